From an optimization exercise on the open Yosys and OpenROAD flow, aimed at small area; shortcuts taken in it are not production practice.
At most, simulation tests tie the RTL to the original design; equivalence was not proved.
Order is by start time. A run may have started before the one above it ended, and the first run may already hold edits.
Some runs may be left out. An edit can pass the tests and still lose a function that they never use.
No functional check of the RTL was part of runs 8 and 9.
No activity file was given, so power comes from the tool's default toggle rates.

--- flow/design.v ---
`timescale 1ns / 1ps
module sram_if(
		input clk,
		input reset_n,
		input [15:0] data_write,
		output [15:0] data_read,
		input [19:0] addr,
		input uds,  
		input lds,  
		input rw,
		output ack,
		output [17:0] ram_addr,
		input  [31:0] ram_data_read,
		output reg [31:0] ram_data_write,
		output reg ram_data_is_output,
		output reg [1:0] ram_ce_n,
		output reg [1:0] ram_ub_n,
		output reg [1:0] ram_lb_n,
		output reg [1:0] ram_we_n,
		output reg [1:0] ram_oe_n
    );
	reg [31:0] data_read_from_ram;  
	wire ram_index = addr[1];  
	wire ram0_ce = ~ram_index;
	wire ram1_ce = ram_index;
	wire read_ack;
	wire write_ack;
	assign ack = read_ack || write_ack;
	assign ram_addr[17:0] = addr[19:2];
	reg data_read_done;  
	wire read_access = ( rw && (uds || lds) );
	assign data_read[15:0] = read_access ? ( ram_index ? data_read_from_ram[31:16] : data_read_from_ram[15:0] ) : 16'h0;
	assign read_ack = data_read_done;
	reg data_write_done;
	wire write_access = (~rw && (uds || lds) );
	assign write_ack = data_write_done;
	wire [1:0] write_ce_n = { ~ram1_ce, ~ram0_ce };
	wire [1:0] write_ub_n;
	wire [1:0] write_lb_n;
	wire [1:0] write_we_n;
	assign write_ub_n[0] = ~(ram0_ce && uds);
	assign write_ub_n[1] = ~(ram1_ce && uds);
	assign write_lb_n[0] = ~(ram0_ce && lds);
	assign write_lb_n[1] = ~(ram1_ce && lds);
	assign write_we_n[0] = ~(ram0_ce && ~rw);
	assign write_we_n[1] = ~(ram1_ce && ~rw);
	reg [2:0] state;
	always @(posedge clk) begin
		ram_ce_n[1:0] <= 2'b11;
		ram_ub_n[1:0] <= 2'b11;
		ram_lb_n[1:0] <= 2'b11;
		ram_we_n[1:0] <= 2'b11;
		ram_oe_n[1:0] <= 2'b11;
		data_read_done <= 0;
		data_write_done <= 0;
		ram_data_write <= 32'd0;
		ram_data_is_output <= 1'b0;
		state <= 'd0;
		if( ~reset_n ) begin
		end else	if ( read_access ) begin  
			ram_ce_n[1:0] <= 2'b00;
			ram_ub_n[1:0] <= 2'b00;
			ram_lb_n[1:0] <= 2'b00;
			ram_oe_n[1:0] <= 2'b00;
			ram_we_n[1:0] <= 2'b11;
			case( state )
				'd0: begin
					state <= 'd1;
				end
				'd1: begin
					data_read_from_ram[31:0] <= ram_data_read[31:0];
					state <= 'd2;
				end
				'd2: begin
					ram_ce_n[1:0] <= 2'b11;
					ram_ub_n[1:0] <= 2'b11;
					ram_lb_n[1:0] <= 2'b11;
					ram_oe_n[1:0] <= 2'b11;
					data_read_done <= 1;
					state <= 'd2;
				end
				default:	begin
					state <= 'd2;
				end
			endcase
		end else if ( write_access ) begin  
			ram_ce_n[1:0] <= write_ce_n[1:0];
			ram_ub_n[1:0] <= write_ub_n[1:0];
			ram_lb_n[1:0] <= write_lb_n[1:0];
			ram_oe_n[1:0] <= 2'b11;
			ram_we_n[1:0] <= write_we_n[1:0];
			ram_data_write[31:24] <= ram1_ce && uds ? data_write[15:8] : 8'd0;  
			ram_data_write[23:16] <= ram1_ce && lds ? data_write[7:0]  : 8'd0;
			ram_data_write[15:8]  <= ram0_ce && uds ? data_write[15:8] : 8'd0;
			ram_data_write[7:0]   <= ram0_ce && lds ? data_write[7:0]  : 8'd0;  
			ram_data_is_output <= 1'b1;
			case( state )
				'd0: begin
					state <= 'd1;
					ram_data_is_output <= 1'b1;
				end
				'd1: begin
					ram_ce_n[1:0] <= 2'b11;
					ram_ub_n[1:0] <= 2'b11;
					ram_lb_n[1:0] <= 2'b11;
					ram_we_n[1:0] <= 2'b11;
					ram_data_is_output <= 1'b0;
					data_write_done <= 1;
					state <= 'd1;
				end
				default:	state <= 'd1;
			endcase
		end
	end
endmodule
`timescale 1ns / 1ps
module fifo(
    input clk,
	 input reset_n,
    input [7:0] data_in,
    output [7:0] data_out,
    input push,
    input pop,
	 output empty,
	 output full
);
	reg [7:0] buffer[3:0];
	reg [1:0] rd_idx;
	reg [1:0] wr_idx;
	reg empty_n;
	assign empty = ~empty_n;
	assign full = ( wr_idx == rd_idx ) && ~empty;
	assign data_out[7:0] = buffer[rd_idx][7:0];
	wire [1:0] rd_idx_next = rd_idx + 2'd1;
	wire [1:0] wr_idx_next = wr_idx + 2'd1;
	reg push_r, pop_r;
	always @(posedge clk) begin
		push_r <= push;
		pop_r <= pop;
	end
	wire push_pe = ~push_r && push;
	wire pop_pe = ~pop_r && pop;
	always @(posedge clk) begin
		if( ~reset_n ) begin
			rd_idx <= 2'd0;
			wr_idx <= 2'd0;
			empty_n <= 1'b0;
			buffer[0] <= 8'd0;
			buffer[1] <= 8'd0;
			buffer[2] <= 8'd0;
			buffer[3] <= 8'd0;
		end else if( push_pe && ~full ) begin
			wr_idx <= wr_idx_next;
			buffer[wr_idx] <= data_in[7:0];
			empty_n <= 1'b1;
		end else if( pop_pe && ~empty ) begin
			rd_idx <= rd_idx_next;
			empty_n <= (wr_idx != rd_idx_next);
		end
	end
endmodule
`timescale 1ns / 1ns
module uart(
		input clk,
		input reset_n,
		input rx,
		output reg tx,
		input [15:0] data_write,
		output reg [15:0] data_read,
		input [7:0] addr,
		input uds,
		input lds,
		input rw,
		output reg ack,
		output tx_active,
		input rx_avail_clear_i,
		output [1:0] interrupt
    );
parameter SYS_CLK = 'd25_000_000;
parameter BAUDRATE = 'd115200;
reg tx_start;
reg [8:0] baud;
wire tick = (baud[8:0] == (SYS_CLK/BAUDRATE));
always @(posedge clk) begin
	if(~reset_n || tx_start || tick) begin
		baud <= 0;
	end else begin
		baud <= baud + 'd1;
	end
end
reg [7:0] tx_reg;
reg rx_is_being_read;  
reg status_is_being_read;  
wire [7:0] fifo_out;
reg fifo_pop;
wire [7:0] status;
reg rx_avail_flag;
assign rx_avail = rx_avail_flag;
always @(posedge clk) begin
	data_read[15:0] <= 16'h0;
	ack <= 1'b0;
	tx_start <= 0;
	rx_is_being_read <= 1'b0;
	status_is_being_read <= 1'b0;
	fifo_pop <= 1'b0;
	if( ~reset_n ) begin
	end else
	if( rw ) begin  
		if( addr[7:1] == 7'd0 ) begin
			if( uds ) begin  
			end
			if( lds ) begin  
			end
			ack <= 1;
		end else
		if( addr[7:1] == 7'd1 ) begin
			ack <= 1'b1;
			if( uds ) begin  
			end
			if( lds ) begin  
				data_read[7:0] <= fifo_out[7:0];
				rx_is_being_read <= 1'b1;
				fifo_pop <= 1;
			end
		end else
		if( addr[7:1] == 7'd2 ) begin
			if( uds ) begin  
			end
			if( lds ) begin  
			end
			ack <= 1'b1;
		end else
		if( addr[7:1] == 7'd3 ) begin
			ack <= 1'b1;
			if( uds ) begin  
			end
			if( lds ) begin  
				data_read[7:0] <= status[7:0];
				status_is_being_read <= 1'b1;
			end
		end
	end else begin  
		if( addr[7:1] == 7'd0 ) begin
			if( uds ) begin  
			end
			if( lds ) begin  
			end
			ack <= 1'b1;
		end else
		if( addr[7:1] == 7'd1 ) begin
			if( uds ) begin  
				if( tx_active == 0 ) begin
					ack <= 1'b1;
				end
			end
			if( lds ) begin  
				if( tx_active == 0 ) begin
					tx_start <= 1;
					ack <= 1'b1;
				end
			end
		end else
		if( addr[7:1] == 7'd2 ) begin
			if( uds ) begin  
			end
			if( lds ) begin  
			end
			ack <= 1'b1;
		end else
		if( addr[7:1] == 7'd3 ) begin
			if( uds ) begin  
			end
			if( lds ) begin  
			end
			ack <= 1'b1;
		end
	end  
end
reg [3:0] state_tx;
reg tx_send_tick;
assign tx_active = (state_tx != 0) || tx_start;
always @(posedge clk) begin
	state_tx <= state_tx;
	tx <= tx;
	tx_send_tick <= 0;
	if( ~reset_n ) begin
		tx_reg <= 0;
		state_tx <= 0;
		tx <= 1;
	end else begin
		case (state_tx)
			0: begin
				tx <= 1;
				state_tx <= 0;
				if( tx_start ) begin  
					tx_reg[7:0] <= data_write[7:0];
					tx <= 0;
					state_tx <= 1;
				end
			end
			1: begin
					tx <= 0;
					if( tick ) begin
						tx <= tx_reg[0];
						state_tx <= 2;
					end
				end
			2: begin
					tx <= tx_reg[0];
					if( tick ) begin
						tx <= tx_reg[1];
						state_tx <= 3;
					end
				end
			3: begin
					tx <= tx_reg[1];
					if( tick ) begin
						tx <= tx_reg[2];
						state_tx <= 4;
					end
				end
			4: begin
					tx <= tx_reg[2];
					if( tick ) begin
						tx <= tx_reg[3];
						state_tx <= 5;
					end
				end
			5: begin
					tx <= tx_reg[3];
					if( tick ) begin
						tx <= tx_reg[4];
						state_tx <= 6;
					end
				end
			6: begin
					tx <= tx_reg[4];
					if( tick ) begin
						tx <= tx_reg[5];
						state_tx <= 7;
					end
				end
			7: begin
					tx <= tx_reg[5];
					if( tick ) begin
						tx <= tx_reg[6];
						state_tx <= 8;
					end
				end
			8: begin
					tx <= tx_reg[6];
					if( tick ) begin
						tx <= tx_reg[7];
						state_tx <= 9;
					end
				end
			9: begin
					tx <= tx_reg[7];
					if( tick ) begin
						tx <= 1;
						state_tx <= 10;
					end
				end
			10: begin
					tx <= 1;
					if( tick ) begin
						tx <= 1;
						state_tx <= 11;
					end
				end
			11: begin
				tx <= 1;
				if( tick ) begin
					state_tx <= 12;
				end
			end
			12: begin
				tx <= 1;
				tx_send_tick <= 1;
				state_tx <= 0;
			end
			default: begin
					state_tx <= 0;
					tx <= 1;
				end
		endcase
	end
end
reg [8:0] baud_rx;
reg baud_start;
reg rx_overflow_flag;
wire baud_reset = (baud_rx[8:0] == (SYS_CLK/BAUDRATE));
wire tick_rx = (baud_rx[8:0] == (SYS_CLK/BAUDRATE)/2);
always @(posedge clk) begin
	if(~reset_n || baud_start || baud_reset ) begin
		baud_rx <= 0;
	end else begin
		baud_rx <= baud_rx + 9'd1;
	end
end
reg [3:0] state_rx;
reg rx_avail_tick;
reg [7:0] rx_reg;
always @(posedge clk) begin
	state_rx <= state_rx;
	baud_start <= 0;
	rx_avail_tick <= 0;
	if( ~reset_n ) begin
		state_rx <= 0;
		rx_reg <= 0;
	end else begin
		case ( state_rx )
			0:  
			begin
				if( rx == 0 ) begin
					baud_start <= 1;  
					state_rx <= 1;
				end
			end
			1:  
			if( tick_rx ) begin
				state_rx <= 2;
				if(rx == 1) begin
					state_rx <= 0;  
				end
			end
			2:  
			if( tick_rx ) begin
				rx_reg[0] <= rx;
				state_rx <= 3;
			end
			3:  
			if( tick_rx ) begin
				rx_reg[1] <= rx;
				state_rx <= 4;
			end
			4:  
			if( tick_rx ) begin
				rx_reg[2] <= rx;
				state_rx <= 5;
			end
			5:  
			if( tick_rx ) begin
				rx_reg[3] <= rx;
				state_rx <= 6;
			end
			6:  
			if( tick_rx ) begin
				rx_reg[4] <= rx;
				state_rx <= 7;
			end
			7:  
			if( tick_rx ) begin
				rx_reg[5] <= rx;
				state_rx <= 8;
			end
			8:  
			if( tick_rx ) begin
				rx_reg[6] <= rx;
				state_rx <= 9;
			end
			9:  
			if( tick_rx ) begin
				rx_reg[7] <= rx;
				state_rx <= 10;
			end
			10:  
			if( tick_rx ) begin
				if( rx == 1) begin
					rx_avail_tick <= 1;  
				end
				state_rx <= 0;
			end
			default: state_rx <= 0;
		endcase
	end
end
wire fifo_empty;
wire fifo_full;
always @(posedge clk) begin
	if( ~reset_n || rx_is_being_read || rx_avail_clear_i ) begin
		rx_avail_flag <= 1'b0;
	end else
	if(rx_avail_tick==1'b1) begin
		rx_avail_flag <= 1'b1;
	end
end
always @(posedge clk) begin
	if( ~reset_n || status_is_being_read ) begin
		rx_overflow_flag <= 0;
	end else
	if( rx_avail_tick && fifo_full ) begin
		rx_overflow_flag <= 1;
	end
end
fifo fifo_rx (
    .clk(clk), 
    .reset_n(reset_n), 
    .data_in(rx_reg), 
    .data_out(fifo_out), 
    .push(rx_avail_tick), 
    .pop(fifo_pop), 
    .empty(fifo_empty), 
    .full(fifo_full)
);
assign status[7:0] = { 5'd0, rx_overflow_flag, tx_active, ~fifo_empty };
assign interrupt[1:0] = { tx_send_tick, rx_avail_tick };
endmodule
`timescale 1ns / 1ns
module leds_dev(
		input clk,
		input reset_n,
		input [15:0] data_write,
		output reg [15:0] data_read,
		input [7:0] addr,
		input uds,
		input lds,
		input rw,
		output reg ack,
		output reg [7:0] leds
    );
	always @(posedge clk) begin
		data_read[15:0] <= 16'h0;
		ack <= 1'b0;
		if( ~reset_n ) begin
			leds <= 8'd0;
		end else
		if( rw ) begin  
			if( addr[7:1] == 7'd0 ) begin
				if( uds ) begin  
					data_read[15:8] <= leds[7:0];
					ack <= 1'b1;
				end
				if( lds ) begin  
					data_read[7:0] <= 8'd0;
					ack <= 1'b1;
				end
			end
		end else begin  
			if( addr[7:1] == 7'd0 ) begin
				if( uds ) begin  
					leds[7:0] <= data_write[15:8];
					ack <= 1'b1;
				end
				if( lds ) begin  
					ack <= 1'b1;
				end
			end  
		end  
	end
endmodule
`timescale 1ns / 1ps
module spi(
	input clk,
	input reset_n,
	input [15:0] data_write,
	output reg [15:0] data_read,
	input [7:0] addr,
	input uds,
	input lds,
	input rw,
	output reg ack,
	output spi_mosi,
	output spi_clk,
	input spi_miso,
	output [2:0] spi_cs_n,
	output spi_active
);
reg [15:0] clk_counter;
reg [2:0] clk_div;
reg [2:0] spi_cs_reg;
reg [7:0] rx_reg;
reg [7:0] tx_reg;
wire active;
assign spi_active = active;
reg start;
reg tx_out;
assign spi_mosi = active ? tx_out : 1'b0;  
assign spi_clk = active ? clk_counter[ clk_div[2:0] ] : 1'b0;
assign spi_cs_n[2:0] =	spi_cs_reg==1 ? 3'b110 : 
								spi_cs_reg==2 ? 3'b101 : 
								spi_cs_reg==3 ? 3'b011 :  3'b111;
always @(posedge clk) begin
	ack <= 1'b0;
	start <= 0;
	data_read[15:0] <= 0;
	if( ~reset_n ) begin
		clk_div <= 0;
		spi_cs_reg <= 0;
	end else
	if( rw ) begin  
		if( addr[7:1] == 7'd0 ) begin
			ack <= 1'b1;
			if( uds ) begin  
			end
			if( lds ) begin  
			end
		end else
		if( addr[7:1] == 7'd1 ) begin
			if( uds ) begin  
				if( ~active ) begin
					ack <= 1'b1;
				end
			end
			if( lds ) begin  
				if( ~active ) begin
					data_read[7:0] <= rx_reg[7:0];
					ack <= 1'b1;
				end
			end
		end else
		if( addr[7:1] == 7'd2 ) begin
			ack <= 1'b1;
			if( uds ) begin  
			end
			if( lds ) begin  
			end
		end else
		if( addr[7:1] == 7'd3 ) begin
			ack <= 1'b1;
			if( uds ) begin  
			end
			if( lds ) begin  
				data_read[7:0] <= { spi_cs_reg[2:0], clk_div[2:0], active };
			end
		end
	end else begin  
		if( addr[7:1] == 7'd0 ) begin
			ack <= 1'b1;
			if( uds ) begin  
			end
			if( lds ) begin  
			end
		end else
		if( addr[7:1] == 7'd1 ) begin
			if( uds ) begin  
				if( ~active ) begin
					ack <= 1'b1;
				end
			end
			if( lds ) begin  
				if( ~active ) begin
					start <= 1;
					tx_reg <= data_write[7:0];
					ack <= 1'b1;
				end
			end
		end else
		if( addr[7:1] == 7'd2 ) begin
			ack <= 1;
			if( uds ) begin  
			end
			if( lds ) begin  
			end
		end else
		if( addr[7:1] == 7'd3 ) begin
			if( uds ) begin  
				if( ~active ) begin
					ack <= 1;
				end
			end
			if( lds ) begin  
				if( ~active ) begin
					clk_div[2:0] <= data_write[3:1];
					spi_cs_reg[2:0] <= data_write[6:4];
					ack <= 1'b1;
				end
			end
		end
	end
end
always @(posedge clk) begin
	if( ~reset_n ) begin
		clk_counter <= 0; 
	end else
	if( active ) begin
		clk_counter <= clk_counter + 1'b1;
	end
end
reg spi_clk_r;
always @(posedge clk) spi_clk_r <= spi_clk;
wire spi_clk_ne = { spi_clk_r, spi_clk } == 2'b10;
wire spi_clk_pe = { spi_clk_r, spi_clk } == 2'b01;
wire tx_clk_tick = spi_clk_ne;  
wire rx_clk_tick = spi_clk_pe;  
reg [3:0] state_tx;
assign active = (state_tx != 0);
always @(posedge clk) begin
	if( ~reset_n ) begin
		state_tx <= 0;
		tx_out <= 'b0;
	end else begin
		case ( state_tx )
			0: if( start ) begin
				state_tx <= 'd1;
				tx_out <= tx_reg[7];
			end
			1: begin
					tx_out <= tx_reg[7];  
					if( tx_clk_tick ) begin
						state_tx <= 'd2;
						tx_out <= tx_reg[6];
					end
			end
			2: if( tx_clk_tick ) begin
				state_tx <= 'd3;
				tx_out <= tx_reg[5];
			end
			3: if( tx_clk_tick ) begin
				state_tx <= 'd4;
				tx_out <= tx_reg[4];
			end
			4: if( tx_clk_tick ) begin
				state_tx <= 'd5;
				tx_out <= tx_reg[3];
			end
			5: if( tx_clk_tick ) begin
				state_tx <= 'd6;
				tx_out <= tx_reg[2];
			end
			6: if( tx_clk_tick ) begin
				state_tx <= 'd7;
				tx_out <= tx_reg[1];
			end
			7: if( tx_clk_tick ) begin
				state_tx <= 'd8;
				tx_out <= tx_reg[0];
			end
			8: if( tx_clk_tick ) begin
				state_tx <= 'd0;
				tx_out <= 'b0;
			end
			default: state_tx <= 0;
		endcase
	end
end
reg [3:0] state_rx;
always @(posedge clk) begin
	if( ~reset_n ) begin
		state_rx <= 0;
		rx_reg <= 0;
	end else begin
		case ( state_rx )
			0: if( start ) begin
				state_rx <= 'd1;
			end
			1: if( rx_clk_tick ) begin
				rx_reg[7] <= spi_miso;
				state_rx <= 'd2;
			end
			2: if( rx_clk_tick ) begin
				rx_reg[6] <= spi_miso;
				state_rx <= 'd3;
			end
			3: if( rx_clk_tick ) begin
				rx_reg[5] <= spi_miso;
				state_rx <= 'd4;
			end
			4: if( rx_clk_tick ) begin
				rx_reg[4] <= spi_miso;
				state_rx <= 'd5;
			end
			5: if( rx_clk_tick ) begin
				rx_reg[3] <= spi_miso;
				state_rx <= 'd6;
			end
			6: if( rx_clk_tick ) begin
				rx_reg[2] <= spi_miso;
				state_rx <= 'd7;
			end
			7: if( rx_clk_tick ) begin
				rx_reg[1] <= spi_miso;
				state_rx <= 'd8;
			end
			8: if( rx_clk_tick ) begin
				rx_reg[0] <= spi_miso;
				state_rx <= 'd0;
			end
			default: state_rx <= 0;
		endcase
	end
end
endmodule
`timescale 1ns / 1ps
module timer(
		input clk,
		input reset_n,
		input [15:0] data_write,
		output reg [15:0] data_read,
		input [7:0] addr,
		input uds,
		input lds,
		input rw,
		output reg ack,
		output interrupt
);
reg [15:0] cnt;
reg [4:0] clk_div;
wire timer_clk = cnt[clk_div[3:0]];
reg timer_clk_r;
always @(posedge clk) timer_clk_r <= timer_clk;
wire timer_tick = { timer_clk_r, timer_clk } == 2'b01;
reg [31:0] cmp;
reg [31:0] timer;
reg enable;
wire overflow = enable && ( timer == cmp );
reg overflow_r;
always @(posedge clk) overflow_r <= overflow;
assign interrupt = { overflow_r, overflow } == 2'b01;
wire [15:0] ctrl = { 8'd0, { 2'b00, clk_div[4:0], enable } };
wire [6:0] addr7 = addr[7:1];
always @(posedge clk) begin
	ack <= 1'b0;
	if( ~reset_n ) begin
		clk_div <= 0;
		cmp <= 0;
		enable <= 0;
		data_read <= 16'd0;
	end else
	if( rw ) begin  
		if( addr[7:1] == 7'd0 ) begin
			if( uds ) begin  
				data_read[15:8] <= timer[31:24];
			end
			if( lds ) begin  
				data_read[7:0] <= timer[23:16];
			end
		end else
		if( addr[7:1] == 7'd1 ) begin
			if( uds ) begin  
				data_read[15:8] <= timer[15:8];
			end
			if( lds ) begin  
				data_read[7:0] <= timer[7:0];
			end
		end else
		if( addr[7:1] == 7'd2 ) begin
			if( uds ) begin  
				data_read[15:8] <= cmp[31:24];
			end
			if( lds ) begin  
				data_read[7:0] <= cmp[23:16];
			end
		end else
		if( addr[7:1] == 7'd3 ) begin
			if( uds ) begin  
				data_read[15:8] <= cmp[15:8];
			end
			if( lds ) begin  
				data_read[7:0] <= cmp[7:0];
			end
		end else		
		if( addr[7:1] == 7'd4 ) begin
			if( uds ) begin  
				data_read[15:8] <= 8'd1;
			end
			if( lds ) begin  
				data_read[7:0] <= 8'd2;
			end
		end else
		if( addr[7:1] == 7'd5 ) begin
			if( uds ) begin  
				data_read[15:8] <= 8'd3; 
			end
			if( lds ) begin  
				data_read[7:0] <= 8'd4; 
			end
		end
		if( uds || lds ) ack <= 1'b1;
	end else begin  
		if( addr[7:1] == 7'd0 ) begin
		end else
		if( addr[7:1] == 7'd1 ) begin
		end else
		if( addr[7:1] == 7'd2 ) begin
			if( uds ) begin  
				cmp[31:24] <= data_write[15:8];
			end
			if( lds ) begin  
				cmp[23:16] <= data_write[7:0];
			end
		end else
		if( addr[7:1] == 7'd3 ) begin
			if( uds ) begin  
				cmp[15:8] <= data_write[15:8];
			end
			if( lds ) begin  
				cmp[7:0] <= data_write[7:0];
			end
		end else
		if( addr[7:1] == 7'd4 ) begin
			if( uds ) begin  
			end
			if( lds ) begin  
			end
		end else
		if( addr[7:1] == 7'd5 ) begin
			if( uds ) begin  
			end
			if( lds ) begin  
				{ clk_div[4:0], enable } <= data_write[5:0];
			end
		end
		if( uds || lds ) ack <= 1;
	end
end
always @(posedge clk) begin
	if( ~reset_n ) begin
		timer <= 0;
	end else begin
		if( ~rw ) begin
			if( addr[7:1] == 7'd0 ) begin
				if( uds ) timer[31:24] <= data_write[15:8];
				if( lds ) timer[23:16] <= data_write[7:0];
			end else
			if( addr[7:1] == 7'd1 ) begin
				if( uds ) timer[15:8] <= data_write[15:8];
				if( lds ) timer[7:0] <= data_write[7:0];
			end
		end
		if( overflow && timer_tick ) begin
			timer <= 'd0;
		end else
		if( enable && timer_tick ) begin
			timer <= timer + 1'b1;
		end
	end
end
always @(posedge clk) begin
	if( ~reset_n ) begin
		cnt <= 0;
	end else
	if(enable) begin
		cnt <= cnt + 'd1;
	end
end
endmodule
`timescale 1ns / 1ps
module intctrl(
		input clk,
		input reset_n,
		input [15:0] data_write,
		output reg [15:0] data_read,
		input [7:0] addr,
		input uds,
		input lds,
		input rw,
		output reg ack,
		input as,
		output [2:0] ipl_n,
		input [2:0] interrupts
);
wire signal_int;  
reg [7:0] int_en;  
reg global_int_enable;  
reg [7:0] int_status;
wire [7:0] int_masked = int_en & int_status;
wire int_active = (int_masked != 0);
always @(posedge clk) begin
	ack <= 1'b0;
	data_read[15:0] <= 0;
	if( ~reset_n ) begin
		int_en <= 0;
		global_int_enable <= 0;
	end else
	if( rw ) begin  
		if( addr[7:1] == 7'd0 ) begin
			ack <= 1'b1;
			if( uds ) begin  
			end
			if( lds ) begin  
			end
		end else
		if( addr[7:1] == 7'd1 ) begin
			ack <= 1'b1;
			if( uds ) begin  
			end
			if( lds ) begin  
				data_read[7:0] <= { 6'd0, global_int_enable };
			end
		end else
		if( addr[7:1] == 7'd2 ) begin
			ack <= 1'b1;
			if( uds ) begin  
			end
			if( lds ) begin  
			end
		end else
		if( addr[7:1] == 7'd3 ) begin
			ack <= 1'b1;
			if( uds ) begin  
			end
			if( lds ) begin  
				data_read[7:0] <= int_en[7:0];
			end
		end else
		if( addr[7:1] == 7'd4 ) begin
			ack <= 1'b1;
			if( uds ) begin  
			end
			if( lds ) begin  
			end
		end else
		if( addr[7:1] == 7'd5 ) begin
			ack <= 1'b1;
			if( uds ) begin  
			end
			if( lds ) begin  
				data_read[7:0] <= int_status[7:0];
			end
		end
	end else begin  
		if( addr[7:1] == 7'd0 ) begin
			ack <= 1'b1;
			if( uds ) begin  
			end
			if( lds ) begin  
			end
		end else
		if( addr[7:1] == 7'd1 ) begin
			ack <= 1'b1;
			if( uds ) begin  
			end
			if( lds ) begin  
				global_int_enable <= data_write[0];
			end
		end else
		if( addr[7:1] == 7'd2 ) begin
			ack <= 1;
			if( uds ) begin  
			end
			if( lds ) begin  
			end
		end else
		if( addr[7:1] == 7'd3 ) begin
			ack <= 1'b1;
			if( uds ) begin  
			end
			if( lds ) begin  
				int_en[7:0] <= data_write[7:0];
			end
		end else
		if( addr[7:1] == 7'd4 ) begin
			ack <= 1'b1;
		end else
		if( addr[7:1] == 7'd5 ) begin
			ack <= 1'b1;
		end
	end
end
always @(posedge clk) begin : int_status_handling
	if( ~reset_n ) begin
		int_status <= 0;
	end else  
	if( global_int_enable && (interrupts != 0) ) begin
		int_status[2:0] <= int_status[2:0] | (int_en[2:0] & interrupts[2:0]);
	end else  
	if( ~rw ) begin  
		if( addr[7:1] == 7'd4 ) begin
			if( uds ) begin  
			end
			if( lds ) begin  
			end
		end else
		if( addr[7:1] == 7'd5 ) begin
			if( uds ) begin  
			end
			if( lds ) begin  
				int_status[7:0] <= data_write[7:0];
			end
		end
	end
end
assign ipl_n[2:0] =	global_int_enable ?
								int_masked[0] ? 3'd6 :  
								int_masked[1] ? 3'd6 :  
								int_masked[2] ? 3'd5 :  
								3'b111
							: 3'b111;
endmodule
`timescale 1ns / 1ps
module device_mux(
		input clk,
		input reset_n,
		input as,
		input [15:0] master_write,
		output [15:0] master_read,
		input [31:0] master_addr,
		input master_uds,
		input master_lds,
		output master_ack,
		input [15:0] slave1_read,
		output [15:0] slave1_write,
		output [23:0] slave1_addr,
		output slave1_uds,
		output slave1_lds,
		input slave1_ack,
		input [15:0] slave2_read,
		output [15:0] slave2_write,
		output [7:0] slave2_addr,
		output slave2_uds,
		output slave2_lds,
		input slave2_ack,
		input [15:0] slave3_read,
		output [15:0] slave3_write,
		output [7:0] slave3_addr,
		output slave3_uds,
		output slave3_lds,
		input slave3_ack,
		input [15:0] slave4_read,
		output [15:0] slave4_write,
		output [7:0] slave4_addr,
		output slave4_uds,
		output slave4_lds,
		input slave4_ack,
		input  [15:0] slave5_read,
		output [15:0] slave5_write,
		output [7:0]  slave5_addr,
		output slave5_uds,
		output slave5_lds,
		input  slave5_ack,
		input  [15:0] slave6_read,
		output [15:0] slave6_write,
		output [7:0]  slave6_addr,
		output slave6_uds,
		output slave6_lds,
		input  slave6_ack
    );
reg [3:0] slave_index;
reg int_ack;
always @(*) begin
	int_ack = 1'b0;
	slave_index = 4'd0;
	if( master_uds || master_lds ) begin
		if( master_addr < 32'h100000 ) begin
			slave_index = 4'd1;
		end else
		if( master_addr < 32'h100100 ) begin
			slave_index = 4'd2;
		end else
		if( master_addr < 32'h100200 ) begin
			slave_index = 4'd3;
		end else
		if( master_addr < 32'h100300 ) begin
			slave_index = 4'd4;
		end else
		if( master_addr < 32'h100400 ) begin
			slave_index = 4'd5;
		end else
		if( master_addr < 32'h100500 ) begin
			slave_index = 4'd6;
		end else
		if( master_addr >= 32'hFFFF_FFF0 ) begin
			int_ack = 1'b1;
		end
	end
end
assign master_read[15:0] =
	(slave_index == 1 ) ? slave1_read[15:0] :
	(slave_index == 2 ) ? slave2_read[15:0] :
	(slave_index == 3 ) ? slave3_read[15:0] :
	(slave_index == 4 ) ? slave4_read[15:0] :
	(slave_index == 5 ) ? slave5_read[15:0] :
	(slave_index == 6 ) ? slave6_read[15:0] :
		16'd0;
assign master_ack =
	(slave_index == 1 ) ? slave1_ack :
	(slave_index == 2 ) ? slave2_ack :
	(slave_index == 3 ) ? slave3_ack :
	(slave_index == 4 ) ? slave4_ack :
	(slave_index == 5 ) ? slave5_ack :
	(slave_index == 6 ) ? slave6_ack :
	            int_ack ? 1'b1 :  
		1'd0;
assign slave1_write[15:0] = master_write[15:0];
assign slave2_write[15:0] = master_write[15:0];
assign slave3_write[15:0] = master_write[15:0];
assign slave4_write[15:0] = master_write[15:0];
assign slave5_write[15:0] = master_write[15:0];
assign slave6_write[15:0] = master_write[15:0];
assign slave1_addr[23:0] = master_addr[23:0];
assign slave2_addr[7:0]  = master_addr[7:0];
assign slave3_addr[7:0]  = master_addr[7:0];
assign slave4_addr[7:0]  = master_addr[7:0];
assign slave5_addr[7:0]  = master_addr[7:0];
assign slave6_addr[7:0]  = master_addr[7:0];
assign slave1_uds = (slave_index == 1 ) ? master_uds : 1'b0;
assign slave1_lds = (slave_index == 1 ) ? master_lds : 1'b0;
assign slave2_uds = (slave_index == 2 ) ? master_uds : 1'b0;
assign slave2_lds = (slave_index == 2 ) ? master_lds : 1'b0;
assign slave3_uds = (slave_index == 3 ) ? master_uds : 1'b0;
assign slave3_lds = (slave_index == 3 ) ? master_lds : 1'b0;
assign slave4_uds = (slave_index == 4 ) ? master_uds : 1'b0;
assign slave4_lds = (slave_index == 4 ) ? master_lds : 1'b0;
assign slave5_uds = (slave_index == 5 ) ? master_uds : 1'b0;
assign slave5_lds = (slave_index == 5 ) ? master_lds : 1'b0;
assign slave6_uds = (slave_index == 6 ) ? master_uds : 1'b0;
assign slave6_lds = (slave_index == 6 ) ? master_lds : 1'b0;
endmodule
`timescale 1ns / 1ps
module m68k_periph(
	input clk,
	input reset_n,
	input  [31:0] bus_addr,
	input  [15:0] bus_wdata,
	output [15:0] bus_rdata,
	input  bus_uds,
	input  bus_lds,
	input  bus_rw,
	output bus_ack,
	output [2:0] ipl_n,
	output tx,
	input rx,
	output [7:0] leds,
	output [17:0] ram_addr,
	input  [31:0] ram_data_read,
	output [31:0] ram_data_write,
	output ram_data_is_output,
	output [1:0] ram_ce_n,
	output [1:0] ram_ub_n,
	output [1:0] ram_lb_n,
	output [1:0] ram_we_n,
	output [1:0] ram_oe_n,
	input spi_miso,
	output spi_mosi,
	output spi_clk,
	output [2:0] spi_cs_n
);
	wire rw = bus_rw;
	wire [15:0] mem_write;
	wire [15:0] mem_read;
	wire [23:0] mem_addr;
	wire mem_uds, mem_lds, mem_ack;
	sram_if sram (
		.clk(clk),
		.reset_n(reset_n),
		.data_write(mem_write),
		.data_read(mem_read),
		.addr(mem_addr[19:0]),
		.uds(mem_uds),
		.lds(mem_lds),
		.rw(rw),
		.ack(mem_ack),
		.ram_addr(ram_addr),
		.ram_data_read(ram_data_read),
		.ram_data_write(ram_data_write),
		.ram_data_is_output(ram_data_is_output),
		.ram_ce_n(ram_ce_n),
		.ram_ub_n(ram_ub_n),
		.ram_lb_n(ram_lb_n),
		.ram_we_n(ram_we_n),
		.ram_oe_n(ram_oe_n)
	);
	wire [15:0] uart1_write;
	wire [15:0] uart1_read;
	wire [7:0] uart1_addr;
	wire uart1_uds, uart1_lds, uart1_ack, uart1_tx_active;
	wire [1:0] uart_interrupt;
	uart #(.SYS_CLK('d12_500_000), .BAUDRATE('d115200)) uart1 (
		.clk(clk),
		.reset_n(reset_n),
		.rx(rx),
		.tx(tx),
		.data_write(uart1_write),
		.data_read(uart1_read),
		.addr(uart1_addr),
		.uds(uart1_uds),
		.lds(uart1_lds),
		.rw(rw),
		.ack(uart1_ack),
		.tx_active(uart1_tx_active),
		.rx_avail_clear_i(1'b0),
		.interrupt(uart_interrupt)
	);
	wire [15:0] leds_write;
	wire [15:0] leds_read;
	wire [7:0] leds_addr;
	wire leds_uds, leds_lds, leds_ack;
	leds_dev leds1 (
		.clk(clk),
		.reset_n(reset_n),
		.data_write(leds_write),
		.data_read(leds_read),
		.addr(leds_addr),
		.uds(leds_uds),
		.lds(leds_lds),
		.rw(rw),
		.ack(leds_ack),
		.leds(leds)
	);
	wire [15:0] spi_write;
	wire [15:0] spi_read;
	wire [7:0] spi_addr;
	wire spi_uds, spi_lds, spi_ack, spi_active;
	spi spi1 (
		.clk(clk),
		.reset_n(reset_n),
		.data_write(spi_write),
		.data_read(spi_read),
		.addr(spi_addr),
		.uds(spi_uds),
		.lds(spi_lds),
		.rw(rw),
		.ack(spi_ack),
		.spi_mosi(spi_mosi),
		.spi_clk(spi_clk),
		.spi_miso(spi_miso),
		.spi_cs_n(spi_cs_n),
		.spi_active(spi_active)
	);
	wire [15:0] timer_write;
	wire [15:0] timer_read;
	wire [7:0] timer_addr;
	wire timer_uds, timer_lds, timer_ack;
	wire timer_interrupt;
	timer timer1 (
		.clk(clk),
		.reset_n(reset_n),
		.data_write(timer_write),
		.data_read(timer_read),
		.addr(timer_addr),
		.uds(timer_uds),
		.lds(timer_lds),
		.rw(rw),
		.ack(timer_ack),
		.interrupt(timer_interrupt)
	);
	wire [2:0] interrupts = { uart_interrupt[1:0], timer_interrupt };
	wire [15:0] intctrl_write;
	wire [15:0] intctrl_read;
	wire [7:0] intctrl_addr;
	wire intctrl_uds, intctrl_lds, intctrl_ack;
	intctrl intctrl1 (
		.clk(clk),
		.reset_n(reset_n),
		.data_write(intctrl_write),
		.data_read(intctrl_read),
		.addr(intctrl_addr),
		.uds(intctrl_uds),
		.lds(intctrl_lds),
		.rw(rw),
		.ack(intctrl_ack),
		.as(1'b0),
		.ipl_n(ipl_n),
		.interrupts(interrupts)
	);
	device_mux mux (
		.clk(clk),
		.reset_n(reset_n),
		.as(1'b0),
		.master_write(bus_wdata),
		.master_read(bus_rdata),
		.master_addr(bus_addr),
		.master_uds(bus_uds),
		.master_lds(bus_lds),
		.master_ack(bus_ack),
		.slave1_read(mem_read),
		.slave1_write(mem_write),
		.slave1_addr(mem_addr),
		.slave1_uds(mem_uds),
		.slave1_lds(mem_lds),
		.slave1_ack(mem_ack),
		.slave2_read(uart1_read),
		.slave2_write(uart1_write),
		.slave2_addr(uart1_addr),
		.slave2_uds(uart1_uds),
		.slave2_lds(uart1_lds),
		.slave2_ack(uart1_ack),
		.slave3_read(leds_read),
		.slave3_write(leds_write),
		.slave3_addr(leds_addr),
		.slave3_uds(leds_uds),
		.slave3_lds(leds_lds),
		.slave3_ack(leds_ack),
		.slave4_read(spi_read),
		.slave4_write(spi_write),
		.slave4_addr(spi_addr),
		.slave4_uds(spi_uds),
		.slave4_lds(spi_lds),
		.slave4_ack(spi_ack),
		.slave5_read(timer_read),
		.slave5_write(timer_write),
		.slave5_addr(timer_addr),
		.slave5_uds(timer_uds),
		.slave5_lds(timer_lds),
		.slave5_ack(timer_ack),
		.slave6_read(intctrl_read),
		.slave6_write(intctrl_write),
		.slave6_addr(intctrl_addr),
		.slave6_uds(intctrl_uds),
		.slave6_lds(intctrl_lds),
		.slave6_ack(intctrl_ack)
	);
endmodule
--- flow/run.sh ---
#!/bin/bash
# synth_recipe.tcl (not shown) runs the flow's synth.tcl, then flattens the netlist and writes it again
# the make line also repeats each setting of config.mk as NAME=value (left out here)
make -C /OpenROAD-flow-scripts/flow DESIGN_CONFIG=/design/flow/config.mk WORK_HOME=/design/flow/orfs CLKGATE_MAP_FILE= SYNTH_SCRIPT=/design/flow/synth_recipe.tcl finish
--- flow/config.mk ---
export PLATFORM = sky130hd
export DESIGN_NAME = m68k_periph
export DESIGN_NICKNAME = m68k_periph
export VERILOG_FILES = /design/flow/design.v
export SDC_FILE = /design/flow/constraint.sdc
export NUM_CORES = 4
export LEC_CHECK = 0
export CAP_MARGIN = 20
export CORE_MARGIN = 2
export CORE_UTILIZATION = 40
export SLEW_MARGIN = 20
--- flow/constraint.sdc ---
create_clock -name core_clock -period 10.0 [get_ports {clk}]
set_input_delay 2.0000 -clock core_clock [delete_from_list [all_inputs] [get_ports {clk}]]
set_output_delay 2.0000 -clock core_clock [all_outputs]
set_load 0.01 [all_outputs]
==> results of run 1 <==
-- cell type report --
| class | instances | area [um2] |
|---|---|---|
| Tap cell | 585 | 732 |
| Inverter | 31 | 116 |
| Timing Repair Buffer | 195 | 1900 |
| Clock inverter | 15 | 236 |
| Fill cell | 4031 | 22000 |
| Multi-Input combinational cell | 1238 | 8430 |
| Sequential cell | 375 | 8230 |
| Clock buffer | 65 | 1300 |
-- layer usage --
layer | GRT usage | wire length (um) | up-vias
met5 | 0 | 0 | -
met2 | 0.363 | 23100 | 380
met1 | 0.267 | 20900 | 6449
li1 | - | - | 6514
met3 | 0.0387 | 2770 | 78
met4 | 0.0702 | 1330 | 0
-- path summary, 6_finish.rpt --
| check | endpoint | slack, ns | cells after the start |
|---|---|---|---|
| max | bus_rdata[6] | 2.42 | 8 |
| min reg2reg | uart1.fifo_rx.pop_r$_DFF_P_ | 0.38 | 0 |
| max reg2reg | timer1.timer[30]$_SDFFE_PP0P_ | 6.60 | 6 |
| min | uart1.fifo_rx.pop_r$_DFF_P_ | 0.38 | 0 |
-- kinds of logic (layout without fill, tap and decap cells) --
logic type / Yosys count / count (layout) / share of synthesized area
xor gates and xnor gates: 79 / 79 / 0.0399
and+or+nand+nor: 756 / 756 / 0.241
other: 1 / 1 / 0.000216
buffers and inverters: 162 / 306 / 0.0419
DFF: 375 / 375 / 0.474
muxes: 141 / 141 / 0.0962
adders and majority gates: 8 / 8 / 0.00577
AOI/OAI and AO/OA: 253 / 253 / 0.101
-- power by group --
group / switching, uW / leakage, uW / internal (uW) / total [uW]
clock network: 647 / 0.000749 / 1040 / 1680
logic: 73.0 / 0.00357 / 59.3 / 132
registers: 5.13 / 0.00310 / 1550 / 1550
-- stage by stage --
stage               hold WS [ns]  instances
floorplan                  0.344       1775
CTS                        0.379       2504
finish                     0.379       2504
global placement           0.375       2424
global route               0.381       2504
detailed placement         0.375       2424
-- cells in the final DEF, fill, tap and decap left out, types with 11 or more instances in the layout --
master / netlist / routed
nor3_1: 35 / 34
clkdlybuf4s50_1: 0 / 177
and2_1: 91 / 91
nand3_1: 50 / 50
nor2_1: 125 / 124
and3_1: 38 / 38
clkbuf_16: 0 / 46
xnor2_1: 55 / 55
nand4_1: 42 / 42
nor2b_1: 114 / 113
nand2b_1: 28 / 28
buf_4: 21 / 17
o211ai_1: 19 / 19
a21boi_0: 24 / 24
mux2i_1: 106 / 106
mux2_2: 16 / 16
a21oi_1: 39 / 39
mux4_2: 19 / 19
edfxtp_1: 72 / 72
inv_1: 31 / 31
xor2_1: 24 / 24
nor4_1: 27 / 27
and4_1: 12 / 12
nand2_1: 138 / 137
a211oi_1: 17 / 17
a22oi_1: 34 / 34
o21ai_0: 54 / 52
dfxtp_1: 303 / 303
clkbuf_1: 82 / 11
-- worst register-to-register path, cell delays in order (launching register included) --
cell       delay (ns)
dfxtp_1          0.49
mux4_2           0.55
mux4_2           0.53
nand2_1          0.72
and4_1           0.51
a211oi_1         0.12
a2111oi_2        0.38
==> flow_summary.toml, run 1 <==
[setup_path]
crit_required_ns = 8.00
cp_slowest_stage_delay_ns = 0.60
crit_buf_inv = 2
crit_chain = "clkdlybuf4s50_1 > nor4_1 > nand4_1 > o32ai_2 > and2_1 > nand2_1 > o211ai_1 > clkdlybuf4s50_1"
rr_startpoint = "timer1.clk_div[1]$_SDFFE_PN0P_"
cp-startpoint = "bus_addr[28]"
path_common_cell = "clkdlybuf4s50_1"
crit_family = "simple AND/OR/NAND/NOR gates"
critPathMaxFanout = 17
crit_slowest_cell = "clkdlybuf4s50_1"
worstSetupPathType = "input port to output pin"
end_kind = "output pin"
cp-start-kind = "input port"
cp.arrival_ns = 5.58

[clock_network]
cts.repair.resized = 0
clock_latency_ns = 0.57
postCtsSetupRepairBufs = 0
clk_pin_slew_ns = 0.06
ctsHoldBuffers = 0
cts_tree = "yes"
ctsRootBufferMaster = "clkbuf_16"
cts_max_level = 2
clock_tree.buffer_depth = 3
numCtsBuffers = 43
clkSinkCount = 375

[detailed_routing]
via_per_inst = 5.36
vias = 13421
wirelength_mm = 48.1
drtIter0Drc = 1035
drt-pass1-iter-count = 5
ant_nets = 0
wl_per_cell_um = 19.2
route.detailed.drc = 0

[placed_design]
post-place-ws_ns = 2.44
gp_congestion = 0.925
port-buffer-count = 179
dp_hpwl_mm = 34.4
placed_area_um2 = 19400

[floorplan]
coreArea_um2 = 43000
ios = 182
fp.dieArea_um2 = 45100
dieHeight_um = 212
die_x_um = 212
initial_core_util = 0.404
num_rows = 76

[timing]
hold_viol = 0
drv_slew = 0
period_needed_ns = 7.58
relSlewSlack = 0.271
fmax_ghz = 0.132
fin_crit_sh = 0.758
setup_viol = 0
skew_ns = 0.0195
fin_setup_tns_ns = 0
tightest_slew_ns = 1.08
rsz0062_at_grt = "false"
worst_slack_ns = 2.42

[synth]
synth_cell_type_count = 84
synth-edff-count = 72
syn_area_um2 = 17400
syn_avg_cell_area_um2 = 9.78
yosysTopAreaCellShare = 0.350
seq_area_frac_synth = 0.474
ys_ff_latch = 375
synth-main-ff-cell = "dfxtp_1"
syn-num-nets = 1870
synth_cells = 1775
synth_common_cells = "303 x dfxtp_1, 138 x nand2_1, 125 x nor2_1"
yosysMostFrequentCell = "dfxtp_1"
synthArstFlopShare = 0
ys.warnings.count = 9
synth_area_leaders = "dfxtp_1 35%, edfxtp_1 12%, mux2i_1 6.1%, nor2b_1 4.1%, and2_1 3.3%"
synth_top_cell_by_area = "dfxtp_1"

[power]
vdd.ir_drop.worst_mv = 0.0989
p_per_area_nw_per_um2 = 161
total_power_uw = 3370
cellLeakagePower_uw = 0.00742

[cells_and_area]
nNetsFinal = 1979
design_area_um2 = 21000
layout-drive-gt1-share = 0.0792
syn2layout_area_growth_pct = 20.7
antenna_cells = 0
utilization = 0.487

[global_route]
grt_max_degree = 74
grt_pass1_vias = 12990
antenna_found_initial = 0
track_usage = 0.211
grt_first_pass_wirelength_mm = 74.1
gr-total-overflow = 0

[outcome]
status = "timing/DRC/antenna clean"

[min_path]
hp-class = "flop to flop"
min_from = "uart1.fifo_pop$_SDFF_PP0_"

[flow_run]
drv_cap = 0
==> run 2, diff against run 1 <==
==> flow/design.v (replaced) <==
`timescale 1ns / 1ps
module m68k_periph(
	input clk,
	input reset_n,
	input  [31:0] bus_addr,
	input  [15:0] bus_wdata,
	output [15:0] bus_rdata,
	input  bus_uds,
	input  bus_lds,
	input  bus_rw,
	output bus_ack,
	output [2:0] ipl_n,
	output tx,
	input rx,
	output [7:0] leds,
	output [17:0] ram_addr,
	input  [31:0] ram_data_read,
	output [31:0] ram_data_write,
	output ram_data_is_output,
	output [1:0] ram_ce_n,
	output [1:0] ram_ub_n,
	output [1:0] ram_lb_n,
	output [1:0] ram_we_n,
	output [1:0] ram_oe_n,
	input spi_miso,
	output spi_mosi,
	output spi_clk,
	output [2:0] spi_cs_n
);
	wire uds = bus_uds;
	wire lds = bus_lds;
	wire rw = bus_rw;
	wire [15:0] wd = bus_wdata;
	wire [6:0] a71 = bus_addr[7:1];
	wire strobe = uds | lds;
	wire io_page = (bus_addr[31:20] == 12'h001) && (bus_addr[19:11] == 9'd0);
	wire sel_ram  = strobe && (bus_addr[31:20] == 12'h000);
	wire sel_uart = strobe && io_page && (bus_addr[10:8] == 3'd0);
	wire sel_leds = strobe && io_page && (bus_addr[10:8] == 3'd1);
	wire sel_spi  = strobe && io_page && (bus_addr[10:8] == 3'd2);
	wire sel_tmr  = strobe && io_page && (bus_addr[10:8] == 3'd3);
	wire sel_int  = strobe && io_page && (bus_addr[10:8] == 3'd4);
	wire sel_iack = strobe && (&bus_addr[31:4]);
	reg [1:0] ph;
	always @(posedge clk) begin
		if (~reset_n || ~strobe)
			ph <= 2'd0;
		else if (ph != 2'd3)
			ph <= ph + 2'd1;
	end
	reg ram_rd;       
	reg ram_w0;       
	reg [3:0] ram_be;  
	always @(posedge clk) begin
		ram_rd <= reset_n & sel_ram & rw & ~ph[1];
		ram_w0 <= reset_n & sel_ram & ~rw & (ph == 2'd0);
		ram_be <= {4{reset_n & sel_ram & ~rw}} &
			{ bus_addr[1] & uds, bus_addr[1] & lds, ~bus_addr[1] & uds, ~bus_addr[1] & lds };
	end
	wire ram_w1 = ram_w0 & (ram_be[3] | ram_be[2]);
	wire ram_w0b = ram_w0 & (ram_be[1] | ram_be[0]);
	assign ram_addr = bus_addr[19:2];
	assign ram_oe_n = {2{~ram_rd}};
	assign ram_we_n = { ~ram_w1, ~ram_w0b };
	assign ram_ce_n = { ~(ram_rd | ram_w1), ~(ram_rd | ram_w0b) };
	assign ram_ub_n = { ~(ram_rd | (ram_w0 & ram_be[3])), ~(ram_rd | (ram_w0 & ram_be[1])) };
	assign ram_lb_n = { ~(ram_rd | (ram_w0 & ram_be[2])), ~(ram_rd | (ram_w0 & ram_be[0])) };
	assign ram_data_is_output = ram_w0;
	reg [15:0] rd;
	assign ram_data_write = {
		{8{ram_be[3]}} & rd[15:8], {8{ram_be[2]}} & rd[7:0],
		{8{ram_be[1]}} & rd[15:8], {8{ram_be[0]}} & rd[7:0] };
	wire [15:0] ram_half = bus_addr[1] ? ram_data_read[31:16] : ram_data_read[15:0];
	localparam TICK = 7'd108;  
	localparam TX_IDLE = 4'd0, TX_STOP1 = 4'd1, TX_STOP2 = 4'd2, TX_LAST = 4'd3,
		TX_DONE = 4'd4, TX_START = 4'd7;  
	reg [6:0] baud;
	reg [3:0] txs;
	reg [7:0] tx_reg;
	reg tx_start;
	wire tick = (baud == TICK);
	wire tx_idle = (txs == TX_IDLE) || (txs == TX_DONE);
	wire tx_active = ~tx_idle || tx_start;
	wire tx_send_tick = (txs == TX_DONE);
	always @(posedge clk) begin
		if (~reset_n || tx_start || tick)
			baud <= 7'd0;
		else
			baud <= baud + 7'd1;
	end
	always @(posedge clk) begin
		tx_start <= reset_n & sel_uart & ~rw & (a71 == 7'd1) & lds & ~tx_active;
	end
	always @(posedge clk) begin
		if (~reset_n) begin
			txs <= TX_IDLE;
		end else if (tx_idle) begin
			txs <= TX_IDLE;
			if (tx_start) begin
				tx_reg <= wd[7:0];
				txs <= TX_START;
			end
		end else if (txs == TX_LAST) begin
			txs <= TX_DONE;
		end else if (tick) begin
			txs <= (txs == 4'd15) ? TX_STOP1 : txs + 4'd1;
		end
	end
	assign tx = txs[3] ? tx_reg[txs[2:0]] : (txs != TX_START);
	localparam RX_IDLE = 4'd0, RX_AVAIL = 4'd1, RX_STOP = 4'd2, RX_START = 4'd7;
	reg [6:0] baud_rx;
	reg baud_start;
	reg [3:0] rxs;
	reg [7:0] rx_reg;
	wire tick_rx = (baud_rx == TICK / 2);
	wire rx_idle = (rxs == RX_IDLE) || (rxs == RX_AVAIL);
	wire rx_avail_tick = (rxs == RX_AVAIL);
	always @(posedge clk) begin
		if (~reset_n || baud_start || baud_rx == TICK)
			baud_rx <= 7'd0;
		else
			baud_rx <= baud_rx + 7'd1;
	end
	always @(posedge clk) begin
		baud_start <= reset_n & rx_idle & ~rx;
	end
	always @(posedge clk) begin
		if (~reset_n) begin
			rxs <= RX_IDLE;
			rx_reg <= 8'd0;
		end else if (rx_idle) begin
			rxs <= rx ? RX_IDLE : RX_START;
		end else if (tick_rx) begin
			if (rxs == RX_START)
				rxs <= rx ? RX_IDLE : 4'd8;
			else if (rxs == RX_STOP)
				rxs <= rx ? RX_AVAIL : RX_IDLE;
			else begin
				rx_reg <= { rx, rx_reg[7:1] };
				rxs <= (rxs == 4'd15) ? RX_STOP : rxs + 4'd1;
			end
		end
	end
	reg [7:0] fb0, fb1, fb2, fb3;
	reg [1:0] rd_idx, wr_idx;
	reg fifo_ne;
	reg pop_now;      
	reg stat_read;    
	reg rx_ovf;
	wire fifo_full = (wr_idx == rd_idx) && fifo_ne;
	wire fifo_push = rx_avail_tick && ~fifo_full;
	wire fifo_pop = pop_now && fifo_ne && ~fifo_push;
	wire [1:0] rd_idx_next = rd_idx + 2'd1;
	wire [7:0] fifo_out = rd_idx[1] ? (rd_idx[0] ? fb3 : fb2) : (rd_idx[0] ? fb1 : fb0);
	always @(posedge clk) begin
		if (~reset_n) begin
			rd_idx <= 2'd0;
			wr_idx <= 2'd0;
			fifo_ne <= 1'b0;
		end else if (fifo_push) begin
			wr_idx <= wr_idx + 2'd1;
			fifo_ne <= 1'b1;
		end else if (fifo_pop) begin
			rd_idx <= rd_idx_next;
			fifo_ne <= (wr_idx != rd_idx_next);
		end
	end
	wire [7:0] fifo_din = {8{reset_n}} & rx_reg;
	always @(posedge clk) begin
		if (~reset_n || (fifo_push && wr_idx == 2'd0)) fb0 <= fifo_din;
		if (~reset_n || (fifo_push && wr_idx == 2'd1)) fb1 <= fifo_din;
		if (~reset_n || (fifo_push && wr_idx == 2'd2)) fb2 <= fifo_din;
		if (~reset_n || (fifo_push && wr_idx == 2'd3)) fb3 <= fifo_din;
	end
	always @(posedge clk) begin
		pop_now <= reset_n & sel_uart & rw & (a71 == 7'd1) & lds & (ph == 2'd0);
		stat_read <= reset_n & sel_uart & rw & (a71 == 7'd3) & lds;
	end
	always @(posedge clk) begin
		if (~reset_n || stat_read)
			rx_ovf <= 1'b0;
		else if (rx_avail_tick && fifo_full)
			rx_ovf <= 1'b1;
	end
	wire [7:0] uart_status = { 5'd0, rx_ovf, tx_active, fifo_ne };
	reg ack_uart;
	always @(posedge clk) begin
		ack_uart <= reset_n & (rw ? (a71 < 7'd4) :
			((a71 == 7'd0) | (a71 == 7'd2) | (a71 == 7'd3) | ((a71 == 7'd1) & sel_uart & ~tx_active)));
	end
	reg [7:0] leds_r;
	assign leds = leds_r;
	always @(posedge clk) begin
		if (~reset_n)
			leds_r <= 8'd0;
		else if (sel_leds & ~rw & (a71 == 7'd0) & uds)
			leds_r <= wd[15:8];
	end
	reg [7:0] spi_cnt;
	reg [2:0] spi_div;
	reg [2:0] spi_cs;
	reg [8:0] spi_sr;   
	reg [3:0] spi_st;   
	reg spi_clk_r;
	reg spi_start;
	wire spi_active = (spi_st != 4'd0);
	wire sclk = spi_active & spi_cnt[spi_div];
	wire spi_pe = sclk & ~spi_clk_r;
	wire spi_ne = ~sclk & spi_clk_r;
	wire spi_wr_data = sel_spi & ~rw & (a71 == 7'd1) & lds & ~spi_active;
	wire spi_wr_ctl = sel_spi & ~rw & (a71 == 7'd3) & lds & ~spi_active;
	assign spi_clk = sclk;
	assign spi_mosi = spi_active & (spi_clk_r ? spi_sr[8] : spi_sr[7]);
	assign spi_cs_n = (spi_cs == 3'd1) ? 3'b110 :
	                  (spi_cs == 3'd2) ? 3'b101 :
	                  (spi_cs == 3'd3) ? 3'b011 : 3'b111;
	always @(posedge clk) begin
		spi_clk_r <= sclk;
		spi_start <= reset_n & spi_wr_data;
	end
	always @(posedge clk) begin
		if (~reset_n) begin
			spi_div <= 3'd0;
			spi_cs <= 3'd0;
		end else if (spi_wr_ctl) begin
			spi_div <= wd[3:1];
			spi_cs <= wd[6:4];
		end
	end
	always @(posedge clk) begin
		if (~reset_n)
			spi_cnt <= 8'd0;
		else if (spi_active)
			spi_cnt <= spi_cnt + 8'd1;
	end
	always @(posedge clk) begin
		if (~reset_n)
			spi_st <= 4'd0;
		else if (~spi_active) begin
			if (spi_start)
				spi_st <= 4'd1;
		end else if (spi_ne)
			spi_st <= (spi_st == 4'd8) ? 4'd0 : spi_st + 4'd1;
	end
	always @(posedge clk) begin
		if (~reset_n)
			spi_sr <= 9'd0;
		else if (spi_wr_data)
			spi_sr[7:0] <= wd[7:0];
		else if (spi_pe)
			spi_sr <= { spi_sr[7:0], spi_miso };
	end
	reg ack_spi;
	always @(posedge clk) begin
		ack_spi <= reset_n & ((a71 == 7'd0) | (a71 == 7'd2) |
			((a71 == 7'd3) & (rw | (sel_spi & ~spi_active))) |
			((a71 == 7'd1) & sel_spi & ~spi_active));
	end
	reg [15:0] tcnt;
	reg [3:0] tdiv;
	reg ten;
	reg tclk_r;
	reg [31:0] cmp;
	reg [31:0] timer;
	reg tovf_r;
	reg [15:0] td;    
	wire tclk = tcnt[tdiv];
	wire ttick = tclk & ~tclk_r;
	wire teq = (timer == cmp);
	wire tovf = ten & teq;
	wire tmr_int = tovf & ~tovf_r;
	wire tw = sel_tmr & ~rw;
	always @(posedge clk) begin
		tclk_r <= tclk;
		tovf_r <= tovf;
	end
	always @(posedge clk) begin
		if (~reset_n)
			{ tdiv, ten } <= 5'd0;
		else if (tw & (a71 == 7'd5) & lds)
			{ tdiv, ten } <= wd[4:0];
	end
	always @(posedge clk) begin
		if (~reset_n)
			tcnt <= 16'd0;
		else if (ten)
			tcnt <= tcnt + 16'd1;
	end
	always @(posedge clk) begin
		if (~reset_n) begin
			cmp <= 32'd0;
		end else begin
			if (tw & (a71 == 7'd2) & uds) cmp[31:24] <= wd[15:8];
			if (tw & (a71 == 7'd2) & lds) cmp[23:16] <= wd[7:0];
			if (tw & (a71 == 7'd3) & uds) cmp[15:8] <= wd[15:8];
			if (tw & (a71 == 7'd3) & lds) cmp[7:0] <= wd[7:0];
		end
	end
	always @(posedge clk) begin
		if (~reset_n) begin
			timer <= 32'd0;
		end else if (ten & ttick) begin
			timer <= teq ? 32'd0 : timer + 32'd1;
		end else begin
			if (tw & (a71 == 7'd0) & uds) timer[31:24] <= wd[15:8];
			if (tw & (a71 == 7'd0) & lds) timer[23:16] <= wd[7:0];
			if (tw & (a71 == 7'd1) & uds) timer[15:8] <= wd[15:8];
			if (tw & (a71 == 7'd1) & lds) timer[7:0] <= wd[7:0];
		end
	end
	always @(posedge clk) begin
		if (~reset_n) begin
			td <= 16'd0;
		end else if (sel_tmr & rw) begin
			if (uds) begin
				case (a71)
					7'd0: td[15:8] <= timer[31:24];
					7'd1: td[15:8] <= timer[15:8];
					7'd2: td[15:8] <= cmp[31:24];
					7'd3: td[15:8] <= cmp[15:8];
					7'd4: td[15:8] <= 8'd1;
					7'd5: td[15:8] <= 8'd3;
					default: ;
				endcase
			end
			if (lds) begin
				case (a71)
					7'd0: td[7:0] <= timer[23:16];
					7'd1: td[7:0] <= timer[7:0];
					7'd2: td[7:0] <= cmp[23:16];
					7'd3: td[7:0] <= cmp[7:0];
					7'd4: td[7:0] <= 8'd2;
					7'd5: td[7:0] <= 8'd4;
					default: ;
				endcase
			end
		end
	end
	reg gie;
	reg [7:0] int_en;
	reg [7:0] int_status;
	wire [2:0] interrupts = { tx_send_tick, rx_avail_tick, tmr_int };
	wire iw = sel_int & ~rw & lds;
	always @(posedge clk) begin
		if (~reset_n) begin
			gie <= 1'b0;
			int_en <= 8'd0;
		end else begin
			if (iw & (a71 == 7'd1)) gie <= wd[0];
			if (iw & (a71 == 7'd3)) int_en <= wd[7:0];
		end
	end
	always @(posedge clk) begin
		if (~reset_n)
			int_status <= 8'd0;
		else if (gie && (interrupts != 3'd0))
			int_status[2:0] <= int_status[2:0] | (int_en[2:0] & interrupts);
		else if (iw & (a71 == 7'd5))
			int_status <= wd[7:0];
	end
	wire [2:0] int_masked = int_en[2:0] & int_status[2:0];
	assign ipl_n = ~gie ? 3'b111 :
		(int_masked[0] | int_masked[1]) ? 3'd6 :
		int_masked[2] ? 3'd5 : 3'b111;
	reg ack_int;
	always @(posedge clk) begin
		ack_int <= reset_n & (a71 <= 7'd5);
	end
	always @(posedge clk) begin
		if (reset_n & sel_ram) begin
			if (~rw)
				rd <= wd;
			else if (~ph[1])
				rd <= ram_half;
		end else if (reset_n & sel_uart) begin
			rd <= { 8'd0, a71[1] ? (a71[0] ? uart_status : 8'd0) : (a71[0] ? fifo_out : 8'd0) };
		end else if (reset_n & sel_leds) begin
			rd <= { leds_r, 8'd0 };
		end else if (reset_n & sel_spi) begin
			rd <= { 8'd0, a71[1] ? (a71[0] ? { 1'b0, spi_cs, spi_div, spi_active } : 8'd0) :
			                       (a71[0] ? spi_sr[7:0] : 8'd0) };
		end else if (reset_n & sel_int) begin
			rd <= { 8'd0, ~a71[0] ? 8'd0 : a71[2] ? int_status : a71[1] ? int_en : { 7'd0, gie } };
		end else begin
			rd <= 16'd0;
		end
	end
	assign bus_rdata = sel_tmr ? td : rd;
	assign bus_ack =
		sel_ram  ? (rw ? (ph == 2'd3) : ph[1]) :
		sel_uart ? ack_uart :
		sel_leds ? ((ph != 2'd0) & (a71 == 7'd0)) :
		sel_spi  ? ack_spi :
		sel_tmr  ? (ph != 2'd0) :
		sel_int  ? ack_int :
		sel_iack;
endmodule
==> run 2 against run 1 <==
Highest routed layer unchanged. Global-route usage is 2.2 points higher. Count of clock-buffer cells in the layout shrank 19. Routed wire length shrank 9.6%. Largest cell class unchanged. Combinational power grew about 70%. Total power shrank 29%.
==> flow_summary.toml, run 2 <==
[outcome]
status = "timing/DRC/antenna clean"

[cells_and_area]
reg_top3 = "cmp: 32 flops, timer: 32 flops"
antenna_cells = 0
design_area_um2 = 16900
final_common_cell = "nand2_1"
syn2layout_area_growth_pct = 20.7
nNetsFinal = 1832
layout_common_cells = "240 x nand2_1, 208 x dfxtp_1, 185 x nor2_1"
layout-drive-gt1-share = 0.0693
final_cell_count_no_fill = 2201

[detailed_routing]
via_per_inst = 5.58
route.detailed.drc = 0
drt-pass1-iter-count = 5
ant_nets = 0
wirelength_mm = 43.5
vias = 12274
drtIter0Drc = 972
wl_per_cell_um = 19.8

[timing]
setup_viol = 0
period_needed_ns = 7.87
skew_ns = 0.00705
hold_viol = 0
drv_slew = 0
fin_setup_tns_ns = 0
fmax_ghz = 0.127
holdWs_ns = 0.460
rsz0062_at_grt = "false"
relSlewSlack = 0.308
tightest_slew_ns = 1.04
fin_crit_sh = 0.787

[synth]
syn_area_um2 = 14000
synth_cell_type_count = 84
synth_compound_area_frac = 0.136
synth_top_cell_by_area = "dfxtp_1"
synth_top_family_by_area = "simple AND/OR/NAND/NOR gates"
synth_cells = 1610
syn-num-nets = 1719
synth-main-ff-cell = "dfxtp_1"
yosysMostFrequentCell = "nand2_1"
synthSimpleGateAreaFrac = 0.228
synth_area_leaders = "dfxtp_1 30%, edfxtp_1 12%, mux2i_1 7.4%, nand2_1 6.4%, nor2_1 4.9%"
synth_common_cells = "240 x nand2_1, 208 x dfxtp_1, 185 x nor2_1"
ys.warnings.count = 1
yosysTopAreaCellShare = 0.297
synth.area.mux_share = 0.105
ys_ff_latch = 264
yosys.area_share.adder = 0.0196
synth_xor_area_frac = 0.0449
synth-edff-count = 56
synthArstFlopShare = 0
syn_avg_cell_area_um2 = 8.72
seq_area_frac_synth = 0.416

[floorplan]
coreArea_um2 = 34500
dieHeight_um = 191
initial_core_util = 0.406
die_x_um = 191
num_rows = 68
ios = 182
fp.dieArea_um2 = 36600

[setup_path]
path_common_cell = "clkdlybuf4s50_1"
cp-start-kind = "input port"
reg2reg_slack_ns = 6.50
end_kind = "output pin"
cp-startpoint = "bus_addr[4]"
cp.arrival_ns = 5.87
rr_startpoint = "tdiv[2]$_SDFFE_PN0P_"
cp_slowest_stage_delay_ns = 0.72
crit_required_ns = 8.00
critPathMaxFanout = 16
crit_slowest_cell = "nor3_1"
worstSetupPathType = "input port to output pin"
reg2reg_depth = 8
crit_chain = "clkdlybuf4s50_1 > nor4_2 > nand2b_1 > nor3_1 > o21bai_1 > a211oi_1 > a221oi_1 > o21ai_0 > clkdlybuf4s50_1"

[placed_design]
dpl.cell_count = 2147
port-buffer-count = 179
gp_congestion = 0.891
dp_hpwl_mm = 31.4
placed_area_um2 = 16000

[global_route]
grt_max_degree = 67
antenna_found_initial = 1
grt_first_pass_wirelength_mm = 66.9
gr-total-overflow = 0
grt_pass1_vias = 11818
track_usage = 0.233

[clock_network]
clock_latency_ns = 0.56
clock_tree.buffer_depth = 3
ctsHoldBuffers = 0
cts.repair.resized = 0
clkSinkCount = 264
clk_pin_slew_ns = 0.06
postCtsSetupRepairBufs = 0
numCtsBuffers = 29
cts_max_level = 1
cts_tree = "yes"
ctsRootBufferMaster = "clkbuf_16"

[power]
cellLeakagePower_uw = 0.00680
p_per_area_nw_per_um2 = 142
vdd.ir_drop.worst_mv = 0.130
total_power_uw = 2400

[min_path]
min_from = "td[6]$_SDFFE_PN0P_"
hold_path_depth = 2
hp-class = "flop to flop"

[flow_run]
drv_cap = 0
==> run 2: cell count changes in the layout (fill, tap and decap cells not counted), moves of 19 or more <==
cell      before  now
a21boi_0      24    3
a21oi_1       39  102
a22oi_1       34   14
and2_1        91   52
dfxtp_1      303  208
nand2_1      137  240
nor2_1       124  185
nor2b_1      113   11
nor3_1        34   15
xnor2_1       55   12
xor2_1        24   60
==> run 2: layout make-up <==
type	instances	area, um2
flip-flops and latches	264	5850
well taps	455	569
clock inverters	8	57.6
fillers	3361	17600
clock buffers	46	895
multi-input cells	1185	7480
inverters	46	175
repair buffers	197	1910
==> run 2: worst max-delay path: cells and delay by family <==
kind,cells,cell delay (ns)
AND/OR/NAND/NOR,3,1.94
buffers and inverters,2,1.14
AO/OA/AOI/OAI,4,0.77
==> run 2: metal layers <==
layer,track usage,vias to the layer above,part of all wire
met5,0,-,0
li1,-,5875,-
met1,0.312,5847,0.45
met2,0.388,470,0.46
met3,0.0358,82,0.069
met4,0.0666,0,0.026
==> run 2: power breakdown <==
part	switching, uW	internal, uW	leakage, uW	total, uW
clock	443	614	0.000473	1060
sequential	18.0	1100	0.00228	1120
combinational	129	96.1	0.00404	225
==> run 2: path summary, 6_finish.rpt <==
check	end
min	td[6]$_SDFFE_PN0P_
min reg2reg	td[6]$_SDFFE_PN0P_
max	bus_ack
max reg2reg	timer[29]$_SDFFE_PN0P_
==> run 2: cell families after synthesis <==
logic type / after synthesis
muxes: 125
xor gates and xnor gates: 72
DFF: 264
adders and majority gates: 22
buffers and inverters: 161
AOI/OAI and AO/OA: 303
other: 1
and+or+nand+nor: 662
==> run 2: stage by stage <==
stage	setup WS, ns	util
finish	2.13	0.490
global placement	2.25	0.463
global route	2.00	0.490
detailed placement	2.17	0.463
CTS	2.15	0.490
floorplan	4.12	-
==> run 3, diff against run 2 <==
--- a/flow/config.mk
+++ b/flow/config.mk
@@ -7,5 +7,7 @@
 export LEC_CHECK = 0
+export ABC_AREA = 1
 export CAP_MARGIN = 20
 export CORE_MARGIN = 2
-export CORE_UTILIZATION = 40
+export CORE_UTILIZATION = 60
+export CTS_BUF_LIST = sky130_fd_sc_hd__clkbuf_4 sky130_fd_sc_hd__clkbuf_8
 export SLEW_MARGIN = 20
==> run 3 against run 2 <==
Flip-flop and latch count is the same. Non-clock buffer count shrank 14. Routed wire length grew 10%. Global-route usage grew 13 points. Largest power group unchanged.
==> flow_summary.toml, run 3 <==
[setup_path]
crit_required_ns = 8.00
critPathMaxFanout = 18
cp.arrival_ns = 5.04
r2r-end = "timer[8]$_SDFFE_PN0P_"
reg2reg_depth = 15
reg2reg_slack_ns = 6.97
cp_slowest_stage_delay_ns = 0.64
worstSetupPathType = "input port to output pin"
crit_chain = "clkdlybuf4s50_1 > nor2_2 > nor3_4 > nand3_2 > nor2_4 > nand4_2 > inv_2 > nand2_1 > nand2_1 > clkdlybuf4s50_1"
crit_slowest_cell = "clkdlybuf4s50_1"
cp-start-kind = "input port"
rr_startpoint = "timer[10]$_SDFFE_PN0P_"
end_kind = "output pin"

[synth]
synthArstFlopShare = 0
syn_avg_cell_area_um2 = 6.88
yosysMostFrequentCell = "nand2_1"
synth-main-ff-cell = "dfxtp_1"
synth_top_cell_by_area = "dfxtp_1"
synth_area_leaders = "dfxtp_1 28%, nand2_1 13%, edfxtp_1 11%, nor2_1 7.3%, inv_1 7.0%"
synth_common_cells = "511 x nand2_1, 292 x nor2_1, 278 x inv_1"
synth_cell_type_count = 55
yosysTopAreaCellShare = 0.279
syn-num-nets = 2281
seq_area_frac_synth = 0.391
syn_area_um2 = 14900
ys_ff_latch = 264
synth-edff-count = 56
synth_cells = 2172
ys.warnings.count = 1

[floorplan]
die_x_um = 162
dieHeight_um = 162
num_rows = 57
ios = 182
coreArea_um2 = 24400
initial_core_util = 0.613
fp.dieArea_um2 = 26200

[cells_and_area]
layout-drive-gt1-share = 0.0636
reg_top3 = "cmp: 32 flops, timer: 32 flops"
syn2layout_area_growth_pct = 18.3
layout_common_cells = "511 x nand2_1, 291 x nor2_1, 277 x inv_1"
final_cell_count_no_fill = 2665
final_common_cell = "nand2_1"
num-fill-cells = 2101
antenna_cells = 0
design_area_um2 = 17700
nNetsFinal = 2414

[detailed_routing]
route.detailed.drc = 0
via_per_inst = 5.78
ant_nets = 0
wl_per_cell_um = 18.0
drt-pass1-iter-count = 6
drtIter0Drc = 1601
vias = 15391
wirelength_mm = 48.0

[global_route]
grt_busiest_layer = "met2"
track_usage = 0.360
grt_first_pass_wirelength_mm = 74.8
use_met2 = 0.591
gr-total-overflow = 0
grt_pass1_vias = 14014
use_met3 = 0.0679
antenna_found_initial = 0
grtUsageMet1 = 0.479
grt_max_degree = 82

[outcome]
status = "timing/DRC/antenna clean"

[clock_network]
ctsHoldBuffers = 0
clock_latency_ns = 0.59
cts_tree = "yes"
postCtsSetupRepairBufs = 0
clock_tree.buffer_depth = 3
cts_max_level = 2
clkSinkCount = 264
clk_pin_slew_ns = 0.07
ctsRootBufferMaster = "clkbuf_8"
cts.repair.resized = 0
numCtsBuffers = 45

[power]
p_sw_frac = 0.260
sequentialPowerShare = 0.469
p_clk_frac = 0.438
p_per_area_nw_per_um2 = 135
pwr-share-comb = 0.093
cellLeakagePower_uw = 0.00727
p_switching_uw = 621
p_int_uw = 1770
vdd.ir_drop.worst_mv = 0.146

[timing]
hold_viol = 0
skew_ns = 0.0460
rsz0062_at_grt = "false"
fin_crit_sh = 0.704
tightest_slew_ns = 0.959
period_needed_ns = 7.04
relSlewSlack = 0.359
drv_slew = 0
fin_setup_tns_ns = 0
setup_viol = 0
worst_slack_ns = 2.96
fmax_ghz = 0.142

[placed_design]
dp_hpwl_mm = 35.2
post-place-ws_ns = 2.99
placed_area_um2 = 16700
dpl.cell_count = 2582
port-buffer-count = 179
gp_congestion = 0.988

[flow_run]
drv_cap = 0

[min_path]
hold_path_depth = 1
hold_path_end = "rx_ovf$_SDFFE_PP0P_"
hp-class = "flop to flop"
min_from = "stat_read$_DFF_P_"
[run 3: changes by cell type in the layout (fill, tap and decap cells not counted), sizes merged, moves of 43 or more]
cell / before / now
and2: 52 / 0
mux2i: 104 / 1
nor3: 18 / 61
nand2: 241 / 516
nand3: 44 / 108
o21ai: 77 / 202
inv: 46 / 287
nor2: 186 / 304
[run 3: cell type report]
cell class | instances | area (um2) | area share
clock buffers | 72 | 916 | 0.0518
clock inverters | 11 | 82.6 | 0.00467
inverters | 291 | 1090 | 0.0618
multi-input cells | 1520 | 7520 | 0.425
flip-flops and latches | 264 | 5850 | 0.331
well taps | 324 | 405 | 0.0229
repair buffers | 183 | 1820 | 0.103
[run 3: worst max path at each step]
stage	from	end	slack, ns	cells after the start
floorplan	bus_addr[24]	bus_rdata[10]	4.70	10
global placement	bus_uds	bus_rdata[1]	3.02	10
detailed placement	bus_uds	bus_rdata[1]	2.99	10
CTS	bus_uds	bus_rdata[1]	2.98	10
global route	bus_uds	bus_rdata[1]	2.83	10
finish	bus_uds	bus_rdata[1]	2.96	10
[run 3: through the flow]
step           total power, uW  utilization  hold WS, ns
2_1_floorplan             1270            -        0.367
3_3_place_gp              1350        0.684        0.393
3_5_place_dp              1360        0.684        0.383
4_1_cts                   2390        0.725        0.363
5_1_grt                   2460        0.725        0.391
6_report                  2390        0.725        0.386
[run 3: critical path: cells and delay by family]
| kind | cells | cell delay (ns) |
|---|---|---|
| buffers and inverters | 3 | 1.67 |
| and+or+nand+nor | 7 | 1.36 |
[run 3: kinds of logic (layout without fill, tap and decap cells)]
group                      count (synthesis)  in the layout  share of synthesized area
and+or+nand+nor                         1059           1059                      0.308
AOI/OAI and AO/OA                        406            406                      0.157
buffers and inverters                    388            557                      0.107
DFF                                      264            264                      0.391
xor gates and xnor gates                  31             31                     0.0182
adders and majority gates                 22             22                     0.0184
other                                      1              1                   0.000251
muxes                                      1              1                   0.000670
[run 3: per-layer routing]
metal  vias to the layer above  routed length (um)
met5                         -                   0
met4                         0                1590
met3                       120                5180
met2                       903               21600
met1                      7000               19700
li1                       7368                   -
[run 3: power groups by stage]
stage          logic, uW  clock network [uW]  registers, uW
2_1_floorplan        126                   0           1140
3_3_place_gp         209                   0           1140
3_5_place_dp         216                   0           1140
4_1_cts              217                1050           1120
5_1_grt              242                1100           1120
6_report             223                1050           1120
==> run 4, diff against run 3 <==
==> flow/flow/run.sh (new file) <==
#!/bin/bash
# Standard ORFS layout with smaller port buffers and a clock tree without
# dummy loads. Synthesis, floorplan, power grid and tap cells are the standard flow's own.
set -euo pipefail
export BUFFER_PORTS_ARGS="-buffer_cell sky130_fd_sc_hd__buf_1"
export CTS_ARGS="-sink_clustering_enable -repair_clock_nets -dont_use_dummy_load -buf_list {sky130_fd_sc_hd__clkbuf_2 sky130_fd_sc_hd__clkbuf_4}"
bash standard.sh finish > orfs_make.log 2>&1
==> flow/standard.sh (new file) <==
#!/bin/bash
# synth_recipe.tcl (not shown) runs the flow's synth.tcl, then flattens the netlist and writes it again
# the make line also repeats each setting of config.mk as NAME=value (left out here)
make -C /OpenROAD-flow-scripts/flow DESIGN_CONFIG=/design/flow/config.mk WORK_HOME=/design/flow/orfs CLKGATE_MAP_FILE= SYNTH_SCRIPT=/design/flow/synth_recipe.tcl "${@:-finish}"
--- a/flow/config.mk
+++ b/flow/config.mk
@@ -7,7 +7,5 @@
 export LEC_CHECK = 0
-export ABC_AREA = 1
 export CAP_MARGIN = 20
 export CORE_MARGIN = 2
-export CORE_UTILIZATION = 60
-export CTS_BUF_LIST = sky130_fd_sc_hd__clkbuf_4 sky130_fd_sc_hd__clkbuf_8
+export CORE_UTILIZATION = 40
 export SLEW_MARGIN = 20
removed: flow/run.sh
==> run 4 against run 3 <==
First-iteration DRC count fell by 39%. Clock skew rose by 0.037 ns. Flip-flop and latch count did not move. Register-to-register slack got worse by 0.37 ns. Via count fell by 19%. Combinational power fell by 9%. Critical endpoint is now bus_ack. Clock power fell by about 30%. Largest cell class unchanged. Count of clock-buffer cells in the layout rose by 1. Non-clock buffer count rose by 17. Sequential share of layout area rose by 4.7 points. Routed wire length fell by 11%. Synthesized cell count fell by 26%.
==> flow_summary.toml, run 4 <==
[synth]
synth_top_cell_by_area = "dfxtp_1"
syn-num-nets = 1719
synth_common_cells = "240 x nand2_1, 208 x dfxtp_1, 185 x nor2_1"
synth_cell_type_count = 84
ys_ff_latch = 264
seq_area_frac_synth = 0.416
yosysTopAreaCellShare = 0.297
synth-edff-count = 56
ys.warnings.count = 1
synth_cells = 1610
syn_area_um2 = 14000
syn_avg_cell_area_um2 = 8.72
synth-main-ff-cell = "dfxtp_1"
synthArstFlopShare = 0
yosysMostFrequentCell = "nand2_1"
synth_area_leaders = "dfxtp_1 30%, edfxtp_1 12%, mux2i_1 7.4%, nand2_1 6.4%, nor2_1 4.9%"

[flow_run]
drv_cap = 0

[clock_network]
cts_max_level = 3
numCtsBuffers = 73
postCtsSetupRepairBufs = 0
clock_latency_ns = 0.74
clk_pin_slew_ns = 0.05
clock_tree.buffer_depth = 3
cts.repair.resized = 0
cts_tree = "yes"
clkSinkCount = 264
ctsHoldBuffers = 0
ctsRootBufferMaster = "clkbuf_4"

[global_route]
grt_pass1_vias = 11890
antenna_found_initial = 2
grt_max_degree = 74
gr-total-overflow = 0
grt_first_pass_wirelength_mm = 65.7
track_usage = 0.232

[floorplan]
initial_core_util = 0.406
fp.dieArea_um2 = 36600
num_rows = 68
die_x_um = 191
dieHeight_um = 191
coreArea_um2 = 34500
ios = 182

[cells_and_area]
num-fill-cells = 3460
nNetsFinal = 1879
layout-drive-gt1-share = 0.0860
syn2layout_area_growth_pct = 10.1
final_common_cell = "nand2_1"
reg_top3 = "cmp: 32 flops, timer: 32 flops"
layout_common_cells = "240 x nand2_1, 208 x dfxtp_1, 184 x nor2_1"

[outcome]
status = "timing/DRC/antenna clean"

[detailed_routing]
ant_nets = 0
vias = 12425
via_per_inst = 5.59
wl_per_cell_um = 19.2
wirelength_mm = 42.7
route.detailed.drc = 0
drtIter0Drc = 969
drt-pass1-iter-count = 5

[setup_path]
end_kind = "output pin"
worstSetupPathType = "input port to output pin"
crit_required_ns = 8.00
cp.arrival_ns = 4.89
critPathMaxFanout = 16
cp-start-kind = "input port"

[timing]
drv_slew = 0
fin_crit_sh = 0.689
fin_setup_tns_ns = 0
tightest_slew_ns = 1.00
hold_viol = 0
period_needed_ns = 6.89
skew_ns = 0.0826
setup_viol = 0
fmax_ghz = 0.145
rsz0062_at_grt = "false"
worst_slack_ns = 3.11
relSlewSlack = 0.329
holdWs_ns = 0.455

[power]
p_per_area_nw_per_um2 = 134
p_switching_uw = 559
pwr-share-comb = 0.099
vdd.ir_drop.worst_mv = 0.0895
p_clk_frac = 0.358
p_int_uw = 1510
p_sw_frac = 0.271
cellLeakagePower_uw = 0.00622
sequentialPowerShare = 0.543

[placed_design]
post-place-ws_ns = 3.09
dp_hpwl_mm = 30.5
gp_congestion = 0.924
port-buffer-count = 179

[min_path]
hp-class = "flop to flop"
run 4: changes by cell type after synthesis, moves of 40 or more:
cell,change
mux2i_1,+103
nand2_1,-271
and2_1,+52
inv_1,-235
xor2_1,+40
o21ai_0,-119
nor2_1,-107
nand3_1,-62
run 4: per-stage QoR:
step,cell area (um2),instances,power [uW],utilization
floorplan,14000,1610,1270,-
global placement,14900,2150,1340,0.432
detailed placement,14900,2150,1340,0.432
CTS,15500,2223,2090,0.447
global route,15500,2224,2160,0.448
finish,15500,2224,2060,0.448
run 4: path summary, 6_finish.rpt:
check / end / cells after the start / slack [ns] / startpoint
hold / removal: td[2]$_SDFFE_PN0P_ / 2 / 0.46 / td[2]$_SDFFE_PN0P_
setup / recovery: bus_ack / 9 / 3.11 / bus_addr[5]
setup reg to reg: timer[29]$_SDFFE_PN0P_ / 8 / 6.60 / tdiv[2]$_SDFFE_PN0P_
hold reg to reg: td[2]$_SDFFE_PN0P_ / 2 / 0.46 / td[2]$_SDFFE_PN0P_
run 4: power groups by stage:
stage               Combinational [uW]  Clock (uW)  Sequential [uW]
floorplan                          137           0             1140
detailed placement                 200           0             1140
finish                             204         740             1120
global placement                   197           0             1140
CTS                                203         769             1120
global route                       224         811             1120
run 4: routing by layer:
layer	vias to the layer above	wire, um	track usage
li1	5959	-	-
met1	5832	18800	0.305
met2	529	19100	0.370
met3	105	3160	0.0411
met4	0	1730	0.109
met5	-	0	0
run 4: cell type report:
type,instances,area [um2],area share
Antenna cell,1,2.50,0.000162
Tap cell,455,569,0.0368
Clock buffer,73,548,0.0354
Timing Repair Buffer,200,835,0.0540
Sequential cell,264,5850,0.378
Multi-Input combinational cell,1185,7480,0.484
Inverter,46,175,0.0113
run 4: cells by family after synthesis:
kind of cell / count (synthesis) / synth area share
multiplexers: 125 / 0.105
XOR/XNOR: 72 / 0.0449
buffers and inverters: 161 / 0.0505
adder cells (fa/ha/maj): 22 / 0.0196
AND/OR/NAND/NOR: 662 / 0.228
flip-flops: 264 / 0.416
other: 1 / 0.000267
AO/OA/AOI/OAI: 303 / 0.136
run 4: critical path, cell delays in order:
cell and delay (ns):
buf_1 0.16, nor4_2 0.53, nand2b_1 0.54, nor3_1 0.68
o21bai_1 0.12, a211oi_1 0.26, a221oi_1 0.07, o21ai_0 0.30
buf_1 0.22
==> run 5, diff against run 4 <==
==> flow/flow/run.sh (replaced) <==
#!/bin/bash
set -euo pipefail
export BUFFER_PORTS_ARGS="-buffer_cell sky130_fd_sc_hd__buf_1"
export CTS_ARGS="-sink_clustering_enable -repair_clock_nets -dont_use_dummy_load -sink_clustering_size 30 -sink_clustering_max_diameter 150 -buf_list {sky130_fd_sc_hd__clkbuf_8 sky130_fd_sc_hd__clkbuf_16}"
bash standard.sh finish > orfs_make.log 2>&1
==> run 5 against run 4 <==
Still clean on timing, DRC and antenna. Global-route usage decreased by 0.66 points. Count of clock-buffer cells in the layout decreased by 61. Maximum frequency increased by 0.15%. Flip-flop and latch count unchanged. Clock power decreased by 24%. Cell area decreased by 1.6%. Routed wire length decreased by 1.5%. Die area unchanged. Total power decreased by 8.8%. First-iteration DRC count increased by 9.9%. Cell count decreased by 2.8%. Non-clock buffer count unchanged. Critical endpoint unchanged. Largest power group unchanged.
==> flow_summary.toml, run 5 <==
[clock_network]
ctsRootBufferMaster = "clkbuf_16"
cts_max_level = 1
postCtsSetupRepairBufs = 0
ctsHoldBuffers = 0
cts_tree = "yes"
clock_tree.buffer_depth = 3
cts.repair.resized = 0
clock_latency_ns = 0.52
numCtsBuffers = 12
clkSinkCount = 264
clk_pin_slew_ns = 0.11

[setup_path]
end_kind = "output pin"
r2r-end = "timer[29]$_SDFFE_PN0P_"
path_common_cell = "buf_1"
crit_slowest_cell = "nor3_1"
worstSetupPathType = "input port to output pin"
reg2reg_depth = 8
cp.arrival_ns = 4.88
crit_chain = "buf_1 > nor4_2 > nand2b_1 > nor3_1 > o21bai_1 > a211oi_1 > a221oi_1 > o21ai_0 > buf_1"
critPathMaxFanout = 16
crit_buf_inv = 2
crit_required_ns = 8.00
crit_family = "simple AND/OR/NAND/NOR gates"
cp-start-kind = "input port"
reg2reg_slack_ns = 6.55
rr_startpoint = "tdiv[2]$_SDFFE_PN0P_"
cp_slowest_stage_delay_ns = 0.68

[floorplan]
num_rows = 68
ios = 182
fp.dieArea_um2 = 36600
die_x_um = 191
initial_core_util = 0.406
coreArea_um2 = 34500
dieHeight_um = 191

[timing]
fin_crit_sh = 0.688
setup_viol = 0
relSlewSlack = 0.307
drv_slew = 0
hold_viol = 0
period_needed_ns = 6.88
skew_ns = 0.0610
tightest_slew_ns = 1.04
rsz0062_at_grt = "false"
fin_setup_tns_ns = 0
fmax_ghz = 0.145
holdWs_ns = 0.443

[power]
p_per_area_nw_per_um2 = 124
total_power_uw = 1880
cellLeakagePower_uw = 0.00603
p_sw_frac = 0.260
sequentialPowerShare = 0.595
vdd.ir_drop.worst_mv = 0.0913
pwr-share-comb = 0.107
p_switching_uw = 490
p_clk_frac = 0.298
p_int_uw = 1390

[detailed_routing]
wirelength_mm = 42.1
via_per_inst = 5.59
drtIter0Drc = 1065
vias = 12083
wl_per_cell_um = 19.5
drt-pass1-iter-count = 5
ant_nets = 0
route.detailed.drc = 0

[global_route]
grt_max_degree = 74
track_usage = 0.226
grt_first_pass_wirelength_mm = 64.6
gr-total-overflow = 0
antenna_found_initial = 2
grt_pass1_vias = 11389

[synth]
synth_top_cell_by_area = "dfxtp_1"
synth_cell_type_count = 84
synth-main-ff-cell = "dfxtp_1"
yosysMostFrequentCell = "nand2_1"
syn_avg_cell_area_um2 = 8.72
yosysTopAreaCellShare = 0.297
ys_ff_latch = 264
synth_common_cells = "240 x nand2_1, 208 x dfxtp_1, 185 x nor2_1"
synthArstFlopShare = 0
syn-num-nets = 1719
synth_area_leaders = "dfxtp_1 30%, edfxtp_1 12%, mux2i_1 7.4%, nand2_1 6.4%, nor2_1 4.9%"
synth-edff-count = 56
ys.warnings.count = 1
synth_cells = 1610
seq_area_frac_synth = 0.416
syn_area_um2 = 14000

[cells_and_area]
final_common_cell = "nand2_1"
num-fill-cells = 3441
layout-drive-gt1-share = 0.0533
reg_top3 = "cmp: 32 flops, timer: 32 flops"
multi_input_area_um2 = 7480
layout_common_cells = "240 x nand2_1, 208 x dfxtp_1, 184 x nor2_1"
nNetsFinal = 1818
register_area_um2 = 5850
utilization = 0.440
antenna_cells = 0
syn2layout_area_growth_pct = 8.35

[min_path]
hp-class = "flop to flop"
hold_path_end = "rx_reg[1]$_SDFFE_PN0P_"
hold_path_depth = 2
min_from = "rx_reg[2]$_SDFFE_PN0P_"

[placed_design]
port-buffer-count = 179
gp_congestion = 0.924
dp_hpwl_mm = 30.5

[flow_run]
drv_cap = 0

[outcome]
status = "timing/DRC/antenna clean"
==> run 5: cell type report <==
type	count	area share
clock buffers	12	0.0197
repair buffers	200	0.0549
well taps	455	0.0374
inverters	46	0.0115
flip-flops and latches	264	0.384
multi-input cells	1185	0.492
==> run 5: cells by family after synthesis <==
family	after synthesis	synth area share
simple gates	662	0.228
other cells	1	0.000267
buf+inv	161	0.0505
flops	264	0.416
xor+xnor	72	0.0449
mux	125	0.105
fa+ha+maj	22	0.0196
compound gates	303	0.136
==> run 5: worst max-delay path by stage <==
| stage | from | end | slack (ns) | cells after the start |
|---|---|---|---|---|
| floorplan | bus_addr[11] | bus_rdata[10] | 4.12 | 7 |
| global placement | bus_addr[4] | bus_ack | 3.13 | 9 |
| detailed placement | bus_addr[4] | bus_ack | 3.09 | 9 |
| CTS | bus_addr[4] | bus_ack | 3.09 | 9 |
| global route | bus_addr[4] | bus_ack | 2.78 | 9 |
| finish | bus_addr[5] | bus_ack | 3.12 | 9 |
==> run 5: power groups by stage <==
stage	Clock, uW	Sequential (uW)	Combinational [uW]
after floorplan	0	1140	137
after global placement	0	1140	197
after detailed placement	0	1140	200
after CTS	572	1120	202
after global routing	603	1120	224
final	560	1120	202
==> run 5: worst register-to-register path: cells and delay by family, from the launching register on <==
family                 cells  cell delay, ns
buffers and inverters      2            0.48
and+or+nand+nor            2            0.81
muxes                      2            1.04
DFF                        1            0.51
AOI/OAI and AO/OA          2            0.48
==> run 5: metal layers <==
layer | GRT usage | wire (um)
met5 | 0 | 0
met4 | 0.0689 | 1190
met3 | 0.0226 | 2850
met2 | 0.372 | 19000
met1 | 0.312 | 19000
==> run 5: metrics by stage <==
step	cell area [um2]	setup WS [ns]	std cells
after floorplan	14000	4.12	1610
after CTS	15200	3.09	2162
after detailed placement	14900	3.09	2150
after global placement	14900	3.13	2150
after global routing	15200	2.78	2162
final	15200	3.12	2162
==> run 6, diff against run 5 <==
--- a/flow/design.v
+++ b/flow/design.v
@@ -29,2 +29,14 @@
 );
+	function [31:0] inc;
+		input [31:0] x;
+		integer i;
+		reg c;
+		begin
+			c = 1'b1;
+			for (i = 0; i < 32; i = i + 1) begin
+				inc[i] = x[i] ^ c;
+				c = c & x[i];
+			end
+		end
+	endfunction
 	wire uds = bus_uds;
@@ -48,3 +60,3 @@
 		else if (ph != 2'd3)
-			ph <= ph + 2'd1;
+			ph <= { ph[1] ^ ph[0], ~ph[0] };
 	end
@@ -88,3 +100,3 @@
 		else
-			baud <= baud + 7'd1;
+			baud <= inc(baud);
 	end
@@ -105,3 +117,3 @@
 		end else if (tick) begin
-			txs <= (txs == 4'd15) ? TX_STOP1 : txs + 4'd1;
+			txs <= (txs == 4'd15) ? TX_STOP1 : inc(txs);
 		end
@@ -121,3 +133,3 @@
 		else
-			baud_rx <= baud_rx + 7'd1;
+			baud_rx <= inc(baud_rx);
 	end
@@ -139,3 +151,3 @@
 				rx_reg <= { rx, rx_reg[7:1] };
-				rxs <= (rxs == 4'd15) ? RX_STOP : rxs + 4'd1;
+				rxs <= (rxs == 4'd15) ? RX_STOP : inc(rxs);
 			end
@@ -152,3 +164,3 @@
 	wire fifo_pop = pop_now && fifo_ne && ~fifo_push;
-	wire [1:0] rd_idx_next = rd_idx + 2'd1;
+	wire [1:0] rd_idx_next = { rd_idx[1] ^ rd_idx[0], ~rd_idx[0] };
 	wire [7:0] fifo_out = rd_idx[1] ? (rd_idx[0] ? fb3 : fb2) : (rd_idx[0] ? fb1 : fb0);
@@ -160,3 +172,3 @@
 		end else if (fifo_push) begin
-			wr_idx <= wr_idx + 2'd1;
+			wr_idx <= { wr_idx[1] ^ wr_idx[0], ~wr_idx[0] };
 			fifo_ne <= 1'b1;
@@ -187,3 +199,3 @@
 	always @(posedge clk) begin
-		ack_uart <= reset_n & (rw ? (a71 < 7'd4) :
+		ack_uart <= reset_n & (rw ? (a71[6:2] == 5'd0) :
 			((a71 == 7'd0) | (a71 == 7'd2) | (a71 == 7'd3) | ((a71 == 7'd1) & sel_uart & ~tx_active)));
@@ -233,3 +245,3 @@
 		else if (spi_active)
-			spi_cnt <= spi_cnt + 8'd1;
+			spi_cnt <= inc(spi_cnt);
 	end
@@ -242,3 +254,3 @@
 		end else if (spi_ne)
-			spi_st <= (spi_st == 4'd8) ? 4'd0 : spi_st + 4'd1;
+			spi_st <= (spi_st == 4'd8) ? 4'd0 : inc(spi_st);
 	end
@@ -286,3 +298,3 @@
 		else if (ten)
-			tcnt <= tcnt + 16'd1;
+			tcnt <= inc(tcnt);
 	end
@@ -302,3 +314,3 @@
 		end else if (ten & ttick) begin
-			timer <= teq ? 32'd0 : timer + 32'd1;
+			timer <= teq ? 32'd0 : inc(timer);
 		end else begin
@@ -366,3 +378,3 @@
 	always @(posedge clk) begin
-		ack_int <= reset_n & (a71 <= 7'd5);
+		ack_int <= reset_n & (a71[6:3] == 4'd0) & ~(a71[2] & a71[1]);
 	end
==> flow/flow/run.sh (replaced) <==
#!/bin/bash
# The standard ORFS layout with three changes:
#  - synthesis: no prefix-adder extra map, no adder extraction, and an
#    area-oriented ABC script (flow/abc.script); registers are mapped exactly
#    as in the standard synthesis (dfflibmap runs before ABC, which only
#    remaps combinational logic);
#  - port buffers are sky130_fd_sc_hd__buf_1;
#  - clock tree: larger sink clusters, no dummy loads.
set -euo pipefail
W=$(pwd)
{
  head -n 1 synth_recipe.tcl
  cat <<'EOT'
proc abc {args} {
  set i [lsearch -exact $args -script]
  if {$i >= 0} { lset args [expr {$i + 1}] $::env(MY_ABC_SCRIPT) }
  yosys abc {*}$args
}
EOT
  tail -n +2 synth_recipe.tcl
} > my_synth.tcl
export MY_ABC_SCRIPT="$W/flow/abc.script"
export BUFFER_PORTS_ARGS="-buffer_cell sky130_fd_sc_hd__buf_1"
export CTS_ARGS="-sink_clustering_enable -repair_clock_nets -dont_use_dummy_load -sink_clustering_size 20 -sink_clustering_max_diameter 150 -buf_list {sky130_fd_sc_hd__clkbuf_8 sky130_fd_sc_hd__clkbuf_16}"
bash standard.sh SYNTH_SCRIPT="$W/my_synth.tcl" SYNTH_OPERATIONS_ARGS=-noshare ADDER_MAP_FILE= finish > orfs_make.log 2>&1
==> flow/flow/abc.script (new file) <==
strash
dc2
dch -f
amap
==> run 6 against run 5 <==
Maximum frequency is 2.7% higher. Sequential share of layout area is 3.6 points higher. Sequential power about the same. Flip-flop and latch count stayed put. Hold slack got worse by 0.050 ns. Routed wire length shrank 3.5%. Utilization grew 1.8 points. Critical endpoint unchanged.
==> flow_summary.toml, run 6 <==
[timing]
fin_crit_sh = 0.669
rsz0062_at_grt = "false"
setup_viol = 0
skew_ns = 0.0482
period_needed_ns = 6.69
fmax_ghz = 0.149
fin_setup_tns_ns = 0
relSlewSlack = 0.305
hold_viol = 0
tightest_slew_ns = 1.04
drv_slew = 0

[setup_path]
crit_chain = "buf_1 > nor2_1 > nor3_1 > nand4_1 > or4_1 > or2_0 > or3_1 > o221a_1 > o221ai_1 > o21ai_0 > buf_1"
crit_slowest_cell = "or4_1"
crit_family = "simple AND/OR/NAND/NOR gates"
crit_buf_inv = 2
cp.arrival_ns = 4.69
critPathMaxFanout = 7
end_kind = "output pin"
worstSetupPathType = "input port to output pin"
crit_required_ns = 8.00
path_common_cell = "buf_1"
cp-start-kind = "input port"
cp_slowest_stage_delay_ns = 0.47

[global_route]
grtUsageMet1 = 0.336
antenna_found_initial = 0
grt_max_degree = 94
gr-total-overflow = 0
track_usage = 0.247
grt_busiest_layer = "met2"
use_met2 = 0.414
grt_first_pass_wirelength_mm = 61.6
grt_pass1_vias = 10760
use_met3 = 0.0257

[synth]
synth_top_family_by_area = "compound AO/OA/AOI/OAI gates"
ys_ff_latch = 264
synth_cell_type_count = 46
yosysTopAreaCellShare = 0.340
synth_common_cells = "280 x nor2_1, 208 x dfxtp_1, 203 x clkinv_1"
synth_xor_area_frac = 0.000714
yosys.area_share.adder = 0
synthSimpleGateAreaFrac = 0.188
synth-main-ff-cell = "dfxtp_1"
seq_area_frac_synth = 0.477
synth_cells = 1457
synth-edff-count = 56
syn_area_um2 = 12300
synth_top_cell_by_area = "dfxtp_1"
synthArstFlopShare = 0
syn-num-nets = 1544
syn_avg_cell_area_um2 = 8.42
synth.area.mux_share = 0
synth_compound_area_frac = 0.260
ys.warnings.count = 1
synth_area_leaders = "dfxtp_1 34%, edfxtp_1 14%, nor2_1 8.6%, clkinv_1 6.2%, a221oi_1 3.9%"
yosysMostFrequentCell = "nor2_1"

[power]
p_int_uw = 1450
vdd.ir_drop.worst_mv = 0.106
total_power_uw = 1930
pwr-share-comb = 0.080
cellLeakagePower_uw = 0.00433
p_switching_uw = 480
sequentialPowerShare = 0.577
p_clk_frac = 0.342
p_sw_frac = 0.249
p_per_area_nw_per_um2 = 139

[cells_and_area]
layout-drive-gt1-share = 0.0296
antenna_cells = 0
reg_top3 = "cmp: 32 flops, timer: 32 flops"
final_common_cell = "nor2_1"
nNetsFinal = 1747
syn2layout_area_growth_pct = 13.5
layout_common_cells = "278 x nor2_1, 208 x dfxtp_1, 202 x clkinv_1"
num-fill-cells = 2971

[detailed_routing]
route.detailed.drc = 0
ant_nets = 0
vias = 12055
drtIter0Drc = 1305
via_per_inst = 5.87
drt-pass1-iter-count = 6
wl_per_cell_um = 19.8
wirelength_mm = 40.6

[flow_run]
drv_cap = 0

[clock_network]
ctsHoldBuffers = 0
cts_max_level = 1
ctsRootBufferMaster = "clkbuf_16"
cts_tree = "yes"
postCtsSetupRepairBufs = 0
clk_pin_slew_ns = 0.09
clock_latency_ns = 0.52
clkSinkCount = 264
numCtsBuffers = 17
cts.repair.resized = 0
clock_tree.buffer_depth = 3

[placed_design]
gp_congestion = 0.890
dp_hpwl_mm = 29.6
port-buffer-count = 179

[floorplan]
die_x_um = 179
ios = 182
fp.dieArea_um2 = 32100
initial_core_util = 0.404
dieHeight_um = 179
num_rows = 64
coreArea_um2 = 30300

[min_path]
hp-class = "flop to flop"

[outcome]
status = "timing/DRC/antenna clean"
==> run 6: cell types whose count changed in the layout (fill, tap and decap cells not counted), sizes merged, moves of 45 or more <==
cell    before  now
nor2       186  280
xor2        60    0
a221oi       8   54
a211oi      10   55
nand2      241   87
clkinv       1  202
mux2i      104    0
==> run 6: logic make-up (layout without fill, tap and decap cells) <==
group                     after synthesis  count (layout)
xor gates and xnor gates                1               1
and+or+nand+nor                       528             528
buffers and inverters                 223             424
DFF                                   264             264
AOI/OAI and AO/OA                     440             440
other                                   1               1
==> run 6: final cells by class <==
type	count	area, um2	area share
clock buffer	17	425	0.0306
inverter	203	764	0.0549
multi-input combinational	970	5530	0.397
sequential	264	5850	0.420
tap	396	495	0.0356
timing repair buffer	204	865	0.0621
==> run 6: power groups by stage <==
stage	logic (uW)	registers (uW)	clock network, uW
after floorplan	92.9	1140	0
after global placement	152	1140	0
after detailed placement	153	1140	0
after CTS	154	1110	674
after global routing	171	1120	712
final	155	1110	661
==> run 6: metrics by stage <==
| stage | hold slack (ns) | setup WS, ns | instance area [um2] | std cells | util |
|---|---|---|---|---|---|
| 2_1_floorplan | 0.367 | 2.83 | 12300 | 1457 | - |
| 3_3_place_gp | 0.396 | 3.29 | 13500 | 2036 | 0.444 |
| 3_5_place_dp | 0.383 | 3.29 | 13500 | 2036 | 0.444 |
| 4_1_cts | 0.383 | 3.29 | 13900 | 2053 | 0.458 |
| 5_1_grt | 0.404 | 3.12 | 13900 | 2054 | 0.459 |
| 6_report | 0.393 | 3.31 | 13900 | 2054 | 0.459 |
==> run 6: path summary, 6_finish.rpt <==
path	to	startpoint	slack [ns]	depth (start not counted)
setup / recovery	bus_ack	bus_lds	3.31	11
hold / removal	rx_ovf$_SDFFE_PP0P_	stat_read$_DFF_P_	0.39	1
setup reg to reg	timer[31]$_SDFFE_PN0P_	timer[0]$_SDFFE_PN0P_	4.16	34
hold reg to reg	rx_ovf$_SDFFE_PP0P_	stat_read$_DFF_P_	0.39	1
==> run 6: metal layers <==
metal / part of all wire / vias to the layer above
li1: - / 5796
met5: 0 / -
met1: 0.43 / 5718
met3: 0.064 / 72
met2: 0.48 / 469
met4: 0.029 / 0
==> run 6: worst reg2reg max path, delay by kind of cell, from the launching register on <==
family / cells / cell delay, ns
AND/OR/NAND/NOR: 32 / 5.09
AO/OA/AOI/OAI: 2 / 0.15
flip-flops: 1 / 0.48
==> run 7, diff against run 6 <==
--- a/flow/flow/run.sh
+++ b/flow/flow/run.sh
@@ -23,3 +23,3 @@
 export BUFFER_PORTS_ARGS="-buffer_cell sky130_fd_sc_hd__buf_1"
-export CTS_ARGS="-sink_clustering_enable -repair_clock_nets -dont_use_dummy_load -sink_clustering_size 20 -sink_clustering_max_diameter 150 -buf_list {sky130_fd_sc_hd__clkbuf_8 sky130_fd_sc_hd__clkbuf_16}"
+export CTS_ARGS="-sink_clustering_enable -repair_clock_nets -dont_use_dummy_load -sink_clustering_size 12 -sink_clustering_max_diameter 100 -buf_list {sky130_fd_sc_hd__clkbuf_4 sky130_fd_sc_hd__clkbuf_8}"
 bash standard.sh SYNTH_SCRIPT="$W/my_synth.tcl" SYNTH_OPERATIONS_ARGS=-noshare ADDER_MAP_FILE= finish > orfs_make.log 2>&1
==> run 7 against run 6 <==
Utilization fell by 0.27 points. Still clean on timing, DRC and antenna. Sequential share of layout area up 0.25 points. Critical path type unchanged. Via count about the same. Largest power group unchanged. Cell area down 0.58%.
==> flow_summary.toml, run 7 <==
[floorplan]
coreArea_um2 = 30300
dieHeight_um = 179
ios = 182
die_x_um = 179
fp.dieArea_um2 = 32100
num_rows = 64
initial_core_util = 0.404

[detailed_routing]
wirelength_mm = 40.8
route.detailed.drc = 0
routed-wl-met2_mm = 19.7
met1_length_mm = 17.4
vias = 12044
drt-pass1-iter-count = 8
wl_met3_mm = 2.51
ant_nets = 0
drtIter0Drc = 1302
wl_per_cell_um = 19.8
via_per_inst = 5.84
highest_layer = "met4"

[power]
p_per_area_nw_per_um2 = 134
vdd.ir_drop.worst_mv = 0.123
cellLeakagePower_uw = 0.00430

[setup_path]
r2r-end = "timer[31]$_SDFFE_PN0P_"
critPathCapture = "bus_ack"
reg2reg_depth = 34
worstSetupPathType = "input port to output pin"
critPathMaxFanout = 7
cp-start-kind = "input port"
end_kind = "output pin"
cp-startpoint = "bus_lds"
rr_startpoint = "timer[0]$_SDFFE_PN0P_"
reg2reg_slack_ns = 4.14
crit_required_ns = 8.00
cp.arrival_ns = 4.76

[timing]
tightest_slew_ns = 1.04
rsz0062_at_grt = "false"
fin_crit_sh = 0.676
fin_setup_tns_ns = 0
setup_viol = 0
holdWs_ns = 0.422
hold_viol = 0
relSlewSlack = 0.308
drv_slew = 0
skew_ns = 0.0702
fmax_ghz = 0.148
period_needed_ns = 6.76

[synth]
synth_xor_area_frac = 0.000714
synthSimpleGateAreaFrac = 0.188
synthArstFlopShare = 0
synth_top_cell_by_area = "dfxtp_1"
syn_avg_cell_area_um2 = 8.42
synth-main-ff-cell = "dfxtp_1"
ys_ff_latch = 264
seq_area_frac_synth = 0.477
ys.warnings.count = 1
yosysMostFrequentCell = "nor2_1"
synth_compound_area_frac = 0.260
synth_common_cells = "280 x nor2_1, 208 x dfxtp_1, 203 x clkinv_1"
synth_area_leaders = "dfxtp_1 34%, edfxtp_1 14%, nor2_1 8.6%, clkinv_1 6.2%, a221oi_1 3.9%"
synth_cells = 1457
syn_area_um2 = 12300
yosys.area_share.adder = 0
synth_top_family_by_area = "compound AO/OA/AOI/OAI gates"
yosysTopAreaCellShare = 0.340
synth_cell_type_count = 46
synth-edff-count = 56
syn-num-nets = 1544
synth.area.mux_share = 0

[global_route]
grt_first_pass_wirelength_mm = 61.7
gr-total-overflow = 0
grt_max_degree = 94
antenna_found_initial = 0
grt_pass1_vias = 10832
track_usage = 0.247

[clock_network]
postCtsSetupRepairBufs = 0
ctsHoldBuffers = 0
clock_tree.buffer_depth = 3
ctsRootBufferMaster = "clkbuf_8"
cts.repair.resized = 0
numCtsBuffers = 25
cts_max_level = 1
cts_tree = "yes"
clock_latency_ns = 0.60
clkSinkCount = 264
clk_pin_slew_ns = 0.10

[cells_and_area]
antenna_cells = 0
reg_top3 = "cmp: 32 flops, timer: 32 flops"
final_common_cell = "nor2_1"
layout_common_cells = "278 x nor2_1, 208 x dfxtp_1, 202 x clkinv_1"
design_area_um2 = 13800
nNetsFinal = 1755
syn2layout_area_growth_pct = 12.9
layout-drive-gt1-share = 0.0342

[placed_design]
port-buffer-count = 179
placed_area_um2 = 13500
gp_congestion = 0.890
dp_hpwl_mm = 29.6

[outcome]
status = "timing/DRC/antenna clean"

[min_path]
min_from = "stat_read$_DFF_P_"
hp-class = "flop to flop"

[flow_run]
drv_cap = 0
## run 7: cell types whose count changed in the layout (fill, tap and decap cells not counted)
| cell | change |
|---|---|
| clkbuf_16 | -17 |
| clkbuf_8 | +25 |
## run 7: how the worst min path moves through the flow
stage | to | cells past startpoint
detailed placement | rx_ovf$_SDFFE_PP0P_ | 1
finish | rx_ovf$_SDFFE_PP0P_ | 1
global placement | rx_ovf$_SDFFE_PP0P_ | 1
CTS | rx_ovf$_SDFFE_PP0P_ | 1
global route | rx_ovf$_SDFFE_PP0P_ | 1
floorplan | rx_ovf$_SDFFE_PP0P_ | 1
## run 7: metal layers
metal / track usage / up-vias
met3: 0.0327 / 77
met4: 0.0722 / 0
li1: - / 5805
met5: 0 / -
met2: 0.416 / 435
met1: 0.331 / 5727
## run 7: cell families (layout without fill, tap and decap cells)
logic type	after synthesis	in the layout
compound gates	440	440
xor+xnor	1	1
buf+inv	223	432
flops	264	264
other cells	1	1
simple gates	528	528
## run 7: cell type report
cell class,instances,area (um2)
Inverter,203,764
Tap cell,396,495
Multi-Input combinational cell,970,5530
Timing Repair Buffer,204,865
Fill cell,2977,16500
Sequential cell,264,5850
Clock buffer,25,344
## run 7: where the power goes
group | total (uW) | internal, uW | switching (uW) | leakage, uW
Combinational | 156 | 45.4 | 111 | 0.00185
Clock | 580 | 223 | 357 | 0.000180
Sequential | 1110 | 1100 | 13.0 | 0.00227
Total | 1850 | 1370 | 481 | 0.00430
## run 7: per-stage QoR
step / setup slack [ns] / power (uW) / utilization / std cells
4_1_cts: 3.29 / 1860 / 0.455 / 2061
3_3_place_gp: 3.29 / 1290 / 0.444 / 2036
6_report: 3.24 / 1850 / 0.456 / 2062
3_5_place_dp: 3.29 / 1290 / 0.444 / 2036
2_1_floorplan: 2.83 / 1230 / - / 1457
5_1_grt: 3.11 / 1910 / 0.456 / 2062
## run 7: critical path: stages
cell and delay, ns:
buf_1 0.31, nor2_1 0.18, nor3_1 0.16, nand4_1 0.12, or4_1 0.47, or2_0 0.36
or3_1 0.46, o221a_1 0.27, o221ai_1 0.17, o21ai_0 0.11, buf_1 0.15
==> run 8, diff against run 7 <==
--- a/flow/design.v
+++ b/flow/design.v
@@ -47,2 +47,3 @@
 	wire strobe = uds | lds;
+	wire [15:0] wdr = wd & {16{reset_n}};  
 	wire io_page = (bus_addr[31:20] == 12'h001) && (bus_addr[19:11] == 9'd0);
@@ -87,3 +88,3 @@
 	localparam TX_IDLE = 4'd0, TX_STOP1 = 4'd1, TX_STOP2 = 4'd2, TX_LAST = 4'd3,
-		TX_DONE = 4'd4, TX_START = 4'd7;  
+		TX_DONE = 4'd4, TX_LOAD = 4'd5, TX_START = 4'd7;  
 	reg [6:0] baud;
@@ -91,9 +92,9 @@
 	reg [7:0] tx_reg;
-	reg tx_start;
 	wire tick = (baud == TICK);
 	wire tx_idle = (txs == TX_IDLE) || (txs == TX_DONE);
-	wire tx_active = ~tx_idle || tx_start;
+	wire tx_active = ~tx_idle;
+	wire tx_start = (txs == TX_LOAD);
 	wire tx_send_tick = (txs == TX_DONE);
 	always @(posedge clk) begin
-		if (~reset_n || tx_start || tick)
+		if (tx_start || tick)
 			baud <= 7'd0;
@@ -103,5 +104,2 @@
 	always @(posedge clk) begin
-		tx_start <= reset_n & sel_uart & ~rw & (a71 == 7'd1) & lds & ~tx_active;
-	end
-	always @(posedge clk) begin
 		if (~reset_n) begin
@@ -109,7 +107,6 @@
 		end else if (tx_idle) begin
-			txs <= TX_IDLE;
-			if (tx_start) begin
-				tx_reg <= wd[7:0];
-				txs <= TX_START;
-			end
+			txs <= (sel_uart & ~rw & (a71 == 7'd1) & lds) ? TX_LOAD : TX_IDLE;
+		end else if (tx_start) begin
+			tx_reg <= wd[7:0];
+			txs <= TX_START;
 		end else if (txs == TX_LAST) begin
@@ -121,5 +118,4 @@
 	assign tx = txs[3] ? tx_reg[txs[2:0]] : (txs != TX_START);
-	localparam RX_IDLE = 4'd0, RX_AVAIL = 4'd1, RX_STOP = 4'd2, RX_START = 4'd7;
+	localparam RX_IDLE = 4'd0, RX_AVAIL = 4'd1, RX_STOP = 4'd2, RX_BSTART = 4'd6, RX_START = 4'd7;
 	reg [6:0] baud_rx;
-	reg baud_start;
 	reg [3:0] rxs;
@@ -129,2 +125,3 @@
 	wire rx_avail_tick = (rxs == RX_AVAIL);
+	wire baud_start = (rxs == RX_BSTART);
 	always @(posedge clk) begin
@@ -136,5 +133,2 @@
 	always @(posedge clk) begin
-		baud_start <= reset_n & rx_idle & ~rx;
-	end
-	always @(posedge clk) begin
 		if (~reset_n) begin
@@ -143,5 +137,5 @@
 		end else if (rx_idle) begin
-			rxs <= rx ? RX_IDLE : RX_START;
+			rxs <= rx ? RX_IDLE : RX_BSTART;
 		end else if (tick_rx) begin
-			if (rxs == RX_START)
+			if (rxs == RX_START || rxs == RX_BSTART)
 				rxs <= rx ? RX_IDLE : 4'd8;
@@ -153,2 +147,4 @@
 			end
+		end else if (baud_start) begin
+			rxs <= RX_START;
 		end
@@ -205,6 +201,4 @@
 	always @(posedge clk) begin
-		if (~reset_n)
-			leds_r <= 8'd0;
-		else if (sel_leds & ~rw & (a71 == 7'd0) & uds)
-			leds_r <= wd[15:8];
+		if (~reset_n | (sel_leds & ~rw & (a71 == 7'd0) & uds))
+			leds_r <= wdr[15:8];
 	end
@@ -216,4 +210,4 @@
 	reg spi_clk_r;
-	reg spi_start;
-	wire spi_active = (spi_st != 4'd0);
+	wire spi_start = (spi_st == 4'd9);
+	wire spi_active = (spi_st != 4'd0) && ~spi_start;
 	wire sclk = spi_active & spi_cnt[spi_div];
@@ -230,11 +224,7 @@
 		spi_clk_r <= sclk;
-		spi_start <= reset_n & spi_wr_data;
 	end
 	always @(posedge clk) begin
-		if (~reset_n) begin
-			spi_div <= 3'd0;
-			spi_cs <= 3'd0;
-		end else if (spi_wr_ctl) begin
-			spi_div <= wd[3:1];
-			spi_cs <= wd[6:4];
+		if (~reset_n | spi_wr_ctl) begin
+			spi_div <= wdr[3:1];
+			spi_cs <= wdr[6:4];
 		end
@@ -250,5 +240,7 @@
 			spi_st <= 4'd0;
+		else if (spi_start)
+			spi_st <= 4'd1;
 		else if (~spi_active) begin
-			if (spi_start)
-				spi_st <= 4'd1;
+			if (spi_wr_data)
+				spi_st <= 4'd9;
 		end else if (spi_ne)
@@ -289,6 +281,4 @@
 	always @(posedge clk) begin
-		if (~reset_n)
-			{ tdiv, ten } <= 5'd0;
-		else if (tw & (a71 == 7'd5) & lds)
-			{ tdiv, ten } <= wd[4:0];
+		if (~reset_n | (tw & (a71 == 7'd5) & lds))
+			{ tdiv, ten } <= wdr[4:0];
 	end
@@ -301,10 +291,6 @@
 	always @(posedge clk) begin
-		if (~reset_n) begin
-			cmp <= 32'd0;
-		end else begin
-			if (tw & (a71 == 7'd2) & uds) cmp[31:24] <= wd[15:8];
-			if (tw & (a71 == 7'd2) & lds) cmp[23:16] <= wd[7:0];
-			if (tw & (a71 == 7'd3) & uds) cmp[15:8] <= wd[15:8];
-			if (tw & (a71 == 7'd3) & lds) cmp[7:0] <= wd[7:0];
-		end
+		if (~reset_n | (tw & (a71 == 7'd2) & uds)) cmp[31:24] <= wdr[15:8];
+		if (~reset_n | (tw & (a71 == 7'd2) & lds)) cmp[23:16] <= wdr[7:0];
+		if (~reset_n | (tw & (a71 == 7'd3) & uds)) cmp[15:8] <= wdr[15:8];
+		if (~reset_n | (tw & (a71 == 7'd3) & lds)) cmp[7:0] <= wdr[7:0];
 	end
@@ -322,29 +308,19 @@
 	end
+	reg [7:0] td_src_hi, td_src_lo;
+	always @(*) begin
+		case (a71[2:0])
+			3'd0: begin td_src_hi = timer[31:24]; td_src_lo = timer[23:16]; end
+			3'd1: begin td_src_hi = timer[15:8];  td_src_lo = timer[7:0];   end
+			3'd2: begin td_src_hi = cmp[31:24];   td_src_lo = cmp[23:16];   end
+			3'd3: begin td_src_hi = cmp[15:8];    td_src_lo = cmp[7:0];     end
+			3'd4: begin td_src_hi = 8'd1;         td_src_lo = 8'd2;         end
+			default: begin td_src_hi = 8'd3;      td_src_lo = 8'd4;         end
+		endcase
+	end
+	wire td_ld = sel_tmr & rw & (a71[6:3] == 4'd0) & ~(a71[2] & a71[1]);
+	wire [15:0] td_next = {
+		(td_ld & uds) ? td_src_hi : td[15:8],
+		(td_ld & lds) ? td_src_lo : td[7:0] } & {16{reset_n}};
 	always @(posedge clk) begin
-		if (~reset_n) begin
-			td <= 16'd0;
-		end else if (sel_tmr & rw) begin
-			if (uds) begin
-				case (a71)
-					7'd0: td[15:8] <= timer[31:24];
-					7'd1: td[15:8] <= timer[15:8];
-					7'd2: td[15:8] <= cmp[31:24];
-					7'd3: td[15:8] <= cmp[15:8];
-					7'd4: td[15:8] <= 8'd1;
-					7'd5: td[15:8] <= 8'd3;
-					default: ;
-				endcase
-			end
-			if (lds) begin
-				case (a71)
-					7'd0: td[7:0] <= timer[23:16];
-					7'd1: td[7:0] <= timer[7:0];
-					7'd2: td[7:0] <= cmp[23:16];
-					7'd3: td[7:0] <= cmp[7:0];
-					7'd4: td[7:0] <= 8'd2;
-					7'd5: td[7:0] <= 8'd4;
-					default: ;
-				endcase
-			end
-		end
+		td <= td_next;
 	end
@@ -356,9 +332,4 @@
 	always @(posedge clk) begin
-		if (~reset_n) begin
-			gie <= 1'b0;
-			int_en <= 8'd0;
-		end else begin
-			if (iw & (a71 == 7'd1)) gie <= wd[0];
-			if (iw & (a71 == 7'd3)) int_en <= wd[7:0];
-		end
+		if (~reset_n | (iw & (a71 == 7'd1))) gie <= wdr[0];
+		if (~reset_n | (iw & (a71 == 7'd3))) int_en <= wdr[7:0];
 	end
@@ -393,2 +364,4 @@
 			                       (a71[0] ? spi_sr[7:0] : 8'd0) };
+		end else if (sel_tmr) begin
+			rd <= td_next;
 		end else if (reset_n & sel_int) begin
@@ -399,3 +372,3 @@
 	end
-	assign bus_rdata = sel_tmr ? td : rd;
+	assign bus_rdata = rd;
 	assign bus_ack =
==> flow/flow/run.sh (replaced) <==
#!/bin/bash
# The standard ORFS layout with these changes:
#  - synthesis: no prefix-adder extra map, no adder extraction, an
#    area-oriented ABC script (flow/abc.script) and no buffers on
#    pass-through wires; registers are mapped exactly as in the standard
#    synthesis (dfflibmap runs before ABC, which only remaps combinational
#    logic);
#  - port buffers are sky130_fd_sc_hd__buf_1;
#  - clock tree: smaller sink clusters of clkbuf_4/clkbuf_8, no dummy loads.
# ORFS's full output goes to orfs_make.log, each step's log to orfs/logs/.
set -euo pipefail
W=$(pwd)
{
  head -n 1 synth_recipe.tcl
  cat <<'EOT'
proc abc {args} {
  set i [lsearch -exact $args -script]
  if {$i >= 0} { lset args [expr {$i + 1}] $::env(MY_ABC_SCRIPT) }
  yosys abc {*}$args
}
EOT
  tail -n +2 synth_recipe.tcl
} > my_synth.tcl
export MY_ABC_SCRIPT="$W/flow/abc.script"
export BUFFER_PORTS_ARGS="-buffer_cell sky130_fd_sc_hd__buf_1"
export CTS_ARGS="-sink_clustering_enable -repair_clock_nets -dont_use_dummy_load -sink_clustering_size 12 -sink_clustering_max_diameter 100 -buf_list {sky130_fd_sc_hd__clkbuf_4 sky130_fd_sc_hd__clkbuf_8}"
bash standard.sh SYNTH_SCRIPT="$W/my_synth.tcl" SYNTH_OPERATIONS_ARGS=-noshare ADDER_MAP_FILE= SYNTH_INSBUF=0 finish > orfs_make.log 2>&1
==> flow/flow/abc.script (replaced) <==
strash
ifraig
scorr
dc2
strash
&get -n
&dch -f
&nf -R 1000
&put
==> run 8 against run 7 <==
Still clean on timing, DRC and antenna. Cell area decreased by 1.6%. Maximum frequency decreased by 2.9%. Register-to-register slack improved by 0.67 ns. Via count decreased by 12%. Sequential share of layout area increased by 4.6 points. Critical endpoint unchanged. Largest power group unchanged.
==> flow_summary.toml, run 8 <==
[outcome]
status = "timing/DRC/antenna clean"

[detailed_routing]
wirelength_mm = 36.9
drtIter0Drc = 1070
ant_nets = 0
wl_per_cell_um = 20.3
route.detailed.drc = 0
via_per_inst = 5.80
drt-pass1-iter-count = 7
vias = 10546

[synth]
ys_ff_latch = 261
synth_area_leaders = "edfxtp_1 29%, dfxtp_1 24%, o21ai_0 5.2%, a21oi_1 4.4%, and2_0 3.9%"
synth-main-ff-cell = "dfxtp_1"
ys.warnings.count = 1
seq_area_frac_synth = 0.535
yosysMostFrequentCell = "dfxtp_1"
yosysTopAreaCellShare = 0.292
synth_cells = 1200
syn_avg_cell_area_um2 = 9.95
syn-num-nets = 1287
synth_cell_type_count = 57
synth-edff-count = 116
syn_area_um2 = 11900
synth_top_cell_by_area = "edfxtp_1"
synthArstFlopShare = 0
synth_common_cells = "145 x dfxtp_1, 125 x o21ai_0, 116 x edfxtp_1"

[timing]
hold_viol = 0
tightest_slew_ns = 0.987
setup_viol = 0
fmax_ghz = 0.144
rsz0062_at_grt = "false"
period_needed_ns = 6.96
drv_slew = 0
relSlewSlack = 0.340
fin_setup_tns_ns = 0
skew_ns = 0.0150
fin_crit_sh = 0.696

[clock_network]
clock_latency_ns = 0.56
cts.repair.resized = 0
cts_tree = "yes"
cts_max_level = 1
numCtsBuffers = 25
ctsRootBufferMaster = "clkbuf_8"
ctsHoldBuffers = 0
postCtsSetupRepairBufs = 0
clkSinkCount = 261
clk_pin_slew_ns = 0.08
clock_tree.buffer_depth = 3

[global_route]
grtUsageMet1 = 0.295
use_met2 = 0.389
gr-total-overflow = 0
grt_busiest_layer = "met2"
track_usage = 0.229
grt_max_degree = 81
grt_pass1_vias = 9510
grt_first_pass_wirelength_mm = 54.9
use_met3 = 0.0346
antenna_found_initial = 1

[power]
p_switching_uw = 494
pwr-share-comb = 0.092
p_per_area_nw_per_um2 = 142
p_sw_frac = 0.256
p_clk_frac = 0.292
cellLeakagePower_uw = 0.00460
p_int_uw = 1440
vdd.ir_drop.worst_mv = 0.0950
sequentialPowerShare = 0.616

[setup_path]
critPathMaxFanout = 17
reg2reg_slack_ns = 4.81
crit_required_ns = 8.00
cp-start-kind = "input port"
cp_slowest_stage_delay_ns = 0.73
path_common_cell = "buf_1"
end_kind = "output pin"
cp.arrival_ns = 4.96
rr_startpoint = "timer[1]$_SDFFE_PN0P_"
r2r-end = "timer[31]$_SDFFE_PN0P_"
crit_slowest_cell = "and3_1"
crit_chain = "buf_1 > buf_4 > nor2_1 > or4_1 > nor4_1 > and3_1 > a31oi_1 > o21ai_0 > buf_1"
worstSetupPathType = "input port to output pin"
reg2reg_depth = 20

[placed_design]
dp_hpwl_mm = 27.0
gp_congestion = 0.847
port-buffer-count = 179

[min_path]
hold_path_depth = 1
hold_path_end = "rx_ovf$_SDFFE_PP0P_"
min_from = "stat_read$_DFF_P_"
hp-class = "flop to flop"

[floorplan]
fp.dieArea_um2 = 31200
initial_core_util = 0.405
num_rows = 63
ios = 182
dieHeight_um = 177
die_x_um = 177
coreArea_um2 = 29500

[cells_and_area]
syn2layout_area_growth_pct = 14.2
num-fill-cells = 2829
utilization = 0.462
layout_common_cells = "177 x buf_1, 145 x dfxtp_1, 123 x o21ai_0"
final_common_cell = "buf_1"
layout-drive-gt1-share = 0.0399
nNetsFinal = 1516
reg_top3 = "cmp: 32 flops, timer: 32 flops"

[flow_run]
drv_cap = 0
-- run 8: cell count changes after synthesis, sizes merged, moves of 27 or more --
cell / change
a221oi: -48
nor2: -195
a21oi: +45
o21ai: +54
dfxtp: -63
a211oi: -53
clkinv: -175
a31oi: +27
xnor2: +29
edfxtp: +60
o22ai: -32
and2: +67
-- run 8: cells by family after synthesis --
family | share of synthesized area
buffers and inverters | 0.00881
multiplexers | 0.0321
flip-flops | 0.535
AND/OR/NAND/NOR | 0.189
AO/OA/AOI/OAI | 0.203
XOR/XNOR | 0.0323
other | 0.000314
-- run 8: worst max-delay path by stage --
stage                            start  endpoint  cells after the start
final                          bus_lds   bus_ack                      9
after detailed placement       bus_lds   bus_ack                      9
after global routing           bus_lds   bus_ack                      9
after global placement         bus_lds   bus_ack                      9
after floorplan           bus_addr[21]   bus_ack                      5
after CTS                      bus_lds   bus_ack                      9
-- run 8: layout make-up --
cell class / count / area [um2] / share of cell area
repair buffers: 202 / 850 / 0.0624
inverters: 28 / 105 / 0.00771
multi-input cells: 911 / 5450 / 0.400
flip-flops and latches: 261 / 6390 / 0.469
diodes: 1 / 2.50 / 0.000184
well taps: 390 / 488 / 0.0358
clock buffers: 25 / 344 / 0.0253
-- run 8: per-layer routing --
metal / routed length, um / vias to the layer above / part of all wire
li1: - / 5046 / -
met1: 15800 / 5010 / 0.43
met2: 17500 / 427 / 0.47
met3: 2380 / 63 / 0.065
met4: 1220 / 0 / 0.033
met5: 0 / - / 0
-- run 8: worst max-delay path, delay by kind of cell --
kind | cells | cell delay [ns]
and+or+nand+nor | 4 | 1.98
buffers and inverters | 3 | 0.49
AOI/OAI and AO/OA | 2 | 0.48
-- run 8: through the flow --
step	worst slack, ns	area (um2)	power [uW]	cells	hold WS, ns
after floorplan	4.17	11900	1290	1200	0.373
after global placement	3.16	13300	1380	1792	0.416
after detailed placement	3.12	13300	1390	1792	0.407
after CTS	3.08	13600	1940	1817	0.431
after global routing	2.86	13600	2000	1818	0.452
final	3.04	13600	1930	1818	0.431
-- run 8: power by group through the flow --
stage	clock network [uW]	registers, uW	logic (uW)
after detailed placement	0	1210	175
after global placement	0	1210	173
after global routing	613	1190	193
after floorplan	0	1200	88.2
after CTS	580	1190	176
final	564	1190	177
==> run 9, diff against run 8 <==
--- a/flow/config.mk
+++ b/flow/config.mk
@@ -10,2 +10,3 @@
 export CORE_UTILIZATION = 40
+export GPL_TIMING_DRIVEN = 0
 export SLEW_MARGIN = 20
==> run 9 against run 8 <==
Total power up 0.18%. Non-clock buffer count decreased by 16. Via count up 0.63%. First-iteration DRC count is 15% lower. Combinational power about the same. Cell count decreased by 0.94%.
==> flow_summary.toml, run 9 <==
[clock_network]
postCtsSetupRepairBufs = 0
ctsHoldBuffers = 0
clock_latency_ns = 0.56
cts_tree = "yes"
clkSinkCount = 261
clock_tree.buffer_depth = 3
numCtsBuffers = 25
cts.repair.resized = 0
ctsRootBufferMaster = "clkbuf_8"
cts_max_level = 1
clk_pin_slew_ns = 0.09

[setup_path]
end_kind = "output pin"
worstSetupPathType = "input port to output pin"
cp-start-kind = "input port"
reg2reg_slack_ns = 4.82
rr_startpoint = "timer[1]$_SDFFE_PN0P_"
r2r-end = "timer[31]$_SDFFE_PN0P_"
cp.arrival_ns = 5.34
reg2reg_depth = 20
critPathMaxFanout = 17
crit_required_ns = 8.00

[floorplan]
num_rows = 63
initial_core_util = 0.405
ios = 182
coreArea_um2 = 29500
die_x_um = 177
dieHeight_um = 177
fp.dieArea_um2 = 31200

[cells_and_area]
nNetsFinal = 1500
final_common_cell = "buf_1"
antenna_cells = 0
num-fill-cells = 2810
reg_top3 = "cmp: 32 flops, timer: 32 flops"
layout-drive-gt1-share = 0.0333
layout_common_cells = "177 x buf_1, 145 x dfxtp_1, 121 x o21ai_0"
syn2layout_area_growth_pct = 13.8

[global_route]
grt_first_pass_wirelength_mm = 55.3
track_usage = 0.229
grt_pass1_vias = 9734
antenna_found_initial = 1
grt_max_degree = 44
gr-total-overflow = 0

[min_path]
hp-class = "flop to flop"
hold_path_depth = 1
hold_path_end = "rx_ovf$_SDFFE_PP0P_"
min_from = "stat_read$_DFF_P_"

[detailed_routing]
ant_nets = 0
via_per_inst = 5.89
vias = 10612
wl_per_cell_um = 20.6
drtIter0Drc = 912
drt-pass1-iter-count = 6
route.detailed.drc = 0
wirelength_mm = 37.1

[timing]
rsz0062_at_grt = "false"
setup_viol = 0
period_needed_ns = 7.34
drv_slew = 0
worst_slack_ns = 2.66
skew_ns = 0.0210
tightest_slew_ns = 1.11
fmax_ghz = 0.136
relSlewSlack = 0.253
holdWs_ns = 0.418
hold_viol = 0
fin_crit_sh = 0.734

[synth]
syn_avg_cell_area_um2 = 9.95
synthArstFlopShare = 0
synth-main-ff-cell = "dfxtp_1"
ys.warnings.count = 1
syn_area_um2 = 11900
synth_top_cell_by_area = "edfxtp_1"
synth_cells = 1200
synth_common_cells = "145 x dfxtp_1, 125 x o21ai_0, 116 x edfxtp_1"
ys_ff_latch = 261
yosysTopAreaCellShare = 0.292
synth_cell_type_count = 57
yosysMostFrequentCell = "dfxtp_1"
synth_area_leaders = "edfxtp_1 29%, dfxtp_1 24%, o21ai_0 5.2%, a21oi_1 4.4%, and2_0 3.9%"
syn-num-nets = 1287
synth-edff-count = 116
seq_area_frac_synth = 0.535

[flow_run]
drv_cap = 0

[outcome]
status = "timing/DRC/antenna clean"

[placed_design]
port-buffer-count = 179
gp_congestion = 0.885
post-place-ws_ns = 2.69
dp_hpwl_mm = 27.4

[power]
cellLeakagePower_uw = 0.00455
total_power_uw = 1930
vdd.ir_drop.worst_mv = 0.0805
p_per_area_nw_per_um2 = 142
[run 9: logic make-up (layout without fill, tap and decap cells)]
logic type,Yosys count,in the layout,share of synthesized area
muxes,30,30,0.0321
xor gates and xnor gates,44,44,0.0323
other,1,1,0.000314
and+or+nand+nor,448,448,0.189
buffers and inverters,28,239,0.00881
DFF,261,261,0.535
AOI/OAI and AO/OA,388,388,0.203
[run 9: per-stage QoR]
step                setup TNS (ns)  instances  area, um2   util
floorplan                        0       1200      11900      -
global placement             -7.44       1769      13100  0.444
detailed placement               0       1776      13200  0.449
CTS                              0       1801      13600  0.461
global route                     0       1801      13600  0.461
finish                           0       1801      13600  0.461
[run 9: final cells by class]
type | count | area, um2 | area share
Multi-Input combinational cell | 911 | 5460 | 0.402
Timing Repair Buffer | 186 | 796 | 0.0586
Clock buffer | 25 | 344 | 0.0253
Sequential cell | 261 | 6390 | 0.470
Inverter | 28 | 106 | 0.00783
Tap cell | 390 | 488 | 0.0359
[run 9: critical path, cell delays in order]
cell	delay, ns
buf_1	0.60
nor2_1	0.13
or4_1	0.55
nor4_1	0.63
and3_1	0.75
a31oi_1	0.11
o21ai_0	0.35
buf_1	0.19
[run 9: worst max-delay path by stage]
stage	start	to	slack, ns
2_1_floorplan	bus_addr[21]	bus_ack	4.17
3_3_place_gp	reset_n	rd[7]$_DFFE_PP_	-0.77
3_5_place_dp	bus_lds	bus_ack	2.69
4_1_cts	bus_lds	bus_ack	2.69
5_1_grt	bus_lds	bus_ack	2.44
6_report	bus_lds	bus_ack	2.66
[run 9: layer usage]
metal	track usage	vias to the layer above	routed length, um
met5	0	-	0
met3	0.0369	77	2620
li1	-	5005	-
met2	0.389	452	17600
met4	0.0871	0	1380
met1	0.294	5078	15600
[run 9: power by group]
group	leakage (uW)	switching [uW]	internal, uW	total (uW)
registers	0.00235	38.2	1150	1190
logic	0.00203	114	60.2	174
clock network	0.000180	347	223	570
==> run 10, diff against run 9 <==
--- a/flow/design.v
+++ b/flow/design.v
@@ -296,13 +296,10 @@
 	end
-	always @(posedge clk) begin
-		if (~reset_n) begin
-			timer <= 32'd0;
-		end else if (ten & ttick) begin
-			timer <= teq ? 32'd0 : inc(timer);
-		end else begin
-			if (tw & (a71 == 7'd0) & uds) timer[31:24] <= wd[15:8];
-			if (tw & (a71 == 7'd0) & lds) timer[23:16] <= wd[7:0];
-			if (tw & (a71 == 7'd1) & uds) timer[15:8] <= wd[15:8];
-			if (tw & (a71 == 7'd1) & lds) timer[7:0] <= wd[7:0];
-		end
+	wire tinc = ten & ttick;
+	wire [31:0] timer_inc = inc(timer) & {32{reset_n & ~teq}};
+	wire [31:0] timer_d = tinc ? timer_inc : { wdr, wdr };
+	always @(posedge clk) begin
+		if (~reset_n | tinc | (tw & (a71 == 7'd0) & uds)) timer[31:24] <= timer_d[31:24];
+		if (~reset_n | tinc | (tw & (a71 == 7'd0) & lds)) timer[23:16] <= timer_d[23:16];
+		if (~reset_n | tinc | (tw & (a71 == 7'd1) & uds)) timer[15:8] <= timer_d[15:8];
+		if (~reset_n | tinc | (tw & (a71 == 7'd1) & lds)) timer[7:0] <= timer_d[7:0];
 	end
@@ -351,22 +348,26 @@
 	end
-	always @(posedge clk) begin
-		if (reset_n & sel_ram) begin
-			if (~rw)
-				rd <= wd;
-			else if (~ph[1])
-				rd <= ram_half;
-		end else if (reset_n & sel_uart) begin
-			rd <= { 8'd0, a71[1] ? (a71[0] ? uart_status : 8'd0) : (a71[0] ? fifo_out : 8'd0) };
-		end else if (reset_n & sel_leds) begin
-			rd <= { leds_r, 8'd0 };
-		end else if (reset_n & sel_spi) begin
-			rd <= { 8'd0, a71[1] ? (a71[0] ? { 1'b0, spi_cs, spi_div, spi_active } : 8'd0) :
-			                       (a71[0] ? spi_sr[7:0] : 8'd0) };
-		end else if (sel_tmr) begin
-			rd <= td_next;
-		end else if (reset_n & sel_int) begin
-			rd <= { 8'd0, ~a71[0] ? 8'd0 : a71[2] ? int_status : a71[1] ? int_en : { 7'd0, gie } };
-		end else begin
-			rd <= 16'd0;
-		end
+	wire s_ram_cap  = reset_n & sel_ram & rw & ~ph[1];
+	wire s_ram_hold = reset_n & sel_ram & rw & ph[1];
+	wire s_ram_wr   = reset_n & sel_ram & ~rw;
+	wire s_u1 = reset_n & sel_uart & ~a71[1] & a71[0];
+	wire s_u3 = reset_n & sel_uart & a71[1] & a71[0];
+	wire s_l  = reset_n & sel_leds;
+	wire s_s1 = reset_n & sel_spi & ~a71[1] & a71[0];
+	wire s_s3 = reset_n & sel_spi & a71[1] & a71[0];
+	wire s_i1 = reset_n & sel_int & ~a71[2] & ~a71[1] & a71[0];
+	wire s_i3 = reset_n & sel_int & ~a71[2] & a71[1] & a71[0];
+	wire s_i5 = reset_n & sel_int & a71[2] & a71[0];
+	always @(posedge clk) begin
+		rd <= ({16{s_ram_cap}} & ram_half) |
+		      ({16{s_ram_hold}} & rd) |
+		      ({16{s_ram_wr}} & wd) |
+		      ({16{sel_tmr}} & td_next) |
+		      { {8{s_l}} & leds_r,
+		        ({8{s_u1}} & fifo_out) |
+		        ({8{s_u3}} & uart_status) |
+		        ({8{s_s1}} & spi_sr[7:0]) |
+		        ({8{s_s3}} & { 1'b0, spi_cs, spi_div, spi_active }) |
+		        ({8{s_i1}} & { 7'd0, gie }) |
+		        ({8{s_i3}} & int_en) |
+		        ({8{s_i5}} & int_status) };
 	end
==> run 10 against run 9 <==
Hold slack gained 0.023 ns. Non-clock buffer count is the same. Sequential share of layout area grew 1.7 points. Area after synthesis shrank 1.1%. Highest routed layer unchanged. Critical path type unchanged. Largest power group unchanged.
==> flow_summary.toml, run 10 <==
[outcome]
status = "timing/DRC/antenna clean"

[synth]
synth_cells = 1157
synth_area_leaders = "edfxtp_1 34%, dfxtp_1 22%, nand2_1 4.3%, a21oi_1 3.6%, and2_0 3.4%"
syn_avg_cell_area_um2 = 10.2
synth_cell_type_count = 52
syn_area_um2 = 11800
yosysTopAreaCellShare = 0.336
synth_top_cell_by_area = "edfxtp_1"
synth-edff-count = 132
syn-num-nets = 1244
yosysMostFrequentCell = "nand2_1"
ys.warnings.count = 1
ys_ff_latch = 261
synthArstFlopShare = 0
seq_area_frac_synth = 0.555
synth_common_cells = "134 x nand2_1, 132 x edfxtp_1, 129 x dfxtp_1"
synth-main-ff-cell = "edfxtp_1"

[setup_path]
crit_family = "simple AND/OR/NAND/NOR gates"
crit_buf_inv = 2
cp-start-kind = "input port"
cp.arrival_ns = 4.52
path_common_cell = "buf_1"
end_kind = "output pin"
critPathCapture = "bus_ack"
cp_slowest_stage_delay_ns = 0.82
cp-startpoint = "bus_lds"
cp.depth = 8
crit_required_ns = 8.00
crit_chain = "buf_1 > nor2_1 > nand4b_1 > nor3_1 > nand3_1 > a21oi_1 > a211o_1 > buf_1"
crit_slowest_cell = "nor3_1"
critPathMaxFanout = 11
reg2reg_slack_ns = 4.95
reg2reg_depth = 19
worstSetupPathType = "input port to output pin"
r2r-end = "timer[31]$_DFFE_PP_"
rr_startpoint = "timer[0]$_DFFE_PP_"

[clock_network]
clock_tree.buffer_depth = 3
numCtsBuffers = 25
postCtsSetupRepairBufs = 0
clk_pin_slew_ns = 0.08
clkSinkCount = 261
cts_tree = "yes"
cts_max_level = 1
clock_latency_ns = 0.57
cts.repair.resized = 0
ctsRootBufferMaster = "clkbuf_8"
ctsHoldBuffers = 0

[cells_and_area]
register_area_um2 = 6550
multi_input_area_um2 = 5200
final_common_cell = "buf_1"
syn2layout_area_growth_pct = 14.0
reg_top3 = "cmp: 32 flops, timer: 32 flops"
nNetsFinal = 1457
layout-drive-gt1-share = 0.0387
layout_common_cells = "177 x buf_1, 134 x nand2_1, 132 x edfxtp_1"
utilization = 0.466
antenna_cells = 0
num-fill-cells = 2858

[timing]
setup_viol = 0
tightest_slew_ns = 1.12
holdWs_ns = 0.442
fin_crit_sh = 0.652
hold_viol = 0
skew_ns = 0.0410
rsz0062_at_grt = "false"
drv_slew = 0
fmax_ghz = 0.153
relSlewSlack = 0.250
fin_setup_tns_ns = 0
period_needed_ns = 6.52

[detailed_routing]
ant_nets = 0
wl_per_cell_um = 20.6
drt-pass1-iter-count = 6
drtIter0Drc = 1010
wirelength_mm = 36.1
vias = 10130
via_per_inst = 5.78
route.detailed.drc = 0

[global_route]
gr-total-overflow = 0
grt_pass1_vias = 9276
grt_max_degree = 39
antenna_found_initial = 1
grt_first_pass_wirelength_mm = 54.2
track_usage = 0.227

[power]
p_per_area_nw_per_um2 = 143
cellLeakagePower_uw = 0.00457
vdd.ir_drop.worst_mv = 0.0966

[placed_design]
gp_congestion = 0.850
port-buffer-count = 179
dp_hpwl_mm = 26.8

[floorplan]
ios = 182
num_rows = 62
die_x_um = 176
fp.dieArea_um2 = 30900
initial_core_util = 0.409
coreArea_um2 = 28900
dieHeight_um = 176

[flow_run]
drv_cap = 0

[min_path]
hp-class = "flop to flop"
==> run 10: cell count changes in the layout (fill, tap and decap cells not counted), moves of 9 or more <==
cell      before  now
a22o_1        11    2
o31ai_1        6   19
a22oi_1       15   53
and2_0        75   64
dfxtp_1      145  129
nand2_1      112  134
o22ai_1       16    0
o21ai_0      121   75
a21oi_1      104   85
a221o_1       15    2
nand3_1       28   43
a31oi_1       34   25
edfxtp_1     116  132
==> run 10: worst reg2reg max path, stage by stage (launching register included) <==
cell and delay, ns:
edfxtp_1 0.48, and3_1 0.29, and3_1 0.29, and4_1 0.31, and4_1 0.25, and2_0 0.24
and3_1 0.26, and3_1 0.26, and2_0 0.25, and3_1 0.24, and3_1 0.25, and3_1 0.23
and2_0 0.27, and3_1 0.24, and2_0 0.24, and3_1 0.24, and3_1 0.21, a21oi_1 0.07
o21ai_0 0.11, nand2_1 0.07
==> run 10: logic make-up after synthesis <==
kind of cell,share of synthesized area
AO/OA/AOI/OAI,0.174
XOR/XNOR,0.0327
buffers and inverters,0.00827
flip-flops,0.555
multiplexers,0.0318
other,0.000318
AND/OR/NAND/NOR,0.198
==> run 10: metrics by stage <==
step                      total power (uW)  instance area, um2  instances  worst slack [ns]
final                                 1920               13500       1752              3.48
after global routing                  1990               13500       1752              3.18
after CTS                             1930               13400       1752              3.56
after detailed placement              1380               13100       1727              3.56
after global placement                1370               13000       1720             0.103
after floorplan                       1290               11800       1157              4.48
==> run 10: worst min path at each step <==
| stage | start | to | slack [ns] | depth (start not counted) |
|---|---|---|---|---|
| 3_3_place_gp | int_status[7]$_SDFFE_PN0P_ | int_status[7]$_SDFFE_PN0P_ | 0.43 | 2 |
| 3_5_place_dp | int_status[7]$_SDFFE_PN0P_ | int_status[7]$_SDFFE_PN0P_ | 0.43 | 2 |
| 4_1_cts | int_status[7]$_SDFFE_PN0P_ | int_status[7]$_SDFFE_PN0P_ | 0.44 | 2 |
| 2_1_floorplan | stat_read$_DFF_P_ | rx_ovf$_SDFFE_PP0P_ | 0.37 | 1 |
| 6_report | int_status[7]$_SDFFE_PN0P_ | int_status[7]$_SDFFE_PN0P_ | 0.44 | 2 |
| 5_1_grt | int_status[4]$_SDFFE_PN0P_ | int_status[4]$_SDFFE_PN0P_ | 0.47 | 2 |
==> run 10: final cells by class <==
cell class | instances | area share
clock buffers | 25 | 0.0256
inverters | 26 | 0.00735
multi-input cells | 870 | 0.387
flip-flops and latches | 261 | 0.487
well taps | 384 | 0.0357
repair buffers | 186 | 0.0580
==> run 10: power breakdown <==
group	switching, uW	internal [uW]	total, uW	leakage, uW
combinational	97.7	51.7	149	0.00205
clock	344	223	567	0.000180
sequential	39.8	1170	1200	0.00234
==> run 10: per-layer routing <==
layer / share of wire / up-vias / global-route usage / routed length, um
met5: 0 / - / 0 / 0
li1: - / 4827 / - / -
met2: 0.47 / 364 / 0.360 / 16900
met4: 0.028 / 0 / 0.0675 / 1020
met3: 0.075 / 61 / 0.0424 / 2720
met1: 0.43 / 4878 / 0.318 / 15500
==> run 11, diff against run 10 <==
--- a/flow/flow/run.sh
+++ b/flow/flow/run.sh
@@ -8,3 +8,3 @@
 #  - port buffers are sky130_fd_sc_hd__buf_1;
-#  - clock tree: smaller sink clusters of clkbuf_4/clkbuf_8, no dummy loads.
+#  - clock tree: small sink clusters of clkbuf_4, no dummy loads.
 # ORFS's full output goes to orfs_make.log, each step's log to orfs/logs/.
@@ -25,3 +25,3 @@
 export BUFFER_PORTS_ARGS="-buffer_cell sky130_fd_sc_hd__buf_1"
-export CTS_ARGS="-sink_clustering_enable -repair_clock_nets -dont_use_dummy_load -sink_clustering_size 12 -sink_clustering_max_diameter 100 -buf_list {sky130_fd_sc_hd__clkbuf_4 sky130_fd_sc_hd__clkbuf_8}"
+export CTS_ARGS="-sink_clustering_enable -repair_clock_nets -dont_use_dummy_load -sink_clustering_size 8 -sink_clustering_max_diameter 50 -buf_list {sky130_fd_sc_hd__clkbuf_4}"
 bash standard.sh SYNTH_SCRIPT="$W/my_synth.tcl" SYNTH_OPERATIONS_ARGS=-noshare ADDER_MAP_FILE= SYNTH_INSBUF=0 finish > orfs_make.log 2>&1
==> run 11 against run 10 <==
Non-clock buffer count unchanged. Combinational power about the same. Still clean on timing, DRC and antenna. Cell area decreased by 0.36%. Global-route usage increased by 0.34 points.
==> flow_summary.toml, run 11 <==
[outcome]
status = "timing/DRC/antenna clean"

[cells_and_area]
reg_top3 = "cmp: 32 flops, timer: 32 flops"
register_area_um2 = 6550
utilization = 0.464
final_common_cell = "buf_1"
layout_common_cells = "177 x buf_1, 134 x nand2_1, 132 x edfxtp_1"
layout-drive-gt1-share = 0.0485
num-fill-cells = 2868
nNetsFinal = 1471
multi_input_area_um2 = 5200
syn2layout_area_growth_pct = 13.5

[clock_network]
postCtsSetupRepairBufs = 0
clkSinkCount = 261
cts.repair.resized = 0
clock_tree.buffer_depth = 3
cts_tree = "yes"
numCtsBuffers = 39
clock_latency_ns = 0.67
clk_pin_slew_ns = 0.09
ctsRootBufferMaster = "clkbuf_4"
cts_max_level = 2
ctsHoldBuffers = 0

[min_path]
hp-class = "flop to flop"
hold_path_depth = 2
hold_path_end = "int_status[7]$_SDFFE_PN0P_"
min_from = "int_status[7]$_SDFFE_PN0P_"

[setup_path]
cp-start-kind = "input port"
rr_startpoint = "timer[0]$_DFFE_PP_"
cp.arrival_ns = 4.53
reg2reg_depth = 19
critPathMaxFanout = 11
crit_required_ns = 8.00
worstSetupPathType = "input port to output pin"
cp-startpoint = "bus_lds"
end_kind = "output pin"
r2r-end = "timer[31]$_DFFE_PP_"
reg2reg_slack_ns = 4.95

[synth]
yosysMostFrequentCell = "nand2_1"
syn_area_um2 = 11800
syn-num-nets = 1244
ys.warnings.count = 1
synthArstFlopShare = 0
yosysTopAreaCellShare = 0.336
synth_area_leaders = "edfxtp_1 34%, dfxtp_1 22%, nand2_1 4.3%, a21oi_1 3.6%, and2_0 3.4%"
synth_common_cells = "134 x nand2_1, 132 x edfxtp_1, 129 x dfxtp_1"
synth-main-ff-cell = "edfxtp_1"
synth_cell_type_count = 52
syn_avg_cell_area_um2 = 10.2
synth_top_cell_by_area = "edfxtp_1"
seq_area_frac_synth = 0.555
ys_ff_latch = 261
synth-edff-count = 132
synth_cells = 1157

[global_route]
grt_first_pass_wirelength_mm = 54.7
grt_max_degree = 39
grt_pass1_vias = 9387
track_usage = 0.231
gr-total-overflow = 0
antenna_found_initial = 2

[timing]
tightest_slew_ns = 1.10
fin_crit_sh = 0.653
fmax_ghz = 0.153
period_needed_ns = 6.53
rsz0062_at_grt = "false"
relSlewSlack = 0.259
hold_viol = 0
setup_viol = 0
fin_setup_tns_ns = 0
skew_ns = 0.0428
drv_slew = 0

[detailed_routing]
wl_per_cell_um = 20.6
drt-pass1-iter-count = 8
met1_length_mm = 15.9
drtIter0Drc = 928
vias = 10211
highest_layer = "met4"
route.detailed.drc = 0
ant_nets = 0
routed-wl-met2_mm = 16.8
wirelength_mm = 36.4
wl_met3_mm = 2.50
via_per_inst = 5.78

[flow_run]
drv_cap = 0

[placed_design]
port-buffer-count = 179
dp_hpwl_mm = 26.8
gp_congestion = 0.850

[floorplan]
fp.dieArea_um2 = 30900
num_rows = 62
coreArea_um2 = 28900
dieHeight_um = 176
initial_core_util = 0.409
die_x_um = 176
ios = 182

[power]
total_power_uw = 1890
cellLeakagePower_uw = 0.00457
vdd.ir_drop.worst_mv = 0.0762
p_per_area_nw_per_um2 = 141
[run 11: cell counts after synthesis]
Identical to the previous run, type by type.
[run 11: worst max-delay path by stage]
stage,end,slack (ns)
2_1_floorplan,bus_ack,4.48
3_3_place_gp,rd[2]$_DFF_P_,0.10
3_5_place_dp,bus_ack,3.56
4_1_cts,bus_ack,3.56
5_1_grt,bus_ack,3.18
6_report,bus_ack,3.47
[run 11: report_power, final]
group,internal [uW],switching [uW]
registers,1170,39.8
logic,51.7,97.0
clock network,180,360
total,1400,496
[run 11: area by class of cell]
cell class | count | area share
flip-flops and latches | 261 | 0.488
multi-input cells | 870 | 0.388
repair buffers | 186 | 0.0582
well taps | 384 | 0.0359
clock buffers | 39 | 0.0218
inverters | 26 | 0.00738
diodes | 1 | 0.000187
[run 11: layer usage]
layer	up-vias	global-route usage
met5	-	0
met4	0	0.0892
met3	74	0.0418
met2	370	0.358
met1	4893	0.321
li1	4874	-
[run 11: cells by family (layout without fill, tap and decap cells)]
group | count (synthesis) | count (layout) | synth area share
multiplexers | 28 | 28 | 0.0318
AND/OR/NAND/NOR | 475 | 475 | 0.198
other | 1 | 2 | 0.000318
XOR/XNOR | 44 | 44 | 0.0327
flip-flops | 261 | 261 | 0.555
AO/OA/AOI/OAI | 322 | 322 | 0.174
buffers and inverters | 26 | 251 | 0.00827
[run 11: worst max-delay path, stage by stage]
cell and delay, ns:
buf_1 0.42, nor2_1 0.16, nand4b_1 0.29, nor3_1 0.81, nand3_1 0.34, a21oi_1 0.20, a211o_1 0.14, buf_1 0.16
[run 11: metrics by stage]
| stage | cell area, um2 | hold slack, ns | std cells | worst slack [ns] |
|---|---|---|---|---|
| after floorplan | 11800 | 0.373 | 1157 | 4.48 |
| after global placement | 13000 | 0.428 | 1720 | 0.103 |
| after detailed placement | 13100 | 0.430 | 1727 | 3.56 |
| after CTS | 13400 | 0.444 | 1766 | 3.56 |
| after global routing | 13400 | 0.474 | 1767 | 3.18 |
| final | 13400 | 0.446 | 1767 | 3.47 |
==> run 12, diff against run 11 <==
--- a/flow/config.mk
+++ b/flow/config.mk
@@ -9,3 +9,3 @@
 export CORE_MARGIN = 2
-export CORE_UTILIZATION = 40
+export CORE_UTILIZATION = 60
 export GPL_TIMING_DRIVEN = 0
==> run 12 against run 11 <==
Die area down 33%. Critical path depth stayed put. Via count up 2.3%. Routed wire length is 5.4% lower. Utilization is 22 points higher. Maximum frequency decreased by 3.2%. Hold slack lost 0.0016 ns. Synthesized cell count unchanged. Clock skew increased by 0.034 ns. Cell count is 6.8% lower. Register-to-register slack lost 0.18 ns.
==> flow_summary.toml, run 12 <==
[synth]
synthArstFlopShare = 0
ys.warnings.count = 1
syn-num-nets = 1244
yosysTopAreaCellShare = 0.336
syn_area_um2 = 11800
ys_ff_latch = 261
synth_cells = 1157
yosysMostFrequentCell = "nand2_1"
synth_cell_type_count = 52
synth-edff-count = 132
synth_area_leaders = "edfxtp_1 34%, dfxtp_1 22%, nand2_1 4.3%, a21oi_1 3.6%, and2_0 3.4%"
synth-main-ff-cell = "edfxtp_1"
seq_area_frac_synth = 0.555
syn_avg_cell_area_um2 = 10.2
synth_top_cell_by_area = "edfxtp_1"
synth_common_cells = "134 x nand2_1, 132 x edfxtp_1, 129 x dfxtp_1"

[setup_path]
crit_chain = "buf_1 > nor2_1 > nand4b_1 > nor3_1 > nand3_1 > a21oi_1 > a211o_1 > buf_1"
rr_startpoint = "timer[0]$_DFFE_PP_"
crit_buf_inv = 2
critPathMaxFanout = 11
cp.depth = 8
crit_required_ns = 8.00
reg2reg_depth = 19
r2r-end = "timer[31]$_DFFE_PP_"
end_kind = "output pin"
crit_family = "simple AND/OR/NAND/NOR gates"
worstSetupPathType = "input port to output pin"
cp_slowest_stage_delay_ns = 0.85
cp.arrival_ns = 4.74
path_common_cell = "buf_1"
reg2reg_slack_ns = 4.77
cp-start-kind = "input port"
crit_slowest_cell = "nor3_1"

[timing]
period_needed_ns = 6.74
setup_viol = 0
fin_setup_tns_ns = 0
tightest_slew_ns = 1.01
skew_ns = 0.0766
relSlewSlack = 0.323
drv_slew = 0
hold_viol = 0
rsz0062_at_grt = "false"
fmax_ghz = 0.148
fin_crit_sh = 0.674

[global_route]
antenna_found_initial = 1
track_usage = 0.329
gr-total-overflow = 0
grt_pass1_vias = 9470
grt_first_pass_wirelength_mm = 51.8
grt_max_degree = 44

[placed_design]
dp_hpwl_mm = 24.8
gp_congestion = 0.960
port-buffer-count = 179

[clock_network]
clk_pin_slew_ns = 0.09
ctsRootBufferMaster = "clkbuf_4"
clock_latency_ns = 0.68
cts_max_level = 2
postCtsSetupRepairBufs = 0
numCtsBuffers = 39
cts_tree = "yes"
clock_tree.buffer_depth = 3
clkSinkCount = 261
ctsHoldBuffers = 0
cts.repair.resized = 0

[cells_and_area]
layout-drive-gt1-share = 0.0478
nNetsFinal = 1470
reg_top3 = "cmp: 32 flops, timer: 32 flops"
layout_common_cells = "177 x buf_1, 134 x nand2_1, 132 x edfxtp_1"
syn2layout_area_growth_pct = 12.3
final_common_cell = "buf_1"

[detailed_routing]
route.detailed.drc = 0
via_per_inst = 6.34
ant_nets = 0
drt-pass1-iter-count = 6
drtIter0Drc = 1223
wl_per_cell_um = 20.9
wirelength_mm = 34.4
vias = 10443

[power]
p_per_area_nw_per_um2 = 142
total_power_uw = 1880
cellLeakagePower_uw = 0.00456
vdd.ir_drop.worst_mv = 0.0998

[min_path]
hold_path_depth = 2
hp-class = "flop to flop"
hold_path_end = "int_status[5]$_SDFFE_PN0P_"
min_from = "int_status[5]$_SDFFE_PN0P_"

[floorplan]
ios = 182
die_x_um = 144
num_rows = 51
initial_core_util = 0.608
fp.dieArea_um2 = 20800
dieHeight_um = 144
coreArea_um2 = 19400

[outcome]
status = "timing/DRC/antenna clean"

[flow_run]
drv_cap = 0
run 12: cell count changes in the layout (fill, tap and decap cells not counted):
cell     previous run  this run
buf_8               0         1
buf_6               2         1
nor3_2              2         3
nor3_1             37        36
o31ai_2             2         1
buf_4               2         1
o31ai_1            19        20
run 12: worst max-delay path by stage:
stage,startpoint,end,slack [ns]
6_report,bus_lds,bus_ack,3.26
5_1_grt,bus_lds,bus_ack,3.09
4_1_cts,bus_lds,bus_ack,3.38
3_5_place_dp,bus_lds,bus_ack,3.38
3_3_place_gp,reset_n,timer[20]$_DFFE_PP_,0.32
2_1_floorplan,bus_addr[24],bus_ack,4.48
run 12: worst reg2reg max path, cell delays in order, from the launching register on:
cell	delay, ns
edfxtp_1	0.48
and3_1	0.28
and3_1	0.30
and4_1	0.33
and4_1	0.27
and2_0	0.26
and3_1	0.28
and3_1	0.29
and2_0	0.27
and3_1	0.26
and3_1	0.26
and3_1	0.22
and2_0	0.25
and3_1	0.24
and2_0	0.27
and3_1	0.26
and3_1	0.21
a21oi_1	0.07
o21ai_0	0.10
nand2_1	0.07
run 12: layout make-up:
type,instances,area [um2]
sequential,261,6550
fill,1585,6150
multi-input combinational,870,5200
timing repair buffer,185,776
tap,265,332
clock buffer,39,293
inverter,26,98.8
antenna,1,2.50
run 12: power breakdown:
part / switching, uW / internal, uW
clock network: 342 / 180
logic: 99.0 / 51.6
registers: 38.6 / 1170
total: 480 / 1400
run 12: logic make-up after synthesis:
kind of cell	Yosys count	synth area share
compound gates	322	0.174
mux	28	0.0318
buf+inv	26	0.00827
other cells	1	0.000318
flops	261	0.555
xor+xnor	44	0.0327
simple gates	475	0.198
run 12: metrics by stage:
step	cell area, um2	worst slack, ns	instances	hold slack [ns]	util
6_report	13200	3.26	1647	0.444	0.683
5_1_grt	13200	3.09	1647	0.443	0.683
4_1_cts	13200	3.38	1646	0.444	0.682
3_5_place_dp	12900	3.38	1607	0.431	0.667
3_3_place_gp	12800	0.317	1601	0.427	0.660
2_1_floorplan	11800	4.48	1157	0.373	-
run 12: layer usage:
layer	track usage	part of all wire	vias up	wire [um]
met5	0	0	-	0
met4	0.126	0.033	0	1130
met3	0.0636	0.096	75	3300
met2	0.509	0.46	544	15700
met1	0.462	0.41	4954	14300
li1	-	-	4870	-
==> run 13, diff against run 12 <==
--- a/flow/flow/run.sh
+++ b/flow/flow/run.sh
@@ -25,3 +25,3 @@
 export BUFFER_PORTS_ARGS="-buffer_cell sky130_fd_sc_hd__buf_1"
-export CTS_ARGS="-sink_clustering_enable -repair_clock_nets -dont_use_dummy_load -sink_clustering_size 8 -sink_clustering_max_diameter 50 -buf_list {sky130_fd_sc_hd__clkbuf_4}"
+export CTS_ARGS="-sink_clustering_enable -repair_clock_nets -dont_use_dummy_load -sink_clustering_size 9 -sink_clustering_max_diameter 60 -buf_list {sky130_fd_sc_hd__clkbuf_4}"
 bash standard.sh SYNTH_SCRIPT="$W/my_synth.tcl" SYNTH_OPERATIONS_ARGS=-noshare ADDER_MAP_FILE= SYNTH_INSBUF=0 finish > orfs_make.log 2>&1
--- a/flow/config.mk
+++ b/flow/config.mk
@@ -9,3 +9,3 @@
 export CORE_MARGIN = 2
-export CORE_UTILIZATION = 60
+export CORE_UTILIZATION = 40
 export GPL_TIMING_DRIVEN = 0
==> run 13 against run 12 <==
Non-clock buffer count rose by 1. Die area rose by 48%. Sequential power barely moved. Register-to-register slack improved by 0.20 ns. Hold slack got worse by 0.019 ns. Via count fell by 2.5%. Clock power fell by 2%. Flip-flop and latch count did not move.
==> flow_summary.toml, run 13 <==
[synth]
ys.warnings.count = 1
synth_cell_type_count = 52
syn_area_um2 = 11800
syn-num-nets = 1244
synth_cells = 1157
synth_area_leaders = "edfxtp_1 34%, dfxtp_1 22%, nand2_1 4.3%, a21oi_1 3.6%, and2_0 3.4%"
synth-main-ff-cell = "edfxtp_1"
synth-edff-count = 132
synthArstFlopShare = 0
synth_top_cell_by_area = "edfxtp_1"
seq_area_frac_synth = 0.555
syn_avg_cell_area_um2 = 10.2
yosysMostFrequentCell = "nand2_1"
synth_common_cells = "134 x nand2_1, 132 x edfxtp_1, 129 x dfxtp_1"
yosysTopAreaCellShare = 0.336
ys_ff_latch = 261

[clock_network]
clk_pin_slew_ns = 0.10
numCtsBuffers = 35
postCtsSetupRepairBufs = 0
ctsHoldBuffers = 0
cts_max_level = 2
clock_latency_ns = 0.68
cts_tree = "yes"
cts.repair.resized = 0
clock_tree.buffer_depth = 3
clkSinkCount = 261
ctsRootBufferMaster = "clkbuf_4"

[cells_and_area]
syn2layout_area_growth_pct = 13.3
num-fill-cells = 2879
layout-drive-gt1-share = 0.0457
final_common_cell = "buf_1"
utilization = 0.463
multi_input_area_um2 = 5200
nNetsFinal = 1467
register_area_um2 = 6550
layout_common_cells = "177 x buf_1, 134 x nand2_1, 132 x edfxtp_1"
reg_top3 = "cmp: 32 flops, timer: 32 flops"

[outcome]
status = "timing/DRC/antenna clean"

[detailed_routing]
drt-pass1-iter-count = 5
vias = 10181
drtIter0Drc = 845
ant_nets = 0
via_per_inst = 5.77
route.detailed.drc = 0
wirelength_mm = 36.1
wl_per_cell_um = 20.5

[timing]
fin_crit_sh = 0.651
tightest_slew_ns = 1.12
fin_setup_tns_ns = 0
drv_slew = 0
fmax_ghz = 0.154
hold_viol = 0
rsz0062_at_grt = "false"
skew_ns = 0.0673
period_needed_ns = 6.51
relSlewSlack = 0.245
setup_viol = 0

[floorplan]
ios = 182
initial_core_util = 0.409
dieHeight_um = 176
num_rows = 62
fp.dieArea_um2 = 30900
coreArea_um2 = 28900
die_x_um = 176

[setup_path]
rr_startpoint = "timer[0]$_DFFE_PP_"
cp-start-kind = "input port"
reg2reg_depth = 19
critPathCapture = "bus_ack"
cp-startpoint = "bus_lds"
worstSetupPathType = "input port to output pin"
reg2reg_slack_ns = 4.97
end_kind = "output pin"
path_common_cell = "buf_1"
crit_required_ns = 8.00
crit_slowest_cell = "nor3_1"
crit_chain = "buf_1 > nor2_1 > nand4b_1 > nor3_1 > nand3_1 > a21oi_1 > a211o_1 > buf_1"
cp.arrival_ns = 4.51
r2r-end = "timer[31]$_DFFE_PP_"
cp_slowest_stage_delay_ns = 0.79
critPathMaxFanout = 11

[power]
vdd.ir_drop.worst_mv = 0.0769
p_per_area_nw_per_um2 = 139
cellLeakagePower_uw = 0.00455

[placed_design]
dp_hpwl_mm = 26.8
port-buffer-count = 179
gp_congestion = 0.850

[global_route]
antenna_found_initial = 2
gr-total-overflow = 0
grt_first_pass_wirelength_mm = 54.5
track_usage = 0.230
grt_max_degree = 39
grt_pass1_vias = 9394

[flow_run]
drv_cap = 0

[min_path]
hp-class = "flop to flop"
[run 13: cell types whose count changed in the layout (fill, tap and decap cells not counted), sizes merged]
cell,previous run,this run
clkbuf,39,35
buf,185,186
[run 13: worst min path at each step]
| stage | slack (ns) | endpoint | depth (start not counted) | start |
|---|---|---|---|---|
| CTS | 0.45 | int_status[7]$_SDFFE_PN0P_ | 2 | int_status[7]$_SDFFE_PN0P_ |
| floorplan | 0.37 | rx_ovf$_SDFFE_PP0P_ | 1 | stat_read$_DFF_P_ |
| global route | 0.44 | rx_ovf$_SDFFE_PP0P_ | 1 | stat_read$_DFF_P_ |
| finish | 0.43 | rx_ovf$_SDFFE_PP0P_ | 1 | stat_read$_DFF_P_ |
| global placement | 0.43 | int_status[7]$_SDFFE_PN0P_ | 2 | int_status[7]$_SDFFE_PN0P_ |
| detailed placement | 0.43 | int_status[7]$_SDFFE_PN0P_ | 2 | int_status[7]$_SDFFE_PN0P_ |
[run 13: logic make-up (layout without fill, tap and decap cells)]
family                    after synthesis  count (layout)  share of synthesized area
buffers and inverters                  26             247                    0.00827
muxes                                  28              28                     0.0318
and+or+nand+nor                       475             475                      0.198
other                                   1               2                   0.000318
AOI/OAI and AO/OA                     322             322                      0.174
xor gates and xnor gates               44              44                     0.0327
DFF                                   261             261                      0.555
[run 13: worst max-delay path: cells and delay by family]
kind | cells | cell delay (ns)
AO/OA/AOI/OAI | 2 | 0.34
buffers and inverters | 2 | 0.58
AND/OR/NAND/NOR | 4 | 1.59
[run 13: stage by stage]
stage	total power [uW]	hold WS [ns]	std cells	setup slack, ns	instance area [um2]
2_1_floorplan	1290	0.373	1157	4.48	11800
3_3_place_gp	1370	0.428	1720	0.103	13000
3_5_place_dp	1380	0.430	1727	3.56	13100
4_1_cts	1880	0.446	1762	3.56	13400
5_1_grt	1940	0.439	1763	3.18	13400
6_report	1860	0.426	1763	3.49	13400
[run 13: per-layer routing]
layer  up-vias  track usage  wire (um)
met4         0       0.0816       1140
met2       370        0.358      16700
met5         -            0          0
li1       4859            -          -
met1      4886        0.321      15700
met3        66       0.0429       2630
[run 13: power by group]
part	leakage, uW	internal (uW)	switching (uW)	total (uW)
Clock	0.000161	162	347	509
Combinational	0.00205	51.7	96.9	149
Sequential	0.00234	1170	39.8	1200
[run 13: final cells by class]
cell class                      instances  area share
Inverter                               26     0.00739
Multi-Input combinational cell        870       0.389
Clock buffer                           35      0.0197
Antenna cell                            1    0.000187
Sequential cell                       261       0.490
Timing Repair Buffer                  186      0.0583
Tap cell                              384      0.0359
==> run 14, diff against run 13 <==
--- a/flow/design.v
+++ b/flow/design.v
@@ -65,3 +65,4 @@
 	reg ram_w0;       
-	reg [3:0] ram_be;  
+	reg [3:0] ram_be_n;  
+	wire [3:0] ram_be = ~ram_be_n;
 	always @(posedge clk) begin
@@ -69,4 +70,4 @@
 		ram_w0 <= reset_n & sel_ram & ~rw & (ph == 2'd0);
-		ram_be <= {4{reset_n & sel_ram & ~rw}} &
-			{ bus_addr[1] & uds, bus_addr[1] & lds, ~bus_addr[1] & uds, ~bus_addr[1] & lds };
+		ram_be_n <= ~({4{reset_n & sel_ram & ~rw}} &
+			{ bus_addr[1] & uds, bus_addr[1] & lds, ~bus_addr[1] & uds, ~bus_addr[1] & lds });
 	end
@@ -81,6 +82,7 @@
 	assign ram_data_is_output = ram_w0;
-	reg [15:0] rd;
-	assign ram_data_write = {
-		{8{ram_be[3]}} & rd[15:8], {8{ram_be[2]}} & rd[7:0],
-		{8{ram_be[1]}} & rd[15:8], {8{ram_be[0]}} & rd[7:0] };
+	reg [15:0] rd_n;    
+	wire [15:0] rd = ~rd_n;
+	assign ram_data_write = ~{
+		{8{ram_be_n[3]}} | rd_n[15:8], {8{ram_be_n[2]}} | rd_n[7:0],
+		{8{ram_be_n[1]}} | rd_n[15:8], {8{ram_be_n[0]}} | rd_n[7:0] };
 	wire [15:0] ram_half = bus_addr[1] ? ram_data_read[31:16] : ram_data_read[15:0];
@@ -360,3 +362,3 @@
 	always @(posedge clk) begin
-		rd <= ({16{s_ram_cap}} & ram_half) |
+		rd_n <= ~(({16{s_ram_cap}} & ram_half) |
 		      ({16{s_ram_hold}} & rd) |
@@ -371,3 +373,3 @@
 		        ({8{s_i3}} & int_en) |
-		        ({8{s_i5}} & int_status) };
+		        ({8{s_i5}} & int_status) });
 	end
--- a/flow/flow/run.sh
+++ b/flow/flow/run.sh
@@ -8,3 +8,3 @@
 #  - port buffers are sky130_fd_sc_hd__buf_1;
-#  - clock tree: small sink clusters of clkbuf_4, no dummy loads.
+#  - clock tree: clusters of at most 9 sinks on clkbuf_4, no dummy loads.
 # ORFS's full output goes to orfs_make.log, each step's log to orfs/logs/.
==> run 14 against run 13 <==
Still clean. Synthesized cell count up 0.61%. Critical path depth increased by 1. Via count increased by 1.0%. Global-route usage hardly changed. Flip-flop and latch count unchanged. Non-clock buffer count is 2 higher. Combinational power grew 3%. Hold slack gained 0.015 ns. Routed wire length is 0.58% higher. First-iteration DRC count rose by 33%. Highest routed layer unchanged.
==> flow_summary.toml, run 14 <==
[outcome]
status = "timing/DRC/antenna clean"

[placed_design]
post-place-ws_ns = 3.64
dp_hpwl_mm = 26.8
port-buffer-count = 179
gp_congestion = 0.865
placed_area_um2 = 13100

[timing]
period_needed_ns = 6.36
drv_slew = 0
relSlewSlack = 0.227
fin_crit_sh = 0.636
tightest_slew_ns = 1.15
setup_viol = 0
fmax_ghz = 0.157
rsz0062_at_grt = "false"
hold_viol = 0
skew_ns = 0.0526
worst_slack_ns = 3.64
fin_setup_tns_ns = 0

[global_route]
grt_pass1_vias = 9456
use_met3 = 0.0377
track_usage = 0.230
grt_max_degree = 44
antenna_found_initial = 1
grt_first_pass_wirelength_mm = 54.8
use_met2 = 0.368
grtUsageMet1 = 0.319
grt_busiest_layer = "met2"
gr-total-overflow = 0

[synth]
synth_cells = 1164
syn-num-nets = 1251
synth_area_leaders = "edfxtp_1 34%, dfxtp_1 22%, a21oi_1 4.2%, nor2_1 4.2%, nand2_1 3.6%"
ys_ff_latch = 261
synth_common_cells = "132 x edfxtp_1, 132 x nor2_1, 129 x dfxtp_1"
syn_area_um2 = 11800
syn_avg_cell_area_um2 = 10.1
synth_top_cell_by_area = "edfxtp_1"
seq_area_frac_synth = 0.555
yosysTopAreaCellShare = 0.336
ys.warnings.count = 1
synth-edff-count = 132
synthArstFlopShare = 0
synth_cell_type_count = 54
synth-main-ff-cell = "edfxtp_1"

[cells_and_area]
utilization = 0.465
layout_common_cells = "177 x buf_1, 132 x edfxtp_1, 129 x dfxtp_1"
reg_top3 = "cmp: 32 flops, timer: 32 flops"
syn2layout_area_growth_pct = 13.8
nNetsFinal = 1476
layout-drive-gt1-share = 0.0490
design_area_um2 = 13400
final_common_cell = "buf_1"

[clock_network]
cts.repair.resized = 0
cts_tree = "yes"
clock_tree.buffer_depth = 3
cts_max_level = 2
ctsRootBufferMaster = "clkbuf_4"
clkSinkCount = 261
clock_latency_ns = 0.65
numCtsBuffers = 35
ctsHoldBuffers = 0
postCtsSetupRepairBufs = 0
clk_pin_slew_ns = 0.10

[detailed_routing]
via_per_inst = 5.79
ant_nets = 0
drtIter0Drc = 1122
route.detailed.drc = 0
wl_per_cell_um = 20.5
vias = 10283
wirelength_mm = 36.4
drt-pass1-iter-count = 7

[setup_path]
critPathMaxFanout = 9
crit_buf_inv = 2
crit_family = "simple AND/OR/NAND/NOR gates"
critPathCapture = "bus_ack"
reg2reg_depth = 18
end_kind = "output pin"
crit_chain = "buf_1 > nor2_1 > nand4b_1 > nor2b_1 > nor2b_1 > nand3_1 > a21oi_1 > a211o_1 > buf_1"
cp.depth = 9
cp.arrival_ns = 4.36
cp-startpoint = "bus_lds"
cp-start-kind = "input port"
r2r-end = "timer[30]$_DFFE_PP_"
rr_startpoint = "timer[0]$_DFFE_PP_"
crit_required_ns = 8.00
cp_slowest_stage_delay_ns = 0.51
worstSetupPathType = "input port to output pin"
reg2reg_slack_ns = 5.07
crit_slowest_cell = "nor2b_1"

[floorplan]
initial_core_util = 0.409
coreArea_um2 = 28900
die_x_um = 176
dieHeight_um = 176
num_rows = 62
fp.dieArea_um2 = 30900
ios = 182

[flow_run]
drv_cap = 0

[power]
cellLeakagePower_uw = 0.00447
p_per_area_nw_per_um2 = 139
vdd.ir_drop.worst_mv = 0.0978
total_power_uw = 1860

[min_path]
hp-class = "flop to flop"
[run 14: changes by cell type in the layout (fill, tap and decap cells not counted), sizes merged, moves of 8 or more]
cell and change:
clkinv +13, nand2 -20, o211ai +8, mux2i +8, nor2 +40, and2 -35, a22oi -9, a21oi +14
[run 14: worst min-delay path by stage]
stage	start	end	slack, ns	depth (start not counted)
floorplan	stat_read$_DFF_P_	rx_ovf$_SDFFE_PP0P_	0.37	1
global placement	stat_read$_DFF_P_	rx_ovf$_SDFFE_PP0P_	0.43	1
detailed placement	stat_read$_DFF_P_	rx_ovf$_SDFFE_PP0P_	0.42	1
CTS	stat_read$_DFF_P_	rx_ovf$_SDFFE_PP0P_	0.43	1
global route	stat_read$_DFF_P_	rx_ovf$_SDFFE_PP0P_	0.43	1
finish	stat_read$_DFF_P_	rx_ovf$_SDFFE_PP0P_	0.44	1
[run 14: report_power, final]
part           switching [uW]  internal [uW]  leakage (uW)
logic                     101           52.6       0.00196
clock network             341            162      0.000161
registers                38.2           1170       0.00234
total                     480           1380       0.00447
[run 14: cell families (layout without fill, tap and decap cells)]
group / Yosys count / count (layout) / synth area share
AOI/OAI and AO/OA: 325 / 325 / 0.176
xor gates and xnor gates: 45 / 45 / 0.0334
buffers and inverters: 39 / 262 / 0.0124
DFF: 261 / 261 / 0.555
muxes: 33 / 33 / 0.0358
other: 1 / 5 / 0.000318
and+or+nand+nor: 460 / 460 / 0.187
[run 14: cell type report]
cell class | instances | area, um2
Fill cell | 2802 | 15400
Sequential cell | 261 | 6550
Multi-Input combinational cell | 864 | 5160
Timing Repair Buffer | 188 | 806
Tap cell | 384 | 480
Clock buffer | 35 | 263
Inverter | 39 | 148
Antenna cell | 4 | 10.0
[run 14: stage by stage]
step | std cells | hold WS [ns]
finish | 1775 | 0.441
global route | 1772 | 0.432
CTS | 1771 | 0.431
detailed placement | 1736 | 0.416
global placement | 1727 | 0.428
floorplan | 1164 | 0.368
[run 14: layer usage]
| layer | vias to the layer above | routed length (um) | part of all wire |
|---|---|---|---|
| met4 | 0 | 801 | 0.022 |
| met3 | 59 | 2300 | 0.063 |
| met1 | 4953 | 15900 | 0.44 |
| li1 | 4898 | - | - |
| met2 | 373 | 17300 | 0.48 |
| met5 | - | 0 | 0 |
==> run 15, diff against run 14 <==
--- a/flow/config.mk
+++ b/flow/config.mk
@@ -7,3 +7,3 @@
 export LEC_CHECK = 0
-export CAP_MARGIN = 20
+export CAP_MARGIN = 5
 export CORE_MARGIN = 2
@@ -11,2 +11,2 @@
 export GPL_TIMING_DRIVEN = 0
-export SLEW_MARGIN = 20
+export SLEW_MARGIN = 5
==> run 15 against run 14 <==
Maximum frequency is 1.0% lower. Combinational power is essentially flat. Count of clock-buffer cells in the layout is the same. Worst setup slack got worse by 0.065 ns. First-iteration DRC count rose by 0.45%. Area after synthesis unchanged. Register-to-register slack lost 0.04 ns. Routed wire length rose by 0.49%. Highest routed layer unchanged. Global-route usage is essentially flat. Die area did not move. Clock power about the same.
==> flow_summary.toml, run 15 <==
[setup_path]
critPathMaxFanout = 9
critPathCapture = "bus_ack"
end_kind = "output pin"
worstSetupPathType = "input port to output pin"
crit_family = "simple AND/OR/NAND/NOR gates"
crit_buf_inv = 2
r2r-end = "timer[30]$_DFFE_PP_"
cp.depth = 9
cp.arrival_ns = 4.42
rr_startpoint = "timer[2]$_DFFE_PP_"
cp-startpoint = "bus_lds"
crit_required_ns = 8.00
cp_slowest_stage_delay_ns = 0.53
crit_chain = "buf_1 > nor2_1 > nand4b_1 > nor2b_1 > nor2b_1 > nand3_1 > a21oi_1 > a211o_1 > buf_1"
reg2reg_slack_ns = 5.03
reg2reg_depth = 18
crit_slowest_cell = "nor2b_1"
cp-start-kind = "input port"

[detailed_routing]
met1_length_mm = 15.6
via_per_inst = 5.89
highest_layer = "met4"
drt-pass1-iter-count = 6
drtIter0Drc = 1127
vias = 10436
route.detailed.drc = 0
wl_met3_mm = 2.59
ant_nets = 0
routed-wl-met2_mm = 17.0
wirelength_mm = 36.5
wl_per_cell_um = 20.6

[synth]
synth_xor_area_frac = 0.0334
ys_ff_latch = 261
synth_common_cells = "132 x edfxtp_1, 132 x nor2_1, 129 x dfxtp_1"
synthSimpleGateAreaFrac = 0.187
synth_top_family_by_area = "simple AND/OR/NAND/NOR gates"
syn-num-nets = 1251
synthArstFlopShare = 0
syn_avg_cell_area_um2 = 10.1
ys.warnings.count = 1
yosysTopAreaCellShare = 0.336
synth_area_leaders = "edfxtp_1 34%, dfxtp_1 22%, a21oi_1 4.2%, nor2_1 4.2%, nand2_1 3.6%"
seq_area_frac_synth = 0.555
synth-main-ff-cell = "edfxtp_1"
synth_cell_type_count = 54
synth_cells = 1164
yosys.area_share.adder = 0
synth.area.mux_share = 0.0358
synth_top_cell_by_area = "edfxtp_1"
syn_area_um2 = 11800
synth-edff-count = 132
synth_compound_area_frac = 0.176

[cells_and_area]
final_common_cell = "buf_1"
syn2layout_area_growth_pct = 13.4
num-fill-cells = 2800
utilization = 0.463
layout_common_cells = "177 x buf_1, 132 x edfxtp_1, 129 x nor2_1, 129 x dfxtp_1, 114 x nand2_1"
reg_top3 = "cmp: 32 flops, timer: 32 flops"
nNetsFinal = 1475
layout-drive-gt1-share = 0.0447

[global_route]
antenna_found_initial = 1
grt_first_pass_wirelength_mm = 54.8
grt_max_degree = 54
track_usage = 0.231
grt_pass1_vias = 9504
gr-total-overflow = 0

[placed_design]
dp_hpwl_mm = 26.7
port-buffer-count = 179
gp_congestion = 0.865

[outcome]
status = "timing/DRC/antenna clean"

[clock_network]
ctsHoldBuffers = 0
clkSinkCount = 261
postCtsSetupRepairBufs = 0
cts_max_level = 2
numCtsBuffers = 35
cts.repair.resized = 0
clock_tree.buffer_depth = 3
clock_latency_ns = 0.64
ctsRootBufferMaster = "clkbuf_4"
cts_tree = "yes"
clk_pin_slew_ns = 0.09

[timing]
tightest_slew_ns = 1.33
period_needed_ns = 6.42
drv_slew = 0
skew_ns = 0.0623
fin_crit_sh = 0.642
hold_viol = 0
relSlewSlack = 0.109
rsz0062_at_grt = "false"
fmax_ghz = 0.156
setup_viol = 0
holdWs_ns = 0.447

[floorplan]
num_rows = 62
ios = 182
initial_core_util = 0.409
fp.dieArea_um2 = 30900
dieHeight_um = 176
coreArea_um2 = 28900
die_x_um = 176

[flow_run]
drv_cap = 0

[power]
cellLeakagePower_uw = 0.00446
total_power_uw = 1860
vdd.ir_drop.worst_mv = 0.100
p_per_area_nw_per_um2 = 139

[min_path]
hp-class = "flop to flop"
run 15: cell counts after synthesis:
Identical to the previous run, type by type.
run 15: area by class of cell:
class                      count  area, um2  share of cell area
timing repair buffer         187        790              0.0591
inverter                      39        148              0.0110
antenna                        1       2.50            0.000187
tap                          384        480              0.0360
multi-input combinational    864       5130               0.384
sequential                   261       6550               0.490
clock buffer                  35        263              0.0197
run 15: cells by family (layout without fill, tap and decap cells):
family	Yosys count	after routing
simple gates	460	460
compound gates	325	325
flops	261	261
xor+xnor	45	45
buf+inv	39	261
mux	33	33
other cells	1	2
run 15: layer usage:
metal	GRT usage	vias to the layer above
met4	0.0954	0
met3	0.0333	88
met5	0	-
met2	0.364	395
met1	0.319	5076
li1	-	4877
run 15: worst min path at each step:
stage / startpoint / cells past startpoint / endpoint / slack, ns
global route: stat_read$_DFF_P_ / 1 / rx_ovf$_SDFFE_PP0P_ / 0.44
finish: stat_read$_DFF_P_ / 1 / rx_ovf$_SDFFE_PP0P_ / 0.45
floorplan: stat_read$_DFF_P_ / 1 / rx_ovf$_SDFFE_PP0P_ / 0.37
detailed placement: stat_read$_DFF_P_ / 1 / rx_ovf$_SDFFE_PP0P_ / 0.41
CTS: stat_read$_DFF_P_ / 1 / rx_ovf$_SDFFE_PP0P_ / 0.44
global placement: stat_read$_DFF_P_ / 1 / rx_ovf$_SDFFE_PP0P_ / 0.43
run 15: power breakdown:
part | total, uW | switching [uW] | internal, uW
sequential | 1200 | 38.0 | 1170
combinational | 152 | 100 | 51.5
clock | 504 | 342 | 162
run 15: per-stage QoR:
stage	cell area (um2)	setup TNS, ns	setup slack, ns	instances
floorplan	11800	0	4.47	1164
global placement	12900	-4.41	-0.307	1727
detailed placement	13100	0	3.59	1735
CTS	13400	0	3.59	1770
global route	13400	0	3.30	1771
finish	13400	0	3.58	1771

==> afterwards: timing with drivers on the ports <==
In the flow no input, the clock included, has a driving cell. The finished layouts below were timed again as built, in two steps.
Step 1 (the two cells are an assumption about what drives the block):
set clk [get_ports {clk}]
set_driving_cell -lib_cell sky130_fd_sc_hd__clkbuf_16 $clk
set_driving_cell -lib_cell sky130_fd_sc_hd__buf_2 [delete_from_list [all_inputs] $clk]
Step 2 adds t to the input delays and takes it off the output delays; t is the mean of the earliest and latest rising clock arrival at the registers after step 1. Input paths then give back, and output paths get back, about the clock's delay inside the block.
Slacks: no drivers / after step 1 / after step 2; pairs: no drivers / after step 1.
run	t, ns	slack for setup (ns)	worst setup path after step 2	worst register clock-pin slew, ns	cell pins on the clock port's net
run 1	0.613	2.424 / 2.395 / 2.395	input to output	0.07 / 0.07	1
run 2	0.609	2.131 / 2.111 / 2.111	input to output	0.06 / 0.06	1
run 3	0.615	2.965 / 2.903 / 2.903	input to output	0.07 / 0.07	1
run 4	0.746	3.112 / 3.085 / 3.085	input to output	0.07 / 0.07	1
run 5	0.540	3.122 / 3.096 / 3.096	input to output	0.12 / 0.12	1
run 6	0.546	3.305 / 3.277 / 3.213	input to register	0.09 / 0.09	1
run 7	0.619	3.243 / 3.215 / 3.215	input to output	0.10 / 0.10	1
run 8	0.601	3.039 / 3.011 / 3.011	input to output	0.09 / 0.09	1
run 9	0.600	2.662 / 2.630 / 2.630	input to output	0.09 / 0.09	1
run 10	0.595	3.479 / 3.452 / 3.452	input to output	0.09 / 0.09	1
run 11	0.695	3.474 / 3.447 / 3.447	input to output	0.10 / 0.10	1
run 12	0.682	3.258 / 3.225 / 3.225	input to output	0.10 / 0.10	1
run 13	0.689	3.487 / 3.461 / 3.461	input to output	0.11 / 0.11	1
run 14	0.665	3.643 / 3.614 / 3.614	input to output	0.10 / 0.10	1
run 15	0.659	3.577 / 3.551 / 3.551	input to output	0.11 / 0.11	1
After both steps every run listed still meets setup and hold. For run 6, which loses most, drivers alone change the setup slack by -0.028 ns; drivers and shift together by -0.092 ns.
